Source: an optimization exercise on an open RTL-to-GDS flow (aim: small area). Production flows keep margins and buffers that such runs may drop.
Where RTL was checked, it was by simulation tests only, not by an equivalence proof against the original.
The runs stand in the order in which they began. Some may have run side by side, so a run need not build on the results above it, and the first need not be the original design.
Some runs may be left out. An edit can pass the tests and still lose a function that they never use.
The RTL of run 15 was laid out without a check of its function.
The clock port is modelled as an ideal driver, which makes a skipped or thinned clock tree look cheaper than it is; a real chip needs a root buffer or a tree.

### flow/run.sh
#!/bin/bash
# synth_recipe.tcl (not shown) runs the flow's synth.tcl, then flattens the netlist and writes it again
# the make line also repeats each setting of config.mk as NAME=value (left out here)
make -C /OpenROAD-flow-scripts/flow DESIGN_CONFIG=/design/flow/config.mk WORK_HOME=/design/flow/orfs CLKGATE_MAP_FILE= SYNTH_SCRIPT=/design/flow/synth_recipe.tcl finish
### flow/config.mk
export PLATFORM = sky130hd
export DESIGN_NAME = Uart_Top
export DESIGN_NICKNAME = Uart_Top
export VERILOG_FILES = /design/flow/design.v
export SDC_FILE = /design/flow/constraint.sdc
export NUM_CORES = 4
export LEC_CHECK = 0
export CAP_MARGIN = 20
export CORE_MARGIN = 2
export CORE_UTILIZATION = 40
export SLEW_MARGIN = 20
### flow/constraint.sdc
create_clock -name core_clock -period 5.0 [get_ports {Sys_CLK}]
set_input_delay 1.0000 -clock core_clock [delete_from_list [all_inputs] [get_ports {Sys_CLK}]]
set_output_delay 1.0000 -clock core_clock [all_outputs]
set_load 0.01 [all_outputs]
### flow/design.v
module Uart_ClkDiv(Sys_CLK,Sys_RST,Uart_CE);
input Sys_CLK;
input Sys_RST;
output Uart_CE;
reg Uart_CLK;
reg [7:0]Uart_CLK_Cnt;
assign Uart_CE = (Uart_CLK_Cnt > 8'd161) && !Uart_CLK;
always@(posedge Sys_CLK or negedge Sys_RST)
begin
	if(!Sys_RST)
	begin
		Uart_CLK <= 1'b0;
		Uart_CLK_Cnt <= 8'd0;
	end
	else if(Uart_CLK_Cnt <= 8'd161)
		Uart_CLK_Cnt <= Uart_CLK_Cnt + 1'b1;
	else
	begin
		Uart_CLK <= ~Uart_CLK;
		Uart_CLK_Cnt <= 8'd0;
	end
end
endmodule
module Uart_Tx(Sys_CLK,Sys_RST,Uart_CE,Data_Tx,Wrsig,Idle,Signal_Tx);
input Sys_CLK;
input Sys_RST;
input Uart_CE;
input [7:0]Data_Tx;
input Wrsig;
output Idle;
output Signal_Tx;
reg Idle;
reg Signal_Tx;
reg Send;
reg WrsigBuf;
reg WrsigRise;
reg Presult;
reg	[7:0]Tx_Cnt;
parameter paritymode = 1'b0;
always@(posedge Sys_CLK or negedge Sys_RST)
begin
	if(!Sys_RST)
	begin
		WrsigBuf <= 1'b0;
		WrsigRise <= 1'b0;
	end
	else if(Uart_CE)
	begin
		WrsigBuf <= Wrsig;
		WrsigRise <= (~WrsigBuf) & Wrsig;
	end
end
always@(posedge Sys_CLK or negedge Sys_RST)
begin
	if(!Sys_RST)
		Send <= 1'b0;
	else if(Uart_CE)
	begin
		if(WrsigRise && (~Idle))   
			Send <= 1'b1;
		else if(Tx_Cnt == 8'd168)       
			Send <= 1'b0;
	end
end
always@(posedge Sys_CLK or negedge Sys_RST)
begin
	if(!Sys_RST)
	begin
		Signal_Tx <= 1'b1;
		Tx_Cnt <= 8'd0;
		Idle <= 1'b0;
		Presult <= 1'b0;
	end
	else if(Uart_CE)
	begin
	if(Send == 1'b1)
	begin
		case(Tx_Cnt)                  
			8'd0:
			begin
				Signal_Tx <= 1'b0;
				Idle <= 1'b1;
				Tx_Cnt <= Tx_Cnt + 8'd1;
			end
			8'd16:
			begin
				Signal_Tx <= Data_Tx[0];     
				Presult <= Data_Tx[0]^paritymode;
				Idle <= 1'b1;
				Tx_Cnt <= Tx_Cnt + 8'd1;
			end
			8'd32:
			begin
				Signal_Tx <= Data_Tx[1];     
				Presult <= Data_Tx[1]^Presult;
				Idle <= 1'b1;
				Tx_Cnt <= Tx_Cnt + 8'd1;
			end
			8'd48:
			begin
				Signal_Tx <= Data_Tx[2];     
				Presult <= Data_Tx[2]^Presult;
				Idle <= 1'b1;
				Tx_Cnt <= Tx_Cnt + 8'd1;
			end
			8'd64:
			begin
				Signal_Tx <= Data_Tx[3];     
				Presult <= Data_Tx[3]^Presult;
				Idle <= 1'b1;
				Tx_Cnt <= Tx_Cnt + 8'd1;
			end
			8'd80:
			begin
				Signal_Tx <= Data_Tx[4];     
				Presult <= Data_Tx[4]^Presult;
				Idle <= 1'b1;
				Tx_Cnt <= Tx_Cnt + 8'd1;
			end
			8'd96:
			begin
				Signal_Tx <= Data_Tx[5];     
				Presult <= Data_Tx[5]^Presult;
				Idle <= 1'b1;
				Tx_Cnt <= Tx_Cnt + 8'd1;
			end
			8'd112:
			begin
				Signal_Tx <= Data_Tx[6];     
				Presult <= Data_Tx[6]^Presult;
				Idle <= 1'b1;
				Tx_Cnt <= Tx_Cnt + 8'd1;
			end
			8'd128:
			begin
				Signal_Tx <= Data_Tx[7];     
				Presult <= Data_Tx[7]^Presult;
				Idle <= 1'b1;
				Tx_Cnt <= Tx_Cnt + 8'd1;
			end
			8'd144:
			begin
				Signal_Tx <= Presult;       
				Presult <= Data_Tx[0]^paritymode;
				Idle <= 1'b1;
				Tx_Cnt <= Tx_Cnt + 8'd1;
			end
			8'd160:
			begin
				Signal_Tx <= 1'b1;          
				Idle <= 1'b1;
				Tx_Cnt <= Tx_Cnt + 8'd1;
			end
			8'd168:
			begin
				Signal_Tx <= 1'b1;
				Idle <= 1'b0;        
				Tx_Cnt <= Tx_Cnt + 8'd1;
			end
			default:
				Tx_Cnt <= Tx_Cnt + 8'd1;
		endcase
	end
	else
	begin
		Signal_Tx <= 1'b1;
		Tx_Cnt <= 8'd0;
		Idle <= 1'b0;
	end
	end
end
endmodule
module Uart_Rx(Sys_CLK,RST,Uart_CE,Signal_Rx,Data_Rx,Rdsig,DataError_Flag,FrameError_Flag);
input Sys_CLK;              
input RST;                  
input Uart_CE;              
input Signal_Rx;            
output [7:0]Data_Rx;        
output Rdsig;
output DataError_Flag;      
output FrameError_Flag;     
reg [7:0]Data_Rx;
reg Rdsig;
reg DataError_Flag;
reg FrameError_Flag;
reg [7:0]cnt;
reg RxBuf;
reg RxFall;
reg Recieve;
reg Presult;
reg Idle;
parameter paritymode = 1'b0;
always@(posedge Sys_CLK or negedge RST)    
begin
	if(!RST)
	begin
		RxBuf <= 1'b1;
		RxFall <= 1'b0;
	end
	else if(Uart_CE)
	begin
		RxBuf <= Signal_Rx;
		RxFall <= RxBuf & (~Signal_Rx);
	end
end
always@(posedge Sys_CLK or negedge RST)
begin
	if(!RST)
		Recieve <= 1'b0;
	else if(Uart_CE)
	begin
		if (RxFall && (~Idle))	 
			Recieve <= 1'b1;
		else if(cnt == 8'd168)   
			Recieve <= 1'b0;
	end
end
always@(posedge Sys_CLK or negedge RST)
begin
	if (!RST)
	begin
		Idle<=1'b0;
		cnt<=8'd0;
		Rdsig <= 1'b0;
		FrameError_Flag <= 1'b0;
		DataError_Flag <= 1'b0;
		Presult<=1'b0;
		Data_Rx <= 8'd0;
	end
	else if(Uart_CE)
	begin
	if(Recieve == 1'b1)
	begin
		case(cnt)
			8'd0:begin
				Idle <= 1'b1;
				cnt <= cnt + 8'd1;
				Rdsig <= 1'b0;
			end
			8'd24:begin                  
				Idle <= 1'b1;
				Data_Rx[0] <= Signal_Rx;
				Presult <= paritymode^Signal_Rx;
				cnt <= cnt + 8'd1;
				Rdsig <= 1'b0;
			end
			8'd40:begin                  
				Idle <= 1'b1;
				Data_Rx[1] <= Signal_Rx;
				Presult <= Presult^Signal_Rx;
				cnt <= cnt + 8'd1;
				Rdsig <= 1'b0;
			end
			8'd56:begin                  
				Idle <= 1'b1;
				Data_Rx[2] <= Signal_Rx;
				Presult <= Presult^Signal_Rx;
				cnt <= cnt + 8'd1;
				Rdsig <= 1'b0;
			end
			8'd72:begin                  
				Idle <= 1'b1;
				Data_Rx[3] <= Signal_Rx;
				Presult <= Presult^Signal_Rx;
				cnt <= cnt + 8'd1;
				Rdsig <= 1'b0;
			end
			8'd88:begin                  
				Idle <= 1'b1;
				Data_Rx[4] <= Signal_Rx;
				Presult <= Presult^Signal_Rx;
				cnt <= cnt + 8'd1;
				Rdsig <= 1'b0;
			end
			8'd104:begin                  
				Idle <= 1'b1;
				Data_Rx[5] <= Signal_Rx;
				Presult <= Presult^Signal_Rx;
				cnt <= cnt + 8'd1;
				Rdsig <= 1'b0;
			end
			8'd120:begin                  
				Idle <= 1'b1;
				Data_Rx[6] <= Signal_Rx;
				Presult <= Presult^Signal_Rx;
				cnt <= cnt + 8'd1;
				Rdsig <= 1'b0;
			end
			8'd136:begin                  
				Idle <= 1'b1;
				Data_Rx[7] <= Signal_Rx;
				Presult <= Presult^Signal_Rx;
				cnt <= cnt + 8'd1;
				Rdsig <= 1'b1;
			end
			8'd152:begin             
				Idle <= 1'b1;
				if(Presult == Signal_Rx)
					DataError_Flag <= 1'b0;
				else
					DataError_Flag <= 1'b1;        
				cnt <= cnt + 8'd1;
				Rdsig <= 1'b1;
			end
			8'd168:begin
				Idle <= 1'b1;
				if(1'b1 == Signal_Rx)
					FrameError_Flag <= 1'b0;
				else
					FrameError_Flag <= 1'b1;       
				cnt <= cnt + 8'd1;
				Rdsig <= 1'b1;
			end
			default:
				cnt <= cnt + 8'd1;
		endcase
	end
	else
	begin
		cnt <= 8'd0;
		Idle <= 1'b0;
		Rdsig <= 1'b0;
	end
	end
end
endmodule
module Uart_Top(Sys_CLK,Sys_RST,Signal_Tx,Signal_Rx);
input Sys_CLK;
input Sys_RST;
input Signal_Rx;
output Signal_Tx;
wire Uart_CE;
Uart_ClkDiv Uart_ClkDiv(.Sys_CLK(Sys_CLK),.Sys_RST(Sys_RST),.Uart_CE(Uart_CE));
reg [7:0]Data_Tx;
wire [7:0]Data_Rx;
reg [7:0]Data_Reg;
reg Wrsig;
wire Rdsig;
wire Rx_DataError_Flag;
wire Rx_FrameError_Flag;
reg Error_Flag;
reg [2:0]State;
reg [7:0]cnt;
reg [3:0]Char_Cnt;
wire Idle;
parameter Wait_Rdsig = 3'b000;
parameter Check_Data = 3'b001;
parameter Save_Data = 3'b010;
parameter Trans_Data = 3'b011;
parameter State_Delay = 3'b100;
function [7:0]Char;
input [3:0]i;
begin
	case(i[2:0])
		3'd0: Char = 8'd82;	 
		3'd1: Char = 8'd101;	 
		3'd2: Char = 8'd116;	 
		3'd3: Char = 8'd117;	 
		3'd4: Char = 8'd114;	 
		3'd5: Char = 8'd110;	 
		3'd6: Char = 8'd58;	 
		default: Char = 8'd32;	 
	endcase
end
endfunction
function [7:0]Error_Char;
input [3:0]i;
begin
	case(i[2:0])
		3'd0: Error_Char = 8'd69;	 
		3'd1: Error_Char = 8'd114;	 
		3'd2: Error_Char = 8'd114;	 
		3'd3: Error_Char = 8'd111;	 
		3'd4: Error_Char = 8'd114;	 
		default: Error_Char = 8'd33;	 
	endcase
end
endfunction
always@(posedge Sys_CLK or negedge Sys_RST)
begin
	if(!Sys_RST)
	begin
		Wrsig <= 1'b0;
		cnt <= 8'd0;
		State <= 3'd0;
		Char_Cnt <= 4'b0;
		Data_Reg <= 8'b0;
		Data_Tx <= 8'b0;
		Error_Flag <= 1'b0;
	end
	else if(Uart_CE)
	begin
		case(State)
			Wait_Rdsig:begin
				if(!Rdsig)
					State <= Wait_Rdsig;
				else
					State <= Check_Data;
			end
			Check_Data:begin
				if(Rdsig)
					State <= Check_Data;
				else
				begin
					Error_Flag <= Rx_DataError_Flag || Rx_FrameError_Flag;
					State <= Save_Data;
				end
			end
			Save_Data:begin
				if(!Error_Flag)
					Data_Reg <= Data_Rx;
				State <= Trans_Data;
			end
			Trans_Data:begin
				if(!Error_Flag)
				begin
					if(Char_Cnt == 4'd8)
					begin
						Char_Cnt <= 4'd0;
						Data_Tx <= Data_Reg;
						State <= State_Delay;
					end
					else
					begin
						State <= Trans_Data;
						if(cnt == 254)
						begin
							Data_Tx <= Char(Char_Cnt);
							Wrsig <= 1'b1;
							cnt <= 8'd0;
							Char_Cnt <= Char_Cnt + 1'b1;
						end
						else
						begin
							Wrsig <= 1'b0;
							cnt <= cnt + 8'd1;
						end
					end
				end
				else
				begin
					if(Char_Cnt == 4'd6)
					begin
						Char_Cnt <= 4'd0;
						State <= State_Delay;
					end
					else
					begin
						State <= Trans_Data;
						if(cnt == 254)
						begin
							Data_Tx <= Error_Char(Char_Cnt);
							Wrsig <= 1'b1;
							cnt <= 8'd0;
							Char_Cnt <= Char_Cnt + 1'b1;
						end
						else
						begin
							Wrsig <= 1'b0;
							cnt <= cnt + 8'd1;
						end
					end
				end
			end
			State_Delay:begin
				if(cnt == 254)
				begin
					Data_Tx <= 8'd13;
					Wrsig <= 1'b1;
					cnt <= 8'd0;
					State <= Wait_Rdsig;
				end
				else
				begin
					Wrsig <= 1'b0;
					cnt <= cnt + 8'd1;
				end
			end
			default:begin
				Wrsig <= 1'b0;
				cnt <= 8'd0;
				State <= 3'd0;
				Char_Cnt <= 4'b0;
				Data_Reg <= 8'b0;
			end
		endcase
	end
end
Uart_Tx Uart_Tx(.Sys_CLK(Sys_CLK),.Sys_RST(Sys_RST),.Uart_CE(Uart_CE),.Data_Tx(Data_Tx),.Wrsig(Wrsig),.Idle(Idle),.Signal_Tx(Signal_Tx));
Uart_Rx Uart_Rx(.Sys_CLK(Sys_CLK),.RST(Sys_RST),.Uart_CE(Uart_CE),.Signal_Rx(Signal_Rx),.Data_Rx(Data_Rx),.Rdsig(Rdsig),
				.DataError_Flag(Rx_DataError_Flag),.FrameError_Flag(Rx_FrameError_Flag));
endmodule
==> results of run 1 <==
[worst paths after layout]
kind	startpoint	endpoint	slack (ps)	depth (start not counted)
min in group asynchronous	Sys_RST	Uart_ClkDiv.Uart_CLK_Cnt[6]	700	1
worst min-delay path	Uart_Rx.RxBuf	Uart_Rx.RxBuf	460	2
max in group asynchronous	Sys_RST	Uart_Rx.Presult	3810	1
worst min register to register	Uart_Rx.RxBuf	Uart_Rx.RxBuf	460	2
worst max register to register	Uart_ClkDiv.Uart_CLK_Cnt[0]	cnt[5]	2490	7
worst max-delay path	Uart_ClkDiv.Uart_CLK_Cnt[0]	cnt[5]	2490	7
[per-stage QoR]
step | cell area (µm²) | setup slack [ps] | utilization | instances | hold slack, ps
after global placement | 4700 | 2600 | 0.415 | 626 | 449
after detailed placement | 4700 | 2480 | 0.415 | 626 | 454
after CTS | 5010 | 2480 | 0.443 | 642 | 461
after floorplan | 4610 | 2980 | - | 509 | 437
after global routing | 5010 | 2290 | 0.443 | 642 | 500
final | 5010 | 2490 | 0.443 | 642 | 460
[routing by layer]
| layer | routed length (µm) | track usage | share of wire | vias up |
|---|---|---|---|---|
| met2 | 4600 | 0.263 | 0.48 | 50 |
| met1 | 4550 | 0.215 | 0.48 | 1751 |
| met5 | 0 | 0 | 0 | - |
| met3 | 297 | 0.0463 | 0.031 | 7 |
| li1 | - | - | - | 1809 |
| met4 | 121 | 0.0444 | 0.013 | 0 |
[synth_stat cells, drive strengths merged (7+ instances only)]
library cell / n / share of area
a21oi: 19 / 0.021
and3: 8 / 0.011
buf: 11 / 0.012
clkbuf: 19 / 0.016
dfrtp: 78 / 0.42
ha: 14 / 0.038
inv: 24 / 0.020
mux2: 11 / 0.027
nand2: 58 / 0.047
nand3: 31 / 0.036
nor2: 38 / 0.031
nor2b: 7 / 0.0095
nor3: 10 / 0.013
o21ai: 52 / 0.056
o31ai: 13 / 0.021
[worst register-to-register path, cell delays in order, from the launching register on]
cell                       delay [ps]
sky130_fd_sc_hd__dfrtp_1          440
sky130_fd_sc_hd__inv_1             70
sky130_fd_sc_hd__ha_1             230
sky130_fd_sc_hd__o21bai_2         200
sky130_fd_sc_hd__o211a_4          440
sky130_fd_sc_hd__nand2_1          340
sky130_fd_sc_hd__or2_1            400
sky130_fd_sc_hd__o41ai_2          290
[sequential cells by signal, summed over array words and instances, names as in the netlist, 3 cells and up]
register	cells
Char_Cnt	4
Uart_Rx.cnt	8
Uart_Tx.Tx_Cnt	8
Data_Reg	8
cnt	8
Uart_Rx.Data_Rx	8
Uart_ClkDiv.Uart_CLK_Cnt	8
Data_Tx	8
State	3
[cell families (layout without fill, tap and decap cells)]
logic type,count (synthesis),count (layout)
AOI/OAI and AO/OA,138,138
xor gates and xnor gates,9,9
buffers and inverters,54,44
and+or+nand+nor,197,197
DFF,80,80
adders and majority gates,14,14
muxes,17,17
[cell type report]
| cell class | instances | share of cell area |
|---|---|---|
| tap | 143 | 0.0357 |
| multi-input combinational | 375 | 0.476 |
| clock buffer | 11 | 0.0464 |
| inverter | 24 | 0.0180 |
| clock inverter | 5 | 0.0162 |
| sequential | 80 | 0.400 |
| timing repair buffer | 4 | 0.00774 |
==> notes.md, run 1 <==
- The flow ran to the end and the layout has no timing, DRC or antenna violations.
- At the pin with the least slew margin, the transition time is 993 ps.
- Summed over all nets, the half-perimeter wirelength after detailed placement is 6.31 mm.
- Across every metal layer, demand over resource in global routing totals 0.162.
- The core box area is roughly 11,000 µm².
- Of the total synthesized cell area, the portion taken by full adders, half adders and majority gates is 0.0380.
- Fill cells in the final layout number 1,106.
- For this run, the leading register cell type out of synthesis is sky130_fd_sc_hd__dfrtp_1.
- Measured against its own limit, the worst slew margin works out to 0.338.
- The H-tree was split into 3 levels.
- The time the final worst path needs with I/O delays and setup is ~2500 ps.
- The worst-skew pair later-pin latency is 340 ps.
- The achievable frequency is around 400 MHz.
- For this run, the detailed router's first-pass iteration total came to 4.
- The number of CTS-inserted buffers is 9.
- Dividing the final minimum period by the clock period gives 0.503.
- Measured against the total synthesized area, the mux share comes to 0.0399.
- In this run the core area contains 39 standard-cell rows.
- The multi-input combinational cells in the finished layout cover a total of 2390 µm².
- In the synthesized netlist the async set-or-reset flop fraction comes to 1.00.
- Data on the critical path is required at its endpoint by 5240 ps.
- The slowest stage of the critical path is the sky130_fd_sc_hd__dfrtp_1 cell.
- The final layout contains a little over 500 nets.
- The average instance in the mapped netlist occupies 9.06 µm².
- The detailed-route wire length per cell is 14.9 µm.
- Leaving out fill and tap cells, the most frequent cell in the layout is sky130_fd_sc_hd__dfrtp_1.
- The count of hold buffers inserted by post-cts repair is 0.
- 0 antenna diodes ended up in the layout.
- The die width is 111 µm.
- After technology mapping, the gate count stands at 509.
- The wire length of the first global-routing pass is ~17 mm.
- In this run the remaining antenna-violating nets after routing total 0.
- The number of antenna violations at the first check in global routing is 0.
- The total count of max-transition violations in the final report came to 0.
- In this design, the stage delay of the slowest critical-path cell is 440 ps.
- Buffers added to address setup during post-CTS repair amount to 0.
- Measured along the y axis, the die boundary spans approximately 110 µm.
- The count of different cell masters after synthesis is 68.
- CTS saw 80 sinks.
- The startpoint class of the critical path is a flop.
- In the final layout, flip-flops and latches occupy 2000 µm².
- The post-cts gate resize count is 0.
- The library cells used most frequently in the layout, excluding fill and tap cells, are sky130_fd_sc_hd__dfrtp_1, sky130_fd_sc_hd__nand2_1, sky130_fd_sc_hd__o21ai_0.
- Yosys printed 4 warnings.
- The die covers 12,400 µm².
- The area of the mapped netlist is 4610 µm².
- The overflow left after global routing is 0.
- The share of layout cells above drive strength 1 is 0.0842.
- Setup violations remaining at the end of the flow were counted as 0.
- The number of enable flip-flop cells after synthesis is 0.
- Across the run, the number of max-cap violations was 0.
- The via density per instance is 5.63.
- The area growth from synthesis to layout is 8.77%.
- The initial standard-cell utilization of the core is 0.407.
- The congestion estimate from routability-driven global placement came to 0.815.
- After clock tree synthesis, the clock-pin slew on the worst setup and hold paths is 60 ps.
- TritonCTS built the clock tree.
- After detailed routing, the number of remaining DRC violations is 0.
- Walking the worst path, the cells encountered are inv_1, ha_1, o21bai_2, o211a_4, nand2_1, or2_1, o41ai_2.
- Across all layers, the routed design uses 3,617 vias.
- The tightest min-delay check is of the flop to flop type.
- The maximum fanout count along the critical path is 33.
- The number of nets handed over by synthesis was 526.
- By area, the combinational part of the netlist is dominated by simple AND/OR/NAND/NOR gates.
- The synthesized design contains 80 register bits.
- The kind of cell adding the most delay to the critical path is compound AO/OA/AOI/OAI gates.
- The top-level I/O count is 4.
- The compound-gate portion of the synthesized area is 0.204.
- The count of buffers from port buffering is 3.
- For this run, the register share of the synthesized area comes to 0.435.
- The xor and xnor fraction of the mapped netlist area is 0.0171.
- Of the total synthesized cell area, the portion taken by AND, OR, NAND and NOR gates is 0.219.
- The endpoint type of the worst setup path is a flop.
- The clock skew is about 6.3 ps.
- The final layout contains routed wiring with a total length of between 9 and 10 mm.
- The classification of the worst setup path is flop to flop.
- Data on the critical path arrives at its endpoint at 2750 ps.
- The post-route setup TNS is 0 ps.
- The via count of the first global-routing pass was 3,441.
- Setup repair after global routing left no endpoint under its margin.
- The CTS root buffer is sky130_fd_sc_hd__clkbuf_16.
- In this run, the number of DRC markers left after iteration 0 of detailed routing was 238.
- The maximum number of pins on one net before global-route repair is 81.
- The final hold violation count was 0.
- The buffers plus inverters on the worst setup path is 1.
- The clock passes through at most 2 buffers.
Power of run 1 is not shown: the default activity estimate is doubtful for this run.
==> inputs of run 2 (changes only) <==
==> flow/design.v (replaced) <==
module Uart_ClkDiv(Sys_CLK,Sys_RST,Uart_CE);
input Sys_CLK;
input Sys_RST;
output Uart_CE;
reg [8:0]Div;
assign Uart_CE = (Div == 9'b110000010);
always@(posedge Sys_CLK or negedge Sys_RST)
begin
	if(!Sys_RST)
		Div <= 9'b001010110;
	else
		Div <= {Div[7:0], (Div[8] ^ Div[4]) & ~Uart_CE};
end
endmodule
module Uart_Tx(Sys_CLK,Sys_RST,Uart_CE,Fin,Err_Rx,Data_Rx,Signal_Tx);
input Sys_CLK;
input Sys_RST;
input Uart_CE;
input Fin;
input Err_Rx;
input [7:0]Data_Rx;
output Signal_Tx;
reg Signal_Tx;
reg Busy;
reg [3:0]Char_Cnt;        
reg [7:0]Tx_Cnt;
reg [7:0]Cnt;
reg Presult;
reg Error_Flag;
reg [7:0]Data_Reg;
wire Trig = Fin && !Busy && (Tx_Cnt != 8'hEE);
wire Last = Error_Flag ? (Char_Cnt == 4'd6) : (Char_Cnt == 4'd8);
wire Long = Last || (Char_Cnt == 4'd0);
wire Load = Busy && (Cnt[7:1] == 7'h7F) && (Cnt[0] || !Long);
wire Stop = Tx_Cnt[7] && !Tx_Cnt[6] && Tx_Cnt[4];
reg Bit;
always@(*)
begin
	case({Error_Flag, Char_Cnt})
		5'h01: Bit = 8'h52 >> Tx_Cnt[6:4];
		5'h02: Bit = 8'h65 >> Tx_Cnt[6:4];
		5'h03: Bit = 8'h74 >> Tx_Cnt[6:4];
		5'h04: Bit = 8'h75 >> Tx_Cnt[6:4];
		5'h05: Bit = 8'h72 >> Tx_Cnt[6:4];
		5'h06: Bit = 8'h6E >> Tx_Cnt[6:4];
		5'h07: Bit = 8'h3A >> Tx_Cnt[6:4];
		5'h08: Bit = Data_Reg >> Tx_Cnt[6:4];
		5'h11: Bit = 8'h45 >> Tx_Cnt[6:4];
		5'h12: Bit = 8'h72 >> Tx_Cnt[6:4];
		5'h13: Bit = 8'h72 >> Tx_Cnt[6:4];
		5'h14: Bit = 8'h6F >> Tx_Cnt[6:4];
		5'h15: Bit = 8'h72 >> Tx_Cnt[6:4];
		5'h16: Bit = 8'h21 >> Tx_Cnt[6:4];
		default: Bit = 8'h0D >> Tx_Cnt[6:4];
	endcase
end
always@(posedge Sys_CLK or negedge Sys_RST)
begin
	if(!Sys_RST)
	begin
		Busy <= 1'b0;
		Char_Cnt <= 4'd0;
		Tx_Cnt <= 8'h90;
		Signal_Tx <= 1'b1;
	end
	else if(Uart_CE)
	begin
		if(Trig)
			Busy <= 1'b1;
		else if(Load && Last)
			Busy <= 1'b0;
		if(Load)
		begin
			Char_Cnt <= Last ? 4'd0 : Char_Cnt + 4'd1;
			Tx_Cnt <= 8'hEE;
		end
		else if(!Stop)
			Tx_Cnt <= Tx_Cnt + 8'd1;
		if(Tx_Cnt[3:0] == 4'd0)
		begin
			if(!Tx_Cnt[7])
				Signal_Tx <= Bit;
			else if(Tx_Cnt[6])
				Signal_Tx <= 1'b0;             
			else if(!Tx_Cnt[4])
				Signal_Tx <= Presult;          
			else
				Signal_Tx <= 1'b1;             
		end
	end
end
always@(posedge Sys_CLK)
begin
	if(Uart_CE)
	begin
		if(Trig)
		begin
			Cnt <= 8'd0;
			Error_Flag <= Err_Rx;
			Data_Reg <= Data_Rx;
		end
		else
			Cnt <= Load ? 8'd0 : Cnt + 8'd1;
		if(Tx_Cnt[3:0] == 4'd0)
			Presult <= Tx_Cnt[7] ? 1'b0 : Presult ^ Bit;
	end
end
endmodule
module Uart_Rx(Sys_CLK,RST,Uart_CE,Signal_Rx,Data_Rx,Err,Fin);
input Sys_CLK;
input RST;
input Uart_CE;
input Signal_Rx;
output [7:0]Data_Rx;
output Err;
output Fin;               
reg [7:0]Data_Rx;
reg Err;
reg RxBuf;
reg RxFall;
reg [7:0]Cnt;
wire Idle = (Cnt == 8'd0) || (Cnt == 8'd171);
wire Samp = Uart_CE && (Cnt[3:0] == 4'd9) && (Cnt[7:4] != 4'd0);
assign Fin = (Cnt == 8'd171);
always@(posedge Sys_CLK or negedge RST)
begin
	if(!RST)
	begin
		RxBuf <= 1'b1;
		RxFall <= 1'b0;
		Cnt <= 8'd0;
	end
	else if(Uart_CE)
	begin
		RxBuf <= Signal_Rx;
		RxFall <= RxBuf & ~Signal_Rx;
		Cnt <= Idle ? {7'd0, RxFall} : Cnt + 8'd1;
	end
end
always@(posedge Sys_CLK)
begin
	if(Samp)
	begin
		if(Cnt[7:4] <= 4'd8)                  
			Data_Rx <= {Signal_Rx, Data_Rx[7:1]};
		if(Cnt[7:4] == 4'd1)
			Err <= Signal_Rx;
		else if(Cnt[7:4] == 4'd10)            
			Err <= Err | ~Signal_Rx;
		else                                  
			Err <= Err ^ Signal_Rx;
	end
end
endmodule
module Uart_Top(Sys_CLK,Sys_RST,Signal_Tx,Signal_Rx);
input Sys_CLK;
input Sys_RST;
input Signal_Rx;
output Signal_Tx;
wire Uart_CE;
wire [7:0]Data_Rx;
wire Err;
wire Fin;
Uart_ClkDiv Uart_ClkDiv(.Sys_CLK(Sys_CLK),.Sys_RST(Sys_RST),.Uart_CE(Uart_CE));
Uart_Rx Uart_Rx(.Sys_CLK(Sys_CLK),.RST(Sys_RST),.Uart_CE(Uart_CE),.Signal_Rx(Signal_Rx),
				.Data_Rx(Data_Rx),.Err(Err),.Fin(Fin));
Uart_Tx Uart_Tx(.Sys_CLK(Sys_CLK),.Sys_RST(Sys_RST),.Uart_CE(Uart_CE),.Fin(Fin),.Err_Rx(Err),
				.Data_Rx(Data_Rx),.Signal_Tx(Signal_Tx));
endmodule
==> run 2 against run 1 <==
Cell area shrank 32%. Global-route usage shrank 0.74 points. Register-to-register slack lost 160 ps. Sequential cell count shrank 20. Count of clock-buffer cells in the layout is the same. Sequential share of layout area grew 8.2 points. Routed wire length shrank 38%. Critical endpoint is now Uart_Tx.Presult. Largest cell class is now registers.
==> notes.md, run 2 <==
- The kind of path behind the tightest hold check was flop to flop (unchanged).
- The number of antenna repair diodes is 0 (unchanged).
- The flip-flop and latch area is 1650 µm² (was 2000 µm²).
- The via count of the first global-routing pass came to 2,259 (was 3,441).
- Result of the run: finished clean (unchanged).
- The achievable frequency came to 374 MHz (was 398 MHz).
- The average size of a mapped cell is 10.7 µm² (was 9.06 µm²).
- The commonest register cell after synthesis is sky130_fd_sc_hd__edfxtp_1 (was sky130_fd_sc_hd__dfrtp_1).
- The slew of the pin with the lowest slew margin was 742 ps (was 993 ps).
- The cell with the largest stage delay on the worst path is sky130_fd_sc_hd__dfrtp_1 (unchanged).
- The via density per instance is 5.40 (was 5.63).
- The most used standard cell by instance count after synthesis is sky130_fd_sc_hd__nor2_1 (was sky130_fd_sc_hd__dfrtp_1).
- The endpoint type of the worst setup path is a flop (unchanged).
- The flip-flop count of the largest register, all copies and words added is 9.
- The count of synthesis-stage warnings from yosys was 3 (was 4).
- The HPWL after detailed placement is 4.02 mm (was 6.31 mm).
- The startpoint class of the critical path is a flop (unchanged).
- The top-level I/O count is 4 (unchanged).
- The max-capacitance violation count is 0 (unchanged).
- The post-route antenna net violation count is 0 (unchanged).
- RSZ-0062 raised after global routing: false (unchanged).
- The fraction of the mapped netlist area in adder cells was 0.0478 (was 0.0380).
- The layout net count is 314 (was 511).
- The maximum root-to-sink buffer count was 2 (unchanged).
- The classification of the worst setup path is flop to flop (unchanged).
- The total non-filler cell area in the finished layout is 3420 µm² (was 5010 µm²).
- The post-synthesis share of cell area spent on and, or, nand and nor gates is 0.200 (was 0.219).
- The placed instance area came to 3250 µm² (was 4700 µm²).
- The synthesis-to-finish area growth is 8.84% (was 8.77%).
- The final hold violation count is 0 (unchanged).
- The final wirelength came to 5.92 mm (was 9.56 mm).
- The count of standard-cell rows is 32 (was 39).
- The register with the highest flop count is Uart_ClkDiv.Div.
- Synth top cells by count: sky130_fd_sc_hd__nor2_1, sky130_fd_sc_hd__edfxtp_1, sky130_fd_sc_hd__dfrtp_1 (was sky130_fd_sc_hd__dfrtp_1, sky130_fd_sc_hd__nand2_1, sky130_fd_sc_hd__o21ai_0).
- The met1 layer wirelength in the final routing is 2.98 mm (was 4.55 mm).
- The clock skew is 8.38 ps (was 6.30 ps).
- The met3 routed wirelength was 126 µm (was 297 µm).
- The detailed-route wire length per cell is 14.6 µm (was 14.9 µm).
- The number of fill cells is 731 (was 1,106).
- The area share of the leading cell type in the synthesized netlist is 0.258 (was 0.423).
- The maximum number of pins on one net before global-route repair is 34 (was 81).
- The number of CTS-inserted buffers is 9 (unchanged).
- The total clock sinks came to 60 (was 80).
- The area of the mapped netlist is 3140 µm² (was 4610 µm²).
- The vertical die dimension was 92.6 µm (was 111 µm).
- The total count of max-transition violations in the final report came to 0 (unchanged).
- The area taken by multi-input logic gates is 1370 µm² (was 2390 µm²).
- The number of endpoints failing setup at the final stage was 0 (unchanged).
- The highest cell delay on the worst timing path is 740 ps (was 440 ps).
- The topmost layer with routed signal wires is met4 (unchanged).
- The CTS root buffer is sky130_fd_sc_hd__clkbuf_8 (was sky130_fd_sc_hd__clkbuf_16).
- The die width came to 92.6 µm (was 111 µm).
- The synthesized instance count came to 294 (was 509).
- The initial detailed-routing violation count was 103 (was 238).
- The global-route usage over all layers came to 0.155 (was 0.162).
- The detailed-routing iteration count for the pre-antenna-repair pass is 4 (unchanged).
- The largest family of logic cells by synthesized area was simple AND/OR/NAND/NOR gates (unchanged).
- The count of hold buffers inserted by post-cts repair is 0 (unchanged).
- The time the final worst path needs with I/O delays and setup was 2670 ps (was 2510 ps).
- The count of buffers from port buffering is 3 (unchanged).
- The count of different cell masters after synthesis is 59 (was 68).
- The worst slew margin relative to its limit is 0.503 (was 0.338).
- The number of vias after detailed routing is 2,193 (was 3,617).
- The depth of the CTS H-tree was 3 (unchanged).
- The core box area is 7650 µm² (was 11,300 µm²).
- The post-CTS setup-driven buffer insertion count came to 0 (unchanged).
- The flip-flop and latch count after synthesis is 60 (was 80).
- The number of antenna violations at the first check in global routing was 0 (unchanged).
- The share of async-settable or async-resettable flops after synthesis came to 0.550 (was 1.00).
- The part of the cycle the worst path needs is 0.535 (was 0.503).
- The residual DRC count is 0 (unchanged).
- The data required time at the worst endpoint was 5080 ps (was 5240 ps).
- Ranking of synthesized cells by area: sky130_fd_sc_hd__edfxtp_1, sky130_fd_sc_hd__dfrtp_1, sky130_fd_sc_hd__dfstp_2 (was sky130_fd_sc_hd__dfrtp_1, sky130_fd_sc_hd__o21ai_0, sky130_fd_sc_hd__nand2_1).
- The xor and xnor fraction of the mapped netlist area came to 0.0363 (was 0.0171).
- The post-synthesis cell type with the largest combined area is sky130_fd_sc_hd__edfxtp_1 (was sky130_fd_sc_hd__dfrtp_1).
- The signal arrival time at the worst endpoint is 2750 ps (about the same).
- The number of enable flip-flop cells after synthesis is 27 (was 0).
- The maximum fanout count along the critical path came to 21 (was 33).
- The worst-skew pair later-pin latency is 330 ps (was 340 ps).
- The floorplan die area came to 8580 µm² (was 12,400 µm²).
- The post-route setup TNS is 0 ps (unchanged).
- The total nets after synthesis came to 309 (was 526).
- The post-cts gate resize count is 0 (unchanged).
- The compound-gate portion of the synthesized area was 0.131 (was 0.204).
- The final estimated routing congestion in global placement is 0.820 (was 0.815).
- The initial standard-cell utilization of the core is 0.411 (was 0.407).
- The overflow left after global routing is 0 (unchanged).
- The sequential-to-total area share from yosys stat is 0.524 (was 0.435).
- The clock transition at the register clock pins on the worst setup and hold paths after CTS is 60 ps (about the same).
- The routed length on met2 is 2.73 mm (was 4.60 mm).
- The share of layout cells above drive strength 1 came to 0.122 (was 0.0842).
- The most common library cell in the layout ignoring fill and taps is sky130_fd_sc_hd__nor2_1 (was sky130_fd_sc_hd__dfrtp_1).
- Series of cell instances along the critical path: mux2i_1, a211oi_1, a2111oi_0, o32ai_1, a211oi_2, mux2_1 (was inv_1, ha_1, o21bai_2, o211a_4, nand2_1, or2_1, o41ai_2).
- Leading cell types in the layout, fill and taps excluded: sky130_fd_sc_hd__nor2_1, sky130_fd_sc_hd__edfxtp_1, sky130_fd_sc_hd__dfrtp_1 (was sky130_fd_sc_hd__dfrtp_1, sky130_fd_sc_hd__nand2_1, sky130_fd_sc_hd__o21ai_0).
- The CTS tree is yes (unchanged).
- The mux share of post-synthesis cell area is 0.0199 (was 0.0399).
- The wire length of the first global-routing pass is 10.7 mm (was 16.7 mm).
==> run 2: kinds of logic (layout without fill, tap and decap cells) <==
| group | after synthesis | in the layout |
|---|---|---|
| simple gates | 118 | 118 |
| flops | 60 | 60 |
| xor+xnor | 13 | 13 |
| buf+inv | 28 | 38 |
| fa+ha+maj | 12 | 12 |
| compound gates | 57 | 57 |
| mux | 6 | 6 |
==> run 2: final cells by class <==
| cell class | instances | share of cell area |
|---|---|---|
| multi-input cells | 206 | 0.399 |
| flip-flops and latches | 60 | 0.482 |
| well taps | 102 | 0.0373 |
| repair buffers | 5 | 0.0132 |
| inverters | 17 | 0.0187 |
| clock buffers | 11 | 0.0414 |
| clock inverters | 5 | 0.00842 |
==> run 2: critical path, delay by kind of cell (launching register included) <==
| family | cells | cell delay [ps] |
|---|---|---|
| AO/OA/AOI/OAI | 4 | 960 |
| flip-flops | 1 | 740 |
| multiplexers | 2 | 720 |
==> run 2: through the flow <==
stage                      util  instances  hold slack [ps]  worst slack [ps]
after CTS                 0.447        406              368              2350
after global routing      0.447        406              368              2000
after detailed placement  0.425        390              360              2350
final                     0.447        406              367              2330
after global placement    0.425        390              359              2400
after floorplan               -        294              351              2570
==> run 2: metal layers <==
metal | vias to the layer above | global-route usage
li1 | 1091 | -
met3 | 13 | 0.0358
met2 | 20 | 0.249
met4 | 0 | 0.0535
met5 | - | 0
met1 | 1069 | 0.207
==> run 2: path summary, 6_finish.rpt <==
kind,slack [ps],to,depth (start not counted),start
max,2330,Uart_Tx.Presult,6,Uart_Tx.Char_Cnt[2]
max reg2reg,2330,Uart_Tx.Presult,6,Uart_Tx.Char_Cnt[2]
min reg2reg,370,Uart_ClkDiv.Div[2],0,Uart_ClkDiv.Div[1]
min in group asynchronous,1060,Uart_Rx.Cnt[3],2,Sys_RST
min,370,Uart_ClkDiv.Div[2],0,Uart_ClkDiv.Div[1]
max in group asynchronous,3600,Uart_Tx.Tx_Cnt[7],2,Sys_RST
Power of run 2 is not shown: the default activity estimate is doubtful for this run.
==> inputs of run 3 (changes only) <==
--- a/flow/design.v
+++ b/flow/design.v
@@ -12,48 +12,51 @@
 		Div <= {Div[7:0], (Div[8] ^ Div[4]) & ~Uart_CE};
 end
 endmodule
-module Uart_Tx(Sys_CLK,Sys_RST,Uart_CE,Fin,Err_Rx,Data_Rx,Signal_Tx);
+module Uart_Tx(Sys_CLK,Sys_RST,Uart_CE,Fin,Err_Rx,Data_Rx,Hold,Signal_Tx);
 input Sys_CLK;
 input Sys_RST;
 input Uart_CE;
 input Fin;
 input Err_Rx;
 input [7:0]Data_Rx;
+output Hold;
 output Signal_Tx;
 reg Signal_Tx;
 reg Busy;
-reg [3:0]Char_Cnt;        
+reg [3:0]Char_Cnt;
 reg [7:0]Tx_Cnt;
 reg [7:0]Cnt;
 reg Presult;
-reg Error_Flag;
-reg [7:0]Data_Reg;
+reg [1:0]Data_Hi;
 wire Trig = Fin && !Busy && (Tx_Cnt != 8'hEE);
-wire Last = Error_Flag ? (Char_Cnt == 4'd6) : (Char_Cnt == 4'd8);
+wire Last = (Char_Cnt[2:0] == 3'd7);
 wire Long = Last || (Char_Cnt == 4'd0);
 wire Load = Busy && (Cnt[7:1] == 7'h7F) && (Cnt[0] || !Long);
 wire Stop = Tx_Cnt[7] && !Tx_Cnt[6] && Tx_Cnt[4];
-reg Bit;
+wire Late = Tx_Cnt[7] ? !Tx_Cnt[6] : (Tx_Cnt[6] && (Tx_Cnt[5] || Tx_Cnt[4]));
+assign Hold = Busy && !(Last && Late);
+reg [7:0]Char;
 always@(*)
 begin
-	case({Error_Flag, Char_Cnt})
-		5'h01: Bit = 8'h52 >> Tx_Cnt[6:4];
-		5'h02: Bit = 8'h65 >> Tx_Cnt[6:4];
-		5'h03: Bit = 8'h74 >> Tx_Cnt[6:4];
-		5'h04: Bit = 8'h75 >> Tx_Cnt[6:4];
-		5'h05: Bit = 8'h72 >> Tx_Cnt[6:4];
-		5'h06: Bit = 8'h6E >> Tx_Cnt[6:4];
-		5'h07: Bit = 8'h3A >> Tx_Cnt[6:4];
-		5'h08: Bit = Data_Reg >> Tx_Cnt[6:4];
-		5'h11: Bit = 8'h45 >> Tx_Cnt[6:4];
-		5'h12: Bit = 8'h72 >> Tx_Cnt[6:4];
-		5'h13: Bit = 8'h72 >> Tx_Cnt[6:4];
-		5'h14: Bit = 8'h6F >> Tx_Cnt[6:4];
-		5'h15: Bit = 8'h72 >> Tx_Cnt[6:4];
-		5'h16: Bit = 8'h21 >> Tx_Cnt[6:4];
-		default: Bit = 8'h0D >> Tx_Cnt[6:4];
+	case(Char_Cnt)
+		4'd8: Char = 8'h52;    
+		4'd9: Char = 8'h65;    
+		4'd10: Char = 8'h74;   
+		4'd11: Char = 8'h75;   
+		4'd12: Char = 8'h72;   
+		4'd13: Char = 8'h6E;   
+		4'd14: Char = 8'h3A;   
+		4'd15: Char = {Data_Hi, Data_Rx[5:0]};
+		4'd2: Char = 8'h45;    
+		4'd3: Char = 8'h72;    
+		4'd4: Char = 8'h72;    
+		4'd5: Char = 8'h6F;    
+		4'd6: Char = 8'h72;    
+		4'd7: Char = 8'h21;    
+		default: Char = 8'h0D;
 	endcase
 end
+wire Bit = Char[Tx_Cnt[6:4]];
 always@(posedge Sys_CLK or negedge Sys_RST)
 begin
 	if(!Sys_RST)
@@ -71,7 +74,12 @@
 			Busy <= 1'b0;
 		if(Load)
 		begin
-			Char_Cnt <= Last ? 4'd0 : Char_Cnt + 4'd1;
+			if(Char_Cnt == 4'd0)
+				Char_Cnt <= Err_Rx ? 4'd2 : 4'd8;
+			else if(Char_Cnt == 4'd7)
+				Char_Cnt <= 4'd0;
+			else
+				Char_Cnt <= Char_Cnt + 4'd1;
 			Tx_Cnt <= 8'hEE;
 		end
 		else if(!Stop)
@@ -96,8 +104,7 @@
 		if(Trig)
 		begin
 			Cnt <= 8'd0;
-			Error_Flag <= Err_Rx;
-			Data_Reg <= Data_Rx;
+			Data_Hi <= Data_Rx[7:6];
 		end
 		else
 			Cnt <= Load ? 8'd0 : Cnt + 8'd1;
@@ -106,11 +113,12 @@
 	end
 end
 endmodule
-module Uart_Rx(Sys_CLK,RST,Uart_CE,Signal_Rx,Data_Rx,Err,Fin);
+module Uart_Rx(Sys_CLK,RST,Uart_CE,Signal_Rx,Hold,Data_Rx,Err,Fin);
 input Sys_CLK;
 input RST;
 input Uart_CE;
 input Signal_Rx;
+input Hold;
 output [7:0]Data_Rx;
 output Err;
 output Fin;               
@@ -120,7 +128,7 @@
 reg RxFall;
 reg [7:0]Cnt;
 wire Idle = (Cnt == 8'd0) || (Cnt == 8'd171);
-wire Samp = Uart_CE && (Cnt[3:0] == 4'd9) && (Cnt[7:4] != 4'd0);
+wire Samp = Uart_CE && !Hold && (Cnt[3:0] == 4'd9) && (Cnt[7:4] != 4'd0);
 assign Fin = (Cnt == 8'd171);
 always@(posedge Sys_CLK or negedge RST)
 begin
@@ -161,9 +169,10 @@
 wire [7:0]Data_Rx;
 wire Err;
 wire Fin;
+wire Hold;
 Uart_ClkDiv Uart_ClkDiv(.Sys_CLK(Sys_CLK),.Sys_RST(Sys_RST),.Uart_CE(Uart_CE));
-Uart_Rx Uart_Rx(.Sys_CLK(Sys_CLK),.RST(Sys_RST),.Uart_CE(Uart_CE),.Signal_Rx(Signal_Rx),
+Uart_Rx Uart_Rx(.Sys_CLK(Sys_CLK),.RST(Sys_RST),.Uart_CE(Uart_CE),.Signal_Rx(Signal_Rx),.Hold(Hold),
 				.Data_Rx(Data_Rx),.Err(Err),.Fin(Fin));
 Uart_Tx Uart_Tx(.Sys_CLK(Sys_CLK),.Sys_RST(Sys_RST),.Uart_CE(Uart_CE),.Fin(Fin),.Err_Rx(Err),
-				.Data_Rx(Data_Rx),.Signal_Tx(Signal_Tx));
+				.Data_Rx(Data_Rx),.Hold(Hold),.Signal_Tx(Signal_Tx));
 endmodule
==> run 3 against run 2 <==
Area after synthesis decreased by 6.5%. Hold slack improved by 3.4 ps. Cell count decreased by 5.7%. Count of clock-buffer cells in the layout decreased by 4. Critical endpoint is now Uart_Rx.Data_Rx[1]. Still clean. Largest cell class unchanged. First-iteration DRC count increased by 26%. Cell area decreased by 8.5%. Maximum frequency increased by 6.0%. Die area decreased by 6.2%. Highest routed layer unchanged.
==> notes.md, run 3 <==
- The via density per instance is 5.31 (was 5.40).
- The post-route setup TNS came to 0 ps (unchanged).
- Synth top cells by count: sky130_fd_sc_hd__nor2_1, sky130_fd_sc_hd__dfrtp_1, sky130_fd_sc_hd__nand2_1, sky130_fd_sc_hd__o21ai_0, sky130_fd_sc_hd__edfxtp_1 (was sky130_fd_sc_hd__nor2_1, sky130_fd_sc_hd__edfxtp_1, sky130_fd_sc_hd__dfrtp_1).
- The post-cts gate resize count is 0 (unchanged).
- The total nets after synthesis is 302 (was 309).
- The core utilization of the finished layout is 0.436 (was 0.447).
- The met1 layer usage reported by global route is 0.210 (was 0.207).
- The final wirelength is 5.47 mm (was 5.92 mm).
- The depth of the CTS H-tree is 2 (was 3).
- The count of different cell masters after synthesis is 58 (was 59).
- The most common library cell in the layout ignoring fill and taps is sky130_fd_sc_hd__nor2_1 (unchanged).
- The synthesis-to-finish area growth is 6.48% (was 8.84%).
- The area of the mapped netlist is 2940 µm² (was 3140 µm²).
- The max-capacitance violation count came to 0 (unchanged).
- The maximum number of pins on one net before global-route repair is 34 (unchanged).
- The core box area was 7180 µm² (was 7650 µm²).
- The CTS root buffer is sky130_fd_sc_hd__clkbuf_8 (unchanged).
- The most used standard cell by instance count after synthesis is sky130_fd_sc_hd__nor2_1 (unchanged).
- The final hold violation count is 0 (unchanged).
- The post-route antenna net violation count came to 0 (unchanged).
- The share of async-settable or async-resettable flops after synthesis is 0.623 (was 0.550).
- The detailed-route wire length per cell is 14.3 µm (was 14.6 µm).
- The number of vias after detailed routing came to 2,033 (was 2,193).
- The reg-to-reg endpoint is Uart_Rx.Data_Rx[1] (was Uart_Tx.Presult).
- The area taken by multi-input logic gates is 1380 µm² (was 1370 µm²).
- The average size of a mapped cell is 10.3 µm² (was 10.7 µm²).
- The number of instances on the worst hold path is 0 (unchanged).
- The HPWL after detailed placement was 3.77 mm (was 4.02 mm).
- The wire length of the first global-routing pass is 9.35 mm (was 10.7 mm).
- The count of hold buffers inserted by post-cts repair came to 0 (unchanged).
- The worst-skew pair later-pin latency was 310 ps (was 330 ps).
- The register with the highest flop count is Uart_ClkDiv.Div (unchanged).
- The post-synthesis cell type with the largest combined area is sky130_fd_sc_hd__dfrtp_1 (was sky130_fd_sc_hd__edfxtp_1).
- The total count of max-transition violations in the final report came to 0 (unchanged).
- The endpoint of the worst hold path is Uart_ClkDiv.Div[2] (unchanged).
- RSZ-0062 raised after global routing: false (unchanged).
- The clock skew was 8.89 ps (was 8.38 ps).
- The synthesized instance count is 286 (was 294).
- The number of antenna violations at the first check in global routing came to 0 (unchanged).
- The residual DRC count came to 0 (unchanged).
- Leading cell types in the layout, fill and taps excluded: sky130_fd_sc_hd__nor2_1, sky130_fd_sc_hd__dfrtp_1, sky130_fd_sc_hd__o21ai_0, sky130_fd_sc_hd__nand2_1, sky130_fd_sc_hd__edfxtp_1 (was sky130_fd_sc_hd__nor2_1, sky130_fd_sc_hd__edfxtp_1, sky130_fd_sc_hd__dfrtp_1).
- The vertical die dimension is 89.7 µm (was 92.6 µm).
- The signal arrival time at the worst endpoint is 2510 ps (was 2750 ps).
- The source of the worst hold timing path is Uart_ClkDiv.Div[1] (unchanged).
- The number of cell instances on the worst register-to-register path was 5 (was 6).
- The clock transition at the register clock pins on the worst setup and hold paths after CTS is 100 ps (was 60 ps).
- The area share of the leading cell type in the synthesized netlist is 0.213 (was 0.258).
- The endpoint type of the worst setup path is a flop (unchanged).
- The via count of the first global-routing pass is 1,936 (was 2,259).
- The worst-case hold slack is 371 ps (was 367 ps).
- The flip-flop count of the largest register, all copies and words added is 9 (unchanged).
- The flip-flop and latch area was 1440 µm² (was 1650 µm²).
- The final estimated routing congestion in global placement came to 0.819 (was 0.820).
- The kind of path behind the tightest hold check was flop to flop (unchanged).
- The total clock sinks came to 53 (was 60).
- Ranking of synthesized cells by area: sky130_fd_sc_hd__dfrtp_1, sky130_fd_sc_hd__edfxtp_1, sky130_fd_sc_hd__dfstp_2 (was sky130_fd_sc_hd__edfxtp_1, sky130_fd_sc_hd__dfrtp_1, sky130_fd_sc_hd__dfstp_2).
- The CTS tree is yes (unchanged).
- The count of buffers from port buffering came to 3 (unchanged).
- The number of enable flip-flop cells after synthesis came to 20 (was 27).
- The sequential-to-total area share from yosys stat is 0.489 (was 0.524).
- The minimum setup slack among reg-to-reg paths came to 2480 ps (was 2330 ps).
- The number of antenna repair diodes was 0 (unchanged).
- The data required time at the worst endpoint is 4990 ps (was 5080 ps).
- The number of CTS-inserted buffers is 5 (was 9).
- The highest cell delay on the worst timing path is 500 ps (was 740 ps).
- The global routing met3 resource utilization is 0.0366 (was 0.0358).
- The slew of the pin with the lowest slew margin is 726 ps (was 742 ps).
- The maximum fanout count along the critical path was 16 (was 21).
- The flip-flop and latch count after synthesis is 53 (was 60).
- The most crowded layer after global routing is met2 (unchanged).
- The time the final worst path needs with I/O delays and setup was 2520 ps (was 2670 ps).
- The detailed-routing iteration count for the pre-antenna-repair pass is 4 (unchanged).
- The layout net count is 299 (was 314).
- The achievable frequency came to 396 MHz (was 374 MHz).
- The worst slew margin relative to its limit came to 0.513 (was 0.503).
- The cell with the most instances on the worst path is sky130_fd_sc_hd__ha_1.
- The count of synthesis-stage warnings from yosys came to 3 (unchanged).
- The number of endpoints failing setup at the final stage is 0 (unchanged).
- The count of standard-cell rows is 31 (was 32).
- Series of cell instances along the critical path: ha_1, ha_1, o21ai_0, a2111oi_2, and2_1 (was mux2i_1, a211oi_1, a2111oi_0, o32ai_1, a211oi_2, mux2_1).
- The startpoint of the worst-slack reg-to-reg timing path is Uart_Tx.Char_Cnt[1] (was Uart_Tx.Char_Cnt[2]).
- The overflow left after global routing is 0 (unchanged).
- The number of fill cells came to 686 (was 731).
- The post-CTS setup-driven buffer insertion count is 0 (unchanged).
- The initial standard-cell utilization of the core is 0.409 (was 0.411).
- The origin of the worst setup path is Uart_Tx.Char_Cnt[1] (was Uart_Tx.Char_Cnt[2]).
- The commonest register cell after synthesis was sky130_fd_sc_hd__dfrtp_1 (was sky130_fd_sc_hd__edfxtp_1).
- The part of the cycle the worst path needs is 0.504 (was 0.535).
- The met2 global-route usage came to 0.236 (was 0.249).
- The maximum root-to-sink buffer count is 2 (unchanged).
- The floorplan die area is 8040 µm² (was 8580 µm²).
- The share of layout cells above drive strength 1 came to 0.106 (was 0.122).
- The startpoint class of the critical path was a flop (unchanged).
- The die width was 89.7 µm (was 92.6 µm).
- The classification of the worst setup path was flop to flop (unchanged).
- The global-route usage over all layers is 0.150 (was 0.155).
- The initial detailed-routing violation count is 130 (was 103).
- Result of the run: finished clean (unchanged).
- The top-level I/O count was 4 (unchanged).
- The cell with the largest stage delay on the worst path is sky130_fd_sc_hd__ha_1 (was sky130_fd_sc_hd__dfrtp_1).
==> run 3: changes by cell type in the layout (fill, tap and decap cells not counted), moves of 4 or more <==
cell / previous run / this run
sky130_fd_sc_hd__o21ai_0: 13 / 24
sky130_fd_sc_hd__nor4_1: 7 / 1
sky130_fd_sc_hd__edfxtp_1: 27 / 20
sky130_fd_sc_hd__clkbuf_8: 10 / 5
sky130_fd_sc_hd__a21oi_1: 4 / 16
sky130_fd_sc_hd__inv_1: 16 / 11
sky130_fd_sc_hd__nor3_1: 6 / 2
sky130_fd_sc_hd__a21o_1: 5 / 1
==> run 3: cell type report <==
| type | instances | share of cell area |
|---|---|---|
| clock inverters | 1 | 0.00280 |
| multi-input cells | 207 | 0.441 |
| repair buffers | 4 | 0.0120 |
| clock buffers | 7 | 0.0312 |
| well taps | 99 | 0.0396 |
| inverters | 12 | 0.0144 |
| flip-flops and latches | 53 | 0.459 |
==> run 3: worst max-delay path by stage <==
stage / to / slack, ps / cells after the start
final: Uart_Rx.Data_Rx[1] / 2480 / 5
after global placement: Uart_Rx.Data_Rx[2] / 2620 / 5
after CTS: Uart_Rx.Data_Rx[2] / 2470 / 5
after floorplan: Uart_Rx.Data_Rx[0] / 2900 / 6
after global routing: Uart_Rx.Data_Rx[2] / 2270 / 5
after detailed placement: Uart_Rx.Data_Rx[3] / 2460 / 5
==> run 3: per-stage QoR <==
stage,area [µm²],setup slack (ps),instances
CTS,3130,2470,383
floorplan,2940,2900,286
finish,3130,2480,383
global placement,3020,2620,375
detailed placement,3020,2460,375
global route,3130,2270,383
==> run 3: logic make-up (layout without fill, tap and decap cells) <==
family | count (synthesis) | count (layout) | share of synthesized area
AND/OR/NAND/NOR | 106 | 106 | 0.202
buffers and inverters | 26 | 24 | 0.0418
AO/OA/AOI/OAI | 69 | 69 | 0.150
XOR/XNOR | 10 | 10 | 0.0298
multiplexers | 9 | 9 | 0.0315
adder cells (fa/ha/maj) | 13 | 13 | 0.0554
flip-flops | 53 | 53 | 0.489
==> run 3: worst max-delay path: cells and delay by family, from the launching register on <==
family / cells / cell delay, ps
flip-flops: 1 / 420
AO/OA/AOI/OAI: 2 / 600
adder cells (fa/ha/maj): 2 / 780
AND/OR/NAND/NOR: 1 / 410
==> run 3: per-layer routing <==
layer / part of all wire / up-vias / wire, µm
met4: 0.0073 / 0 / 40
met3: 0.030 / 5 / 162
met2: 0.46 / 25 / 2520
li1: - / 1038 / -
met5: 0 / - / 0
met1: 0.50 / 965 / 2750
Power of run 3 is not shown: the default activity estimate is doubtful for this run.
==> inputs of run 4 (changes only) <==
--- a/flow/config.mk
+++ b/flow/config.mk
@@ -8,4 +8,7 @@
 export CAP_MARGIN = 20
 export CORE_MARGIN = 2
 export CORE_UTILIZATION = 40
+export CTS_BUF_LIST = sky130_fd_sc_hd__clkbuf_16
+export CTS_CLUSTER_DIAMETER = 500
+export CTS_CLUSTER_SIZE = 100
 export SLEW_MARGIN = 20
==> run 4 against run 3 <==
Critical endpoint is now Uart_Rx.Data_Rx[0]. Sequential cell count stayed put. Hold slack worse by 3.9 ps. Count of clock-buffer cells in the layout is 1 lower. Die area stayed put. Highest routed layer unchanged.
==> notes.md, run 4 <==
- The share of async-settable or async-resettable flops after synthesis is 0.623 (unchanged).
- The time the final worst path needs with I/O delays and setup came to 2530 ps (was 2520 ps).
- The register with the highest flop count was Uart_ClkDiv.Div (unchanged).
- The detailed-route wire length per cell is 14.3 µm (about the same).
- The synthesized instance count is 286 (unchanged).
- Ranking of synthesized cells by area: sky130_fd_sc_hd__dfrtp_1, sky130_fd_sc_hd__edfxtp_1, sky130_fd_sc_hd__dfstp_2 (unchanged).
- The final wirelength came to 5.46 mm (was 5.47 mm).
- The signal arrival time at the worst endpoint was 2490 ps (was 2510 ps).
- The total nets after synthesis came to 302 (unchanged).
- The final hold violation count is 0 (unchanged).
- The data required time at the worst endpoint was 4960 ps (was 4990 ps).
- The post-route setup TNS came to 0 ps (unchanged).
- The part of the cycle the worst path needs is 0.507 (was 0.504).
- The worst slew margin relative to its limit is 0.515 (was 0.513).
- The maximum fanout count along the critical path is 16 (unchanged).
- The number of CTS-inserted buffers is 5 (unchanged).
- The startpoint class of the critical path was a flop (unchanged).
- The origin of the worst setup path is Uart_Tx.Char_Cnt[1] (unchanged).
- The wire length of the first global-routing pass came to 9.40 mm (was 9.35 mm).
- The global-route usage over all layers was 0.149 (was 0.150).
- The flip-flop and latch count after synthesis is 53 (unchanged).
- The overflow left after global routing was 0 (unchanged).
- The number of vias after detailed routing is 2,025 (was 2,033).
- The maximum number of pins on one net before global-route repair is 34 (unchanged).
- The flip-flop count of the largest register, all copies and words added was 9 (unchanged).
- The clock skew is 9.87 ps (was 8.89 ps).
- The most common library cell in the layout ignoring fill and taps was sky130_fd_sc_hd__nor2_1 (unchanged).
- The number of antenna repair diodes was 0 (unchanged).
- The startpoint of the worst-slack reg-to-reg timing path is Uart_Tx.Char_Cnt[1] (unchanged).
- The slew of the pin with the lowest slew margin is 723 ps (was 726 ps).
- The total clock sinks is 53 (unchanged).
- The met2 global-route usage is 0.240 (was 0.236).
- Result of the run: finished clean (unchanged).
- The number of antenna violations at the first check in global routing is 0 (unchanged).
- The count of synthesis-stage warnings from yosys came to 3 (unchanged).
- The HPWL after detailed placement came to 3.77 mm (unchanged).
- The count of buffers from port buffering is 3 (unchanged).
- The synthesis-to-finish area growth is 8.39% (was 6.48%).
- The number of endpoints failing setup at the final stage came to 0 (unchanged).
- The share of layout cells above drive strength 1 is 0.106 (unchanged).
- The endpoint type of the worst setup path is a flop (unchanged).
- The most used standard cell by instance count after synthesis was sky130_fd_sc_hd__nor2_1 (unchanged).
- The residual DRC count came to 0 (unchanged).
- The area share of the leading cell type in the synthesized netlist is 0.213 (unchanged).
- The maximum root-to-sink buffer count is 2 (unchanged).
- Leading cell types in the layout, fill and taps excluded: sky130_fd_sc_hd__nor2_1, sky130_fd_sc_hd__dfrtp_1, sky130_fd_sc_hd__o21ai_0, sky130_fd_sc_hd__nand2_1, sky130_fd_sc_hd__edfxtp_1 (unchanged).
- The post-CTS setup-driven buffer insertion count is 0 (unchanged).
- The clock transition at the register clock pins on the worst setup and hold paths after CTS is 70 ps (was 100 ps).
- The commonest register cell after synthesis is sky130_fd_sc_hd__dfrtp_1 (unchanged).
- The average size of a mapped cell was 10.3 µm² (unchanged).
- The source of the worst hold timing path is Uart_ClkDiv.Div[1] (unchanged).
- The via count of the first global-routing pass is 1,955 (was 1,936).
- The post-cts gate resize count was 0 (unchanged).
- The achievable frequency is 395 MHz (was 396 MHz).
- The CTS tree is yes (unchanged).
- The vertical die dimension came to 89.7 µm (unchanged).
- The layout net count came to 299 (unchanged).
- The classification of the worst setup path is flop to flop (unchanged).
- The sequential-to-total area share from yosys stat is 0.489 (unchanged).
- The count of standard-cell rows was 31 (unchanged).
- The post-synthesis cell type with the largest combined area is sky130_fd_sc_hd__dfrtp_1 (unchanged).
- The worst-skew pair later-pin latency is 290 ps (was 310 ps).
- Synth top cells by count: sky130_fd_sc_hd__nor2_1, sky130_fd_sc_hd__dfrtp_1, sky130_fd_sc_hd__nand2_1, sky130_fd_sc_hd__o21ai_0, sky130_fd_sc_hd__edfxtp_1 (unchanged).
- The post-route antenna net violation count is 0 (unchanged).
- The kind of path behind the tightest hold check is flop to flop (unchanged).
- The global routing met3 resource utilization came to 0.0247 (was 0.0366).
- The count of different cell masters after synthesis was 58 (unchanged).
- The number of enable flip-flop cells after synthesis is 20 (unchanged).
- The core box area was 7180 µm² (unchanged).
- RSZ-0062 raised after global routing: false (unchanged).
- The initial standard-cell utilization of the core is 0.409 (unchanged).
- The max-capacitance violation count is 0 (unchanged).
- The top-level I/O count was 4 (unchanged).
- The initial detailed-routing violation count is 160 (was 130).
- The floorplan die area came to 8040 µm² (unchanged).
- The met1 layer usage reported by global route is 0.211 (was 0.210).
- The count of hold buffers inserted by post-cts repair is 0 (unchanged).
- The CTS root buffer was sky130_fd_sc_hd__clkbuf_16 (was sky130_fd_sc_hd__clkbuf_8).
- The depth of the CTS H-tree came to 2 (unchanged).
- The total count of max-transition violations in the final report came to 0 (unchanged).
- The detailed-routing iteration count for the pre-antenna-repair pass was 4 (unchanged).
- The area of the mapped netlist is 2940 µm² (unchanged).
- The final estimated routing congestion in global placement was 0.819 (unchanged).
- The via density per instance was 5.29 (was 5.31).
- The most crowded layer after global routing is met2 (unchanged).
- The die width is 89.7 µm (unchanged).
## run 4: cell count changes in the layout (fill, tap and decap cells not counted), sizes merged
cell    previous run  this run
clkbuf             7         6
inv               12        13
## run 4: path summary, 6_finish.rpt
path | end | slack (ps) | depth (start not counted)
setup / recovery | Uart_Rx.Data_Rx[0] | 2470 | 5
hold / removal | Uart_ClkDiv.Div[2] | 370 | 0
setup reg to reg | Uart_Rx.Data_Rx[0] | 2470 | 5
hold reg to reg | Uart_ClkDiv.Div[2] | 370 | 0
max in group asynchronous | Uart_Rx.RxBuf | 3550 | 2
min in group asynchronous | Uart_Tx.Busy | 1120 | 2
## run 4: metal layers
| layer | routed length (µm) | up-vias |
|---|---|---|
| met4 | 29 | 0 |
| met1 | 2780 | 963 |
| li1 | - | 1039 |
| met2 | 2550 | 21 |
| met3 | 107 | 2 |
| met5 | 0 | - |
## run 4: cell families (layout without fill, tap and decap cells)
family	count (synthesis)	count (layout)	synth area share
and+or+nand+nor	106	106	0.202
AOI/OAI and AO/OA	69	69	0.150
DFF	53	53	0.489
buffers and inverters	26	24	0.0418
adders and majority gates	13	13	0.0554
xor gates and xnor gates	10	10	0.0298
muxes	9	9	0.0315
## run 4: worst max-delay path: stages, from the launching register on
cell and delay [ps]:
sky130_fd_sc_hd__dfrtp_1 410, sky130_fd_sc_hd__ha_1 490, sky130_fd_sc_hd__ha_1 290, sky130_fd_sc_hd__o21ai_0 140, sky130_fd_sc_hd__a2111oi_2 460, sky130_fd_sc_hd__and2_1 410
## run 4: metrics by stage
step / instances / hold WS, ps / utilization / setup WS (ps) / area (µm²)
after floorplan: 286 / 351 / - / 2900 / 2940
after global placement: 375 / 352 / 0.421 / 2620 / 3020
after detailed placement: 375 / 355 / 0.421 / 2460 / 3020
after CTS: 383 / 367 / 0.444 / 2460 / 3180
after global routing: 383 / 376 / 0.444 / 2250 / 3180
final: 383 / 367 / 0.444 / 2470 / 3180
## run 4: area by class of cell
cell class	instances	area (µm²)
Clock buffer	6	150
Clock inverter	2	12.5
Fill cell	677	3990
Inverter	12	45.0
Multi-Input combinational cell	207	1380
Sequential cell	53	1440
Tap cell	99	124
Timing Repair Buffer	4	37.5
Power of run 4 is not shown: the default activity estimate is doubtful for this run.
==> inputs of run 5 (changes only) <==
==> flow/design.v (replaced) <==
module Uart_ClkDiv(Sys_CLK,Sys_RST,Uart_CE);
input Sys_CLK;
input Sys_RST;
output Uart_CE;
reg [8:0]Div;
assign Uart_CE = (Div == 9'b110000010);
always@(posedge Sys_CLK or negedge Sys_RST)
begin
	if(!Sys_RST)
		Div <= 9'b001010110;
	else
		Div <= {Div[7:0], (Div[8] ^ Div[4]) & ~Uart_CE};
end
endmodule
module Uart_Tx(Sys_CLK,Sys_RST,Uart_CE,Fin,Err_Rx,Data_Rx,Hold,Shift,Signal_Tx);
input Sys_CLK;
input Sys_RST;
input Uart_CE;
input Fin;
input Err_Rx;
input [7:0]Data_Rx;
output Hold;
output Shift;
output Signal_Tx;
reg Signal_Tx;
reg [3:0]Char_Cnt;
reg [7:0]Tx_Cnt;
reg [7:0]Cnt;
reg Presult;
reg [1:0]Data_Hi;
wire Busy = (Char_Cnt != 4'd0);
wire Trig = Fin && !Busy && (Tx_Cnt != 8'hEE);
wire Last = (Char_Cnt[2:0] == 3'd7);
wire Long = Last || (Char_Cnt == 4'd1);
wire Load = Busy && (Cnt[7:1] == 7'h7F) && (Cnt[0] || !Long);
wire Stop = Tx_Cnt[7] && !Tx_Cnt[6] && Tx_Cnt[4];
wire Late = Tx_Cnt[7] ? !Tx_Cnt[6] : (Tx_Cnt[6] && (Tx_Cnt[5] || Tx_Cnt[4]));
wire Upd = Uart_CE && (Tx_Cnt[3:0] == 4'd0);
assign Hold = Busy && !(Last && Late);
assign Shift = Upd && (Char_Cnt == 4'd15) && !Tx_Cnt[7] && !(Tx_Cnt[6] && Tx_Cnt[5]);
reg Bit;
always@(*)
begin
	case(Char_Cnt)
		4'd8: Bit = 8'h52 >> Tx_Cnt[6:4];    
		4'd9: Bit = 8'h65 >> Tx_Cnt[6:4];    
		4'd10: Bit = 8'h74 >> Tx_Cnt[6:4];   
		4'd11: Bit = 8'h75 >> Tx_Cnt[6:4];   
		4'd12: Bit = 8'h72 >> Tx_Cnt[6:4];   
		4'd13: Bit = 8'h6E >> Tx_Cnt[6:4];   
		4'd14: Bit = 8'h3A >> Tx_Cnt[6:4];   
		4'd15: Bit = (Tx_Cnt[6] && Tx_Cnt[5]) ? Data_Hi[Tx_Cnt[4]] : Data_Rx[0];
		4'd2: Bit = 8'h45 >> Tx_Cnt[6:4];    
		4'd3: Bit = 8'h72 >> Tx_Cnt[6:4];    
		4'd4: Bit = 8'h72 >> Tx_Cnt[6:4];    
		4'd5: Bit = 8'h6F >> Tx_Cnt[6:4];    
		4'd6: Bit = 8'h72 >> Tx_Cnt[6:4];    
		4'd7: Bit = 8'h21 >> Tx_Cnt[6:4];    
		default: Bit = 8'h0D >> Tx_Cnt[6:4];
	endcase
end
always@(posedge Sys_CLK or negedge Sys_RST)
begin
	if(!Sys_RST)
	begin
		Char_Cnt <= 4'd0;
		Tx_Cnt <= 8'h90;
		Signal_Tx <= 1'b1;
	end
	else if(Uart_CE)
	begin
		if(Trig)
			Char_Cnt <= 4'd1;
		else if(Load)
		begin
			if(Char_Cnt == 4'd1)
				Char_Cnt <= Err_Rx ? 4'd2 : 4'd8;
			else if(Last)
				Char_Cnt <= 4'd0;
			else
				Char_Cnt <= Char_Cnt + 4'd1;
		end
		if(Load)
			Tx_Cnt <= 8'hEE;
		else if(!Stop)
			Tx_Cnt <= Tx_Cnt + 8'd1;
		if(Tx_Cnt[3:0] == 4'd0)
		begin
			if(!Tx_Cnt[7])
				Signal_Tx <= Bit;
			else if(Tx_Cnt[6])
				Signal_Tx <= 1'b0;             
			else if(!Tx_Cnt[4])
				Signal_Tx <= Presult;          
			else
				Signal_Tx <= 1'b1;             
		end
	end
end
always@(posedge Sys_CLK)
begin
	if(Uart_CE)
	begin
		if(Trig)
		begin
			Cnt <= 8'd0;
			Data_Hi <= Data_Rx[7:6];
		end
		else
			Cnt <= Load ? 8'd0 : Cnt + 8'd1;
	end
	if(Upd)
		Presult <= Tx_Cnt[7] ? 1'b0 : Presult ^ Bit;
end
endmodule
module Uart_Rx(Sys_CLK,RST,Uart_CE,Signal_Rx,Hold,Shift,Data_Rx,Err,Fin);
input Sys_CLK;
input RST;
input Uart_CE;
input Signal_Rx;
input Hold;
input Shift;
output [7:0]Data_Rx;
output Err;
output Fin;               
reg [7:0]Data_Rx;
reg Err;
reg RxBuf;
reg RxFall;
reg [7:0]Cnt;
wire Idle = (Cnt == 8'd0) || (Cnt == 8'd171);
wire Samp = Uart_CE && !Hold && (Cnt[3:0] == 4'd9) && (Cnt[7:4] != 4'd0);
assign Fin = (Cnt == 8'd171);
always@(posedge Sys_CLK or negedge RST)
begin
	if(!RST)
	begin
		RxBuf <= 1'b1;
		RxFall <= 1'b0;
		Cnt <= 8'd0;
	end
	else if(Uart_CE)
	begin
		RxBuf <= Signal_Rx;
		RxFall <= RxBuf & ~Signal_Rx;
		Cnt <= Idle ? {7'd0, RxFall} : Cnt + 8'd1;
	end
end
always@(posedge Sys_CLK)
begin
	if((Samp && Cnt[7:4] <= 4'd8) || Shift)    
		Data_Rx <= {Signal_Rx, Data_Rx[7:1]};
	if(Samp)
	begin
		if(Cnt[7:4] == 4'd1)
			Err <= Signal_Rx;
		else if(Cnt[7:4] == 4'd10)            
			Err <= Err | ~Signal_Rx;
		else                                  
			Err <= Err ^ Signal_Rx;
	end
end
endmodule
module Uart_Top(Sys_CLK,Sys_RST,Signal_Tx,Signal_Rx);
input Sys_CLK;
input Sys_RST;
input Signal_Rx;
output Signal_Tx;
wire Uart_CE;
wire [7:0]Data_Rx;
wire Err;
wire Fin;
wire Hold;
wire Shift;
Uart_ClkDiv Uart_ClkDiv(.Sys_CLK(Sys_CLK),.Sys_RST(Sys_RST),.Uart_CE(Uart_CE));
Uart_Rx Uart_Rx(.Sys_CLK(Sys_CLK),.RST(Sys_RST),.Uart_CE(Uart_CE),.Signal_Rx(Signal_Rx),.Hold(Hold),.Shift(Shift),
				.Data_Rx(Data_Rx),.Err(Err),.Fin(Fin));
Uart_Tx Uart_Tx(.Sys_CLK(Sys_CLK),.Sys_RST(Sys_RST),.Uart_CE(Uart_CE),.Fin(Fin),.Err_Rx(Err),
				.Data_Rx(Data_Rx),.Hold(Hold),.Shift(Shift),.Signal_Tx(Signal_Tx));
endmodule
--- a/flow/config.mk
+++ b/flow/config.mk
@@ -8,7 +8,4 @@
 export CAP_MARGIN = 20
 export CORE_MARGIN = 2
 export CORE_UTILIZATION = 40
-export CTS_BUF_LIST = sky130_fd_sc_hd__clkbuf_16
-export CTS_CLUSTER_DIAMETER = 500
-export CTS_CLUSTER_SIZE = 100
 export SLEW_MARGIN = 20
==> run 5 against run 4 <==
Global-route usage up 0.10 points. Still clean on timing, DRC and antenna. Routed wire length up 1.6%. Highest routed layer unchanged. Largest cell class unchanged. Count of clock-buffer cells in the layout up 1.
==> notes.md, run 5 <==
- The met2 global-route usage was 0.241 (was 0.240).
- The sequential-to-total area share from yosys stat came to 0.491 (was 0.489).
- The layout net count is 298 (was 299).
- The minimum setup slack among reg-to-reg paths came to 1930 ps (was 2470 ps).
- The slew of the pin with the lowest slew margin is 757 ps (was 723 ps).
- The maximum fanout count along the critical path is 25 (was 16).
- The clock skew is 13.3 ps (was 9.87 ps).
- The post-synthesis cell type with the largest combined area is sky130_fd_sc_hd__dfrtp_1 (unchanged).
- The flip-flop and latch count after synthesis is 52 (was 53).
- The number of endpoints failing setup at the final stage is 0 (unchanged).
- The count of standard-cell rows is 30 (was 31).
- The number of instances on the worst hold path is 0 (unchanged).
- The number of fill cells is 643 (was 677).
- The count of buffers from port buffering is 3 (unchanged).
- The flip-flop count of the largest register, all copies and words added is 9 (unchanged).
- The initial standard-cell utilization of the core was 0.419 (was 0.409).
- The final hold violation count came to 0 (unchanged).
- The share of layout cells above drive strength 1 is 0.102 (was 0.106).
- The most crowded layer after global routing was met2 (unchanged).
- The CTS tree is yes (unchanged).
- The signal arrival time at the worst endpoint was 3050 ps (was 2490 ps).
- The commonest register cell after synthesis is sky130_fd_sc_hd__dfrtp_1 (unchanged).
- The via density per instance is 5.45 (was 5.29).
- The kind of path behind the tightest hold check is flop to flop (unchanged).
- The achievable frequency is 325 MHz (was 395 MHz).
- The synthesis-to-finish area growth is 5.48% (was 8.39%).
- Synth top cells by count: sky130_fd_sc_hd__nor2_1, sky130_fd_sc_hd__dfrtp_1, sky130_fd_sc_hd__nand2_1 (was sky130_fd_sc_hd__nor2_1, sky130_fd_sc_hd__dfrtp_1, sky130_fd_sc_hd__nand2_1, sky130_fd_sc_hd__o21ai_0, sky130_fd_sc_hd__edfxtp_1).
- The vertical die dimension is 88.8 µm (was 89.7 µm).
- The final wirelength is 5.55 mm (was 5.46 mm).
- The total count of max-transition violations in the final report came to 0 (unchanged).
- The via count of the first global-routing pass was 1,878 (was 1,955).
- The total clock sinks is 52 (was 53).
- The area taken by multi-input logic gates was 1330 µm² (was 1380 µm²).
- The most used standard cell by instance count after synthesis is sky130_fd_sc_hd__nor2_1 (unchanged).
- The register with the highest flop count is Uart_ClkDiv.Div (unchanged).
- The source of the worst hold timing path is Uart_ClkDiv.Div[1] (unchanged).
- The maximum root-to-sink buffer count is 2 (unchanged).
- The top-level I/O count is 4 (unchanged).
- The detailed-routing iteration count for the pre-antenna-repair pass is 4 (unchanged).
- The detailed-route wire length per cell was 14.6 µm (was 14.3 µm).
- The wire length of the first global-routing pass came to 9.22 mm (was 9.40 mm).
- Result of the run: finished clean (unchanged).
- The classification of the worst setup path was flop to flop (unchanged).
- The number of CTS-inserted buffers is 5 (unchanged).
- The synthesized instance count is 285 (was 286).
- The area of the mapped netlist came to 2880 µm² (was 2940 µm²).
- The flip-flop and latch area is 1410 µm² (was 1440 µm²).
- Ranking of synthesized cells by area: sky130_fd_sc_hd__dfrtp_1, sky130_fd_sc_hd__edfxtp_1, sky130_fd_sc_hd__dfstp_2 (unchanged).
- The post-cts gate resize count was 0 (unchanged).
- The initial detailed-routing violation count is 171 (was 160).
- The average size of a mapped cell is 10.1 µm² (was 10.3 µm²).
- The data required time at the worst endpoint is 4980 ps (was 4960 ps).
- The number of antenna repair diodes is 0 (unchanged).
- The number of cell instances on the worst register-to-register path is 6 (was 5).
- The share of async-settable or async-resettable flops after synthesis is 0.615 (was 0.623).
- The number of enable flip-flop cells after synthesis is 20 (unchanged).
- The met1 layer usage reported by global route is 0.212 (was 0.211).
- The endpoint type of the worst setup path is a flop (unchanged).
- The max-capacitance violation count is 0 (unchanged).
- The overflow left after global routing was 0 (unchanged).
- Leading cell types in the layout, fill and taps excluded: sky130_fd_sc_hd__nor2_1, sky130_fd_sc_hd__dfrtp_1, sky130_fd_sc_hd__nand2_1 (was sky130_fd_sc_hd__nor2_1, sky130_fd_sc_hd__dfrtp_1, sky130_fd_sc_hd__o21ai_0, sky130_fd_sc_hd__nand2_1, sky130_fd_sc_hd__edfxtp_1).
- The post-route setup TNS is 0 ps (unchanged).
- The startpoint of the worst-slack reg-to-reg timing path is Uart_ClkDiv.Div[1] (was Uart_Tx.Char_Cnt[1]).
- The post-route antenna net violation count was 0 (unchanged).
- The startpoint class of the critical path is a flop (unchanged).
- The area share of the leading cell type in the synthesized netlist was 0.209 (was 0.213).
- The global-route usage over all layers is 0.150 (was 0.149).
- The worst-skew pair later-pin latency is 300 ps (was 290 ps).
- The reg-to-reg endpoint was Uart_Rx.Data_Rx[4] (was Uart_Rx.Data_Rx[0]).
- The clock transition at the register clock pins on the worst setup and hold paths after CTS came to 90 ps (was 70 ps).
- The count of synthesis-stage warnings from yosys was 3 (unchanged).
- RSZ-0062 raised after global routing: false (unchanged).
- The number of antenna violations at the first check in global routing was 0 (unchanged).
- The most common library cell in the layout ignoring fill and taps was sky130_fd_sc_hd__nor2_1 (unchanged).
- The HPWL after detailed placement is 3.76 mm (was 3.77 mm).
- The final estimated routing congestion in global placement is 0.845 (was 0.819).
- The global routing met3 resource utilization was 0.0271 (was 0.0247).
- The residual DRC count was 0 (unchanged).
- The count of hold buffers inserted by post-cts repair came to 0 (unchanged).
- The count of different cell masters after synthesis is 57 (was 58).
- The floorplan die area came to 7880 µm² (was 8040 µm²).
- The core box area is 6870 µm² (was 7180 µm²).
- The part of the cycle the worst path needs is 0.615 (was 0.507).
- The post-CTS setup-driven buffer insertion count is 0 (unchanged).
- The time the final worst path needs with I/O delays and setup is 3070 ps (was 2530 ps).
- The die width is 88.8 µm (was 89.7 µm).
- The depth of the CTS H-tree is 2 (unchanged).
- The maximum number of pins on one net before global-route repair is 33 (was 34).
- The number of vias after detailed routing was 2,064 (was 2,025).
- The CTS root buffer is sky130_fd_sc_hd__clkbuf_8 (was sky130_fd_sc_hd__clkbuf_16).
- The total nets after synthesis is 301 (was 302).
- The endpoint of the worst hold path is Uart_ClkDiv.Div[2] (unchanged).
- The worst slew margin relative to its limit is 0.492 (was 0.515).
==> run 5: cells by family (layout without fill, tap and decap cells) <==
| family | count (synthesis) | after routing | synth area share |
|---|---|---|---|
| buffers and inverters | 28 | 26 | 0.0466 |
| multiplexers | 8 | 8 | 0.0296 |
| XOR/XNOR | 12 | 12 | 0.0366 |
| AO/OA/AOI/OAI | 63 | 63 | 0.143 |
| AND/OR/NAND/NOR | 109 | 109 | 0.197 |
| flip-flops | 52 | 52 | 0.491 |
| adder cells (fa/ha/maj) | 13 | 13 | 0.0566 |
==> run 5: through the flow <==
stage	cell area (µm²)	hold slack, ps	instances	worst slack [ps]	utilization
CTS	3030	371	379	1910	0.442
finish	3030	369	379	1930	0.442
global route	3030	373	379	1730	0.442
detailed placement	2950	359	371	1930	0.430
floorplan	2880	351	285	2820	-
global placement	2950	354	371	2110	0.430
==> run 5: area by class of cell <==
cell class | instances | share of cell area
Clock buffer | 7 | 0.0252
Timing Repair Buffer | 4 | 0.0124
Tap cell | 96 | 0.0396
Clock inverter | 1 | 0.00165
Sequential cell | 52 | 0.465
Inverter | 14 | 0.0173
Multi-Input combinational cell | 205 | 0.439
==> run 5: layer usage <==
layer	part of all wire	wire, µm
met1	0.50	2790
met2	0.46	2560
met3	0.031	171
met4	0.0052	29
met5	0	0
==> run 5: worst max-delay path by stage <==
stage	endpoint	slack, ps	cells past startpoint	from
2_1_floorplan	Uart_Rx.Data_Rx[0]	2820	5	Uart_ClkDiv.Div[1]
3_5_place_dp	Uart_Rx.Data_Rx[2]	1930	6	Uart_ClkDiv.Div[1]
6_report	Uart_Rx.Data_Rx[4]	1930	6	Uart_ClkDiv.Div[1]
4_1_cts	Uart_Rx.Data_Rx[7]	1910	6	Uart_ClkDiv.Div[1]
5_1_grt	Uart_Rx.Data_Rx[7]	1730	6	Uart_ClkDiv.Div[1]
3_3_place_gp	Uart_Rx.Data_Rx[5]	2110	6	Uart_ClkDiv.Div[1]
==> run 5: critical path, stage by stage, from the launching register on <==
cell	delay (ps)
sky130_fd_sc_hd__dfstp_2	530
sky130_fd_sc_hd__nor3b_1	270
sky130_fd_sc_hd__nand4_2	380
sky130_fd_sc_hd__clkinv_1	570
sky130_fd_sc_hd__nand3_1	290
sky130_fd_sc_hd__nor4b_1	400
sky130_fd_sc_hd__a21o_1	310
Power of run 5 is not shown: the default activity estimate is doubtful for this run.
==> inputs of run 6 (changes only) <==
--- a/flow/config.mk
+++ b/flow/config.mk
@@ -8,4 +8,5 @@
 export CAP_MARGIN = 20
 export CORE_MARGIN = 2
 export CORE_UTILIZATION = 40
+export CTS_BUF_LIST = sky130_fd_sc_hd__clkbuf_8
 export SLEW_MARGIN = 20
==> run 6 against run 5 <==
Hold slack did not move. Synthesized cell count did not move. Worst setup slack improved by 6.9 ps. Routed wire length fell by 0.45%. Sequential share of layout area did not move.
==> notes.md, run 6 <==
- The register with the highest flop count is Uart_ClkDiv.Div (unchanged).
- The clock transition at the register clock pins on the worst setup and hold paths after CTS was 90 ps (about the same).
- The total nets after synthesis is 301 (unchanged).
- The final wirelength was 5.52 mm (was 5.55 mm).
- The post-CTS setup-driven buffer insertion count is 0 (unchanged).
- The count of synthesis-stage warnings from yosys is 3 (unchanged).
- The vertical die dimension is 88.8 µm (unchanged).
- The origin of the worst setup path is Uart_ClkDiv.Div[1] (unchanged).
- The worst slew margin relative to its limit was 0.495 (was 0.492).
- The met1 layer wirelength in the final routing is 2.78 mm (was 2.79 mm).
- The maximum root-to-sink buffer count is 2 (unchanged).
- The final hold violation count is 0 (unchanged).
- The startpoint of the worst-slack reg-to-reg timing path is Uart_ClkDiv.Div[1] (unchanged).
- The worst-skew pair later-pin latency is 300 ps (about the same).
- Result of the run: finished clean (unchanged).
- The slew of the pin with the lowest slew margin was 753 ps (was 757 ps).
- The startpoint class of the critical path is a flop (unchanged).
- The classification of the worst setup path is flop to flop (unchanged).
- The most used standard cell by instance count after synthesis is sky130_fd_sc_hd__nor2_1 (unchanged).
- The overflow left after global routing was 0 (unchanged).
- The total clock sinks is 52 (unchanged).
- The clock skew was 13.6 ps (was 13.3 ps).
- The flip-flop and latch count after synthesis is 52 (unchanged).
- The final estimated routing congestion in global placement is 0.845 (unchanged).
- The flip-flop count of the largest register, all copies and words added came to 9 (unchanged).
- The signal arrival time at the worst endpoint is 3040 ps (was 3050 ps).
- The share of layout cells above drive strength 1 was 0.102 (unchanged).
- The met3 routed wirelength is 184 µm (was 171 µm).
- The count of standard-cell rows is 30 (unchanged).
- The post-route setup TNS is 0 ps (unchanged).
- The die width is 88.8 µm (unchanged).
- The maximum fanout count along the critical path is 25 (unchanged).
- The detailed-route wire length per cell is 14.6 µm (about the same).
- The top-level I/O count is 4 (unchanged).
- The number of CTS-inserted buffers was 5 (unchanged).
- The count of hold buffers inserted by post-cts repair is 0 (unchanged).
- The sequential-to-total area share from yosys stat is 0.491 (unchanged).
- The total count of max-transition violations in the final report is 0 (unchanged).
- The average size of a mapped cell was 10.1 µm² (unchanged).
- The synthesized instance count is 285 (unchanged).
- The worst-case hold slack is 369 ps (unchanged).
- The HPWL after detailed placement was 3.76 mm (unchanged).
- The layout net count is 298 (unchanged).
- The number of vias after detailed routing was 2,048 (was 2,064).
- The CTS tree is yes (unchanged).
- The max-capacitance violation count is 0 (unchanged).
- The number of enable flip-flop cells after synthesis is 20 (unchanged).
- The number of antenna repair diodes came to 0 (unchanged).
- The number of endpoints failing setup at the final stage came to 0 (unchanged).
- The CTS root buffer is sky130_fd_sc_hd__clkbuf_8 (unchanged).
- The synthesis-to-finish area growth was 5.48% (unchanged).
- The initial standard-cell utilization of the core was 0.419 (unchanged).
- The count of different cell masters after synthesis came to 57 (unchanged).
- The endpoint type of the worst setup path is a flop (unchanged).
- The wire length of the first global-routing pass came to 9.22 mm (unchanged).
- The commonest register cell after synthesis is sky130_fd_sc_hd__dfrtp_1 (unchanged).
- The post-synthesis cell type with the largest combined area is sky130_fd_sc_hd__dfrtp_1 (unchanged).
- The source of the worst hold timing path is Uart_ClkDiv.Div[1] (unchanged).
- The residual DRC count is 0 (unchanged).
- Ranking of synthesized cells by area: sky130_fd_sc_hd__dfrtp_1, sky130_fd_sc_hd__edfxtp_1, sky130_fd_sc_hd__dfstp_2 (unchanged).
- The data required time at the worst endpoint is 4980 ps (about the same).
- The depth of the CTS H-tree is 2 (unchanged).
- The global-route usage over all layers came to 0.150 (unchanged).
- The core box area is 6870 µm² (unchanged).
- Synth top cells by count: sky130_fd_sc_hd__nor2_1, sky130_fd_sc_hd__dfrtp_1, sky130_fd_sc_hd__nand2_1 (unchanged).
- The post-route antenna net violation count came to 0 (unchanged).
- The via density per instance was 5.40 (was 5.45).
- The area share of the leading cell type in the synthesized netlist was 0.209 (unchanged).
- The achievable frequency came to 326 MHz (was 325 MHz).
- The count of buffers from port buffering came to 3 (unchanged).
- The via count of the first global-routing pass is 1,878 (unchanged).
- The time the final worst path needs with I/O delays and setup is 3070 ps (about the same).
- The part of the cycle the worst path needs was 0.613 (was 0.615).
- The post-cts gate resize count is 0 (unchanged).
- The initial detailed-routing violation count was 171 (unchanged).
- Leading cell types in the layout, fill and taps excluded: sky130_fd_sc_hd__nor2_1, sky130_fd_sc_hd__dfrtp_1, sky130_fd_sc_hd__nand2_1 (unchanged).
- The detailed-routing iteration count for the pre-antenna-repair pass is 4 (unchanged).
- The most common library cell in the layout ignoring fill and taps is sky130_fd_sc_hd__nor2_1 (unchanged).
- RSZ-0062 raised after global routing: false (unchanged).
- The kind of path behind the tightest hold check is flop to flop (unchanged).
- The routed length on met2 is 2.53 mm (was 2.56 mm).
- The floorplan die area was 7880 µm² (unchanged).
- The maximum number of pins on one net before global-route repair is 33 (unchanged).
- The number of antenna violations at the first check in global routing is 0 (unchanged).
- The topmost layer with routed signal wires is met4 (unchanged).
- The share of async-settable or async-resettable flops after synthesis is 0.615 (unchanged).
- The area of the mapped netlist is 2880 µm² (unchanged).
## run 6: cell counts after synthesis
No cell type changed its count.
## run 6: final cells by class
| type | count | area, µm² |
|---|---|---|
| clock buffer | 5 | 68.8 |
| clock inverter | 3 | 12.5 |
| fill | 643 | 3840 |
| inverter | 14 | 52.6 |
| multi-input combinational | 205 | 1330 |
| sequential | 52 | 1410 |
| tap | 96 | 120 |
| timing repair buffer | 4 | 37.5 |
## run 6: per-layer routing
metal  GRT usage  vias up
li1            -     1019
met1       0.212      993
met2       0.241       34
met3      0.0271        2
met4      0.0358        0
met5           0        -
## run 6: path summary, 6_finish.rpt
check / endpoint / slack, ps / depth (start not counted)
worst max-delay path: Uart_Rx.Data_Rx[4] / 1930 / 6
worst min-delay path: Uart_ClkDiv.Div[2] / 370 / 0
worst max register to register: Uart_Rx.Data_Rx[4] / 1930 / 6
worst min register to register: Uart_ClkDiv.Div[2] / 370 / 0
max in group asynchronous: Uart_Rx.RxBuf / 3560 / 2
min in group asynchronous: Uart_Tx.Tx_Cnt[3] / 1100 / 2
## run 6: through the flow
stage                     setup slack, ps  instance area [µm²]  utilization  std cells
after floorplan                      2820                 2880            -        285
after global placement               2110                 2950        0.430        371
after detailed placement             1930                 2950        0.430        371
after CTS                            1910                 3030        0.442        379
after global routing                 1730                 3030        0.442        379
final                                1930                 3030        0.442        379
## run 6: critical path, stage by stage, from the launching register on
cell and delay (ps):
sky130_fd_sc_hd__dfstp_2 530, sky130_fd_sc_hd__nor3b_1 270, sky130_fd_sc_hd__nand4_2 380, sky130_fd_sc_hd__clkinv_1 570
sky130_fd_sc_hd__nand3_1 290, sky130_fd_sc_hd__nor4b_1 400, sky130_fd_sc_hd__a21o_1 310
## run 6: cells by family (layout without fill, tap and decap cells)
| logic type | after synthesis | after routing | share of synthesized area |
|---|---|---|---|
| simple gates | 109 | 109 | 0.197 |
| fa+ha+maj | 13 | 13 | 0.0566 |
| compound gates | 63 | 63 | 0.143 |
| mux | 8 | 8 | 0.0296 |
| xor+xnor | 12 | 12 | 0.0366 |
| buf+inv | 28 | 26 | 0.0466 |
| flops | 52 | 52 | 0.491 |
Power of run 6 is not shown: the default activity estimate is doubtful for this run.
==> inputs of run 7 (changes only) <==
==> flow/flow/run.sh (new file) <==
#!/bin/bash
# Layout flow: the standard flow, except that synthesis maps the logic with an
# area-oriented ABC script (flow/abc_area.script). Synthesis is ORFS's own
# script run from a copy of ORFS's scripts folder in which abc_area.script is
# replaced, with ABC_AREA=1; registers and names are as in the standard
# synthesis. Every step after synthesis is the standard flow.
set -euo pipefail
cp -r "$FLOW_HOME/scripts" synth_scripts
cp flow/abc_area.script synth_scripts/abc_area.script
bash standard.sh SCRIPTS_DIR="$PWD/synth_scripts" ABC_AREA=1 synth > synth.log 2>&1
bash standard.sh > layout.log 2>&1
==> flow/flow/abc_area.script (new file) <==
strash
&get -n
&st
&deepsyn -T 20
&put
dch -f
amap
topo
==> flow/standard.sh (new file) <==
#!/bin/bash
# synth_recipe.tcl (not shown) runs the flow's synth.tcl, then flattens the netlist and writes it again
# the make line also repeats each setting of config.mk as NAME=value (left out here)
make -C /OpenROAD-flow-scripts/flow DESIGN_CONFIG=/design/flow/config.mk WORK_HOME=/design/flow/orfs CLKGATE_MAP_FILE= SYNTH_SCRIPT=/design/flow/synth_recipe.tcl "${@:-finish}"
--- a/flow/config.mk
+++ b/flow/config.mk
@@ -8,5 +8,4 @@
 export CAP_MARGIN = 20
 export CORE_MARGIN = 2
 export CORE_UTILIZATION = 40
-export CTS_BUF_LIST = sky130_fd_sc_hd__clkbuf_8
 export SLEW_MARGIN = 20
removed: flow/run.sh
==> run 7 against run 6 <==
Still clean. Routed wire length is 13% lower. Cell count is 7.1% lower. Area after synthesis is 10% lower. Non-clock buffer count stayed put. Count of clock-buffer cells in the layout stayed put.
==> notes.md, run 7 <==
- The maximum root-to-sink buffer count is 2 (unchanged).
- The final estimated routing congestion in global placement is 0.791 (was 0.845).
- Result of the run: finished clean (unchanged).
- The number of CTS-inserted buffers is 5 (unchanged).
- The CTS tree is yes (unchanged).
- The post-cts gate resize count is 0 (unchanged).
- The worst slew margin relative to its limit came to 0.447 (was 0.495).
- The register with the highest flop count was Uart_ClkDiv.Div (unchanged).
- The kind of path behind the tightest hold check is flop to flop (unchanged).
- The area share of the leading cell type in the synthesized netlist is 0.233 (was 0.209).
- The post-route setup TNS is 0 ps (unchanged).
- The clock skew came to 8.18 ps (was 13.6 ps).
- The time the final worst path needs with I/O delays and setup was 3070 ps (about the same).
- The die width is 84.2 µm (was 88.8 µm).
- The via count of the first global-routing pass is 1,793 (was 1,878).
- The endpoint type of the worst setup path is a flop (unchanged).
- The detailed-routing iteration count for the pre-antenna-repair pass is 4 (unchanged).
- The part of the cycle the worst path needs is 0.615 (was 0.613).
- The classification of the worst setup path was flop to flop (unchanged).
- The count of different cell masters after synthesis is 35 (was 57).
- The origin of the worst setup path was Uart_ClkDiv.Div[1] (unchanged).
- The global-route usage over all layers is 0.151 (was 0.150).
- The depth of the CTS H-tree came to 2 (unchanged).
- The startpoint of the worst-slack reg-to-reg timing path is Uart_ClkDiv.Div[1] (unchanged).
- The post-synthesis cell type with the largest combined area is sky130_fd_sc_hd__dfrtp_1 (unchanged).
- The share of layout cells above drive strength 1 was 0.0655 (was 0.102).
- The most common library cell in the layout ignoring fill and taps is sky130_fd_sc_hd__clkinv_1 (was sky130_fd_sc_hd__nor2_1).
- The number of antenna violations at the first check in global routing is 0 (unchanged).
- The overflow left after global routing is 0 (unchanged).
- The max-capacitance violation count is 0 (unchanged).
- The top-level I/O count is 4 (unchanged).
- The residual DRC count is 0 (unchanged).
- The wire length of the first global-routing pass is 8.57 mm (was 9.22 mm).
- The floorplan die area is 7090 µm² (was 7880 µm²).
- The number of enable flip-flop cells after synthesis is 20 (unchanged).
- The met1 layer usage reported by global route is 0.224 (was 0.212).
- The number of cell instances on the worst register-to-register path is 7 (was 6).
- The number of endpoints failing setup at the final stage is 0 (unchanged).
- The count of buffers from port buffering was 3 (unchanged).
- The share of async-settable or async-resettable flops after synthesis is 0.615 (unchanged).
- The count of synthesis-stage warnings from yosys was 3 (unchanged).
- The final hold violation count is 0 (unchanged).
- The clock transition at the register clock pins on the worst setup and hold paths after CTS is 90 ps (about the same).
- The number of antenna repair diodes was 0 (unchanged).
- The post-placement setup slack is 1480 ps (was 1930 ps).
- The HPWL after detailed placement was 3.51 mm (was 3.76 mm).
- Leading cell types in the layout, fill and taps excluded: sky130_fd_sc_hd__clkinv_1, sky130_fd_sc_hd__nor2_1, sky130_fd_sc_hd__dfrtp_1 (was sky130_fd_sc_hd__nor2_1, sky130_fd_sc_hd__dfrtp_1, sky130_fd_sc_hd__nand2_1).
- The initial standard-cell utilization of the core is 0.410 (was 0.419).
- The flip-flop and latch count after synthesis is 52 (unchanged).
- The most crowded layer after global routing is met2 (unchanged).
- The most used standard cell by instance count after synthesis is sky130_fd_sc_hd__clkinv_1 (was sky130_fd_sc_hd__nor2_1).
- The synthesis-to-finish area growth is 9.04% (was 5.48%).
- Ranking of synthesized cells by area: sky130_fd_sc_hd__dfrtp_1, sky130_fd_sc_hd__edfxtp_1, sky130_fd_sc_hd__dfstp_2 (unchanged).
- The achievable frequency is 325 MHz (was 326 MHz).
- The global routing met3 resource utilization came to 0.0354 (was 0.0271).
- The detailed-route wire length per cell is 13.7 µm (was 14.6 µm).
- The layout net count was 290 (was 298).
- RSZ-0062 raised after global routing: false (unchanged).
- The data required time at the worst endpoint is 4950 ps (was 4980 ps).
- The total count of max-transition violations in the final report was 0 (unchanged).
- The number of fill cells is 620 (was 643).
- The slew of the pin with the lowest slew margin was 827 ps (was 753 ps).
- The synthesized instance count came to 263 (was 285).
- The minimum setup slack among reg-to-reg paths is 1930 ps (about the same).
- The CTS root buffer was sky130_fd_sc_hd__clkbuf_8 (unchanged).
- The via density per instance is 5.36 (was 5.40).
- The maximum number of pins on one net before global-route repair is 33 (unchanged).
- The total nets after synthesis came to 279 (was 301).
- The post-route antenna net violation count came to 0 (unchanged).
- The core box area was 6280 µm² (was 6870 µm²).
- The vertical die dimension is 84.2 µm (was 88.8 µm).
- The reg-to-reg endpoint is Uart_Rx.Data_Rx[3] (was Uart_Rx.Data_Rx[4]).
- The capturing instance or port of the critical path is Uart_Rx.Data_Rx[3] (was Uart_Rx.Data_Rx[4]).
- The signal arrival time at the worst endpoint is 3030 ps (was 3040 ps).
- The commonest register cell after synthesis is sky130_fd_sc_hd__dfrtp_1 (unchanged).
- Synth top cells by count: sky130_fd_sc_hd__clkinv_1, sky130_fd_sc_hd__nor2_1, sky130_fd_sc_hd__dfrtp_1 (was sky130_fd_sc_hd__nor2_1, sky130_fd_sc_hd__dfrtp_1, sky130_fd_sc_hd__nand2_1).
- The worst-skew pair later-pin latency came to 310 ps (was 300 ps).
- The sequential-to-total area share from yosys stat is 0.548 (was 0.491).
- The maximum fanout count along the critical path was 13 (was 25).
- The flip-flop count of the largest register, all copies and words added is 9 (unchanged).
- The number of vias after detailed routing is 1,886 (was 2,048).
- The final wirelength is 4.82 mm (was 5.52 mm).
- The startpoint class of the critical path is a flop (unchanged).
- The post-CTS setup-driven buffer insertion count is 0 (unchanged).
- The count of hold buffers inserted by post-cts repair was 0 (unchanged).
- The initial detailed-routing violation count is 109 (was 171).
- The total clock sinks is 52 (unchanged).
- The worst-case hold slack was 370 ps (was 369 ps).
- The met2 global-route usage is 0.224 (was 0.241).
- The average size of a mapped cell was 9.79 µm² (was 10.1 µm²).
- The count of standard-cell rows is 29 (was 30).
- The area of the mapped netlist is 2570 µm² (was 2880 µm²).
- The post-layout worst setup margin is 1930 ps (about the same).
[run 7: cell types whose count changed after synthesis, moves of 4 or more]
cell | previous run | this run
sky130_fd_sc_hd__a211oi_1 | 2 | 7
sky130_fd_sc_hd__xnor2_1 | 6 | 0
sky130_fd_sc_hd__or2_0 | 0 | 5
sky130_fd_sc_hd__nor2_1 | 30 | 39
sky130_fd_sc_hd__and3_1 | 4 | 0
sky130_fd_sc_hd__o21ai_0 | 20 | 15
sky130_fd_sc_hd__xor2_1 | 6 | 0
sky130_fd_sc_hd__mux2_2 | 4 | 0
sky130_fd_sc_hd__inv_1 | 13 | 0
sky130_fd_sc_hd__buf_2 | 8 | 0
sky130_fd_sc_hd__nand4_1 | 7 | 2
sky130_fd_sc_hd__o31ai_1 | 4 | 0
sky130_fd_sc_hd__clkinv_1 | 1 | 42
sky130_fd_sc_hd__mux2i_1 | 4 | 0
[run 7: area by class of cell]
class | instances | area, µm² | share of cell area
clock inverters | 3 | 22.5 | 0.00802
well taps | 77 | 96.3 | 0.0343
clock buffers | 5 | 68.8 | 0.0245
repair buffers | 4 | 37.5 | 0.0134
multi-input cells | 169 | 1010 | 0.361
inverters | 42 | 158 | 0.0562
flip-flops and latches | 52 | 1410 | 0.503
[run 7: cell families (layout without fill, tap and decap cells)]
family / Yosys count / in the layout / synth area share
AND/OR/NAND/NOR: 97 / 97 / 0.174
AO/OA/AOI/OAI: 59 / 59 / 0.154
adder cells (fa/ha/maj): 13 / 13 / 0.0632
flip-flops: 52 / 52 / 0.548
buffers and inverters: 42 / 54 / 0.0613
[run 7: worst max-delay path: stages (launching register included)]
cell and delay, ps:
sky130_fd_sc_hd__dfstp_2 540, sky130_fd_sc_hd__nand4bb_1 90, sky130_fd_sc_hd__nor4_1 270, sky130_fd_sc_hd__nand3_1 360, sky130_fd_sc_hd__clkinv_1 370, sky130_fd_sc_hd__nand4_1 220
sky130_fd_sc_hd__or2_0 290, sky130_fd_sc_hd__o32ai_2 570
[run 7: worst min-delay path by stage]
stage / start / endpoint / cells after the start
final: Uart_ClkDiv.Div[1] / Uart_ClkDiv.Div[2] / 0
after global routing: Uart_ClkDiv.Div[1] / Uart_ClkDiv.Div[2] / 0
after CTS: Uart_ClkDiv.Div[1] / Uart_ClkDiv.Div[2] / 0
after detailed placement: Uart_ClkDiv.Div[1] / Uart_ClkDiv.Div[2] / 0
after global placement: Uart_ClkDiv.Div[1] / Uart_ClkDiv.Div[2] / 0
after floorplan: Uart_ClkDiv.Div[1] / Uart_ClkDiv.Div[2] / 0
[run 7: per-layer routing]
metal | share of wire | routed length (µm)
met3 | 0.033 | 159
met4 | 0.012 | 57
met5 | 0 | 0
met1 | 0.51 | 2470
met2 | 0.44 | 2130
[run 7: metrics by stage]
step / utilization / instance area (µm²) / std cells
floorplan: - / 2570 / 263
global placement: 0.431 / 2710 / 344
detailed placement: 0.431 / 2710 / 344
CTS: 0.446 / 2800 / 352
global route: 0.447 / 2810 / 352
finish: 0.447 / 2810 / 352
Power of run 7 is not shown: the default activity estimate is doubtful for this run.
==> inputs of run 8 (changes only) <==
==> flow/flow/run.sh (replaced) <==
#!/bin/bash
# Layout flow: the standard flow, except that synthesis maps the logic with an
# area-oriented ABC script (flow/abc_area.script). Synthesis is ORFS's own
# script run from a copy of ORFS's scripts folder in which abc_area.script is
# replaced, with ABC_AREA=1 and without mapping adders to adder cells first, so
# that ABC maps the counters too; registers and names are as in the standard
# synthesis. Every step after synthesis is the standard flow.
set -euo pipefail
cp -r "$FLOW_HOME/scripts" synth_scripts
cp flow/abc_area.script synth_scripts/abc_area.script
bash standard.sh SCRIPTS_DIR="$PWD/synth_scripts" ABC_AREA=1 ADDER_MAP_FILE= synth > synth.log 2>&1
bash standard.sh > layout.log 2>&1
==> flow/flow/abc_area.script (replaced) <==
strash
&get -n
&st
&deepsyn -T 60
&put
dch -f
amap
topo
==> run 8 against run 7 <==
Die area is 11% lower. Sequential share of layout area rose by 5.6 points. Area after synthesis down 11%. Hold slack better by 0.55 ps. Synthesized cell count down 11%. Maximum frequency increased by 6.2%. First-iteration DRC count decreased by 9.2%. Worst setup slack improved by 180 ps. Cell area is 10% lower. Critical path depth grew 6. Non-clock buffer count unchanged. Via count decreased by 12%.
==> notes.md, run 8 <==
- Result of the run: finished clean (unchanged).
- The achievable frequency is 346 MHz (was 325 MHz).
- The total count of max-transition violations in the final report is 0 (unchanged).
- The detailed-routing iteration count for the pre-antenna-repair pass came to 4 (unchanged).
- The residual DRC count is 0 (unchanged).
- The mux share of post-synthesis cell area is 0 (unchanged).
- The number of enable flip-flop cells after synthesis is 20 (unchanged).
- The core utilization of the finished layout is 0.459 (was 0.447).
- The highest cell delay on the worst timing path is 540 ps (was 570 ps).
- The most common library cell in the layout ignoring fill and taps is sky130_fd_sc_hd__nor2_1 (was sky130_fd_sc_hd__clkinv_1).
- The post-placement setup slack is 2050 ps (was 1480 ps).
- The clock skew was 6.35 ps (was 8.18 ps).
- Synth top cells by count: sky130_fd_sc_hd__nor2_1, sky130_fd_sc_hd__clkinv_1, sky130_fd_sc_hd__dfrtp_1 (was sky130_fd_sc_hd__clkinv_1, sky130_fd_sc_hd__nor2_1, sky130_fd_sc_hd__dfrtp_1).
- The detailed-route wire length per cell came to 13.5 µm (was 13.7 µm).
- The share of layout cells above drive strength 1 is 0.0650 (was 0.0655).
- The buffers plus inverters on the worst setup path came to 1 (unchanged).
- The maximum number of pins on one net before global-route repair is 33 (unchanged).
- The synthesis-to-finish area growth is 10.3% (was 9.04%).
- The share of async-settable or async-resettable flops after synthesis is 0.615 (unchanged).
- The post-synthesis share of cell area spent on and, or, nand and nor gates is 0.199 (was 0.174).
- The final hold violation count is 0 (unchanged).
- The kind of cell adding the most delay to the critical path is simple AND/OR/NAND/NOR gates (unchanged).
- The largest family of logic cells by synthesized area is simple AND/OR/NAND/NOR gates (unchanged).
- The die width was 79.7 µm (was 84.2 µm).
- The via density per instance is 5.19 (was 5.36).
- The count of buffers from port buffering was 3 (unchanged).
- RSZ-0062 raised after global routing: false (unchanged).
- The count of different cell masters after synthesis is 35 (unchanged).
- The final wirelength came to 4.29 mm (was 4.82 mm).
- The CTS tree was yes (unchanged).
- The minimum setup slack among reg-to-reg paths is 2110 ps (was 1930 ps).
- The clock transition at the register clock pins on the worst setup and hold paths after CTS was 90 ps (about the same).
- The count of synthesis-stage warnings from yosys came to 3 (unchanged).
- Ranking of synthesized cells by area: sky130_fd_sc_hd__dfrtp_1, sky130_fd_sc_hd__edfxtp_1, sky130_fd_sc_hd__dfstp_2 (unchanged).
- The post-layout worst setup margin is 2110 ps (was 1930 ps).
- The top-level I/O count is 4 (unchanged).
- The overflow left after global routing is 0 (unchanged).
- The count of hold buffers inserted by post-cts repair is 0 (unchanged).
- The part of the cycle the worst path needs is 0.579 (was 0.615).
- Leading cell types in the layout, fill and taps excluded: sky130_fd_sc_hd__nor2_1, sky130_fd_sc_hd__clkinv_1, sky130_fd_sc_hd__dfrtp_1 (was sky130_fd_sc_hd__clkinv_1, sky130_fd_sc_hd__nor2_1, sky130_fd_sc_hd__dfrtp_1).
- The area of the mapped netlist is 2290 µm² (was 2570 µm²).
- The via count of the first global-routing pass is 1,614 (was 1,793).
- By instance count, the cell type seen most on the critical path is sky130_fd_sc_hd__nor2_1.
- The fraction of the mapped netlist area in adder cells came to 0 (was 0.0632).
- The number of antenna violations at the first check in global routing is 0 (unchanged).
- The post-cts gate resize count is 0 (unchanged).
- The worst slew margin relative to its limit was 0.522 (was 0.447).
- The maximum fanout count along the critical path is 8 (was 13).
- The total clock sinks is 52 (unchanged).
- The classification of the worst setup path is flop to flop (unchanged).
- The post-synthesis cell type with the largest combined area is sky130_fd_sc_hd__dfrtp_1 (unchanged).
- The time the final worst path needs with I/O delays and setup came to 2890 ps (was 3070 ps).
- The compound-gate portion of the synthesized area is 0.136 (was 0.154).
- The worst-case hold slack is 371 ps (was 370 ps).
- The flip-flop and latch count after synthesis is 52 (unchanged).
- The HPWL after detailed placement is 3.14 mm (was 3.51 mm).
- The post-CTS setup-driven buffer insertion count came to 0 (unchanged).
- The data required time at the worst endpoint was 5200 ps (was 4950 ps).
- The xor and xnor fraction of the mapped netlist area is 0 (unchanged).
- The initial detailed-routing violation count came to 99 (was 109).
- The global-route usage over all layers is 0.161 (was 0.151).
- The initial standard-cell utilization of the core is 0.416 (was 0.410).
- The slew of the pin with the lowest slew margin is 712 ps (was 827 ps).
- The most used standard cell by instance count after synthesis is sky130_fd_sc_hd__nor2_1 (was sky130_fd_sc_hd__clkinv_1).
- The CTS root buffer was sky130_fd_sc_hd__clkbuf_8 (unchanged).
- The area share of the leading cell type in the synthesized netlist is 0.262 (was 0.233).
- The signal arrival time at the worst endpoint is 3100 ps (was 3030 ps).
- The average size of a mapped cell is 9.79 µm² (about the same).
- The floorplan die area is 6350 µm² (was 7090 µm²).
- The register with the highest flop count is Uart_ClkDiv.Div (unchanged).
- The depth of the CTS H-tree was 2 (unchanged).
- The layout net count came to 248 (was 290).
- The final estimated routing congestion in global placement was 0.775 (was 0.791).
- The endpoint type of the worst setup path is a flop (unchanged).
- The worst-skew pair later-pin latency is 310 ps (about the same).
- The core box area is 5510 µm² (was 6280 µm²).
- The number of vias after detailed routing is 1,651 (was 1,886).
- The commonest register cell after synthesis is sky130_fd_sc_hd__dfrtp_1 (unchanged).
- The post-route antenna net violation count is 0 (unchanged).
- The startpoint class of the critical path is a flop (unchanged).
- The flip-flop count of the largest register, all copies and words added came to 9 (unchanged).
- The number of CTS-inserted buffers came to 5 (unchanged).
- The vertical die dimension is 79.7 µm (was 84.2 µm).
- The maximum root-to-sink buffer count is 2 (unchanged).
- The wire length of the first global-routing pass is 7.77 mm (was 8.57 mm).
- The total nets after synthesis came to 237 (was 279).
- The number of antenna repair diodes is 0 (unchanged).
- Series of cell instances along the critical path: nand4bb_1, nor4_1, nand3_1, nor2_1, clkinv_1, nor2_1, nand2_1, nor3_1, nand2_1, nor2_1, nor2_1, a21oi_1, nor2_1 (was nand4bb_1, nor4_1, nand3_1, clkinv_1, nand4_1, or2_0, o32ai_2).
- The cell with the largest stage delay on the worst path is sky130_fd_sc_hd__dfstp_2 (was sky130_fd_sc_hd__o32ai_2).
- The max-capacitance violation count was 0 (unchanged).
- The number of endpoints failing setup at the final stage is 0 (unchanged).
- The kind of path behind the tightest hold check was flop to flop (unchanged).
- The post-route setup TNS came to 0 ps (unchanged).
- The synthesized instance count is 234 (was 263).
- The sequential-to-total area share from yosys stat is 0.616 (was 0.548).
- The count of standard-cell rows came to 27 (was 29).
==> run 8: cell types whose count changed in the layout (fill, tap and decap cells not counted), moves of 4 or more <==
cell / previous run / this run
sky130_fd_sc_hd__a21oi_1: 10 / 14
sky130_fd_sc_hd__nand3_1: 8 / 3
sky130_fd_sc_hd__nor2b_1: 4 / 0
sky130_fd_sc_hd__or2_0: 5 / 1
sky130_fd_sc_hd__o22ai_1: 6 / 2
sky130_fd_sc_hd__nor2_1: 39 / 52
sky130_fd_sc_hd__clkinv_1: 42 / 30
sky130_fd_sc_hd__ha_1: 13 / 0
==> run 8: cell type report <==
| cell class | instances | area [µm²] |
|---|---|---|
| fill | 519 | 2980 |
| sequential | 52 | 1410 |
| multi-input combinational | 152 | 766 |
| inverter | 30 | 113 |
| tap | 72 | 90.1 |
| clock buffer | 6 | 72.6 |
| timing repair buffer | 4 | 37.5 |
| clock inverter | 2 | 35.0 |
==> run 8: path summary, 6_finish.rpt <==
check | start | end | cells after the start
setup reg to reg | Uart_ClkDiv.Div[1] | Uart_Rx.Cnt[7] | 13
min in group asynchronous | Sys_RST | Uart_Tx.Tx_Cnt[5] | 2
hold / removal | Uart_ClkDiv.Div[1] | Uart_ClkDiv.Div[2] | 0
max in group asynchronous | Sys_RST | Uart_ClkDiv.Div[2] | 2
setup / recovery | Uart_ClkDiv.Div[1] | Uart_Rx.Cnt[7] | 13
hold reg to reg | Uart_ClkDiv.Div[1] | Uart_ClkDiv.Div[2] | 0
==> run 8: layer usage <==
metal	track usage	wire length (µm)
met5	0	0
met4	0.0517	61
met3	0.0407	127
met2	0.247	1960
met1	0.223	2140
==> run 8: worst register-to-register path, stage by stage, from the launching register on <==
cell and delay (ps):
sky130_fd_sc_hd__dfstp_2 540, sky130_fd_sc_hd__nand4bb_1 100, sky130_fd_sc_hd__nor4_1 280, sky130_fd_sc_hd__nand3_1 330
sky130_fd_sc_hd__nor2_1 260, sky130_fd_sc_hd__clkinv_1 120, sky130_fd_sc_hd__nor2_1 190, sky130_fd_sc_hd__nand2_1 140
sky130_fd_sc_hd__nor3_1 310, sky130_fd_sc_hd__nand2_1 130, sky130_fd_sc_hd__nor2_1 170, sky130_fd_sc_hd__nor2_1 60
sky130_fd_sc_hd__a21oi_1 120, sky130_fd_sc_hd__nor2_1 50
==> run 8: kinds of logic (layout without fill, tap and decap cells) <==
family	Yosys count	count (layout)
flip-flops	52	52
buffers and inverters	30	42
AND/OR/NAND/NOR	103	103
AO/OA/AOI/OAI	49	49
==> run 8: per-stage QoR <==
step | instances | area (µm²)
2_1_floorplan | 234 | 2290
3_3_place_gp | 310 | 2420
3_5_place_dp | 310 | 2420
4_1_cts | 318 | 2520
5_1_grt | 318 | 2520
6_report | 318 | 2520
Power of run 8 is not shown: the default activity estimate is doubtful for this run.
==> inputs of run 9 (changes only) <==
--- a/flow/design.v
+++ b/flow/design.v
@@ -3,7 +3,7 @@
 input Sys_RST;
 output Uart_CE;
 reg [8:0]Div;
-assign Uart_CE = (Div == 9'b110000010);
+assign Uart_CE = Div[8] && (Div[6:1] == 6'b000001);    
 always@(posedge Sys_CLK or negedge Sys_RST)
 begin
 	if(!Sys_RST)
@@ -29,7 +29,7 @@
 reg Presult;
 reg [1:0]Data_Hi;
 wire Busy = (Char_Cnt != 4'd0);
-wire Trig = Fin && !Busy && (Tx_Cnt != 8'hEE);
+wire Trig = Fin && !Busy && !(Tx_Cnt[7:4] == 4'hE && !Tx_Cnt[0]);
 wire Last = (Char_Cnt[2:0] == 3'd7);
 wire Long = Last || (Char_Cnt == 4'd1);
 wire Load = Busy && (Cnt[7:1] == 7'h7F) && (Cnt[0] || !Long);
@@ -99,16 +99,9 @@
 end
 always@(posedge Sys_CLK)
 begin
-	if(Uart_CE)
-	begin
-		if(Trig)
-		begin
-			Cnt <= 8'd0;
-			Data_Hi <= Data_Rx[7:6];
-		end
-		else
-			Cnt <= Load ? 8'd0 : Cnt + 8'd1;
-	end
+	Cnt <= (Uart_CE && (Trig || Load)) ? 8'd0 : Cnt + {7'd0, Uart_CE};
+	if(Uart_CE && Trig)
+		Data_Hi <= Data_Rx[7:6];
 	if(Upd)
 		Presult <= Tx_Cnt[7] ? 1'b0 : Presult ^ Bit;
 end
@@ -126,24 +119,27 @@
 reg [7:0]Data_Rx;
 reg Err;
 reg RxBuf;
-reg RxFall;
 reg [7:0]Cnt;
-wire Idle = (Cnt == 8'd0) || (Cnt == 8'd171);
+wire Idle = Cnt[7] && Cnt[6];
+wire End = Cnt[7] && !Cnt[6] && Cnt[5] && Cnt[3] && Cnt[1];    
 wire Samp = Uart_CE && !Hold && (Cnt[3:0] == 4'd9) && (Cnt[7:4] != 4'd0);
-assign Fin = (Cnt == 8'd171);
+assign Fin = Idle && Cnt[1];
 always@(posedge Sys_CLK or negedge RST)
 begin
 	if(!RST)
 	begin
 		RxBuf <= 1'b1;
-		RxFall <= 1'b0;
-		Cnt <= 8'd0;
+		Cnt <= 8'hC0;
 	end
 	else if(Uart_CE)
 	begin
 		RxBuf <= Signal_Rx;
-		RxFall <= RxBuf & ~Signal_Rx;
-		Cnt <= Idle ? {7'd0, RxFall} : Cnt + 8'd1;
+		if(Idle && Cnt[0] && !RxBuf)
+			Cnt <= 8'd1;
+		else if(Idle || End)
+			Cnt <= {6'b110000, End, RxBuf};
+		else
+			Cnt <= Cnt + 8'd1;
 	end
 end
 always@(posedge Sys_CLK)
--- a/flow/flow/run.sh
+++ b/flow/flow/run.sh
@@ -9,4 +9,5 @@
 cp -r "$FLOW_HOME/scripts" synth_scripts
 cp flow/abc_area.script synth_scripts/abc_area.script
 bash standard.sh SCRIPTS_DIR="$PWD/synth_scripts" ABC_AREA=1 ADDER_MAP_FILE= synth > synth.log 2>&1
-bash standard.sh > layout.log 2>&1
+bash standard.sh "CTS_ARGS=-sink_clustering_enable -repair_clock_nets -dont_use_dummy_load -buf_list sky130_fd_sc_hd__clkbuf_8 -sink_clustering_size 30 -sink_clustering_max_diameter 200" \
+  "BUFFER_PORTS_ARGS=-buffer_cell sky130_fd_sc_hd__buf_1" > layout.log 2>&1
==> run 9 against run 8 <==
Non-clock buffer count stayed put. Sequential cell count is 1 lower. Global-route usage is 1.1 points lower. Still clean on timing, DRC and antenna. Synthesized cell count is 3.0% lower. Critical endpoint is now Uart_Rx.Cnt[6]. Cell area is 6.0% lower. Critical path depth is 1 lower. Cell count is 3.8% lower. Highest routed layer unchanged.
==> notes.md, run 9 <==
- Series of cell instances along the critical path: nor4b_1, nand3_1, clkinv_1, nand2_1, nor2_1, nand2_1, nor3_1, nand2_1, clkinv_1, nor2_1, a222oi_1, clkinv_1 (was nand4bb_1, nor4_1, nand3_1, nor2_1, clkinv_1, nor2_1, nand2_1, nor3_1, nand2_1, nor2_1, nor2_1, a21oi_1, nor2_1).
- The count of synthesis-stage warnings from yosys was 3 (unchanged).
- The floorplan die area was 6080 µm² (was 6350 µm²).
- The top-level I/O count is 4 (unchanged).
- The kind of cell adding the most delay to the critical path is simple AND/OR/NAND/NOR gates (unchanged).
- The total clock sinks is 51 (was 52).
- The vertical die dimension is 78.0 µm (was 79.7 µm).
- The core box area came to 5200 µm² (was 5510 µm²).
- The number of cell instances on the worst register-to-register path is 12 (was 13).
- The initial standard-cell utilization of the core is 0.421 (was 0.416).
- The wire length of the first global-routing pass was 7.18 mm (was 7.77 mm).
- The synthesized instance count was 227 (was 234).
- The data required time at the worst endpoint was 5220 ps (was 5200 ps).
- The most used standard cell by instance count after synthesis is sky130_fd_sc_hd__nor2_1 (unchanged).
- The number of vias after detailed routing is 1,590 (was 1,651).
- The part of the cycle the worst path needs was 0.551 (was 0.579).
- The clock transition at the register clock pins on the worst setup and hold paths after CTS is 90 ps (about the same).
- The source of the worst hold timing path is Uart_ClkDiv.Div[7] (was Uart_ClkDiv.Div[1]).
- The via density per instance is 5.20 (was 5.19).
- Result of the run: finished clean (unchanged).
- The overflow left after global routing is 0 (unchanged).
- The sequential-to-total area share from yosys stat is 0.597 (was 0.616).
- The count of buffers from port buffering was 3 (unchanged).
- The slew of the pin with the lowest slew margin is 699 ps (was 712 ps).
- The count of standard-cell rows came to 26 (was 27).
- The maximum root-to-sink buffer count is 2 (unchanged).
- The maximum number of pins on one net before global-route repair is 32 (was 33).
- The startpoint class of the critical path was a flop (unchanged).
- The final wirelength is 4.07 mm (was 4.29 mm).
- The area share of the leading cell type in the synthesized netlist is 0.240 (was 0.262).
- The time the final worst path needs with I/O delays and setup came to 2750 ps (was 2890 ps).
- The worst slew margin relative to its limit is 0.529 (was 0.522).
- Leading cell types in the layout, fill and taps excluded: sky130_fd_sc_hd__nor2_1, sky130_fd_sc_hd__clkinv_1, sky130_fd_sc_hd__dfrtp_1 (unchanged).
- The post-CTS setup-driven buffer insertion count is 0 (unchanged).
- The via count of the first global-routing pass is 1,549 (was 1,614).
- Ranking of synthesized cells by area: sky130_fd_sc_hd__dfrtp_1, sky130_fd_sc_hd__edfxtp_1, sky130_fd_sc_hd__dfstp_2 (unchanged).
- The classification of the worst setup path was flop to flop (unchanged).
- The cell with the largest stage delay on the worst path is sky130_fd_sc_hd__dfstp_2 (unchanged).
- The depth of the CTS H-tree is 2 (unchanged).
- The residual DRC count is 0 (unchanged).
- The number of CTS-inserted buffers came to 5 (unchanged).
- The post-cts gate resize count is 0 (unchanged).
- The clock skew is 22.1 ps (was 6.35 ps).
- The initial detailed-routing violation count is 57 (was 99).
- The worst-skew pair later-pin latency came to 290 ps (was 310 ps).
- The number of antenna repair diodes came to 0 (unchanged).
- The number of enable flip-flop cells after synthesis came to 12 (was 20).
- The die width is 78.0 µm (was 79.7 µm).
- The signal arrival time at the worst endpoint is 2970 ps (was 3100 ps).
- The CTS root buffer is sky130_fd_sc_hd__clkbuf_8 (unchanged).
- The minimum setup slack among reg-to-reg paths is 2250 ps (was 2110 ps).
- The buffers plus inverters on the worst setup path is 3 (was 1).
- The startpoint of the worst-slack reg-to-reg timing path is Uart_ClkDiv.Div[1] (unchanged).
- The average size of a mapped cell was 9.65 µm² (was 9.79 µm²).
- The share of layout cells above drive strength 1 was 0.0720 (was 0.0650).
- The count of hold buffers inserted by post-cts repair is 0 (unchanged).
- The reg-to-reg endpoint was Uart_Rx.Cnt[6] (was Uart_Rx.Cnt[7]).
- The post-route setup TNS is 0 ps (unchanged).
- The total count of max-transition violations in the final report came to 0 (unchanged).
- The commonest register cell after synthesis is sky130_fd_sc_hd__dfrtp_1 (unchanged).
- The detailed-route wire length per cell was 13.3 µm (was 13.5 µm).
- The post-synthesis cell type with the largest combined area is sky130_fd_sc_hd__dfrtp_1 (unchanged).
- The number of instances on the worst hold path is 0 (unchanged).
- The final hold violation count is 0 (unchanged).
- The number of antenna violations at the first check in global routing is 0 (unchanged).
- The area of the mapped netlist came to 2190 µm² (was 2290 µm²).
- The flip-flop and latch count after synthesis was 51 (was 52).
- The kind of path behind the tightest hold check is flop to flop (unchanged).
- The number of endpoints failing setup at the final stage is 0 (unchanged).
- The HPWL after detailed placement was 3.04 mm (was 3.14 mm).
- The detailed-routing iteration count for the pre-antenna-repair pass is 4 (unchanged).
- RSZ-0062 raised after global routing: false (unchanged).
- The total nets after synthesis is 230 (was 237).
- The register with the highest flop count is Uart_ClkDiv.Div (unchanged).
- The post-route antenna net violation count is 0 (unchanged).
- Synth top cells by count: sky130_fd_sc_hd__nor2_1, sky130_fd_sc_hd__clkinv_1, sky130_fd_sc_hd__dfrtp_1 (unchanged).
- The most common library cell in the layout ignoring fill and taps is sky130_fd_sc_hd__nor2_1 (unchanged).
- The flip-flop count of the largest register, all copies and words added was 9 (unchanged).
- The CTS tree is yes (unchanged).
- The synthesis-to-finish area growth came to 8.34% (was 10.3%).
- The max-capacitance violation count is 0 (unchanged).
- The global-route usage over all layers is 0.150 (was 0.161).
- The maximum fanout count along the critical path is 8 (unchanged).
- The share of async-settable or async-resettable flops after synthesis was 0.608 (was 0.615).
- The achievable frequency is 363 MHz (was 346 MHz).
- The highest cell delay on the worst timing path was 540 ps (about the same).
- The count of different cell masters after synthesis came to 34 (was 35).
- The layout net count was 241 (was 248).
- The final estimated routing congestion in global placement came to 0.825 (was 0.775).
- The endpoint of the worst hold path is Uart_ClkDiv.Div[8] (was Uart_ClkDiv.Div[2]).
- The endpoint type of the worst setup path is a flop (unchanged).
- The worst-case hold slack is 358 ps (was 371 ps).
==> run 9: worst max path at each step <==
| stage | slack [ps] | endpoint | from | cells after the start |
|---|---|---|---|---|
| global placement | 2100 | Uart_Rx.Data_Rx[0] | Uart_ClkDiv.Div[1] | 5 |
| floorplan | 2470 | Uart_Rx.Data_Rx[0] | Uart_ClkDiv.Div[1] | 5 |
| CTS | 1970 | Uart_Rx.Data_Rx[0] | Uart_ClkDiv.Div[1] | 5 |
| finish | 2250 | Uart_Rx.Cnt[6] | Uart_ClkDiv.Div[1] | 12 |
| detailed placement | 2010 | Uart_Rx.Data_Rx[0] | Uart_ClkDiv.Div[1] | 5 |
| global route | 1760 | Uart_Rx.Cnt[6] | Uart_ClkDiv.Div[1] | 12 |
==> run 9: per-layer routing <==
metal  up-vias  global-route usage  wire length (µm)
met5         -                   0                 0
met4         0              0.0526                21
met3         2              0.0326                87
met2        18               0.242              1970
met1       748               0.199              1990
li1        822                   -                 -
==> run 9: cell type report <==
type                    instances  area, µm²
fillers                       537       2830
flip-flops and latches         51       1310
multi-input cells             146        777
inverters                      30        113
well taps                      70       87.6
clock buffers                   5       68.8
repair buffers                  4       18.8
==> run 9: logic make-up after synthesis <==
kind of cell,synth area share
flip-flops,0.597
AND/OR/NAND/NOR,0.194
buffers and inverters,0.0514
AO/OA/AOI/OAI,0.157
==> run 9: metrics by stage <==
step / utilization / instances / cell area [µm²] / setup slack (ps)
2_1_floorplan: - / 227 / 2190 / 2470
3_3_place_gp: 0.441 / 301 / 2300 / 2100
3_5_place_dp: 0.441 / 301 / 2300 / 2010
4_1_cts: 0.455 / 306 / 2370 / 1970
5_1_grt: 0.456 / 306 / 2370 / 1760
6_report: 0.456 / 306 / 2370 / 2250
==> run 9: worst register-to-register path, cell delays in order, from the launching register on <==
cell and delay, ps:
sky130_fd_sc_hd__dfstp_2 540, sky130_fd_sc_hd__nor4b_1 220, sky130_fd_sc_hd__nand3_1 300, sky130_fd_sc_hd__clkinv_1 210
sky130_fd_sc_hd__nand2_1 110, sky130_fd_sc_hd__nor2_1 170, sky130_fd_sc_hd__nand2_1 130, sky130_fd_sc_hd__nor3_1 330
sky130_fd_sc_hd__nand2_1 130, sky130_fd_sc_hd__clkinv_1 70, sky130_fd_sc_hd__nor2_1 50, sky130_fd_sc_hd__a222oi_1 330
sky130_fd_sc_hd__clkinv_1 100
Power of run 9 is not shown: the default activity estimate is doubtful for this run.
==> inputs of run 10 (changes only) <==
--- a/flow/flow/run.sh
+++ b/flow/flow/run.sh
@@ -9,5 +9,5 @@
 cp -r "$FLOW_HOME/scripts" synth_scripts
 cp flow/abc_area.script synth_scripts/abc_area.script
 bash standard.sh SCRIPTS_DIR="$PWD/synth_scripts" ABC_AREA=1 ADDER_MAP_FILE= synth > synth.log 2>&1
-bash standard.sh "CTS_ARGS=-sink_clustering_enable -repair_clock_nets -dont_use_dummy_load -buf_list sky130_fd_sc_hd__clkbuf_8 -sink_clustering_size 30 -sink_clustering_max_diameter 200" \
+bash standard.sh "CTS_ARGS=-sink_clustering_enable -repair_clock_nets -dont_use_dummy_load" \
   "BUFFER_PORTS_ARGS=-buffer_cell sky130_fd_sc_hd__buf_1" > layout.log 2>&1
==> run 10 against run 9 <==
Synthesized cell count did not move. Utilization did not move. Worst setup slack did not move. Via count is the same. Clock skew unchanged. Area after synthesis unchanged. Count of clock-buffer cells in the layout unchanged. Routed wire length unchanged. Die area is the same. Sequential cell count unchanged. Maximum frequency unchanged. Cell count unchanged. Largest cell class unchanged. Highest routed layer unchanged.
==> notes.md, run 10 <==
- The count of different cell masters after synthesis is 34 (unchanged).
- The count of buffers from port buffering is 3 (unchanged).
- The total nets after synthesis came to 230 (unchanged).
- The count of synthesis-stage warnings from yosys is 3 (unchanged).
- The maximum root-to-sink buffer count is 2 (unchanged).
- The part of the cycle the worst path needs came to 0.551 (unchanged).
- The commonest register cell after synthesis is sky130_fd_sc_hd__dfrtp_1 (unchanged).
- The HPWL after detailed placement is 3.04 mm (unchanged).
- The share of layout cells above drive strength 1 is 0.0720 (unchanged).
- The post-route antenna net violation count is 0 (unchanged).
- Series of cell instances along the critical path: nor4b_1, nand3_1, clkinv_1, nand2_1, nor2_1, nand2_1, nor3_1, nand2_1, clkinv_1, nor2_1, a222oi_1, clkinv_1 (unchanged).
- The total non-filler cell area in the finished layout is 2370 µm² (unchanged).
- The post-placement setup slack was 2010 ps (unchanged).
- The final wirelength is 4.07 mm (unchanged).
- Synth top cells by count: sky130_fd_sc_hd__nor2_1, sky130_fd_sc_hd__clkinv_1, sky130_fd_sc_hd__dfrtp_1 (unchanged).
- The register with the highest flop count is Uart_ClkDiv.Div (unchanged).
- The total clock sinks was 51 (unchanged).
- The vertical die dimension was 78.0 µm (unchanged).
- The worst slew margin relative to its limit was 0.529 (unchanged).
- The wire length of the first global-routing pass came to 7.18 mm (unchanged).
- The data required time at the worst endpoint came to 5220 ps (about the same).
- The total count of max-transition violations in the final report is 0 (unchanged).
- The sequential-to-total area share from yosys stat is 0.597 (unchanged).
- The floorplan die area is 6080 µm² (unchanged).
- The detailed-routing iteration count for the pre-antenna-repair pass is 4 (unchanged).
- The post-synthesis share of cell area spent on and, or, nand and nor gates is 0.194 (unchanged).
- The post-synthesis cell type with the largest combined area is sky130_fd_sc_hd__dfrtp_1 (unchanged).
- The post-layout worst setup margin was 2250 ps (unchanged).
- Ranking of synthesized cells by area: sky130_fd_sc_hd__dfrtp_1, sky130_fd_sc_hd__edfxtp_1, sky130_fd_sc_hd__dfstp_2 (unchanged).
- The classification of the worst setup path was flop to flop (unchanged).
- The overflow left after global routing came to 0 (unchanged).
- The clock transition at the register clock pins on the worst setup and hold paths after CTS was 90 ps (about the same).
- The max-capacitance violation count is 0 (unchanged).
- The global-route usage over all layers is 0.150 (unchanged).
- The endpoint type of the worst setup path is a flop (unchanged).
- The number of antenna violations at the first check in global routing is 0 (unchanged).
- The startpoint class of the critical path was a flop (unchanged).
- The worst-skew pair later-pin latency is 290 ps (about the same).
- The maximum fanout count along the critical path is 8 (unchanged).
- The post-route setup TNS is 0 ps (unchanged).
- The count of hold buffers inserted by post-cts repair is 0 (unchanged).
- The most used standard cell by instance count after synthesis is sky130_fd_sc_hd__nor2_1 (unchanged).
- RSZ-0062 raised after global routing: false (unchanged).
- The flip-flop and latch count after synthesis is 51 (unchanged).
- The mux share of post-synthesis cell area is 0 (unchanged).
- The number of vias after detailed routing is 1,590 (unchanged).
- Result of the run: finished clean (unchanged).
- The cell with the largest stage delay on the worst path is sky130_fd_sc_hd__dfstp_2 (unchanged).
- The number of endpoints failing setup at the final stage is 0 (unchanged).
- The kind of path behind the tightest hold check is flop to flop (unchanged).
- The highest cell delay on the worst timing path came to 540 ps (about the same).
- The depth of the CTS H-tree is 2 (unchanged).
- The initial standard-cell utilization of the core is 0.421 (unchanged).
- The slew of the pin with the lowest slew margin is 699 ps (unchanged).
- The post-CTS setup-driven buffer insertion count was 0 (unchanged).
- The post-cts gate resize count is 0 (unchanged).
- The layout net count is 241 (unchanged).
- The maximum number of pins on one net before global-route repair is 32 (unchanged).
- The number of antenna repair diodes is 0 (unchanged).
- The CTS tree is yes (unchanged).
- Leading cell types in the layout, fill and taps excluded: sky130_fd_sc_hd__nor2_1, sky130_fd_sc_hd__clkinv_1, sky130_fd_sc_hd__dfrtp_1 (unchanged).
- The fraction of the mapped netlist area in adder cells is 0 (unchanged).
- The most common library cell in the layout ignoring fill and taps is sky130_fd_sc_hd__nor2_1 (unchanged).
- The compound-gate portion of the synthesized area is 0.157 (unchanged).
- The via count of the first global-routing pass came to 1,549 (unchanged).
- The number of enable flip-flop cells after synthesis is 12 (unchanged).
- The clock skew is 22.1 ps (unchanged).
- The core box area came to 5200 µm² (unchanged).
- The area share of the leading cell type in the synthesized netlist is 0.240 (unchanged).
- The placed instance area is 2300 µm² (unchanged).
- The die width is 78.0 µm (unchanged).
- The xor and xnor fraction of the mapped netlist area was 0 (unchanged).
- The initial detailed-routing violation count is 57 (unchanged).
- The detailed-route wire length per cell is 13.3 µm (unchanged).
- The top-level I/O count came to 4 (unchanged).
- The residual DRC count was 0 (unchanged).
- The area of the mapped netlist is 2190 µm² (unchanged).
- The number of CTS-inserted buffers is 5 (unchanged).
- The signal arrival time at the worst endpoint is 2970 ps (about the same).
- The count of standard-cell rows was 26 (unchanged).
- The largest family of logic cells by synthesized area was simple AND/OR/NAND/NOR gates (unchanged).
- The share of async-settable or async-resettable flops after synthesis was 0.608 (unchanged).
- The synthesis-to-finish area growth is 8.34% (unchanged).
- The final hold violation count is 0 (unchanged).
- The CTS root buffer is sky130_fd_sc_hd__clkbuf_8 (unchanged).
- The final estimated routing congestion in global placement is 0.825 (unchanged).
- The via density per instance is 5.20 (unchanged).
- The achievable frequency was 363 MHz (unchanged).
- The average size of a mapped cell is 9.65 µm² (unchanged).
- The synthesized instance count came to 227 (unchanged).
- The time the final worst path needs with I/O delays and setup came to 2750 ps (unchanged).
- The flip-flop count of the largest register, all copies and words added is 9 (unchanged).
[run 10: path summary, 6_finish.rpt]
check,start,to,slack [ps],cells after the start
worst max-delay path,Uart_ClkDiv.Div[1],Uart_Rx.Cnt[6],2250,12
worst min-delay path,Uart_ClkDiv.Div[7],Uart_ClkDiv.Div[8],360,0
worst max register to register,Uart_ClkDiv.Div[1],Uart_Rx.Cnt[6],2250,12
worst min register to register,Uart_ClkDiv.Div[7],Uart_ClkDiv.Div[8],360,0
max in group asynchronous,Sys_RST,Uart_Tx.Tx_Cnt[4],3960,2
min in group asynchronous,Sys_RST,Uart_ClkDiv.Div[8],690,2
[run 10: kinds of logic (layout without fill, tap and decap cells)]
kind of cell	Yosys count	count (layout)
simple gates	96	96
flops	51	51
compound gates	50	50
buf+inv	30	39
[run 10: area by class of cell]
type                       instances  area [µm²]
timing repair buffer               4        18.8
clock buffer                       5        68.8
fill                             537        2830
multi-input combinational        146         777
tap                               70        87.6
sequential                        51        1310
inverter                          30         113
[run 10: through the flow]
step,hold slack (ps),instances,util
floorplan,331,227,-
detailed placement,339,301,0.441
global placement,336,301,0.441
global route,379,306,0.456
finish,358,306,0.456
CTS,362,306,0.455
[run 10: critical path, delay by kind of cell (launching register included)]
family | cells | cell delay (ps)
AND/OR/NAND/NOR | 8 | 1430
AO/OA/AOI/OAI | 1 | 330
buffers and inverters | 3 | 380
flip-flops | 1 | 540
[run 10: layer usage]
| layer | vias to the layer above | wire, µm | track usage |
|---|---|---|---|
| li1 | 822 | - | - |
| met1 | 748 | 1990 | 0.199 |
| met2 | 18 | 1970 | 0.242 |
| met3 | 2 | 87 | 0.0326 |
| met4 | 0 | 21 | 0.0526 |
| met5 | - | 0 | 0 |
Power of run 10 is not shown: the default activity estimate is doubtful for this run.
==> inputs of run 11 (changes only) <==
--- a/flow/design.v
+++ b/flow/design.v
@@ -24,7 +24,9 @@
 output Signal_Tx;
 reg Signal_Tx;
 reg [3:0]Char_Cnt;
-reg [7:0]Tx_Cnt;
+reg [3:0]Tx_Hi;
+reg [3:0]Tx_Lo;
+wire [7:0]Tx_Cnt = {Tx_Hi, Tx_Lo};
 reg [7:0]Cnt;
 reg Presult;
 reg [1:0]Data_Hi;
@@ -59,12 +61,19 @@
 		default: Bit = 8'h0D >> Tx_Cnt[6:4];
 	endcase
 end
+wire [7:0]Tx_Nxt = (Uart_CE && Load) ? 8'hEE : Tx_Cnt + {7'd0, Uart_CE && !Stop};
+always@(posedge Sys_CLK or negedge Sys_RST)
+begin
+	if(!Sys_RST)
+		Tx_Hi <= 4'h9;
+	else
+		Tx_Hi <= Tx_Nxt[7:4];
+end
 always@(posedge Sys_CLK or negedge Sys_RST)
 begin
 	if(!Sys_RST)
 	begin
 		Char_Cnt <= 4'd0;
-		Tx_Cnt <= 8'h90;
 		Signal_Tx <= 1'b1;
 	end
 	else if(Uart_CE)
@@ -80,10 +89,6 @@
 			else
 				Char_Cnt <= Char_Cnt + 4'd1;
 		end
-		if(Load)
-			Tx_Cnt <= 8'hEE;
-		else if(!Stop)
-			Tx_Cnt <= Tx_Cnt + 8'd1;
 		if(Tx_Cnt[3:0] == 4'd0)
 		begin
 			if(!Tx_Cnt[7])
@@ -100,6 +105,7 @@
 always@(posedge Sys_CLK)
 begin
 	Cnt <= (Uart_CE && (Trig || Load)) ? 8'd0 : Cnt + {7'd0, Uart_CE};
+	Tx_Lo <= Tx_Nxt[3:0];
 	if(Uart_CE && Trig)
 		Data_Hi <= Data_Rx[7:6];
 	if(Upd)
@@ -119,29 +125,32 @@
 reg [7:0]Data_Rx;
 reg Err;
 reg RxBuf;
-reg [7:0]Cnt;
+reg [2:0]Cnt_R;            
+reg [4:0]Cnt_U;            
+wire [7:0]Cnt = {Cnt_R[2:1], Cnt_U[4:1], Cnt_R[0], Cnt_U[0]};
 wire Idle = Cnt[7] && Cnt[6];
 wire End = Cnt[7] && !Cnt[6] && Cnt[5] && Cnt[3] && Cnt[1];    
 wire Samp = Uart_CE && !Hold && (Cnt[3:0] == 4'd9) && (Cnt[7:4] != 4'd0);
 assign Fin = Idle && Cnt[1];
+wire [7:0]Cnt_Nxt = (Uart_CE && Idle && Cnt[0] && !RxBuf) ? 8'd1 :
+                    (Uart_CE && (Idle || End)) ? {6'b110000, End, RxBuf} :
+                    Cnt + {7'd0, Uart_CE};
 always@(posedge Sys_CLK or negedge RST)
 begin
 	if(!RST)
 	begin
 		RxBuf <= 1'b1;
-		Cnt <= 8'hC0;
+		Cnt_R <= 3'b110;
 	end
-	else if(Uart_CE)
+	else
 	begin
-		RxBuf <= Signal_Rx;
-		if(Idle && Cnt[0] && !RxBuf)
-			Cnt <= 8'd1;
-		else if(Idle || End)
-			Cnt <= {6'b110000, End, RxBuf};
-		else
-			Cnt <= Cnt + 8'd1;
+		if(Uart_CE)
+			RxBuf <= Signal_Rx;
+		Cnt_R <= {Cnt_Nxt[7:6], Cnt_Nxt[1]};
 	end
 end
+always@(posedge Sys_CLK)
+	Cnt_U <= {Cnt_Nxt[5:2], Cnt_Nxt[0]};
 always@(posedge Sys_CLK)
 begin
 	if((Samp && Cnt[7:4] <= 4'd8) || Shift)    
--- a/flow/flow/run.sh
+++ b/flow/flow/run.sh
@@ -4,7 +4,8 @@
 # script run from a copy of ORFS's scripts folder in which abc_area.script is
 # replaced, with ABC_AREA=1 and without mapping adders to adder cells first, so
 # that ABC maps the counters too; registers and names are as in the standard
-# synthesis. Every step after synthesis is the standard flow.
+# synthesis. The steps after synthesis are the standard flow, except that
+# clock tree synthesis adds no dummy loads and the ports get buf_1 buffers.
 set -euo pipefail
 cp -r "$FLOW_HOME/scripts" synth_scripts
 cp flow/abc_area.script synth_scripts/abc_area.script
==> run 11 against run 10 <==
Hold slack better by 0.53 ps. Utilization is 0.25 points lower. Cell area is 1.2% lower. Maximum frequency is 16% lower. Sequential share of layout area is 1.3 points lower. Clock skew is 6.6 ps higher.
==> notes.md, run 11 <==
- Result of the run: finished clean (unchanged).
- The most common library cell in the layout ignoring fill and taps is sky130_fd_sc_hd__nor2_1 (unchanged).
- The slew of the pin with the lowest slew margin is 1050 ps (was 699 ps).
- The final estimated routing congestion in global placement is 0.845 (was 0.825).
- The maximum root-to-sink buffer count came to 2 (unchanged).
- The die width was 77.5 µm (was 78.0 µm).
- The post-cts gate resize count came to 0 (unchanged).
- The achievable frequency came to 306 MHz (was 363 MHz).
- The signal arrival time at the worst endpoint was 3170 ps (was 2970 ps).
- The via density per instance came to 5.20 (about the same).
- The clock skew is 28.8 ps (was 22.1 ps).
- The count of standard-cell rows is 26 (unchanged).
- The register with the highest flop count is Uart_ClkDiv.Div (unchanged).
- The layout net count is 246 (was 241).
- The total count of max-transition violations in the final report is 0 (unchanged).
- The number of fill cells is 503 (was 537).
- The post-route antenna net violation count is 0 (unchanged).
- The post-route setup TNS is 0 ps (unchanged).
- Ranking of synthesized cells by area: sky130_fd_sc_hd__edfxtp_1, sky130_fd_sc_hd__dfxtp_1, sky130_fd_sc_hd__dfrtp_1 (was sky130_fd_sc_hd__dfrtp_1, sky130_fd_sc_hd__edfxtp_1, sky130_fd_sc_hd__dfstp_2).
- The synthesis-to-finish area growth was 8.44% (was 8.34%).
- The total clock sinks is 51 (unchanged).
- The synthesized instance count is 231 (was 227).
- The number of antenna violations at the first check in global routing was 0 (unchanged).
- The flip-flop count of the largest register, all copies and words added is 9 (unchanged).
- The final hold violation count is 0 (unchanged).
- The maximum number of pins on one net before global-route repair came to 23 (was 32).
- The global-route usage over all layers was 0.151 (was 0.150).
- The area share of the leading cell type in the synthesized netlist is 0.167 (was 0.240).
- The final wirelength came to 4.14 mm (was 4.07 mm).
- The depth of the CTS H-tree is 2 (unchanged).
- The area of the mapped netlist is 2160 µm² (was 2190 µm²).
- The sequential-to-total area share from yosys stat is 0.584 (was 0.597).
- The share of async-settable or async-resettable flops after synthesis is 0.431 (was 0.608).
- The worst-skew pair later-pin latency is 300 ps (was 290 ps).
- The detailed-routing iteration count for the pre-antenna-repair pass is 4 (unchanged).
- The commonest register cell after synthesis is sky130_fd_sc_hd__dfxtp_1 (was sky130_fd_sc_hd__dfrtp_1).
- The endpoint type of the worst setup path is a flop (unchanged).
- The number of vias after detailed routing is 1,616 (was 1,590).
- The largest registers in the layout are Uart_ClkDiv.Div (9), Uart_Rx.Data_Rx (8), Uart_Tx.Cnt (8).
- RSZ-0062 raised after global routing: false (unchanged).
- The minimum setup slack among reg-to-reg paths came to 1740 ps (was 2250 ps).
- The share of layout cells above drive strength 1 came to 0.0705 (was 0.0720).
- The residual DRC count came to 0 (unchanged).
- The most used standard cell by instance count after synthesis is sky130_fd_sc_hd__nor2_1 (unchanged).
- The number of antenna repair diodes is 0 (unchanged).
- Synth top cells by count: sky130_fd_sc_hd__nor2_1, sky130_fd_sc_hd__clkinv_1, sky130_fd_sc_hd__nand2_1 (was sky130_fd_sc_hd__nor2_1, sky130_fd_sc_hd__clkinv_1, sky130_fd_sc_hd__dfrtp_1).
- The maximum fanout count along the critical path came to 8 (unchanged).
- The initial standard-cell utilization of the core came to 0.418 (was 0.421).
- The startpoint class of the critical path was a flop (unchanged).
- The number of instances on the worst hold path is 0 (unchanged).
- The initial detailed-routing violation count came to 99 (was 57).
- The CTS root buffer is sky130_fd_sc_hd__clkbuf_8 (unchanged).
- The kind of path behind the tightest hold check is flop to flop (unchanged).
- The CTS tree is yes (unchanged).
- The total nets after synthesis is 234 (was 230).
- The post-CTS setup-driven buffer insertion count is 0 (unchanged).
- The worst slew margin relative to its limit is 0.292 (was 0.529).
- The number of endpoints failing setup at the final stage is 0 (unchanged).
- The reg-to-reg endpoint is Uart_Rx.Data_Rx[0] (was Uart_Rx.Cnt[6]).
- The count of different cell masters after synthesis is 32 (was 34).
- The HPWL after detailed placement came to 3.00 mm (was 3.04 mm).
- The time the final worst path needs with I/O delays and setup came to 3260 ps (was 2750 ps).
- The wire length of the first global-routing pass is 7.30 mm (was 7.18 mm).
- The top-level I/O count is 4 (unchanged).
- The max-capacitance violation count is 0 (unchanged).
- The count of synthesis-stage warnings from yosys is 3 (unchanged).
- Leading cell types in the layout, fill and taps excluded: sky130_fd_sc_hd__nor2_1, sky130_fd_sc_hd__clkinv_1, sky130_fd_sc_hd__nand2_1 (was sky130_fd_sc_hd__nor2_1, sky130_fd_sc_hd__clkinv_1, sky130_fd_sc_hd__dfrtp_1).
- The startpoint of the worst-slack reg-to-reg timing path is Uart_ClkDiv.Div[3] (was Uart_ClkDiv.Div[1]).
- The capturing instance or port of the critical path is Uart_Rx.Data_Rx[0] (was Uart_Rx.Cnt[6]).
- The classification of the worst setup path was flop to flop (unchanged).
- The clock transition at the register clock pins on the worst setup and hold paths after CTS is 100 ps (was 90 ps).
- The flip-flop and latch count after synthesis was 51 (unchanged).
- The data required time at the worst endpoint is 4910 ps (was 5220 ps).
- The overflow left after global routing is 0 (unchanged).
- The core box area is 5170 µm² (was 5200 µm²).
- The number of enable flip-flop cells after synthesis came to 12 (unchanged).
- The number of cell instances on the worst register-to-register path is 9 (was 12).
- The post-synthesis cell type with the largest combined area is sky130_fd_sc_hd__edfxtp_1 (was sky130_fd_sc_hd__dfrtp_1).
- The detailed-route wire length per cell is 13.3 µm (about the same).
- The number of CTS-inserted buffers came to 5 (unchanged).
- The count of buffers from port buffering was 3 (unchanged).
- The part of the cycle the worst path needs came to 0.653 (was 0.551).
- The count of hold buffers inserted by post-cts repair is 0 (unchanged).
- The origin of the worst setup path is Uart_ClkDiv.Div[3] (was Uart_ClkDiv.Div[1]).
- The average size of a mapped cell came to 9.37 µm² (was 9.65 µm²).
- The floorplan die area was 6010 µm² (was 6080 µm²).
- The via count of the first global-routing pass is 1,592 (was 1,549).
- The vertical die dimension is 77.5 µm (was 78.0 µm).
-- run 11: cell types whose count changed after synthesis, moves of 4 or more --
cell / before / now
sky130_fd_sc_hd__a211oi_1: 6 / 10
sky130_fd_sc_hd__dfrtp_1: 21 / 12
sky130_fd_sc_hd__dfxtp_1: 8 / 17
sky130_fd_sc_hd__nor2_1: 48 / 39
sky130_fd_sc_hd__nor3_1: 11 / 16
sky130_fd_sc_hd__o22ai_1: 2 / 6
-- run 11: kinds of logic after synthesis --
family / share of synthesized area
AO/OA/AOI/OAI: 0.169
flip-flops: 0.584
buffers and inverters: 0.0486
AND/OR/NAND/NOR: 0.198
-- run 11: metrics by stage --
step                      std cells  area [µm²]  hold WS, ps  utilization  setup WS (ps)
after floorplan                 231        2160          331            -           1910
after global placement          306        2280          338        0.440           1820
after detailed placement        306        2280          339        0.440           1680
after CTS                       311        2350          363        0.454           1660
after global routing            311        2350          367        0.454           1290
final                           311        2350          358        0.454           1740
-- run 11: area by class of cell --
class                           instances  area [µm²]  share of cell area
Clock buffer                            5        68.8              0.0293
Inverter                               28         105              0.0448
Multi-Input combinational cell        152         795               0.339
Sequential cell                        51        1260               0.539
Tap cell                               70        87.6              0.0373
Timing Repair Buffer                    5        26.3              0.0112
-- run 11: worst min path at each step --
stage	startpoint	end
final	Uart_ClkDiv.Div[0]	Uart_ClkDiv.Div[1]
after global routing	Uart_ClkDiv.Div[0]	Uart_ClkDiv.Div[1]
after CTS	Uart_ClkDiv.Div[7]	Uart_ClkDiv.Div[8]
after detailed placement	Uart_ClkDiv.Div[7]	Uart_ClkDiv.Div[8]
after global placement	Uart_ClkDiv.Div[7]	Uart_ClkDiv.Div[8]
after floorplan	Uart_ClkDiv.Div[7]	Uart_ClkDiv.Div[8]
-- run 11: worst max-delay path, stage by stage, from the launching register on --
cell,delay (ps)
sky130_fd_sc_hd__dfrtp_1,390
sky130_fd_sc_hd__nor3_1,190
sky130_fd_sc_hd__nor4bb_1,450
sky130_fd_sc_hd__buf_4,220
sky130_fd_sc_hd__clkinv_1,170
sky130_fd_sc_hd__nor2_1,180
sky130_fd_sc_hd__clkinv_1,130
sky130_fd_sc_hd__a2111oi_0,510
sky130_fd_sc_hd__o21ai_0,180
sky130_fd_sc_hd__o21ai_0,430
-- run 11: layer usage --
metal  global-route usage  share of wire  vias to the layer above
li1                     -              -                      848
met1                0.210           0.50                      734
met2                0.231           0.45                       29
met3               0.0349          0.037                        5
met4               0.0500          0.010                        0
met5                    0              0                        -
Power of run 11 is not shown: the default activity estimate is doubtful for this run.
==> inputs of run 12 (changes only) <==
--- a/flow/flow/run.sh
+++ b/flow/flow/run.sh
@@ -10,5 +10,5 @@
 cp -r "$FLOW_HOME/scripts" synth_scripts
 cp flow/abc_area.script synth_scripts/abc_area.script
 bash standard.sh SCRIPTS_DIR="$PWD/synth_scripts" ABC_AREA=1 ADDER_MAP_FILE= synth > synth.log 2>&1
-bash standard.sh "CTS_ARGS=-sink_clustering_enable -repair_clock_nets -dont_use_dummy_load" \
+bash standard.sh "CTS_ARGS=-sink_clustering_enable -repair_clock_nets -dont_use_dummy_load -root_buf sky130_fd_sc_hd__clkbuf_16 -buf_list sky130_fd_sc_hd__clkbuf_4" \
   "BUFFER_PORTS_ARGS=-buffer_cell sky130_fd_sc_hd__buf_1" > layout.log 2>&1
==> run 12 against run 11 <==
Via count up 0.74%. Worst setup slack improved by 14 ps. Area after synthesis did not move. Count of clock-buffer cells in the layout unchanged. Synthesized cell count unchanged. Die area is the same. Sequential cell count stayed put. Critical path depth stayed put.
==> notes.md, run 12 <==
- The post-layout worst setup margin is 1750 ps (was 1740 ps).
- The post-cts gate resize count is 0 (unchanged).
- The startpoint class of the critical path is a flop (unchanged).
- The share of async-settable or async-resettable flops after synthesis came to 0.431 (unchanged).
- Result of the run: finished clean (unchanged).
- The clock transition at the register clock pins on the worst setup and hold paths after CTS is 70 ps (was 100 ps).
- The HPWL after detailed placement was 3.00 mm (unchanged).
- The count of buffers from port buffering is 3 (unchanged).
- The initial standard-cell utilization of the core was 0.418 (unchanged).
- The initial detailed-routing violation count is 127 (was 99).
- The slew of the pin with the lowest slew margin came to 1060 ps (was 1050 ps).
- The number of antenna repair diodes was 0 (unchanged).
- The detailed-route wire length per cell came to 13.3 µm (about the same).
- The post-route setup TNS came to 0 ps (unchanged).
- The number of CTS-inserted buffers is 5 (unchanged).
- The count of synthesis-stage warnings from yosys is 3 (unchanged).
- The via density per instance is 5.23 (was 5.20).
- The area share of the leading cell type in the synthesized netlist is 0.167 (unchanged).
- Largest registers: Uart_ClkDiv.Div (9), Uart_Rx.Data_Rx (8), Uart_Tx.Cnt (8) (unchanged).
- The vertical die dimension came to 77.5 µm (unchanged).
- The depth of the CTS H-tree is 2 (unchanged).
- The maximum number of pins on one net before global-route repair is 23 (unchanged).
- The overflow left after global routing is 0 (unchanged).
- The number of antenna violations at the first check in global routing was 0 (unchanged).
- Synth top cells by count: sky130_fd_sc_hd__nor2_1, sky130_fd_sc_hd__clkinv_1, sky130_fd_sc_hd__nand2_1 (unchanged).
- The global-route usage over all layers is 0.152 (was 0.151).
- The die width is 77.5 µm (unchanged).
- The number of enable flip-flop cells after synthesis is 12 (unchanged).
- The classification of the worst setup path is flop to flop (unchanged).
- The endpoint type of the worst setup path is a flop (unchanged).
- The most used standard cell by instance count after synthesis is sky130_fd_sc_hd__nor2_1 (unchanged).
- The count of different cell masters after synthesis is 32 (unchanged).
- The post-placement setup slack came to 1680 ps (unchanged).
- The via count of the first global-routing pass came to 1,587 (was 1,592).
- The final hold violation count came to 0 (unchanged).
- The sequential-to-total area share from yosys stat was 0.584 (unchanged).
- The layout net count came to 246 (unchanged).
- The commonest register cell after synthesis is sky130_fd_sc_hd__dfxtp_1 (unchanged).
- The clock skew came to 17.7 ps (was 28.8 ps).
- The worst slew margin relative to its limit is 0.283 (was 0.292).
- The top-level I/O count is 4 (unchanged).
- The average size of a mapped cell is 9.37 µm² (unchanged).
- The total nets after synthesis came to 234 (unchanged).
- The share of layout cells above drive strength 1 was 0.0705 (unchanged).
- The worst-skew pair later-pin latency was 290 ps (was 300 ps).
- The post-synthesis cell type with the largest combined area is sky130_fd_sc_hd__edfxtp_1 (unchanged).
- The detailed-routing iteration count for the pre-antenna-repair pass came to 4 (unchanged).
- The wire length of the first global-routing pass is 7.33 mm (was 7.30 mm).
- The kind of path behind the tightest hold check is flop to flop (unchanged).
- The achievable frequency is 308 MHz (was 306 MHz).
- The core box area was 5170 µm² (unchanged).
- Leading cell types in the layout, fill and taps excluded: sky130_fd_sc_hd__nor2_1, sky130_fd_sc_hd__clkinv_1, sky130_fd_sc_hd__nand2_1 (unchanged).
- The count of standard-cell rows is 26 (unchanged).
- The post-route antenna net violation count is 0 (unchanged).
- The CTS root buffer is sky130_fd_sc_hd__clkbuf_16 (was sky130_fd_sc_hd__clkbuf_8).
- The most common library cell in the layout ignoring fill and taps was sky130_fd_sc_hd__nor2_1 (unchanged).
- RSZ-0062 raised after global routing: false (unchanged).
- Ranking of synthesized cells by area: sky130_fd_sc_hd__edfxtp_1, sky130_fd_sc_hd__dfxtp_1, sky130_fd_sc_hd__dfrtp_1 (unchanged).
- The max-capacitance violation count is 0 (unchanged).
- The residual DRC count was 0 (unchanged).
- The final wirelength was 4.15 mm (was 4.14 mm).
- The maximum root-to-sink buffer count is 2 (unchanged).
- The time the final worst path needs with I/O delays and setup was 3250 ps (was 3260 ps).
- The register with the highest flop count is Uart_ClkDiv.Div (unchanged).
- The signal arrival time at the worst endpoint is 3140 ps (was 3170 ps).
- The synthesized instance count is 231 (unchanged).
- The count of hold buffers inserted by post-cts repair is 0 (unchanged).
- The number of vias after detailed routing is 1,628 (was 1,616).
- The flip-flop count of the largest register, all copies and words added is 9 (unchanged).
- The CTS tree is yes (unchanged).
- The total count of max-transition violations in the final report is 0 (unchanged).
- The data required time at the worst endpoint is 4890 ps (was 4910 ps).
- The final estimated routing congestion in global placement is 0.845 (unchanged).
- The number of fill cells came to 496 (was 503).
- The maximum fanout count along the critical path is 8 (unchanged).
- The area of the mapped netlist is 2160 µm² (unchanged).
- The flip-flop and latch count after synthesis is 51 (unchanged).
- The synthesis-to-finish area growth was 11.0% (was 8.44%).
- The part of the cycle the worst path needs was 0.650 (was 0.653).
- The total clock sinks is 51 (unchanged).
- The post-CTS setup-driven buffer insertion count was 0 (unchanged).
- The floorplan die area is 6010 µm² (unchanged).
- The number of endpoints failing setup at the final stage was 0 (unchanged).
-- run 12: cell counts after synthesis --
Identical to the previous run, type by type.
-- run 12: worst max-delay path, cell delays in order (launching register included) --
cell and delay (ps):
sky130_fd_sc_hd__dfrtp_1 380, sky130_fd_sc_hd__nor3_1 190, sky130_fd_sc_hd__nor4bb_1 450, sky130_fd_sc_hd__buf_4 220
sky130_fd_sc_hd__clkinv_1 170, sky130_fd_sc_hd__nor2_1 180, sky130_fd_sc_hd__clkinv_1 120, sky130_fd_sc_hd__a2111oi_0 510
sky130_fd_sc_hd__o21ai_0 180, sky130_fd_sc_hd__o21ai_0 440
-- run 12: metal layers --
metal  vias up  part of all wire  track usage
met5         -                 0            0
met4         0             0.010       0.0446
met3         5             0.049       0.0384
met2        38              0.46        0.237
met1       738              0.48        0.209
li1        847                 -            -
-- run 12: cells by family (layout without fill, tap and decap cells) --
| group | count (synthesis) | count (layout) | synth area share |
|---|---|---|---|
| AND/OR/NAND/NOR | 95 | 95 | 0.198 |
| buffers and inverters | 28 | 38 | 0.0486 |
| AO/OA/AOI/OAI | 57 | 57 | 0.169 |
| flip-flops | 51 | 51 | 0.584 |
-- run 12: final cells by class --
| type | instances | area (µm²) | area share |
|---|---|---|---|
| flip-flops and latches | 51 | 1260 | 0.526 |
| multi-input cells | 152 | 795 | 0.331 |
| clock buffers | 5 | 125 | 0.0521 |
| inverters | 28 | 105 | 0.0438 |
| well taps | 70 | 87.6 | 0.0365 |
| repair buffers | 5 | 26.3 | 0.0109 |
-- run 12: worst paths after layout --
| path | startpoint | end | slack (ps) | cells past startpoint |
|---|---|---|---|---|
| worst max-delay path | Uart_ClkDiv.Div[3] | Uart_Rx.Data_Rx[0] | 1750 | 9 |
| worst min-delay path | Uart_ClkDiv.Div[0] | Uart_ClkDiv.Div[1] | 350 | 0 |
| worst max register to register | Uart_ClkDiv.Div[3] | Uart_Rx.Data_Rx[0] | 1750 | 9 |
| worst min register to register | Uart_ClkDiv.Div[0] | Uart_ClkDiv.Div[1] | 350 | 0 |
| max in group asynchronous | Sys_RST | Uart_Tx.Tx_Hi[3] | 4010 | 2 |
| min in group asynchronous | Sys_RST | Uart_Tx.Tx_Hi[2] | 680 | 2 |
-- run 12: through the flow --
stage	area [µm²]	instances	utilization	hold slack, ps
detailed placement	2280	306	0.440	339
global route	2400	311	0.464	360
global placement	2280	306	0.440	338
floorplan	2160	231	-	331
finish	2400	311	0.464	353
CTS	2400	311	0.464	355
Power of run 12 is not shown: the default activity estimate is doubtful for this run.
==> inputs of run 13 (changes only) <==
--- a/flow/flow/run.sh
+++ b/flow/flow/run.sh
@@ -10,5 +10,5 @@
 cp -r "$FLOW_HOME/scripts" synth_scripts
 cp flow/abc_area.script synth_scripts/abc_area.script
 bash standard.sh SCRIPTS_DIR="$PWD/synth_scripts" ABC_AREA=1 ADDER_MAP_FILE= synth > synth.log 2>&1
-bash standard.sh "CTS_ARGS=-sink_clustering_enable -repair_clock_nets -dont_use_dummy_load -root_buf sky130_fd_sc_hd__clkbuf_16 -buf_list sky130_fd_sc_hd__clkbuf_4" \
+bash standard.sh "CTS_ARGS=-sink_clustering_enable -repair_clock_nets -dont_use_dummy_load -sink_clustering_size 17 -sink_clustering_max_diameter 1000 -sink_clustering_levels 1" \
   "BUFFER_PORTS_ARGS=-buffer_cell sky130_fd_sc_hd__buf_1" > layout.log 2>&1
==> run 13 against run 12 <==
Count of clock-buffer cells in the layout is the same. Largest cell class unchanged. Clock skew grew 11 ps. Sequential cell count is the same. Still clean. Die area is the same.
==> notes.md, run 13 <==
- The overflow left after global routing is 0 (unchanged).
- Largest registers: Uart_ClkDiv.Div (9), Uart_Rx.Data_Rx (8), Uart_Tx.Cnt (8) (unchanged).
- The number of vias after detailed routing is 1,616 (was 1,628).
- The flip-flop count of the largest register, all copies and words added was 9 (unchanged).
- The worst slew margin relative to its limit is 0.292 (was 0.283).
- The post-cts gate resize count came to 0 (unchanged).
- The max-capacitance violation count is 0 (unchanged).
- Result of the run: finished clean (unchanged).
- RSZ-0062 raised after global routing: false (unchanged).
- The detailed-routing iteration count for the pre-antenna-repair pass is 4 (unchanged).
- The area share of the leading cell type in the synthesized netlist came to 0.167 (unchanged).
- The number of enable flip-flop cells after synthesis is 12 (unchanged).
- The count of synthesis-stage warnings from yosys is 3 (unchanged).
- The CTS tree is yes (unchanged).
- The residual DRC count is 0 (unchanged).
- The most used standard cell by instance count after synthesis is sky130_fd_sc_hd__nor2_1 (unchanged).
- The maximum number of pins on one net before global-route repair came to 23 (unchanged).
- The area of the mapped netlist is 2160 µm² (unchanged).
- The clock skew was 28.8 ps (was 17.7 ps).
- The post-CTS setup-driven buffer insertion count is 0 (unchanged).
- The endpoint type of the worst setup path is a flop (unchanged).
- The count of hold buffers inserted by post-cts repair is 0 (unchanged).
- The via count of the first global-routing pass is 1,592 (was 1,587).
- The number of antenna repair diodes was 0 (unchanged).
- The total count of max-transition violations in the final report is 0 (unchanged).
- The sequential-to-total area share from yosys stat is 0.584 (unchanged).
- The final wirelength is 4.14 mm (was 4.15 mm).
- The highest cell delay on the worst timing path is 510 ps (about the same).
- The maximum fanout count along the critical path is 8 (unchanged).
- The number of endpoints failing setup at the final stage is 0 (unchanged).
- The minimum setup slack among reg-to-reg paths is 1740 ps (was 1750 ps).
- The share of layout cells above drive strength 1 was 0.0705 (unchanged).
- The maximum root-to-sink buffer count is 2 (unchanged).
- Series of cell instances along the critical path: nor3_1, nor4bb_1, buf_4, clkinv_1, nor2_1, clkinv_1, a2111oi_0, o21ai_0, o21ai_0 (unchanged).
- The data required time at the worst endpoint is 4910 ps (was 4890 ps).
- The total nets after synthesis was 234 (unchanged).
- The layout net count is 246 (unchanged).
- The wire length of the first global-routing pass came to 7.30 mm (was 7.33 mm).
- The cell with the largest stage delay on the worst path is sky130_fd_sc_hd__a2111oi_0 (unchanged).
- The core box area is 5170 µm² (unchanged).
- The top-level I/O count is 4 (unchanged).
- Ranking of synthesized cells by area: sky130_fd_sc_hd__edfxtp_1, sky130_fd_sc_hd__dfxtp_1, sky130_fd_sc_hd__dfrtp_1 (unchanged).
- The share of async-settable or async-resettable flops after synthesis is 0.431 (unchanged).
- Synth top cells by count: sky130_fd_sc_hd__nor2_1, sky130_fd_sc_hd__clkinv_1, sky130_fd_sc_hd__nand2_1 (unchanged).
- The classification of the worst setup path is flop to flop (unchanged).
- The total clock sinks is 51 (unchanged).
- The flip-flop and latch count after synthesis is 51 (unchanged).
- The number of antenna violations at the first check in global routing is 0 (unchanged).
- The slew of the pin with the lowest slew margin is 1050 ps (was 1060 ps).
- The CTS root buffer is sky130_fd_sc_hd__clkbuf_8 (was sky130_fd_sc_hd__clkbuf_16).
- The initial detailed-routing violation count is 99 (was 127).
- The achievable frequency is 306 MHz (was 308 MHz).
- The count of different cell masters after synthesis was 32 (unchanged).
- The HPWL after detailed placement was 3.00 mm (unchanged).
- The part of the cycle the worst path needs is 0.653 (was 0.650).
- The most common library cell in the layout ignoring fill and taps is sky130_fd_sc_hd__nor2_1 (unchanged).
- Leading cell types in the layout, fill and taps excluded: sky130_fd_sc_hd__nor2_1, sky130_fd_sc_hd__clkinv_1, sky130_fd_sc_hd__nand2_1 (unchanged).
- The signal arrival time at the worst endpoint is 3170 ps (was 3140 ps).
- The time the final worst path needs with I/O delays and setup came to 3260 ps (was 3250 ps).
- The final estimated routing congestion in global placement is 0.845 (unchanged).
- The die width is 77.5 µm (unchanged).
- The detailed-route wire length per cell is 13.3 µm (about the same).
- The post-synthesis cell type with the largest combined area is sky130_fd_sc_hd__edfxtp_1 (unchanged).
- The via density per instance came to 5.20 (was 5.23).
- The commonest register cell after synthesis was sky130_fd_sc_hd__dfxtp_1 (unchanged).
- The vertical die dimension is 77.5 µm (unchanged).
- The synthesized instance count is 231 (unchanged).
- The count of standard-cell rows was 26 (unchanged).
- The register with the highest flop count is Uart_ClkDiv.Div (unchanged).
- The floorplan die area is 6010 µm² (unchanged).
- The kind of path behind the tightest hold check is flop to flop (unchanged).
- The final hold violation count is 0 (unchanged).
- The synthesis-to-finish area growth came to 8.44% (was 11.0%).
- The post-route antenna net violation count is 0 (unchanged).
- The worst-skew pair later-pin latency is 300 ps (was 290 ps).
- The global-route usage over all layers is 0.151 (was 0.152).
- The average size of a mapped cell is 9.37 µm² (unchanged).
- The depth of the CTS H-tree was 2 (unchanged).
- The post-route setup TNS is 0 ps (unchanged).
- The clock transition at the register clock pins on the worst setup and hold paths after CTS is 100 ps (was 70 ps).
- The initial standard-cell utilization of the core is 0.418 (unchanged).
- The number of CTS-inserted buffers is 5 (unchanged).
- The count of buffers from port buffering is 3 (unchanged).
- The startpoint class of the critical path was a flop (unchanged).
-- run 13: worst max-delay path, delay by kind of cell (launching register included) --
family	cells	cell delay, ps
simple gates	3	820
compound gates	3	1120
flops	1	390
buf+inv	3	520
-- run 13: area by class of cell --
type | instances | area [µm²]
Timing Repair Buffer | 5 | 26.3
Clock buffer | 5 | 68.8
Inverter | 28 | 105
Fill cell | 503 | 2830
Multi-Input combinational cell | 152 | 795
Sequential cell | 51 | 1260
Tap cell | 70 | 87.6
-- run 13: metrics by stage --
stage,cell area [µm²],instances,hold slack (ps),worst slack (ps),util
final,2350,311,358,1740,0.454
after global routing,2350,311,367,1290,0.454
after CTS,2350,311,363,1660,0.454
after detailed placement,2280,306,339,1680,0.440
after global placement,2280,306,338,1820,0.440
after floorplan,2160,231,331,1910,-
-- run 13: final timing paths --
path | end | depth (start not counted) | start
max in group asynchronous | Uart_Tx.Tx_Hi[3] | 2 | Sys_RST
min | Uart_ClkDiv.Div[1] | 0 | Uart_ClkDiv.Div[0]
max | Uart_Rx.Data_Rx[0] | 9 | Uart_ClkDiv.Div[3]
max reg2reg | Uart_Rx.Data_Rx[0] | 9 | Uart_ClkDiv.Div[3]
min in group asynchronous | Uart_Tx.Tx_Hi[2] | 2 | Sys_RST
min reg2reg | Uart_ClkDiv.Div[1] | 0 | Uart_ClkDiv.Div[0]
-- run 13: layer usage --
layer  part of all wire  global-route usage  up-vias  routed length, µm
li1                   -                   -      848                  -
met1               0.50               0.210      734               2070
met2               0.45               0.231       29               1870
met3              0.037              0.0349        5                151
met4              0.010              0.0500        0                 42
met5                  0                   0        -                  0
-- run 13: logic make-up after synthesis --
family / after synthesis / synth area share
buf+inv: 28 / 0.0486
flops: 51 / 0.584
simple gates: 95 / 0.198
compound gates: 57 / 0.169
Power of run 13 is not shown: the default activity estimate is doubtful for this run.
==> inputs of run 14 (changes only) <==
==> flow/flow/run.sh (replaced) <==
#!/bin/bash
# Layout flow: the standard flow, except for the logic mapping in synthesis and
# two settings of the later steps.
#
# Synthesis is ORFS's own script (the standard flow's synth_recipe.tcl), run four times in
# parallel from copies of ORFS's scripts folder in which abc_area.script is
# replaced by one of flow/abc_area*.script, with ABC_AREA=1 and without
# mapping adders to adder cells first, so that ABC maps the counters too. The
# run with the smallest cell area is kept. Registers and names are as in the
# standard synthesis: only the mapping of the logic between them differs.
#
# The steps after synthesis are the standard flow, except that clock tree
# synthesis adds no dummy loads and the ports get buf_1 buffers.
set -euo pipefail
best=""
best_area=""
pids=()
for s in flow/abc_area*.script; do
  n=$(basename "$s" .script)
  cp -r "$FLOW_HOME/scripts" "scripts_$n"
  cp "$s" "scripts_$n/abc_area.script"
  bash standard.sh WORK_HOME="$PWD/orfs_$n" SCRIPTS_DIR="$PWD/scripts_$n" ABC_AREA=1 ADDER_MAP_FILE= \
    synth > "synth_$n.log" 2>&1 &
  pids+=($!)
done
for p in "${pids[@]}"; do wait "$p" || true; done
for s in flow/abc_area*.script; do
  n=$(basename "$s" .script)
  stat="orfs_$n/reports/sky130hd/Uart_Top/base/synth_stat.txt"
  [[ -f "orfs_$n/results/sky130hd/Uart_Top/base/1_synth.odb" && -f "$stat" ]] || continue
  a=$(awk '/Chip area for module/ {print $NF}' "$stat" | tail -1)
  echo "$n $a" >> synth_areas.log
  if [[ -z "$best" ]] || awk -v a="$a" -v b="$best_area" 'BEGIN {exit !(a < b)}'; then
    best="$n"; best_area="$a"
  fi
done
[[ -n "$best" ]]
echo "kept $best" >> synth_areas.log
rm -rf orfs
mv "orfs_$best" orfs
bash standard.sh "CTS_ARGS=-sink_clustering_enable -repair_clock_nets -dont_use_dummy_load" \
  "BUFFER_PORTS_ARGS=-buffer_cell sky130_fd_sc_hd__buf_1" > layout.log 2>&1
==> flow/flow/abc_area_2.script (new file) <==
strash
dc2
&get -n
&st
&deepsyn -T 60
&put
dch -f
amap
topo
==> flow/flow/abc_area_3.script (new file) <==
strash
&get -n
&st
&deepsyn -T 60
&put
dch -f
amap
strash
&get -n
&st
&deepsyn -T 40
&put
dch -f
amap
topo
==> flow/flow/abc_area_4.script (new file) <==
strash
&get -n
&st
&deepsyn -T 60 -S 7
&put
dch -f
amap
topo
==> run 14 against run 13 <==
Non-clock buffer count did not move. Synthesized cell count did not move. Highest routed layer unchanged. Critical endpoint unchanged. Maximum frequency did not move. Sequential cell count did not move. Count of clock-buffer cells in the layout did not move. Routed wire length did not move.
==> notes.md, run 14 <==
- The count of standard-cell rows came to 26 (unchanged).
- The number of endpoints failing setup at the final stage is 0 (unchanged).
- The count of synthesis-stage warnings from yosys is 3 (unchanged).
- The maximum root-to-sink buffer count was 2 (unchanged).
- The register with the highest flop count is Uart_ClkDiv.Div (unchanged).
- The number of fill cells is 503 (unchanged).
- The CTS tree is yes (unchanged).
- The global-route usage over all layers is 0.151 (unchanged).
- The flip-flop and latch count after synthesis is 51 (unchanged).
- The slew of the pin with the lowest slew margin is 1050 ps (unchanged).
- The sequential-to-total area share from yosys stat is 0.584 (unchanged).
- The depth of the CTS H-tree is 2 (unchanged).
- The final estimated routing congestion in global placement was 0.845 (unchanged).
- The kind of path behind the tightest hold check is flop to flop (unchanged).
- The number of antenna violations at the first check in global routing is 0 (unchanged).
- The startpoint of the worst-slack reg-to-reg timing path was Uart_ClkDiv.Div[3] (unchanged).
- The HPWL after detailed placement is 3.00 mm (unchanged).
- The post-cts gate resize count is 0 (unchanged).
- The layout net count is 246 (unchanged).
- Largest registers: Uart_ClkDiv.Div (9), Uart_Rx.Data_Rx (8), Uart_Tx.Cnt (8) (unchanged).
- The placed instance area was 2280 µm² (unchanged).
- The area of the mapped netlist was 2160 µm² (unchanged).
- The time the final worst path needs with I/O delays and setup is 3260 ps (unchanged).
- The number of enable flip-flop cells after synthesis is 12 (unchanged).
- The detailed-route wire length per cell came to 13.3 µm (unchanged).
- The overflow left after global routing is 0 (unchanged).
- The maximum number of pins on one net before global-route repair was 23 (unchanged).
- The data required time at the worst endpoint was 4910 ps (about the same).
- Result of the run: finished clean (unchanged).
- The worst slew margin relative to its limit is 0.292 (unchanged).
- The max-capacitance violation count is 0 (unchanged).
- The post-route setup TNS is 0 ps (unchanged).
- The average size of a mapped cell is 9.37 µm² (unchanged).
- The total count of max-transition violations in the final report is 0 (unchanged).
- The synthesized instance count is 231 (unchanged).
- The post-layout worst setup margin is 1740 ps (unchanged).
- The number of vias after detailed routing was 1,616 (unchanged).
- The area share of the leading cell type in the synthesized netlist came to 0.167 (unchanged).
- The top-level I/O count came to 4 (unchanged).
- The number of antenna repair diodes is 0 (unchanged).
- The part of the cycle the worst path needs is 0.653 (unchanged).
- Synth top cells by count: sky130_fd_sc_hd__nor2_1, sky130_fd_sc_hd__clkinv_1, sky130_fd_sc_hd__nand2_1 (unchanged).
- Leading cell types in the layout, fill and taps excluded: sky130_fd_sc_hd__nor2_1, sky130_fd_sc_hd__clkinv_1, sky130_fd_sc_hd__nand2_1 (unchanged).
- The fraction of the mapped netlist area in adder cells is 0 (unchanged).
- The clock skew is 28.8 ps (unchanged).
- The worst-skew pair later-pin latency is 300 ps (about the same).
- The origin of the worst setup path was Uart_ClkDiv.Div[3] (unchanged).
- The flip-flop count of the largest register, all copies and words added is 9 (unchanged).
- The residual DRC count is 0 (unchanged).
- The detailed-routing iteration count for the pre-antenna-repair pass came to 4 (unchanged).
- The most used standard cell by instance count after synthesis is sky130_fd_sc_hd__nor2_1 (unchanged).
- The synthesis-to-finish area growth is 8.44% (unchanged).
- The clock transition at the register clock pins on the worst setup and hold paths after CTS was 100 ps (about the same).
- The initial detailed-routing violation count was 99 (unchanged).
- The via density per instance came to 5.20 (unchanged).
- The endpoint type of the worst setup path is a flop (unchanged).
- The post-route antenna net violation count is 0 (unchanged).
- The compound-gate portion of the synthesized area was 0.169 (unchanged).
- The source of the worst hold timing path was Uart_ClkDiv.Div[0] (unchanged).
- The wire length of the first global-routing pass was 7.30 mm (unchanged).
- The total non-filler cell area in the finished layout is 2350 µm² (unchanged).
- The largest family of logic cells by synthesized area is simple AND/OR/NAND/NOR gates (unchanged).
- The share of layout cells above drive strength 1 was 0.0705 (unchanged).
- The post-CTS setup-driven buffer insertion count was 0 (unchanged).
- The achievable frequency was 306 MHz (unchanged).
- The count of hold buffers inserted by post-cts repair was 0 (unchanged).
- The signal arrival time at the worst endpoint is 3170 ps (about the same).
- The final hold violation count is 0 (unchanged).
- The number of CTS-inserted buffers is 5 (unchanged).
- The post-synthesis cell type with the largest combined area is sky130_fd_sc_hd__edfxtp_1 (unchanged).
- The core box area is 5170 µm² (unchanged).
- The maximum fanout count along the critical path is 8 (unchanged).
- Ranking of synthesized cells by area: sky130_fd_sc_hd__edfxtp_1, sky130_fd_sc_hd__dfxtp_1, sky130_fd_sc_hd__dfrtp_1 (unchanged).
- The via count of the first global-routing pass is 1,592 (unchanged).
- The share of async-settable or async-resettable flops after synthesis is 0.431 (unchanged).
- The CTS root buffer is sky130_fd_sc_hd__clkbuf_8 (unchanged).
- The count of different cell masters after synthesis was 32 (unchanged).
- The startpoint class of the critical path is a flop (unchanged).
- The commonest register cell after synthesis is sky130_fd_sc_hd__dfxtp_1 (unchanged).
- The total nets after synthesis came to 234 (unchanged).
- The xor and xnor fraction of the mapped netlist area is 0 (unchanged).
- The count of buffers from port buffering came to 3 (unchanged).
- The classification of the worst setup path is flop to flop (unchanged).
- The floorplan die area is 6010 µm² (unchanged).
- The total clock sinks is 51 (unchanged).
- The final wirelength is 4.14 mm (unchanged).
- The post-synthesis share of cell area spent on and, or, nand and nor gates is 0.198 (unchanged).
- RSZ-0062 raised after global routing: false (unchanged).
- The vertical die dimension is 77.5 µm (unchanged).
- The initial standard-cell utilization of the core is 0.418 (unchanged).
- The most common library cell in the layout ignoring fill and taps was sky130_fd_sc_hd__nor2_1 (unchanged).
- The mux share of post-synthesis cell area is 0 (unchanged).
- The post-placement setup slack came to 1680 ps (unchanged).
- The die width is 77.5 µm (unchanged).
==> run 14: cell counts in the layout (fill, tap and decap cells not counted) <==
No cell type changed its count.
==> run 14: routing by layer <==
layer  track usage  wire length (µm)
met1         0.210              2070
met2         0.231              1870
met3        0.0349               151
met4        0.0500                42
met5             0                 0
==> run 14: through the flow <==
| stage | util | hold WS [ps] | cells |
|---|---|---|---|
| finish | 0.454 | 358 | 311 |
| global route | 0.454 | 367 | 311 |
| CTS | 0.454 | 363 | 311 |
| detailed placement | 0.440 | 339 | 306 |
| global placement | 0.440 | 338 | 306 |
| floorplan | - | 331 | 231 |
==> run 14: final cells by class <==
| cell class | count | area, µm² | area share |
|---|---|---|---|
| well taps | 70 | 87.6 | 0.0373 |
| multi-input cells | 152 | 795 | 0.339 |
| repair buffers | 5 | 26.3 | 0.0112 |
| inverters | 28 | 105 | 0.0448 |
| flip-flops and latches | 51 | 1260 | 0.539 |
| clock buffers | 5 | 68.8 | 0.0293 |
==> run 14: critical path, cell delays in order, from the launching register on <==
cell	delay [ps]
sky130_fd_sc_hd__dfrtp_1	390
sky130_fd_sc_hd__nor3_1	190
sky130_fd_sc_hd__nor4bb_1	450
sky130_fd_sc_hd__buf_4	220
sky130_fd_sc_hd__clkinv_1	170
sky130_fd_sc_hd__nor2_1	180
sky130_fd_sc_hd__clkinv_1	130
sky130_fd_sc_hd__a2111oi_0	510
sky130_fd_sc_hd__o21ai_0	180
sky130_fd_sc_hd__o21ai_0	430
==> run 14: path summary, 6_finish.rpt <==
check / cells after the start / end / slack [ps]
worst max register to register: 9 / Uart_Rx.Data_Rx[0] / 1740
worst min-delay path: 0 / Uart_ClkDiv.Div[1] / 360
worst min register to register: 0 / Uart_ClkDiv.Div[1] / 360
min in group asynchronous: 2 / Uart_Tx.Tx_Hi[2] / 660
max in group asynchronous: 2 / Uart_Tx.Tx_Hi[3] / 4020
worst max-delay path: 9 / Uart_Rx.Data_Rx[0] / 1740
==> run 14: cell families after synthesis <==
logic type	after synthesis
and+or+nand+nor	95
AOI/OAI and AO/OA	57
DFF	51
buffers and inverters	28
Power of run 14 is not shown: the default activity estimate is doubtful for this run.
==> inputs of run 15 (changes only) <==
--- a/flow/design.v
+++ b/flow/design.v
@@ -32,33 +32,53 @@
 reg [1:0]Data_Hi;
 wire Busy = (Char_Cnt != 4'd0);
 wire Trig = Fin && !Busy && !(Tx_Cnt[7:4] == 4'hE && !Tx_Cnt[0]);
-wire Last = (Char_Cnt[2:0] == 3'd7);
-wire Long = Last || (Char_Cnt == 4'd1);
+wire Last = (Char_Cnt == 4'd10) || (Char_Cnt == 4'd2);
+wire Long = Last || (Char_Cnt == 4'd8);
 wire Load = Busy && (Cnt[7:1] == 7'h7F) && (Cnt[0] || !Long);
 wire Stop = Tx_Cnt[7] && !Tx_Cnt[6] && Tx_Cnt[4];
 wire Late = Tx_Cnt[7] ? !Tx_Cnt[6] : (Tx_Cnt[6] && (Tx_Cnt[5] || Tx_Cnt[4]));
 wire Upd = Uart_CE && (Tx_Cnt[3:0] == 4'd0);
 assign Hold = Busy && !(Last && Late);
-assign Shift = Upd && (Char_Cnt == 4'd15) && !Tx_Cnt[7] && !(Tx_Cnt[6] && Tx_Cnt[5]);
+assign Shift = Upd && (Char_Cnt == 4'd10) && !Tx_Cnt[7] && !(Tx_Cnt[6] && Tx_Cnt[5]);
 reg Bit;
 always@(*)
 begin
 	case(Char_Cnt)
-		4'd8: Bit = 8'h52 >> Tx_Cnt[6:4];    
-		4'd9: Bit = 8'h65 >> Tx_Cnt[6:4];    
-		4'd10: Bit = 8'h74 >> Tx_Cnt[6:4];   
-		4'd11: Bit = 8'h75 >> Tx_Cnt[6:4];   
-		4'd12: Bit = 8'h72 >> Tx_Cnt[6:4];   
-		4'd13: Bit = 8'h6E >> Tx_Cnt[6:4];   
-		4'd14: Bit = 8'h3A >> Tx_Cnt[6:4];   
-		4'd15: Bit = (Tx_Cnt[6] && Tx_Cnt[5]) ? Data_Hi[Tx_Cnt[4]] : Data_Rx[0];
-		4'd2: Bit = 8'h45 >> Tx_Cnt[6:4];    
-		4'd3: Bit = 8'h72 >> Tx_Cnt[6:4];    
-		4'd4: Bit = 8'h72 >> Tx_Cnt[6:4];    
+		4'd9: Bit = 8'h52 >> Tx_Cnt[6:4];    
+		4'd3: Bit = 8'h65 >> Tx_Cnt[6:4];    
+		4'd12: Bit = 8'h74 >> Tx_Cnt[6:4];   
+		4'd14: Bit = 8'h75 >> Tx_Cnt[6:4];   
+		4'd15: Bit = 8'h72 >> Tx_Cnt[6:4];   
+		4'd7: Bit = 8'h6E >> Tx_Cnt[6:4];   
+		4'd4: Bit = 8'h3A >> Tx_Cnt[6:4];   
+		4'd10: Bit = (Tx_Cnt[6] && Tx_Cnt[5]) ? Data_Hi[Tx_Cnt[4]] : Data_Rx[0];
+		4'd1: Bit = 8'h45 >> Tx_Cnt[6:4];    
+		4'd6: Bit = 8'h72 >> Tx_Cnt[6:4];    
+		4'd13: Bit = 8'h72 >> Tx_Cnt[6:4];    
 		4'd5: Bit = 8'h6F >> Tx_Cnt[6:4];    
-		4'd6: Bit = 8'h72 >> Tx_Cnt[6:4];    
-		4'd7: Bit = 8'h21 >> Tx_Cnt[6:4];    
+		4'd11: Bit = 8'h72 >> Tx_Cnt[6:4];    
+		4'd2: Bit = 8'h21 >> Tx_Cnt[6:4];    
 		default: Bit = 8'h0D >> Tx_Cnt[6:4];
+	endcase
+end
+reg [3:0]Char_Nxt;
+always@(*)
+begin
+	case(Char_Cnt)
+		4'd8: Char_Nxt = Err_Rx ? 4'd1 : 4'd9;
+		4'd9: Char_Nxt = 4'd3;
+		4'd3: Char_Nxt = 4'd12;
+		4'd12: Char_Nxt = 4'd14;
+		4'd14: Char_Nxt = 4'd15;
+		4'd15: Char_Nxt = 4'd7;
+		4'd7: Char_Nxt = 4'd4;
+		4'd4: Char_Nxt = 4'd10;
+		4'd1: Char_Nxt = 4'd6;
+		4'd6: Char_Nxt = 4'd13;
+		4'd13: Char_Nxt = 4'd5;
+		4'd5: Char_Nxt = 4'd11;
+		4'd11: Char_Nxt = 4'd2;
+		default: Char_Nxt = 4'd0;
 	endcase
 end
 wire [7:0]Tx_Nxt = (Uart_CE && Load) ? 8'hEE : Tx_Cnt + {7'd0, Uart_CE && !Stop};
@@ -79,16 +99,9 @@
 	else if(Uart_CE)
 	begin
 		if(Trig)
-			Char_Cnt <= 4'd1;
+			Char_Cnt <= 4'd8;
 		else if(Load)
-		begin
-			if(Char_Cnt == 4'd1)
-				Char_Cnt <= Err_Rx ? 4'd2 : 4'd8;
-			else if(Last)
-				Char_Cnt <= 4'd0;
-			else
-				Char_Cnt <= Char_Cnt + 4'd1;
-		end
+			Char_Cnt <= Char_Nxt;
 		if(Tx_Cnt[3:0] == 4'd0)
 		begin
 			if(!Tx_Cnt[7])
==> run 15 against run 14 <==
Worst setup slack improved by 530 ps. First-iteration DRC count increased by 49%. Cell area increased by 0.53%. Register-to-register slack improved by 530 ps. Hold slack improved by 3.9 ps. Via count decreased by 2.2%. Clock skew decreased by 16 ps. Routed wire length decreased by 6.3%. Sequential cell count unchanged. Cell count increased by 0.64%. Largest cell class unchanged.
==> notes.md, run 15 <==
- The clock transition at the register clock pins on the worst setup and hold paths after CTS came to 90 ps (was 100 ps).
- Ranking of synthesized cells by area: sky130_fd_sc_hd__edfxtp_1, sky130_fd_sc_hd__dfxtp_1, sky130_fd_sc_hd__dfrtp_1 (unchanged).
- The number of endpoints failing setup at the final stage is 0 (unchanged).
- The number of vias after detailed routing is 1,580 (was 1,616).
- The worst slew margin relative to its limit is 0.570 (was 0.292).
- The synthesized instance count was 233 (was 231).
- The count of standard-cell rows was 26 (unchanged).
- The most used standard cell by instance count after synthesis is sky130_fd_sc_hd__nor2_1 (unchanged).
- The maximum fanout count along the critical path is 6 (was 8).
- The post-placement setup slack was 1930 ps (was 1680 ps).
- The flip-flop and latch area was 1260 µm² (unchanged).
- The floorplan die area is 6030 µm² (was 6010 µm²).
- The vertical die dimension came to 77.6 µm (was 77.5 µm).
- The number of CTS-inserted buffers is 5 (unchanged).
- The via count of the first global-routing pass is 1,493 (was 1,592).
- The area of the mapped netlist is 2170 µm² (was 2160 µm²).
- The count of synthesis-stage warnings from yosys is 3 (unchanged).
- The detailed-routing iteration count for the pre-antenna-repair pass was 4 (unchanged).
- The maximum number of pins on one net before global-route repair came to 23 (unchanged).
- The HPWL after detailed placement is 2.88 mm (was 3.00 mm).
- RSZ-0062 raised after global routing: false (unchanged).
- The count of buffers from port buffering was 3 (unchanged).
- The initial standard-cell utilization of the core came to 0.419 (was 0.418).
- The post-route antenna net violation count was 0 (unchanged).
- The cell with the largest stage delay on the worst path is sky130_fd_sc_hd__dfstp_2 (was sky130_fd_sc_hd__a2111oi_0).
- Leading cell types in the layout, fill and taps excluded: sky130_fd_sc_hd__nor2_1, sky130_fd_sc_hd__clkinv_1, sky130_fd_sc_hd__nand2_1 (unchanged).
- The buffers plus inverters on the worst setup path is 3 (unchanged).
- The total non-filler cell area in the finished layout is 2360 µm² (was 2350 µm²).
- The layout net count came to 248 (was 246).
- The CTS tree is yes (unchanged).
- The highest cell delay on the worst timing path is 530 ps (was 510 ps).
- The depth of the CTS H-tree is 2 (unchanged).
- By instance count, the cell type seen most on the critical path is sky130_fd_sc_hd__clkinv_1.
- The CTS root buffer is sky130_fd_sc_hd__clkbuf_8 (unchanged).
- The post-cts gate resize count is 0 (unchanged).
- The count of different cell masters after synthesis is 34 (was 32).
- The initial detailed-routing violation count is 148 (was 99).
- The number of fill cells was 503 (unchanged).
- The wire length of the first global-routing pass is 6.83 mm (was 7.30 mm).
- Result of the run: finished clean (unchanged).
- The via density per instance is 5.05 (was 5.20).
- The number of antenna violations at the first check in global routing was 0 (unchanged).
- The data required time at the worst endpoint was 5220 ps (was 4910 ps).
- The final wirelength was 3.88 mm (was 4.14 mm).
- Series of cell instances along the critical path: nor4bb_1, clkinv_1, a21oi_1, and2_0, and3_1, nand2_1, nor2_1, clkinv_1, nor2_1, clkinv_1, o221ai_1 (was nor3_1, nor4bb_1, buf_4, clkinv_1, nor2_1, clkinv_1, a2111oi_0, o21ai_0, o21ai_0).
- The count of hold buffers inserted by post-cts repair was 0 (unchanged).
- The synthesis-to-finish area growth is 8.77% (was 8.44%).
- The share of async-settable or async-resettable flops after synthesis came to 0.431 (unchanged).
- The worst-skew pair later-pin latency is 290 ps (was 300 ps).
- The kind of path behind the tightest hold check is flop to flop (unchanged).
- The number of antenna repair diodes came to 0 (unchanged).
- The final estimated routing congestion in global placement is 0.810 (was 0.845).
- The post-route setup TNS is 0 ps (unchanged).
- The kind of cell adding the most delay to the critical path was simple AND/OR/NAND/NOR gates (was compound AO/OA/AOI/OAI gates).
- The most common library cell in the layout ignoring fill and taps was sky130_fd_sc_hd__nor2_1 (unchanged).
- The share of layout cells above drive strength 1 is 0.0741 (was 0.0705).
- The top-level I/O count is 4 (unchanged).
- The core box area came to 5170 µm² (unchanged).
- The time the final worst path needs with I/O delays and setup is 2730 ps (was 3260 ps).
- The max-capacitance violation count was 0 (unchanged).
- The classification of the worst setup path is flop to flop (unchanged).
- The area taken by multi-input logic gates is 785 µm² (was 795 µm²).
- The post-layout worst setup margin is 2270 ps (was 1740 ps).
- The signal arrival time at the worst endpoint is 2950 ps (was 3170 ps).
- The startpoint class of the critical path is a flop (unchanged).
- The sequential-to-total area share from yosys stat was 0.583 (was 0.584).
- The maximum root-to-sink buffer count came to 2 (unchanged).
- The flip-flop count of the largest register, all copies and words added is 9 (unchanged).
- The number of enable flip-flop cells after synthesis is 12 (unchanged).
- The area share of the leading cell type in the synthesized netlist came to 0.166 (was 0.167).
- The average size of a mapped cell is 9.31 µm² (was 9.37 µm²).
- The flip-flop and latch count after synthesis came to 51 (unchanged).
- The overflow left after global routing is 0 (unchanged).
- The final hold violation count is 0 (unchanged).
- The endpoint type of the worst setup path was a flop (unchanged).
- The clock skew came to 12.5 ps (was 28.8 ps).
- The global-route usage over all layers is 0.142 (was 0.151).
- The die width came to 77.6 µm (was 77.5 µm).
- The detailed-route wire length per cell is 12.4 µm (was 13.3 µm).
- The residual DRC count is 0 (unchanged).
- The register with the highest flop count was Uart_ClkDiv.Div (unchanged).
- The commonest register cell after synthesis is sky130_fd_sc_hd__dfxtp_1 (unchanged).
- The total clock sinks is 51 (unchanged).
- The total count of max-transition violations in the final report is 0 (unchanged).
- The part of the cycle the worst path needs came to 0.546 (was 0.653).
- Synth top cells by count: sky130_fd_sc_hd__nor2_1, sky130_fd_sc_hd__clkinv_1, sky130_fd_sc_hd__nand2_1 (unchanged).
- The slew of the pin with the lowest slew margin is 646 ps (was 1050 ps).
- The achievable frequency came to 366 MHz (was 306 MHz).
- The post-synthesis cell type with the largest combined area is sky130_fd_sc_hd__edfxtp_1 (unchanged).
- The post-CTS setup-driven buffer insertion count was 0 (unchanged).
- Largest registers: Uart_ClkDiv.Div (9), Uart_Rx.Data_Rx (8), Uart_Tx.Cnt (8) (unchanged).
- The placed instance area is 2280 µm² (about the same).
- The total nets after synthesis is 236 (was 234).
[run 15: changes by cell type after synthesis, sizes merged, moves of 2 or more]
cell / change
clkinv: +6
nor2: +5
and3: -4
o21ai: -4
a211oi: -3
nor3: -3
a221oi: +2
nor4: +2
o21a: +2
o221ai: +2
o32ai: -2
[run 15: path summary, 6_finish.rpt]
| path | from | end | slack [ps] | cells after the start |
|---|---|---|---|---|
| worst max-delay path | Uart_ClkDiv.Div[1] | Uart_Tx.Tx_Hi[3] | 2270 | 11 |
| worst min-delay path | Uart_ClkDiv.Div[1] | Uart_ClkDiv.Div[2] | 360 | 0 |
| worst max register to register | Uart_ClkDiv.Div[1] | Uart_Tx.Tx_Hi[3] | 2270 | 11 |
| worst min register to register | Uart_ClkDiv.Div[1] | Uart_ClkDiv.Div[2] | 360 | 0 |
| max in group asynchronous | Sys_RST | Uart_Tx.Tx_Hi[0] | 4040 | 2 |
| min in group asynchronous | Sys_RST | Uart_Tx.Tx_Hi[1] | 670 | 2 |
[run 15: worst register-to-register path: stages, from the launching register on]
cell,delay [ps]
sky130_fd_sc_hd__dfstp_2,530
sky130_fd_sc_hd__nor4bb_1,370
sky130_fd_sc_hd__clkinv_1,270
sky130_fd_sc_hd__a21oi_1,230
sky130_fd_sc_hd__and2_0,240
sky130_fd_sc_hd__and3_1,220
sky130_fd_sc_hd__nand2_1,90
sky130_fd_sc_hd__nor2_1,180
sky130_fd_sc_hd__clkinv_1,110
sky130_fd_sc_hd__nor2_1,180
sky130_fd_sc_hd__clkinv_1,80
sky130_fd_sc_hd__o221ai_1,150
[run 15: kinds of logic (layout without fill, tap and decap cells)]
kind of cell	count (synthesis)	in the layout	synth area share
simple gates	94	94	0.192
buf+inv	34	44	0.0589
compound gates	54	54	0.166
flops	51	51	0.583
[run 15: stage by stage]
| step | cells | utilization | hold slack, ps |
|---|---|---|---|
| after floorplan | 233 | - | 331 |
| after global placement | 308 | 0.441 | 337 |
| after detailed placement | 308 | 0.441 | 342 |
| after CTS | 313 | 0.455 | 366 |
| after global routing | 313 | 0.456 | 374 |
| final | 313 | 0.456 | 362 |
[run 15: area by class of cell]
class,count,share of cell area
Sequential cell,51,0.536
Multi-Input combinational cell,148,0.333
Inverter,34,0.0541
Tap cell,70,0.0371
Clock buffer,5,0.0292
Timing Repair Buffer,5,0.0111
[run 15: layer usage]
layer,routed length [µm],share of wire,vias to the layer above,global-route usage
met5,0,0,-,0
met4,25,0.0064,0,0.0571
met3,107,0.028,2,0.0395
met2,1710,0.44,16,0.210
met1,2040,0.53,716,0.197
li1,-,-,846,-
Power of run 15 is not shown: the default activity estimate is doubtful for this run.
==> inputs of run 16 (changes only) <==
==> flow/design.v: back to that of run 11 <==
==> flow/flow/run.sh (replaced) <==
#!/bin/bash
# Layout flow: the standard flow, except that synthesis maps the logic with an
# area-oriented ABC script (flow/abc_area.script). Synthesis is ORFS's own
# script run from a copy of ORFS's scripts folder in which abc_area.script is
# replaced, with ABC_AREA=1 and without mapping adders to adder cells first, so
# that ABC maps the counters too; registers and names are as in the standard
# synthesis. The steps after synthesis are the standard flow, except that
# clock tree synthesis adds no dummy loads and the ports get buf_1 buffers.
set -euo pipefail
cp -r "$FLOW_HOME/scripts" synth_scripts
cp flow/abc_area.script synth_scripts/abc_area.script
bash standard.sh SCRIPTS_DIR="$PWD/synth_scripts" ABC_AREA=1 ADDER_MAP_FILE= synth > synth.log 2>&1
bash standard.sh "CTS_ARGS=-sink_clustering_enable -repair_clock_nets -dont_use_dummy_load" \
  "BUFFER_PORTS_ARGS=-buffer_cell sky130_fd_sc_hd__buf_1" POST_CTS_TCL="$PWD/flow/post_cts.tcl" > layout.log 2>&1
==> flow/flow/post_cts.tcl (new file) <==
# Runs after clock tree synthesis (POST_CTS_TCL). The tree is a root buffer
# driving leaf buffers that drive the registers. The leaf with the fewest
# registers is removed and each of its registers moved to the nearest other
# leaf, and the root, which only drives the leaves, is made a clkbuf_2.
set block [ord::get_db_block]
set clk_net [$block findNet Sys_CLK]
set root ""
foreach it [$clk_net getITerms] {
  if {[$it isInputSignal] && [string match "sky130_fd_sc_hd__clkbuf_*" [[[$it getInst] getMaster] getName]]} {
    set root [$it getInst]
  }
}
if {$root eq ""} { error "post_cts: no root clock buffer" }
set root_out [[$root findITerm X] getNet]
set leaves {}
foreach it [$root_out getITerms] {
  set inst [$it getInst]
  if {$inst ne $root && [string match "sky130_fd_sc_hd__clkbuf_*" [[$inst getMaster] getName]]} {
    lappend leaves $inst
  }
}
puts "post_cts: root [$root getName], [llength $leaves] leaves"
if {[llength $leaves] >= 3} {
  set small ""
  set small_n 1000000
  foreach l $leaves {
    set n [llength [[[$l findITerm X] getNet] getITerms]]
    if {$n < $small_n} { set small $l; set small_n $n }
  }
  set small_net [[$small findITerm X] getNet]
  foreach it [$small_net getITerms] {
    if {[$it getInst] eq $small} { continue }
    set loc [[$it getInst] getLocation]
    set best ""
    set best_d 1e18
    foreach l $leaves {
      if {$l eq $small} { continue }
      set ll [$l getLocation]
      set d [expr {abs([lindex $loc 0] - [lindex $ll 0]) + abs([lindex $loc 1] - [lindex $ll 1])}]
      if {$d < $best_d} { set best $l; set best_d $d }
    }
    $it disconnect
    $it connect [[$best findITerm X] getNet]
  }
  puts "post_cts: removed [$small getName] and moved its [expr {$small_n - 1}] registers"
  [$small findITerm A] disconnect
  [$small findITerm X] disconnect
  odb::dbInst_destroy $small
  odb::dbNet_destroy $small_net
}
$root swapMaster [[ord::get_db] findMaster sky130_fd_sc_hd__clkbuf_2]
detailed_placement
check_placement -verbose
estimate_parasitics -placement
report_clock_min_period
removed: flow/flow/abc_area_2.script
removed: flow/flow/abc_area_3.script
removed: flow/flow/abc_area_4.script
==> run 16 against run 15 <==
Worst setup slack worse by 500 ps. Critical endpoint is now Uart_Rx.Data_Rx[0]. Sequential share of layout area is 0.81 points higher. Cell area is 1.5% lower. Hold slack worse by 2.5 ps. Cell count is 0.96% lower. Via count is 1.5% higher. Sequential cell count stayed put. Synthesized cell count is 0.86% lower. Global-route usage is 0.57 points higher. Clock skew is 2.5 ps higher. Utilization is 0.68 points lower.
==> notes.md, run 16 <==
- The worst-skew pair later-pin latency was 340 ps (was 290 ps).
- The residual DRC count is 0 (unchanged).
- The slew of the pin with the lowest slew margin was 1050 ps (was 646 ps).
- The post-synthesis cell type with the largest combined area is sky130_fd_sc_hd__edfxtp_1 (unchanged).
- The number of antenna violations at the first check in global routing is 0 (unchanged).
- The most used standard cell by instance count after synthesis is sky130_fd_sc_hd__nor2_1 (unchanged).
- The count of synthesis-stage warnings from yosys is 3 (unchanged).
- The time the final worst path needs with I/O delays and setup is 3230 ps (was 2730 ps).
- The kind of path behind the tightest hold check is flop to flop (unchanged).
- The final estimated routing congestion in global placement came to 0.845 (was 0.810).
- The number of fill cells is 507 (was 503).
- The via density per instance is 5.17 (was 5.05).
- The flip-flop count of the largest register, all copies and words added is 9 (unchanged).
- The classification of the worst setup path is flop to flop (unchanged).
- The number of vias after detailed routing came to 1,604 (was 1,580).
- The area of the mapped netlist is 2160 µm² (was 2170 µm²).
- The endpoint type of the worst setup path is a flop (unchanged).
- The achievable frequency is 309 MHz (was 366 MHz).
- The final wirelength is 4.10 mm (was 3.88 mm).
- The number of antenna repair diodes came to 0 (unchanged).
- Leading cell types in the layout, fill and taps excluded: sky130_fd_sc_hd__nor2_1, sky130_fd_sc_hd__clkinv_1, sky130_fd_sc_hd__nand2_1 (unchanged).
- The clock skew is 15.0 ps (was 12.5 ps).
- The commonest register cell after synthesis is sky130_fd_sc_hd__dfxtp_1 (unchanged).
- The number of endpoints failing setup at the final stage is 0 (unchanged).
- The share of async-settable or async-resettable flops after synthesis is 0.431 (unchanged).
- The global-route usage over all layers is 0.148 (was 0.142).
- The sequential-to-total area share from yosys stat is 0.584 (was 0.583).
- The data required time at the worst endpoint is 4970 ps (was 5220 ps).
- The worst slew margin relative to its limit is 0.290 (was 0.570).
- The maximum fanout count along the critical path is 8 (was 6).
- The initial standard-cell utilization of the core came to 0.418 (was 0.419).
- The core box area is 5170 µm² (unchanged).
- The via count of the first global-routing pass is 1,579 (was 1,493).
- The post-route antenna net violation count was 0 (unchanged).
- The max-capacitance violation count was 0 (unchanged).
- The area share of the leading cell type in the synthesized netlist is 0.167 (was 0.166).
- RSZ-0062 raised after global routing: false (unchanged).
- The final hold violation count came to 0 (unchanged).
- The part of the cycle the worst path needs came to 0.647 (was 0.546).
- The register with the highest flop count is Uart_ClkDiv.Div (unchanged).
- The cell with the largest stage delay on the worst path is sky130_fd_sc_hd__a2111oi_0 (was sky130_fd_sc_hd__dfstp_2).
- The buffers plus inverters on the worst setup path is 3 (unchanged).
- The overflow left after global routing is 0 (unchanged).
- The number of enable flip-flop cells after synthesis was 12 (unchanged).
- The count of buffers from port buffering came to 3 (unchanged).
- The flip-flop and latch count after synthesis is 51 (unchanged).
- The count of different cell masters after synthesis is 32 (was 34).
- The initial detailed-routing violation count is 90 (was 148).
- The detailed-routing iteration count for the pre-antenna-repair pass is 4 (unchanged).
- The synthesized instance count is 231 (was 233).
- The count of standard-cell rows is 26 (unchanged).
- The maximum number of pins on one net before global-route repair is 23 (unchanged).
- The floorplan die area is 6010 µm² (was 6030 µm²).
- The synthesis-to-finish area growth is 7.40% (was 8.77%).
- The signal arrival time at the worst endpoint came to 3210 ps (was 2950 ps).
- Result of the run: finished clean (unchanged).
- The clock transition at the register clock pins on the worst setup and hold paths after CTS came to 110 ps (was 90 ps).
- The most common library cell in the layout ignoring fill and taps is sky130_fd_sc_hd__nor2_1 (unchanged).
- The total count of max-transition violations in the final report is 0 (unchanged).
- The highest cell delay on the worst timing path is 510 ps (was 530 ps).
- The kind of cell adding the most delay to the critical path is compound AO/OA/AOI/OAI gates (was simple AND/OR/NAND/NOR gates).
- Largest registers: Uart_ClkDiv.Div (9), Uart_Rx.Data_Rx (8), Uart_Tx.Cnt (8) (unchanged).
- The worst-case hold slack is 360 ps (was 362 ps).
- Synth top cells by count: sky130_fd_sc_hd__nor2_1, sky130_fd_sc_hd__clkinv_1, sky130_fd_sc_hd__nand2_1 (unchanged).
- The wire length of the first global-routing pass was 7.19 mm (was 6.83 mm).
- The detailed-route wire length per cell is 13.2 µm (was 12.4 µm).
- The post-route setup TNS was 0 ps (unchanged).
- The top-level I/O count came to 4 (unchanged).
- The total nets after synthesis is 234 (was 236).
- The total clock sinks is 51 (unchanged).
- The startpoint class of the critical path is a flop (unchanged).
- The HPWL after detailed placement is 3.00 mm (was 2.88 mm).
- The vertical die dimension is 77.5 µm (was 77.6 µm).
- The share of layout cells above drive strength 1 is 0.0667 (was 0.0741).
- The die width is 77.5 µm (was 77.6 µm).
- Ranking of synthesized cells by area: sky130_fd_sc_hd__edfxtp_1, sky130_fd_sc_hd__dfxtp_1, sky130_fd_sc_hd__dfrtp_1 (unchanged).
- Series of cell instances along the critical path: nor3_1, nor4bb_1, buf_4, clkinv_1, nor2_1, clkinv_1, a2111oi_0, o21ai_0, o21ai_0 (was nor4bb_1, clkinv_1, a21oi_1, and2_0, and3_1, nand2_1, nor2_1, clkinv_1, nor2_1, clkinv_1, o221ai_1).
- The average size of a mapped cell came to 9.37 µm² (was 9.31 µm²).
- The layout net count was 245 (was 248).
==> run 16: final cells by class <==
type	instances	area, µm²	area share
Sequential cell	51	1260	0.544
Tap cell	70	87.6	0.0377
Multi-Input combinational cell	152	795	0.342
Clock buffer	4	46.3	0.0199
Timing Repair Buffer	5	26.3	0.0113
Inverter	28	105	0.0452
==> run 16: kinds of logic (layout without fill, tap and decap cells) <==
kind of cell / Yosys count / in the layout / synth area share
buf+inv: 28 / 37 / 0.0486
flops: 51 / 51 / 0.584
compound gates: 57 / 57 / 0.169
simple gates: 95 / 95 / 0.198
==> run 16: stage by stage <==
step / area [µm²] / instances / setup slack (ps) / util
after floorplan: 2160 / 231 / 1910 / -
after global placement: 2280 / 306 / 1820 / 0.440
after detailed placement: 2280 / 306 / 1680 / 0.440
after global routing: 2320 / 310 / 1320 / 0.449
final: 2320 / 310 / 1770 / 0.449
==> run 16: path summary, 6_finish.rpt <==
path,slack [ps],cells after the start,startpoint,end
worst min-delay path,360,0,Uart_ClkDiv.Div[0],Uart_ClkDiv.Div[1]
max in group asynchronous,4080,2,Sys_RST,Uart_Rx.RxBuf
min in group asynchronous,620,2,Sys_RST,Uart_Tx.Char_Cnt[3]
worst max-delay path,1770,9,Uart_ClkDiv.Div[3],Uart_Rx.Data_Rx[0]
worst max register to register,1770,9,Uart_ClkDiv.Div[3],Uart_Rx.Data_Rx[0]
worst min register to register,360,0,Uart_ClkDiv.Div[0],Uart_ClkDiv.Div[1]
==> run 16: layer usage <==
metal / up-vias / share of wire / global-route usage
li1: 849 / - / -
met1: 740 / 0.51 / 0.203
met2: 13 / 0.46 / 0.236
met3: 2 / 0.021 / 0.0326
met4: 0 / 0.0066 / 0.0429
met5: - / 0 / 0
Power of run 16 is not shown: the default activity estimate is doubtful for this run.
==> inputs of run 17 (changes only) <==
--- a/flow/flow/post_cts.tcl
+++ b/flow/flow/post_cts.tcl
@@ -1,7 +1,7 @@
 # Runs after clock tree synthesis (POST_CTS_TCL). The tree is a root buffer
 # driving leaf buffers that drive the registers. The leaf with the fewest
 # registers is removed and each of its registers moved to the nearest other
-# leaf, and the root, which only drives the leaves, is made a clkbuf_2.
+# leaf, and the root is removed.
 set block [ord::get_db_block]
 set clk_net [$block findNet Sys_CLK]
 set root ""
@@ -48,7 +48,15 @@
   odb::dbInst_destroy $small
   odb::dbNet_destroy $small_net
 }
-$root swapMaster [[ord::get_db] findMaster sky130_fd_sc_hd__clkbuf_2]
+foreach it [$root_out getITerms] {
+  if {[$it getInst] eq $root} { continue }
+  $it disconnect
+  $it connect $clk_net
+}
+[$root findITerm A] disconnect
+[$root findITerm X] disconnect
+odb::dbInst_destroy $root
+odb::dbNet_destroy $root_out
 detailed_placement
 check_placement -verbose
 estimate_parasitics -placement
==> run 17 against run 16 <==
Still clean on timing, DRC and antenna. Utilization fell by 0.097 points. Global-route usage down 0.22 points. Register-to-register slack is essentially flat. Area after synthesis unchanged. Critical path type unchanged. Largest cell class unchanged.
==> notes.md, run 17 <==
- The cell with the largest stage delay on the worst path is sky130_fd_sc_hd__a2111oi_0 (unchanged).
- The maximum number of pins on one net before global-route repair is 23 (unchanged).
- Largest registers: Uart_ClkDiv.Div (9), Uart_Rx.Data_Rx (8), Uart_Tx.Cnt (8) (unchanged).
- The total nets after synthesis came to 234 (unchanged).
- The detailed-route wire length per cell came to 13.2 µm (about the same).
- The buffers plus inverters on the worst setup path is 3 (unchanged).
- The detailed-routing iteration count for the pre-antenna-repair pass was 4 (unchanged).
- The number of cell instances on the worst register-to-register path is 9 (unchanged).
- The number of enable flip-flop cells after synthesis is 12 (unchanged).
- The source of the worst hold timing path is Uart_ClkDiv.Div[7] (was Uart_ClkDiv.Div[0]).
- The initial detailed-routing violation count was 105 (was 90).
- Result of the run: finished clean (unchanged).
- The post-synthesis cell type with the largest combined area was sky130_fd_sc_hd__edfxtp_1 (unchanged).
- The flip-flop and latch area is 1260 µm² (unchanged).
- The area share of the leading cell type in the synthesized netlist is 0.167 (unchanged).
- The total count of max-transition violations in the final report is 0 (unchanged).
- The final hold violation count is 0 (unchanged).
- The kind of cell adding the most delay to the critical path is compound AO/OA/AOI/OAI gates (unchanged).
- The kind of path behind the tightest hold check is flop to flop (unchanged).
- The signal arrival time at the worst endpoint is 3030 ps (was 3210 ps).
- The final estimated routing congestion in global placement is 0.845 (unchanged).
- The total clock sinks is 51 (unchanged).
- The reg-to-reg endpoint is Uart_Rx.Data_Rx[0] (unchanged).
- The wire length of the first global-routing pass was 7.16 mm (was 7.19 mm).
- The data required time at the worst endpoint came to 4800 ps (was 4970 ps).
- The startpoint of the worst-slack reg-to-reg timing path is Uart_ClkDiv.Div[3] (unchanged).
- The total non-filler cell area in the finished layout is 2320 µm² (about the same).
- The worst-case hold slack is 360 ps (about the same).
- The overflow left after global routing came to 0 (unchanged).
- The number of antenna repair diodes was 0 (unchanged).
- Series of cell instances along the critical path: nor3_1, nor4bb_1, buf_4, clkinv_1, nor2_1, clkinv_1, a2111oi_0, o21ai_0, o21ai_0 (unchanged).
- The count of synthesis-stage warnings from yosys was 3 (unchanged).
- Synth top cells by count: sky130_fd_sc_hd__nor2_1, sky130_fd_sc_hd__clkinv_1, sky130_fd_sc_hd__nand2_1 (unchanged).
- The startpoint class of the critical path is a flop (unchanged).
- The fraction of the mapped netlist area in adder cells was 0 (unchanged).
- The max-capacitance violation count is 0 (unchanged).
- The part of the cycle the worst path needs is 0.647 (about the same).
- The average size of a mapped cell is 9.37 µm² (unchanged).
- The die width came to 77.5 µm (unchanged).
- The flip-flop and latch count after synthesis is 51 (unchanged).
- The placed instance area is 2280 µm² (unchanged).
- The sequential-to-total area share from yosys stat is 0.584 (unchanged).
- The mux share of post-synthesis cell area is 0 (unchanged).
- The floorplan die area is 6010 µm² (unchanged).
- The share of async-settable or async-resettable flops after synthesis is 0.431 (unchanged).
- The initial standard-cell utilization of the core was 0.418 (unchanged).
- The final wirelength came to 4.07 mm (was 4.10 mm).
- The HPWL after detailed placement is 3.00 mm (unchanged).
- The highest cell delay on the worst timing path came to 510 ps (about the same).
- The xor and xnor fraction of the mapped netlist area is 0 (unchanged).
- The vertical die dimension is 77.5 µm (unchanged).
- Ranking of synthesized cells by area: sky130_fd_sc_hd__edfxtp_1, sky130_fd_sc_hd__dfxtp_1, sky130_fd_sc_hd__dfrtp_1 (unchanged).
- The commonest register cell after synthesis was sky130_fd_sc_hd__dfxtp_1 (unchanged).
- The post-route antenna net violation count is 0 (unchanged).
- The maximum fanout count along the critical path was 8 (unchanged).
- The count of different cell masters after synthesis came to 32 (unchanged).
- The endpoint type of the worst setup path was a flop (unchanged).
- The count of buffers from port buffering is 3 (unchanged).
- The clock transition at the register clock pins on the worst setup and hold paths after CTS is 110 ps (about the same).
- The worst slew margin relative to its limit is 0.290 (unchanged).
- The layout net count is 244 (was 245).
- The synthesis-to-finish area growth was 7.17% (was 7.40%).
- The compound-gate portion of the synthesized area is 0.169 (unchanged).
- The post-route setup TNS is 0 ps (unchanged).
- Leading cell types in the layout, fill and taps excluded: sky130_fd_sc_hd__nor2_1, sky130_fd_sc_hd__clkinv_1, sky130_fd_sc_hd__nand2_1 (unchanged).
- RSZ-0062 raised after global routing: false (unchanged).
- The area of the mapped netlist is 2160 µm² (unchanged).
- The flip-flop count of the largest register, all copies and words added came to 9 (unchanged).
- The most used standard cell by instance count after synthesis is sky130_fd_sc_hd__nor2_1 (unchanged).
- The share of layout cells above drive strength 1 is 0.0628 (was 0.0667).
- The core box area is 5170 µm² (unchanged).
- The slew of the pin with the lowest slew margin came to 1050 ps (about the same).
- The clock skew is 14.2 ps (was 15.0 ps).
- The via density per instance is 5.17 (about the same).
- The global-route usage over all layers was 0.146 (was 0.148).
- The post-synthesis share of cell area spent on and, or, nand and nor gates is 0.198 (unchanged).
- The minimum setup slack among reg-to-reg paths is 1760 ps (was 1770 ps).
- The top-level I/O count came to 4 (unchanged).
- The number of vias after detailed routing is 1,597 (was 1,604).
- The number of antenna violations at the first check in global routing is 0 (unchanged).
- The number of endpoints failing setup at the final stage is 0 (unchanged).
- The residual DRC count is 0 (unchanged).
- The achievable frequency is 309 MHz (about the same).
- The most common library cell in the layout ignoring fill and taps is sky130_fd_sc_hd__nor2_1 (unchanged).
- The count of standard-cell rows was 26 (unchanged).
- The number of instances on the worst hold path is 0 (unchanged).
- The synthesized instance count is 231 (unchanged).
- The worst-skew pair later-pin latency is 160 ps (was 340 ps).
- The largest family of logic cells by synthesized area is simple AND/OR/NAND/NOR gates (unchanged).
- The register with the highest flop count was Uart_ClkDiv.Div (unchanged).
- The area taken by multi-input logic gates is 795 µm² (unchanged).
- The number of fill cells came to 505 (was 507).
- The endpoint of the worst hold path was Uart_ClkDiv.Div[8] (was Uart_ClkDiv.Div[1]).
- The classification of the worst setup path is flop to flop (unchanged).
- The via count of the first global-routing pass is 1,567 (was 1,579).
- The time the final worst path needs with I/O delays and setup is 3240 ps (was 3230 ps).
[run 17: cell counts after synthesis]
Identical to the previous run, type by type.
[run 17: layout make-up]
class                           count  share of cell area
Clock buffer                        3              0.0178
Inverter                           28              0.0453
Tap cell                           70              0.0378
Multi-Input combinational cell    152               0.343
Timing Repair Buffer                5              0.0113
Sequential cell                    51               0.545
[run 17: layer usage]
layer,routed length (µm),part of all wire,GRT usage
met4,32,0.0079,0.0375
met1,2070,0.51,0.203
met5,0,0,0
met3,94,0.023,0.0256
met2,1870,0.46,0.236
[run 17: stage by stage]
stage | utilization | worst slack (ps) | instances
after global placement | 0.440 | 1820 | 306
after floorplan | - | 1910 | 231
final | 0.448 | 1760 | 309
after global routing | 0.448 | 1320 | 309
after detailed placement | 0.440 | 1680 | 306
[run 17: worst reg2reg max path, delay by kind of cell (launching register included)]
| kind | cells | cell delay [ps] |
|---|---|---|
| flops | 1 | 390 |
| buf+inv | 3 | 520 |
| simple gates | 3 | 820 |
| compound gates | 3 | 1140 |
[run 17: cell families (layout without fill, tap and decap cells)]
logic type | after synthesis | in the layout
buf+inv | 28 | 36
flops | 51 | 51
simple gates | 95 | 95
compound gates | 57 | 57
[run 17: how the worst max path moves through the flow]
stage	start	endpoint	slack (ps)	cells past startpoint
after floorplan	Uart_ClkDiv.Div[1]	Uart_Rx.Data_Rx[0]	1910	7
after global placement	Uart_ClkDiv.Div[1]	Uart_Rx.Data_Rx[0]	1820	8
after detailed placement	Uart_ClkDiv.Div[3]	Uart_Rx.Data_Rx[3]	1680	7
after global routing	Uart_ClkDiv.Div[3]	Uart_Tx.Char_Cnt[3]	1320	11
final	Uart_ClkDiv.Div[3]	Uart_Rx.Data_Rx[0]	1760	9
Power of run 17 is not shown: the default activity estimate is doubtful for this run.
==> inputs of run 18 (changes only) <==
--- a/flow/config.mk
+++ b/flow/config.mk
@@ -5,7 +5,7 @@
 export SDC_FILE = /design/flow/constraint.sdc
 export NUM_CORES = 4
 export LEC_CHECK = 0
-export CAP_MARGIN = 20
+export CAP_MARGIN = 0
 export CORE_MARGIN = 2
 export CORE_UTILIZATION = 40
-export SLEW_MARGIN = 20
+export SLEW_MARGIN = 0
==> run 18 against run 17 <==
Sequential share of layout area did not move. Critical path depth did not move. Critical endpoint unchanged. Global-route usage did not move. Hold slack did not move. Routed wire length did not move. Critical path type unchanged. Cell count did not move. Via count did not move. Die area did not move. Synthesized cell count did not move. Register-to-register slack barely moved.
==> notes.md, run 18 <==
- The time the final worst path needs with I/O delays and setup was 3240 ps (unchanged).
- The endpoint type of the worst setup path is a flop (unchanged).
- The top-level I/O count is 4 (unchanged).
- The area of the mapped netlist was 2160 µm² (unchanged).
- The die width is 77.5 µm (unchanged).
- The count of buffers from port buffering came to 3 (unchanged).
- The wire length of the first global-routing pass came to 7.16 mm (unchanged).
- The cell with the largest stage delay on the worst path is sky130_fd_sc_hd__a2111oi_0 (unchanged).
- Series of cell instances along the critical path: nor3_1, nor4bb_1, buf_4, clkinv_1, nor2_1, clkinv_1, a2111oi_0, o21ai_0, o21ai_0 (unchanged).
- The count of synthesis-stage warnings from yosys is 3 (unchanged).
- The commonest register cell after synthesis is sky130_fd_sc_hd__dfxtp_1 (unchanged).
- The startpoint class of the critical path is a flop (unchanged).
- The vertical die dimension was 77.5 µm (unchanged).
- The total nets after synthesis is 234 (unchanged).
- The final hold violation count is 0 (unchanged).
- The detailed-routing iteration count for the pre-antenna-repair pass is 4 (unchanged).
- The flip-flop count of the largest register, all copies and words added was 9 (unchanged).
- The data required time at the worst endpoint is 4800 ps (about the same).
- The maximum number of pins on one net before global-route repair is 23 (unchanged).
- The synthesized instance count came to 231 (unchanged).
- Largest registers: Uart_ClkDiv.Div (9), Uart_Rx.Data_Rx (8), Uart_Tx.Cnt (8) (unchanged).
- The number of fill cells was 505 (unchanged).
- The global-route usage over all layers is 0.146 (unchanged).
- The share of layout cells above drive strength 1 came to 0.0628 (unchanged).
- RSZ-0062 raised after global routing: false (unchanged).
- Result of the run: finished clean (unchanged).
- The flip-flop and latch count after synthesis is 51 (unchanged).
- The classification of the worst setup path is flop to flop (unchanged).
- The highest cell delay on the worst timing path was 510 ps (about the same).
- The endpoint of the worst hold path is Uart_ClkDiv.Div[8] (unchanged).
- The part of the cycle the worst path needs came to 0.647 (unchanged).
- The core box area is 5170 µm² (unchanged).
- The minimum setup slack among reg-to-reg paths is 1760 ps (about the same).
- The layout net count is 244 (unchanged).
- The detailed-route wire length per cell is 13.2 µm (unchanged).
- The initial detailed-routing violation count is 105 (unchanged).
- The post-route antenna net violation count is 0 (unchanged).
- The area taken by multi-input logic gates was 795 µm² (unchanged).
- The sequential-to-total area share from yosys stat is 0.584 (unchanged).
- The count of standard-cell rows is 26 (unchanged).
- The number of instances on the worst hold path was 0 (unchanged).
- The overflow left after global routing was 0 (unchanged).
- The total instance count after detailed placement is 306 (unchanged).
- The initial standard-cell utilization of the core is 0.418 (unchanged).
- The count of non-filler cells in the finished layout is 309 (unchanged).
- The register with the highest flop count is Uart_ClkDiv.Div (unchanged).
- The most common library cell in the layout ignoring fill and taps is sky130_fd_sc_hd__nor2_1 (unchanged).
- The via density per instance is 5.17 (unchanged).
- The post-synthesis cell type with the largest combined area is sky130_fd_sc_hd__edfxtp_1 (unchanged).
- The core utilization of the finished layout is 0.448 (unchanged).
- The source of the worst hold timing path is Uart_ClkDiv.Div[7] (unchanged).
- The clock skew is 14.2 ps (unchanged).
- The flip-flop and latch area is 1260 µm² (unchanged).
- The startpoint of the worst-slack reg-to-reg timing path is Uart_ClkDiv.Div[3] (unchanged).
- The reg-to-reg endpoint is Uart_Rx.Data_Rx[0] (unchanged).
- The number of vias after detailed routing was 1,597 (unchanged).
- The clock transition at the register clock pins on the worst setup and hold paths after CTS came to 110 ps (about the same).
- The total clock sinks was 51 (unchanged).
- The signal arrival time at the worst endpoint is 3030 ps (about the same).
- The maximum fanout count along the critical path is 8 (unchanged).
- The number of endpoints failing setup at the final stage is 0 (unchanged).
- The worst-case hold slack is 360 ps (unchanged).
- The kind of path behind the tightest hold check is flop to flop (unchanged).
- The final wirelength was 4.07 mm (unchanged).
- The number of antenna violations at the first check in global routing is 0 (unchanged).
- The floorplan die area came to 6010 µm² (unchanged).
- The worst slew margin relative to its limit is 0.290 (unchanged).
- The achievable frequency is 309 MHz (unchanged).
- The via count of the first global-routing pass is 1,567 (unchanged).
- The slew of the pin with the lowest slew margin is 1050 ps (unchanged).
- The number of antenna repair diodes is 0 (unchanged).
- The number of cell instances on the worst register-to-register path came to 9 (unchanged).
- The post-route setup TNS came to 0 ps (unchanged).
- The max-capacitance violation count is 0 (unchanged).
- The most used standard cell by instance count after synthesis is sky130_fd_sc_hd__nor2_1 (unchanged).
- The worst-skew pair later-pin latency came to 160 ps (about the same).
- Ranking of synthesized cells by area: sky130_fd_sc_hd__edfxtp_1, sky130_fd_sc_hd__dfxtp_1, sky130_fd_sc_hd__dfrtp_1 (unchanged).
- The synthesis-to-finish area growth is 7.17% (unchanged).
- The total count of max-transition violations in the final report is 0 (unchanged).
- The number of enable flip-flop cells after synthesis is 12 (unchanged).
- The count of different cell masters after synthesis is 32 (unchanged).
- The area share of the leading cell type in the synthesized netlist is 0.167 (unchanged).
- The residual DRC count was 0 (unchanged).
- The average size of a mapped cell is 9.37 µm² (unchanged).
- The share of async-settable or async-resettable flops after synthesis is 0.431 (unchanged).
- Leading cell types in the layout, fill and taps excluded: sky130_fd_sc_hd__nor2_1, sky130_fd_sc_hd__clkinv_1, sky130_fd_sc_hd__nand2_1 (unchanged).
- Synth top cells by count: sky130_fd_sc_hd__nor2_1, sky130_fd_sc_hd__clkinv_1, sky130_fd_sc_hd__nand2_1 (unchanged).
- The final estimated routing congestion in global placement is 0.845 (unchanged).
- The HPWL after detailed placement is 3.00 mm (unchanged).
run 18: kinds of logic after synthesis:
logic type | Yosys count | synth area share
flops | 51 | 0.584
simple gates | 95 | 0.198
buf+inv | 28 | 0.0486
compound gates | 57 | 0.169
run 18: worst max path at each step:
stage,startpoint,to,slack (ps),cells past startpoint
global placement,Uart_ClkDiv.Div[1],Uart_Rx.Data_Rx[0],1820,8
global route,Uart_ClkDiv.Div[3],Uart_Tx.Char_Cnt[3],1320,11
finish,Uart_ClkDiv.Div[3],Uart_Rx.Data_Rx[0],1760,9
detailed placement,Uart_ClkDiv.Div[3],Uart_Rx.Data_Rx[3],1680,7
floorplan,Uart_ClkDiv.Div[1],Uart_Rx.Data_Rx[0],1910,7
run 18: per-stage QoR:
step,instance area [µm²],setup slack (ps)
global placement,2280,1820
finish,2320,1760
global route,2320,1320
floorplan,2160,1910
detailed placement,2280,1680
run 18: routing by layer:
metal / up-vias / track usage / part of all wire
met5: - / 0 / 0
met2: 13 / 0.236 / 0.46
met1: 738 / 0.203 / 0.51
li1: 842 / - / -
met3: 4 / 0.0256 / 0.023
met4: 0 / 0.0375 / 0.0079
run 18: worst max-delay path, delay by kind of cell (launching register included):
family	cells	cell delay (ps)
simple gates	3	820
flops	1	390
compound gates	3	1140
buf+inv	3	520
run 18: cell type report:
type	count	area share
Clock buffer	3	0.0178
Inverter	28	0.0453
Sequential cell	51	0.545
Timing Repair Buffer	5	0.0113
Multi-Input combinational cell	152	0.343
Tap cell	70	0.0378
Power of run 18 is not shown: the default activity estimate is doubtful for this run.
==> inputs of run 19 (changes only) <==
--- a/flow/flow/post_cts.tcl
+++ b/flow/flow/post_cts.tcl
@@ -1,7 +1,7 @@
 # Runs after clock tree synthesis (POST_CTS_TCL). The tree is a root buffer
 # driving leaf buffers that drive the registers. The leaf with the fewest
 # registers is removed and each of its registers moved to the nearest other
-# leaf, and the root is removed.
+# leaf, the leaves are made clkbuf_8 and the root is removed.
 set block [ord::get_db_block]
 set clk_net [$block findNet Sys_CLK]
 set root ""
@@ -47,7 +47,11 @@
   [$small findITerm X] disconnect
   odb::dbInst_destroy $small
   odb::dbNet_destroy $small_net
+  set leaves [lsearch -all -inline -not -exact $leaves $small]
 }
+# Each remaining leaf drives about 17 registers: a clkbuf_8 keeps their clock
+# slew well under the limit.
+foreach l $leaves { $l swapMaster [[ord::get_db] findMaster sky130_fd_sc_hd__clkbuf_8] }
 foreach it [$root_out getITerms] {
   if {[$it getInst] eq $root} { continue }
   $it disconnect
==> flow/config.mk (replaced) <==
export PLATFORM = sky130hd
export DESIGN_NAME = Uart_Top
export DESIGN_NICKNAME = Uart_Top
export VERILOG_FILES = /design/flow/design.v
export SDC_FILE = /design/flow/constraint.sdc
export NUM_CORES = 4
export LEC_CHECK = 0
export CAP_MARGIN = 20
export CORE_MARGIN = 2
export CORE_UTILIZATION = 60
export GPL_TIMING_DRIVEN = 0
export SLEW_MARGIN = 20
==> run 19 against run 18 <==
Global-route usage is 6.8 points higher. Via count is 3.9% higher. Cell area is 1.6% lower. Sequential cell count stayed put. Sequential share of layout area is 0.90 points higher. First-iteration DRC count is 62% higher. Maximum frequency is 12% lower. Cell count is 8.4% lower. Clock skew is 26 ps higher. Area after synthesis stayed put. Still clean. Utilization is 22 points higher. Synthesized cell count stayed put.
==> notes.md, run 19 <==
- Largest registers: Uart_ClkDiv.Div (9), Uart_Rx.Data_Rx (8), Uart_Tx.Cnt (8) (unchanged).
- The floorplan die area is 4100 µm² (was 6010 µm²).
- The total count of max-transition violations in the final report is 0 (unchanged).
- The endpoint of the worst hold path is Uart_ClkDiv.Div[1] (was Uart_ClkDiv.Div[8]).
- The origin of the worst setup path is Uart_ClkDiv.Div[4] (was Uart_ClkDiv.Div[3]).
- The initial standard-cell utilization of the core was 0.638 (was 0.418).
- The number of endpoints failing setup at the final stage is 0 (unchanged).
- The number of antenna repair diodes came to 0 (unchanged).
- The register with the highest flop count was Uart_ClkDiv.Div (unchanged).
- The signal arrival time at the worst endpoint is 3460 ps (was 3030 ps).
- The classification of the worst setup path is flop to flop (unchanged).
- Synth top cells by count: sky130_fd_sc_hd__nor2_1, sky130_fd_sc_hd__clkinv_1, sky130_fd_sc_hd__nand2_1 (unchanged).
- The global-route usage over all layers came to 0.214 (was 0.146).
- The kind of path behind the tightest hold check is flop to flop (unchanged).
- The number of vias after detailed routing came to 1,660 (was 1,597).
- The largest family of logic cells by synthesized area is simple AND/OR/NAND/NOR gates (unchanged).
- The total clock sinks is 51 (unchanged).
- The data required time at the worst endpoint came to 4770 ps (was 4800 ps).
- The compound-gate portion of the synthesized area is 0.169 (unchanged).
- The achievable frequency is 271 MHz (was 309 MHz).
- The post-placement setup slack was 957 ps (was 1680 ps).
- The minimum setup slack among reg-to-reg paths was 1320 ps (was 1760 ps).
- The flip-flop and latch count after synthesis was 51 (unchanged).
- The residual DRC count is 0 (unchanged).
- The clock transition at the register clock pins on the worst setup and hold paths after CTS is 100 ps (was 110 ps).
- RSZ-0062 raised after global routing: false (unchanged).
- The average size of a mapped cell is 9.37 µm² (unchanged).
- The count of buffers from port buffering is 3 (unchanged).
- The fraction of the mapped netlist area in adder cells is 0 (unchanged).
- The number of instances on the worst hold path is 0 (unchanged).
- The synthesis-to-finish area growth came to 5.44% (was 7.17%).
- The count of synthesis-stage warnings from yosys is 3 (unchanged).
- The area of the mapped netlist came to 2160 µm² (unchanged).
- The slew of the pin with the lowest slew margin is 755 ps (was 1050 ps).
- The startpoint class of the critical path is a flop (unchanged).
- Result of the run: finished clean (unchanged).
- The count of standard-cell rows is 21 (was 26).
- The worst slew margin relative to its limit came to 0.490 (was 0.290).
- The post-route antenna net violation count is 0 (unchanged).
- The initial detailed-routing violation count is 170 (was 105).
- The detailed-route wire length per cell is 14.2 µm (was 13.2 µm).
- The HPWL after detailed placement is 3.04 mm (was 3.00 mm).
- The kind of cell adding the most delay to the critical path is compound AO/OA/AOI/OAI gates (unchanged).
- The startpoint of the worst-slack reg-to-reg timing path is Uart_ClkDiv.Div[4] (was Uart_ClkDiv.Div[3]).
- The cell with the largest stage delay on the worst path is sky130_fd_sc_hd__nor4bb_2 (was sky130_fd_sc_hd__a2111oi_0).
- The number of cell instances on the worst register-to-register path was 9 (unchanged).
- The maximum fanout count along the critical path came to 8 (unchanged).
- The synthesized instance count came to 231 (unchanged).
- The number of enable flip-flop cells after synthesis is 12 (unchanged).
- The number of antenna violations at the first check in global routing is 0 (unchanged).
- The area share of the leading cell type in the synthesized netlist is 0.167 (unchanged).
- The source of the worst hold timing path is Uart_ClkDiv.Div[0] (was Uart_ClkDiv.Div[7]).
- The post-synthesis cell type with the largest combined area is sky130_fd_sc_hd__edfxtp_1 (unchanged).
- The highest cell delay on the worst timing path is 710 ps (was 510 ps).
- The post-synthesis share of cell area spent on and, or, nand and nor gates is 0.198 (unchanged).
- The placed instance area is 2230 µm² (was 2280 µm²).
- The clock skew is 40.6 ps (was 14.2 ps).
- The via count of the first global-routing pass was 1,568 (was 1,567).
- The via density per instance was 5.87 (was 5.17).
- The flip-flop count of the largest register, all copies and words added is 9 (unchanged).
- The share of async-settable or async-resettable flops after synthesis is 0.431 (unchanged).
- The share of layout cells above drive strength 1 is 0.0633 (was 0.0628).
- The post-route setup TNS is 0 ps (unchanged).
- The buffers plus inverters on the worst setup path is 3 (unchanged).
- The maximum number of pins on one net before global-route repair is 23 (unchanged).
- The most used standard cell by instance count after synthesis is sky130_fd_sc_hd__nor2_1 (unchanged).
- The post-layout worst setup margin is 1320 ps (was 1760 ps).
- The endpoint type of the worst setup path is a flop (unchanged).
- Ranking of synthesized cells by area: sky130_fd_sc_hd__edfxtp_1, sky130_fd_sc_hd__dfxtp_1, sky130_fd_sc_hd__dfrtp_1 (unchanged).
- Leading cell types in the layout, fill and taps excluded: sky130_fd_sc_hd__nor2_1, sky130_fd_sc_hd__clkinv_1, sky130_fd_sc_hd__nand2_1 (unchanged).
- The detailed-routing iteration count for the pre-antenna-repair pass is 5 (was 4).
- The max-capacitance violation count is 0 (unchanged).
- The total nets after synthesis is 234 (unchanged).
- The sequential-to-total area share from yosys stat is 0.584 (unchanged).
- The part of the cycle the worst path needs came to 0.737 (was 0.647).
- The overflow left after global routing is 0 (unchanged).
- The final hold violation count is 0 (unchanged).
- The reg-to-reg endpoint was Uart_Rx.Data_Rx[5] (was Uart_Rx.Data_Rx[0]).
- The commonest register cell after synthesis is sky130_fd_sc_hd__dfxtp_1 (unchanged).
- The mux share of post-synthesis cell area is 0 (unchanged).
- The die width is 64.0 µm (was 77.5 µm).
- The number of fill cells was 270 (was 505).
- The time the final worst path needs with I/O delays and setup was 3680 ps (was 3240 ps).
- The xor and xnor fraction of the mapped netlist area was 0 (unchanged).
- The final estimated routing congestion in global placement is 0.870 (was 0.845).
- The vertical die dimension is 64.0 µm (was 77.5 µm).
- The top-level I/O count came to 4 (unchanged).
- Series of cell instances along the critical path: clkinv_1, nand2_1, nor4bb_2, clkinv_1, nor2_1, clkinv_1, a2111oi_0, o21ai_0, o21ai_1 (was nor3_1, nor4bb_1, buf_4, clkinv_1, nor2_1, clkinv_1, a2111oi_0, o21ai_0, o21ai_0).
- The most common library cell in the layout ignoring fill and taps is sky130_fd_sc_hd__nor2_1 (unchanged).
- The wire length of the first global-routing pass is 6.99 mm (was 7.16 mm).
- The core box area is 3390 µm² (was 5170 µm²).
- Counting stages on the worst path, the most repeated cell is sky130_fd_sc_hd__clkinv_1.
- The count of different cell masters after synthesis is 32 (unchanged).
- The final wirelength came to 4.01 mm (was 4.07 mm).
- The total non-filler cell area in the finished layout is 2280 µm² (was 2320 µm²).
- The worst-skew pair later-pin latency is 170 ps (was 160 ps).
- The layout net count was 242 (was 244).
## run 19: cell counts after synthesis
No cell type changed its count.
## run 19: how the worst max path moves through the flow
stage                          to  depth (start not counted)  slack [ps]
2_1_floorplan  Uart_Rx.Data_Rx[0]                          7        1910
3_3_place_gp   Uart_Rx.Data_Rx[5]                          7        1040
3_5_place_dp   Uart_Rx.Data_Rx[3]                          7         960
5_1_grt        Uart_Rx.Data_Rx[5]                          8         920
6_report       Uart_Rx.Data_Rx[5]                          9        1320
## run 19: layer usage
metal	vias to the layer above	routed length, µm	GRT usage
met5	-	0	0
met4	0	19	0.0462
met3	4	142	0.0317
met2	37	1940	0.355
met1	783	1910	0.299
li1	836	-	-
## run 19: through the flow
step / cells / hold slack (ps) / utilization
final: 283 / 364 / 0.673
after detailed placement: 280 / 339 / 0.659
after global placement: 280 / 337 / 0.659
after global routing: 283 / 378 / 0.673
after floorplan: 231 / 331 / -
## run 19: cell type report
type | instances | area [µm²] | area share
Clock buffer | 3 | 41.3 | 0.0181
Tap cell | 46 | 57.6 | 0.0252
Sequential cell | 51 | 1260 | 0.554
Inverter | 28 | 105 | 0.0461
Multi-Input combinational cell | 152 | 801 | 0.351
Timing Repair Buffer | 3 | 12.5 | 0.00549
## run 19: logic make-up after synthesis
group | after synthesis
simple gates | 95
compound gates | 57
buf+inv | 28
flops | 51
Power of run 19 is not shown: the default activity estimate is doubtful for this run.
==> inputs of run 20 (changes only) <==
==> flow/flow/run.sh (replaced) <==
#!/bin/bash
# Layout flow: the standard flow, except for the logic mapping in synthesis and
# a few settings of the later steps.
#
# Synthesis is ORFS's own script (the standard flow's synth_recipe.tcl), run from a copy of
# ORFS's scripts folder in which abc_area.script is replaced by
# flow/abc_area.script, with ABC_AREA=1 and without mapping adders to adder
# cells first, so that ABC maps the counters too. Registers and names are as in
# the standard synthesis: only the mapping of the logic between them differs.
#
# The steps after synthesis are the standard flow, except that clock tree
# synthesis adds no dummy loads, the ports get buf_1 buffers, and
# flow/post_cts.tcl trims the clock tree after CTS.
set -euo pipefail
cp -r "$FLOW_HOME/scripts" synth_scripts
cp flow/abc_area.script synth_scripts/abc_area.script
bash standard.sh SCRIPTS_DIR="$PWD/synth_scripts" ABC_AREA=1 ADDER_MAP_FILE= synth > synth.log 2>&1
bash standard.sh "CTS_ARGS=-sink_clustering_enable -repair_clock_nets -dont_use_dummy_load" \
  "BUFFER_PORTS_ARGS=-buffer_cell sky130_fd_sc_hd__buf_1" POST_CTS_TCL="$PWD/flow/post_cts.tcl" \
  > layout.log 2>&1
==> flow/flow/post_cts.tcl (replaced) <==
set block [ord::get_db_block]
set clk_net [$block findNet Sys_CLK]
proc is_clkbuf {inst} {
  return [string match "sky130_fd_sc_hd__clkbuf_*" [[$inst getMaster] getName]]
}
set roots {}
foreach it [$clk_net getITerms] {
  if {[$it isInputSignal] && [is_clkbuf [$it getInst]]} { lappend roots [$it getInst] }
}
set leaves {}
set ok 0
if {[llength $roots] == 1} {
  set root [lindex $roots 0]
  set root_out [[$root findITerm X] getNet]
  set ok 1
  foreach it [$root_out getITerms] {
    set inst [$it getInst]
    if {$inst eq $root} { continue }
    if {![is_clkbuf $inst]} { set ok 0; continue }
    lappend leaves $inst
    foreach sit [[[$inst findITerm X] getNet] getITerms] {
      if {[$sit getInst] ne $inst && [is_clkbuf [$sit getInst]]} { set ok 0 }
    }
  }
}
if {!$ok || [llength $leaves] < 2 || [llength $leaves] > 4} {
  puts "post_cts: clock tree left as built ([llength $roots] roots, [llength $leaves] leaves)"
} else {
  puts "post_cts: root [$root getName], [llength $leaves] leaves"
  if {[llength $leaves] == 4} {
    set small ""
    set small_n 1000000
    foreach l $leaves {
      set n [llength [[[$l findITerm X] getNet] getITerms]]
      if {$n < $small_n} { set small $l; set small_n $n }
    }
    set small_net [[$small findITerm X] getNet]
    foreach it [$small_net getITerms] {
      if {[$it getInst] eq $small} { continue }
      set loc [[$it getInst] getLocation]
      set best ""
      set best_d 1e18
      foreach l $leaves {
        if {$l eq $small} { continue }
        set ll [$l getLocation]
        set d [expr {abs([lindex $loc 0] - [lindex $ll 0]) + abs([lindex $loc 1] - [lindex $ll 1])}]
        if {$d < $best_d} { set best $l; set best_d $d }
      }
      $it disconnect
      $it connect [[$best findITerm X] getNet]
    }
    puts "post_cts: removed [$small getName] and moved its [expr {$small_n - 1}] registers"
    [$small findITerm A] disconnect
    [$small findITerm X] disconnect
    odb::dbInst_destroy $small
    odb::dbNet_destroy $small_net
    set leaves [lsearch -all -inline -not -exact $leaves $small]
  }
  foreach l $leaves {
    $l swapMaster [[ord::get_db] findMaster sky130_fd_sc_hd__clkbuf_8]
    [$l findITerm A] disconnect
    [$l findITerm A] connect $clk_net
  }
  [$root findITerm A] disconnect
  [$root findITerm X] disconnect
  odb::dbInst_destroy $root
  odb::dbNet_destroy $root_out
  puts "post_cts: removed the root; the clock port feeds [llength $leaves] leaves"
  detailed_placement
  check_placement -verbose
  estimate_parasitics -placement
}
--- a/flow/config.mk
+++ b/flow/config.mk
@@ -7,6 +7,5 @@
 export LEC_CHECK = 0
 export CAP_MARGIN = 20
 export CORE_MARGIN = 2
-export CORE_UTILIZATION = 60
-export GPL_TIMING_DRIVEN = 0
+export CORE_UTILIZATION = 40
 export SLEW_MARGIN = 20
==> run 20 against run 19 <==
Still clean. Routed wire length up 1.3%. Synthesized cell count is the same. First-iteration DRC count decreased by 38%. Critical path depth unchanged. Hold slack worse by 4.3 ps. Sequential cell count unchanged. Maximum frequency increased by 14%. Cell area increased by 1.6%. Count of clock-buffer cells in the layout stayed put. Register-to-register slack improved by 450 ps.
==> notes.md, run 20 <==
- The final hold violation count came to 0 (unchanged).
- The startpoint class of the critical path is a flop (unchanged).
- The achievable frequency is 309 MHz (was 271 MHz).
- The time the final worst path needs with I/O delays and setup is 3240 ps (was 3680 ps).
- The data required time at the worst endpoint is 4800 ps (was 4770 ps).
- The count of different cell masters after synthesis is 32 (unchanged).
- Result of the run: finished clean (unchanged).
- The via density per instance is 5.17 (was 5.87).
- The total nets after synthesis is 234 (unchanged).
- The most used standard cell by instance count after synthesis is sky130_fd_sc_hd__nor2_1 (unchanged).
- The clock skew is 14.2 ps (was 40.6 ps).
- The share of layout cells above drive strength 1 came to 0.0628 (was 0.0633).
- Leading cell types in the layout, fill and taps excluded: sky130_fd_sc_hd__nor2_1, sky130_fd_sc_hd__clkinv_1, sky130_fd_sc_hd__nand2_1 (unchanged).
- The core utilization of the finished layout was 0.448 (was 0.673).
- The wire length of the first global-routing pass is 7.16 mm (was 6.99 mm).
- The area of the mapped netlist is 2160 µm² (unchanged).
- The classification of the worst setup path is flop to flop (unchanged).
- The most common library cell in the layout ignoring fill and taps is sky130_fd_sc_hd__nor2_1 (unchanged).
- The global-route usage over all layers was 0.146 (was 0.214).
- The share of async-settable or async-resettable flops after synthesis is 0.431 (unchanged).
- The post-route antenna net violation count came to 0 (unchanged).
- The number of enable flip-flop cells after synthesis is 12 (unchanged).
- The synthesis-to-finish area growth was 7.17% (was 5.44%).
- The number of antenna violations at the first check in global routing is 0 (unchanged).
- The overflow left after global routing is 0 (unchanged).
- The core box area was 5170 µm² (was 3390 µm²).
- The average size of a mapped cell is 9.37 µm² (unchanged).
- The initial detailed-routing violation count is 105 (was 170).
- The met2 global-route usage came to 0.236 (was 0.355).
- The count of synthesis-stage warnings from yosys is 3 (unchanged).
- The HPWL after detailed placement is 3.00 mm (was 3.04 mm).
- Largest registers: Uart_ClkDiv.Div (9), Uart_Rx.Data_Rx (8), Uart_Tx.Cnt (8) (unchanged).
- The post-placement setup slack is 1680 ps (was 957 ps).
- The synthesized instance count was 231 (unchanged).
- The signal arrival time at the worst endpoint is 3030 ps (was 3460 ps).
- The part of the cycle the worst path needs is 0.647 (was 0.737).
- The max-capacitance violation count is 0 (unchanged).
- The sequential-to-total area share from yosys stat is 0.584 (unchanged).
- The slew of the pin with the lowest slew margin is 1050 ps (was 755 ps).
- The detailed-routing iteration count for the pre-antenna-repair pass is 4 (was 5).
- The total count of max-transition violations in the final report is 0 (unchanged).
- The flip-flop count of the largest register, all copies and words added is 9 (unchanged).
- The worst slew margin relative to its limit is 0.290 (was 0.490).
- The die width is 77.5 µm (was 64.0 µm).
- The top-level I/O count is 4 (unchanged).
- The number of cell instances on the worst register-to-register path is 9 (unchanged).
- The worst-skew pair later-pin latency is 160 ps (was 170 ps).
- The met1 layer usage reported by global route is 0.203 (was 0.299).
- The floorplan die area is 6010 µm² (was 4100 µm²).
- The number of antenna repair diodes is 0 (unchanged).
- RSZ-0062 raised after global routing: false (unchanged).
- The layout net count is 244 (was 242).
- The number of endpoints failing setup at the final stage is 0 (unchanged).
- Ranking of synthesized cells by area: sky130_fd_sc_hd__edfxtp_1, sky130_fd_sc_hd__dfxtp_1, sky130_fd_sc_hd__dfrtp_1 (unchanged).
- The initial standard-cell utilization of the core is 0.418 (was 0.638).
- The endpoint type of the worst setup path is a flop (unchanged).
- The register with the highest flop count is Uart_ClkDiv.Div (unchanged).
- The post-route setup TNS is 0 ps (unchanged).
- The number of instances on the worst hold path came to 0 (unchanged).
- The vertical die dimension is 77.5 µm (was 64.0 µm).
- Synth top cells by count: sky130_fd_sc_hd__nor2_1, sky130_fd_sc_hd__clkinv_1, sky130_fd_sc_hd__nand2_1 (unchanged).
- The post-synthesis cell type with the largest combined area is sky130_fd_sc_hd__edfxtp_1 (unchanged).
- The global routing met3 resource utilization is 0.0256 (was 0.0317).
- The flip-flop and latch count after synthesis is 51 (unchanged).
- The number of vias after detailed routing came to 1,597 (was 1,660).
- The worst-case hold slack is 360 ps (was 364 ps).
- The maximum number of pins on one net before global-route repair came to 23 (unchanged).
- The count of standard-cell rows is 26 (was 21).
- The post-layout worst setup margin is 1760 ps (was 1320 ps).
- The area share of the leading cell type in the synthesized netlist is 0.167 (unchanged).
- The total clock sinks is 51 (unchanged).
- The final estimated routing congestion in global placement is 0.845 (was 0.870).
- The most crowded layer after global routing is met2 (unchanged).
- The kind of path behind the tightest hold check is flop to flop (unchanged).
- The clock transition at the register clock pins on the worst setup and hold paths after CTS came to 110 ps (was 100 ps).
- The commonest register cell after synthesis is sky130_fd_sc_hd__dfxtp_1 (unchanged).
- The residual DRC count is 0 (unchanged).
- The detailed-route wire length per cell is 13.2 µm (was 14.2 µm).
- The maximum fanout count along the critical path is 8 (unchanged).
- The count of buffers from port buffering came to 3 (unchanged).
- The final wirelength is 4.07 mm (was 4.01 mm).
- The via count of the first global-routing pass was 1,567 (was 1,568).
==> run 20: changes by cell type in the layout (fill, tap and decap cells not counted), sizes merged <==
cell / before / now
buf: 2 / 5
clkbuf: 4 / 3
==> run 20: area by class of cell <==
cell class / instances / area, µm²
multi-input cells: 152 / 795
repair buffers: 5 / 26.3
clock buffers: 3 / 41.3
flip-flops and latches: 51 / 1260
fillers: 505 / 2850
inverters: 28 / 105
well taps: 70 / 87.6
==> run 20: worst paths after layout <==
check | start | endpoint | slack, ps
min in group asynchronous | Sys_RST | Uart_Tx.Char_Cnt[3] | 790
max in group asynchronous | Sys_RST | Uart_Rx.RxBuf | 3900
worst min-delay path | Uart_ClkDiv.Div[7] | Uart_ClkDiv.Div[8] | 360
worst max-delay path | Uart_ClkDiv.Div[3] | Uart_Rx.Data_Rx[0] | 1760
worst min register to register | Uart_ClkDiv.Div[7] | Uart_ClkDiv.Div[8] | 360
worst max register to register | Uart_ClkDiv.Div[3] | Uart_Rx.Data_Rx[0] | 1760
==> run 20: per-layer routing <==
metal / part of all wire / wire length (µm)
met2: 0.46 / 1870
met4: 0.0079 / 32
met1: 0.51 / 2070
met3: 0.023 / 94
met5: 0 / 0
==> run 20: metrics by stage <==
| step | std cells | instance area, µm² |
|---|---|---|
| after floorplan | 231 | 2160 |
| after global placement | 306 | 2280 |
| after detailed placement | 306 | 2280 |
| after global routing | 309 | 2320 |
| final | 309 | 2320 |
==> run 20: critical path: stages (launching register included) <==
cell                        delay (ps)
sky130_fd_sc_hd__dfrtp_1           390
sky130_fd_sc_hd__nor3_1            190
sky130_fd_sc_hd__nor4bb_1          450
sky130_fd_sc_hd__buf_4             220
sky130_fd_sc_hd__clkinv_1          170
sky130_fd_sc_hd__nor2_1            180
sky130_fd_sc_hd__clkinv_1          130
sky130_fd_sc_hd__a2111oi_0         510
sky130_fd_sc_hd__o21ai_0           190
sky130_fd_sc_hd__o21ai_0           440
==> run 20: cell families after synthesis <==
group,count (synthesis),synth area share
buf+inv,28,0.0486
flops,51,0.584
compound gates,57,0.169
simple gates,95,0.198
Power of run 20 is not shown: the default activity estimate is doubtful for this run.
==> inputs of run 21 (changes only) <==
--- a/flow/flow/post_cts.tcl
+++ b/flow/flow/post_cts.tcl
@@ -70,3 +70,29 @@
   check_placement -verbose
   estimate_parasitics -placement
 }
+# Buffers that timing-driven placement added on nets with spare timing are
+# removed again: their loads go back on the buffer's input net.
+set removed 0
+foreach inst [$block getInsts] {
+  if {![string match "place*" [$inst getName]]} { continue }
+  if {![string match "sky130_fd_sc_hd__buf_*" [[$inst getMaster] getName]]} { continue }
+  set in_net [[$inst findITerm A] getNet]
+  set out_net [[$inst findITerm X] getNet]
+  if {$in_net eq "NULL" || $out_net eq "NULL"} { continue }
+  if {[llength [$out_net getBTerms]] > 0} { continue }
+  foreach it [$out_net getITerms] {
+    if {[$it getInst] eq $inst} { continue }
+    $it disconnect
+    $it connect $in_net
+  }
+  [$inst findITerm A] disconnect
+  [$inst findITerm X] disconnect
+  odb::dbInst_destroy $inst
+  odb::dbNet_destroy $out_net
+  incr removed
+}
+puts "post_cts: removed $removed placement buffers"
+if {$removed > 0} {
+  detailed_placement
+  estimate_parasitics -placement
+}
==> run 21 against run 20 <==
Sequential share of layout area increased by 0.33 points. Cell count down 0.65%. Synthesized cell count is the same. Non-clock buffer count shrank 2. Area after synthesis unchanged. Count of clock-buffer cells in the layout did not move. Global-route usage unchanged. Utilization decreased by 0.27 points. Critical path type unchanged. Critical endpoint unchanged.
==> notes.md, run 21 <==
- The detailed-routing iteration count for the pre-antenna-repair pass came to 4 (unchanged).
- The part of the cycle the worst path needs is 0.734 (was 0.647).
- The highest cell delay on the worst timing path was 760 ps (was 510 ps).
- The max-capacitance violation count is 0 (unchanged).
- The achievable frequency came to 272 MHz (was 309 MHz).
- The capturing instance or port of the critical path is Uart_Rx.Data_Rx[0] (unchanged).
- Result of the run: finished clean (unchanged).
- The source of the worst hold timing path is Uart_ClkDiv.Div[7] (unchanged).
- The endpoint type of the worst setup path is a flop (unchanged).
- The number of cell instances on the worst register-to-register path is 8 (was 9).
- The classification of the worst setup path is flop to flop (unchanged).
- The area share of the leading cell type in the synthesized netlist is 0.167 (unchanged).
- The number of antenna violations at the first check in global routing is 0 (unchanged).
- The register with the highest flop count was Uart_ClkDiv.Div (unchanged).
- The via density per instance is 5.18 (was 5.17).
- The residual DRC count came to 0 (unchanged).
- The startpoint of the worst-slack reg-to-reg timing path is Uart_ClkDiv.Div[3] (unchanged).
- The maximum fanout count along the critical path is 8 (unchanged).
- The count of synthesis-stage warnings from yosys was 3 (unchanged).
- The maximum number of pins on one net before global-route repair is 23 (unchanged).
- The initial standard-cell utilization of the core is 0.418 (unchanged).
- The overflow left after global routing is 0 (unchanged).
- The data required time at the worst endpoint is 4800 ps (about the same).
- The signal arrival time at the worst endpoint is 3470 ps (was 3030 ps).
- The number of enable flip-flop cells after synthesis is 12 (unchanged).
- The kind of cell adding the most delay to the critical path is simple AND/OR/NAND/NOR gates (was compound AO/OA/AOI/OAI gates).
- The die width is 77.5 µm (unchanged).
- The detailed-route wire length per cell is 13.3 µm (was 13.2 µm).
- The synthesized instance count is 231 (unchanged).
- The initial detailed-routing violation count is 92 (was 105).
- The synthesis-to-finish area growth is 6.54% (was 7.17%).
- The average size of a mapped cell is 9.37 µm² (unchanged).
- The vertical die dimension is 77.5 µm (unchanged).
- The flip-flop count of the largest register, all copies and words added came to 9 (unchanged).
- Largest registers: Uart_ClkDiv.Div (9), Uart_Rx.Data_Rx (8), Uart_Tx.Cnt (8) (unchanged).
- The top-level I/O count is 4 (unchanged).
- The flip-flop and latch area is 1260 µm² (unchanged).
- The time the final worst path needs with I/O delays and setup came to 3670 ps (was 3240 ps).
- The area of the mapped netlist is 2160 µm² (unchanged).
- The number of endpoints failing setup at the final stage is 0 (unchanged).
- The number of vias after detailed routing is 1,590 (was 1,597).
- The core box area is 5170 µm² (unchanged).
- The final estimated routing congestion in global placement came to 0.845 (unchanged).
- The via count of the first global-routing pass came to 1,560 (was 1,567).
- The post-route setup TNS was 0 ps (unchanged).
- The share of async-settable or async-resettable flops after synthesis was 0.431 (unchanged).
- The origin of the worst setup path is Uart_ClkDiv.Div[3] (unchanged).
- The buffers plus inverters on the worst setup path is 2 (was 3).
- The kind of path behind the tightest hold check is flop to flop (unchanged).
- The area taken by multi-input logic gates is 795 µm² (unchanged).
- The sequential-to-total area share from yosys stat came to 0.584 (unchanged).
- The reg-to-reg endpoint is Uart_Rx.Data_Rx[0] (unchanged).
- The final wirelength was 4.09 mm (was 4.07 mm).
- The count of different cell masters after synthesis was 32 (unchanged).
- The global-route usage over all layers was 0.146 (unchanged).
- Series of cell instances along the critical path: nor3_1, nor4bb_1, clkinv_1, nor2_1, clkinv_1, a2111oi_0, o21ai_0, o21ai_0 (was nor3_1, nor4bb_1, buf_4, clkinv_1, nor2_1, clkinv_1, a2111oi_0, o21ai_0, o21ai_0).
- The clock skew was 14.5 ps (was 14.2 ps).
- The count of buffers from port buffering is 3 (unchanged).
- The most used standard cell by instance count after synthesis was sky130_fd_sc_hd__nor2_1 (unchanged).
- The number of fill cells is 506 (was 505).
- RSZ-0062 raised after global routing: false (unchanged).
- The commonest register cell after synthesis is sky130_fd_sc_hd__dfxtp_1 (unchanged).
- The total nets after synthesis is 234 (unchanged).
- The clock transition at the register clock pins on the worst setup and hold paths after CTS is 110 ps (about the same).
- The worst-skew pair later-pin latency is 160 ps (about the same).
- The cell with the largest stage delay on the worst path is sky130_fd_sc_hd__nor4bb_1 (was sky130_fd_sc_hd__a2111oi_0).
- Ranking of synthesized cells by area: sky130_fd_sc_hd__edfxtp_1, sky130_fd_sc_hd__dfxtp_1, sky130_fd_sc_hd__dfrtp_1 (unchanged).
- The post-route antenna net violation count came to 0 (unchanged).
- The number of antenna repair diodes is 0 (unchanged).
- The HPWL after detailed placement is 3.00 mm (unchanged).
- The layout net count is 242 (was 244).
- The total count of max-transition violations in the final report was 0 (unchanged).
- The wire length of the first global-routing pass is 7.16 mm (about the same).
- The minimum setup slack among reg-to-reg paths is 1330 ps (was 1760 ps).
- The total stage count of the critical path came to 8 (was 9).
- The final hold violation count is 0 (unchanged).
- The most common library cell in the layout ignoring fill and taps is sky130_fd_sc_hd__nor2_1 (unchanged).
- The worst slew margin relative to its limit is 0.290 (unchanged).
- The count of standard-cell rows is 26 (unchanged).
- The slew of the pin with the lowest slew margin is 1050 ps (about the same).
- The floorplan die area was 6010 µm² (unchanged).
- The startpoint class of the critical path is a flop (unchanged).
- The flip-flop and latch count after synthesis is 51 (unchanged).
- The post-synthesis cell type with the largest combined area is sky130_fd_sc_hd__edfxtp_1 (unchanged).
- The total clock sinks is 51 (unchanged).
- The share of layout cells above drive strength 1 came to 0.0591 (was 0.0628).
- Leading cell types in the layout, fill and taps excluded: sky130_fd_sc_hd__nor2_1, sky130_fd_sc_hd__clkinv_1, sky130_fd_sc_hd__nand2_1 (unchanged).
- Synth top cells by count: sky130_fd_sc_hd__nor2_1, sky130_fd_sc_hd__clkinv_1, sky130_fd_sc_hd__nand2_1 (unchanged).
==> run 21: cell counts after synthesis <==
No cell type changed its count.
==> run 21: cell type report <==
cell class	instances	share of cell area
multi-input cells	152	0.345
clock buffers	3	0.0179
well taps	70	0.0380
repair buffers	3	0.00543
flip-flops and latches	51	0.548
inverters	28	0.0456
==> run 21: logic make-up after synthesis <==
| group | count (synthesis) | share of synthesized area |
|---|---|---|
| AO/OA/AOI/OAI | 57 | 0.169 |
| buffers and inverters | 28 | 0.0486 |
| flip-flops | 51 | 0.584 |
| AND/OR/NAND/NOR | 95 | 0.198 |
==> run 21: how the worst min path moves through the flow <==
stage / to / depth (start not counted) / slack [ps]
floorplan: Uart_ClkDiv.Div[8] / 0 / 330
global placement: Uart_ClkDiv.Div[8] / 0 / 340
detailed placement: Uart_ClkDiv.Div[8] / 0 / 340
global route: Uart_ClkDiv.Div[1] / 0 / 370
finish: Uart_ClkDiv.Div[8] / 0 / 360
==> run 21: stage by stage <==
stage,hold slack [ps],util,cell area (µm²),worst slack (ps),std cells
after global routing,368,0.446,2300,926,307
after detailed placement,339,0.440,2280,1680,306
after global placement,338,0.440,2280,1820,306
after floorplan,331,-,2160,1910,231
final,360,0.446,2300,1330,307
==> run 21: per-layer routing <==
metal	GRT usage	vias to the layer above	wire, µm
li1	-	840	-
met1	0.203	737	2090
met2	0.235	9	1880
met3	0.0256	4	81
met4	0.0375	0	32
met5	0	-	0
Power of run 21 is not shown: the default activity estimate is doubtful for this run.
==> inputs of run 22 (changes only) <==
--- a/flow/flow/run.sh
+++ b/flow/flow/run.sh
@@ -10,7 +10,8 @@
 #
 # The steps after synthesis are the standard flow, except that clock tree
 # synthesis adds no dummy loads, the ports get buf_1 buffers, and
-# flow/post_cts.tcl trims the clock tree after CTS.
+# flow/post_cts.tcl trims the clock tree after CTS and removes the buffers
+# that timing-driven placement added.
 set -euo pipefail
 cp -r "$FLOW_HOME/scripts" synth_scripts
 cp flow/abc_area.script synth_scripts/abc_area.script
==> run 22 against run 21 <==
Still clean. Clock skew stayed put. Utilization stayed put. Register-to-register slack hardly changed. Critical path depth stayed put.
==> notes.md, run 22 <==
- The via density per instance is 5.18 (unchanged).
- The post-route antenna net violation count is 0 (unchanged).
- The time the final worst path needs with I/O delays and setup is 3670 ps (unchanged).
- The xor and xnor fraction of the mapped netlist area is 0 (unchanged).
- Leading cell types in the layout, fill and taps excluded: sky130_fd_sc_hd__nor2_1, sky130_fd_sc_hd__clkinv_1, sky130_fd_sc_hd__nand2_1 (unchanged).
- The max-capacitance violation count is 0 (unchanged).
- The total clock sinks is 51 (unchanged).
- The area of the mapped netlist was 2160 µm² (unchanged).
- The highest cell delay on the worst timing path was 760 ps (about the same).
- The die width is 77.5 µm (unchanged).
- The data required time at the worst endpoint is 4800 ps (about the same).
- The vertical die dimension was 77.5 µm (unchanged).
- The cell with the largest stage delay on the worst path is sky130_fd_sc_hd__nor4bb_1 (unchanged).
- The initial standard-cell utilization of the core is 0.418 (unchanged).
- The count of synthesis-stage warnings from yosys is 3 (unchanged).
- The number of vias after detailed routing is 1,590 (unchanged).
- The classification of the worst setup path is flop to flop (unchanged).
- The source of the worst hold timing path is Uart_ClkDiv.Div[7] (unchanged).
- The global-route usage over all layers is 0.146 (unchanged).
- The number of enable flip-flop cells after synthesis is 12 (unchanged).
- The compound-gate portion of the synthesized area is 0.169 (unchanged).
- The total non-filler cell area in the finished layout is 2300 µm² (unchanged).
- The part of the cycle the worst path needs is 0.734 (unchanged).
- The total count of max-transition violations in the final report was 0 (unchanged).
- The number of antenna repair diodes is 0 (unchanged).
- Ranking of synthesized cells by area: sky130_fd_sc_hd__edfxtp_1, sky130_fd_sc_hd__dfxtp_1, sky130_fd_sc_hd__dfrtp_1 (unchanged).
- The placed instance area is 2280 µm² (unchanged).
- The achievable frequency is 272 MHz (unchanged).
- The mux share of post-synthesis cell area is 0 (unchanged).
- The commonest register cell after synthesis is sky130_fd_sc_hd__dfxtp_1 (unchanged).
- The startpoint of the worst-slack reg-to-reg timing path is Uart_ClkDiv.Div[3] (unchanged).
- Series of cell instances along the critical path: nor3_1, nor4bb_1, clkinv_1, nor2_1, clkinv_1, a2111oi_0, o21ai_0, o21ai_0 (unchanged).
- The overflow left after global routing is 0 (unchanged).
- The maximum number of pins on one net before global-route repair is 23 (unchanged).
- The clock transition at the register clock pins on the worst setup and hold paths after CTS is 110 ps (about the same).
- The core utilization of the finished layout is 0.446 (unchanged).
- The average size of a mapped cell came to 9.37 µm² (unchanged).
- The synthesized instance count is 231 (unchanged).
- The worst slew margin relative to its limit was 0.290 (unchanged).
- The flip-flop and latch count after synthesis is 51 (unchanged).
- The layout net count is 242 (unchanged).
- The final hold violation count is 0 (unchanged).
- Synth top cells by count: sky130_fd_sc_hd__nor2_1, sky130_fd_sc_hd__clkinv_1, sky130_fd_sc_hd__nand2_1 (unchanged).
- The origin of the worst setup path is Uart_ClkDiv.Div[3] (unchanged).
- The kind of path behind the tightest hold check is flop to flop (unchanged).
- The area share of the leading cell type in the synthesized netlist was 0.167 (unchanged).
- The largest family of logic cells by synthesized area was simple AND/OR/NAND/NOR gates (unchanged).
- The maximum fanout count along the critical path is 8 (unchanged).
- The signal arrival time at the worst endpoint came to 3470 ps (about the same).
- The share of layout cells above drive strength 1 is 0.0591 (unchanged).
- The share of async-settable or async-resettable flops after synthesis is 0.431 (unchanged).
- The most used standard cell by instance count after synthesis is sky130_fd_sc_hd__nor2_1 (unchanged).
- The count of different cell masters after synthesis is 32 (unchanged).
- The detailed-route wire length per cell is 13.3 µm (unchanged).
- The final estimated routing congestion in global placement came to 0.845 (unchanged).
- The clock skew is 14.5 ps (unchanged).
- The count of buffers from port buffering was 3 (unchanged).
- The total nets after synthesis is 234 (unchanged).
- The slew of the pin with the lowest slew margin is 1050 ps (unchanged).
- The startpoint class of the critical path is a flop (unchanged).
- The fraction of the mapped netlist area in adder cells is 0 (unchanged).
- Largest registers: Uart_ClkDiv.Div (9), Uart_Rx.Data_Rx (8), Uart_Tx.Cnt (8) (unchanged).
- The number of endpoints failing setup at the final stage is 0 (unchanged).
- The HPWL after detailed placement is 3.00 mm (unchanged).
- The number of fill cells is 506 (unchanged).
- The via count of the first global-routing pass is 1,560 (unchanged).
- The count of standard-cell rows is 26 (unchanged).
- The synthesis-to-finish area growth is 6.54% (unchanged).
- The final wirelength came to 4.09 mm (unchanged).
- The endpoint type of the worst setup path was a flop (unchanged).
- The detailed-routing iteration count for the pre-antenna-repair pass came to 4 (unchanged).
- RSZ-0062 raised after global routing: false (unchanged).
- The post-synthesis cell type with the largest combined area was sky130_fd_sc_hd__edfxtp_1 (unchanged).
- The initial detailed-routing violation count is 92 (unchanged).
- The most common library cell in the layout ignoring fill and taps is sky130_fd_sc_hd__nor2_1 (unchanged).
- The sequential-to-total area share from yosys stat is 0.584 (unchanged).
- The number of antenna violations at the first check in global routing came to 0 (unchanged).
- The core box area is 5170 µm² (unchanged).
- The top-level I/O count is 4 (unchanged).
- The residual DRC count is 0 (unchanged).
- The register with the highest flop count is Uart_ClkDiv.Div (unchanged).
- The post-route setup TNS is 0 ps (unchanged).
- Result of the run: finished clean (unchanged).
- The floorplan die area is 6010 µm² (unchanged).
- The worst-skew pair later-pin latency is 160 ps (about the same).
- The flip-flop count of the largest register, all copies and words added is 9 (unchanged).
- The wire length of the first global-routing pass is 7.16 mm (unchanged).
- The post-synthesis share of cell area spent on and, or, nand and nor gates is 0.198 (unchanged).
[run 22: routing by layer]
metal  wire (µm)  part of all wire  global-route usage
met5           0                 0                   0
met4          32            0.0078              0.0375
met3          81             0.020              0.0256
met2        1880              0.46               0.235
met1        2090              0.51               0.203
[run 22: path summary, 6_finish.rpt]
check                                       to  slack [ps]  cells after the start
hold / removal              Uart_ClkDiv.Div[8]         360                      0
max in group asynchronous   Uart_ClkDiv.Div[0]        3780                      1
setup reg to reg            Uart_Rx.Data_Rx[0]        1330                      8
hold reg to reg             Uart_ClkDiv.Div[8]         360                      0
setup / recovery            Uart_Rx.Data_Rx[0]        1330                      8
min in group asynchronous  Uart_Tx.Char_Cnt[3]         820                      1
[run 22: logic make-up (layout without fill, tap and decap cells)]
group	count (synthesis)	after routing
AND/OR/NAND/NOR	95	95
AO/OA/AOI/OAI	57	57
flip-flops	51	51
buffers and inverters	28	34
[run 22: layout make-up]
class / instances / area (µm²) / share of cell area
inverter: 28 / 105 / 0.0456
tap: 70 / 87.6 / 0.0380
sequential: 51 / 1260 / 0.548
multi-input combinational: 152 / 795 / 0.345
clock buffer: 3 / 41.3 / 0.0179
timing repair buffer: 3 / 12.5 / 0.00543
[run 22: critical path: cells and delay by family (launching register included)]
kind	cells	cell delay (ps)
AOI/OAI and AO/OA	3	1150
DFF	1	390
buffers and inverters	2	580
and+or+nand+nor	3	1190
[run 22: through the flow]
stage          worst slack, ps  hold WS [ps]  instances
6_report                  1330           360        307
3_5_place_dp              1680           339        306
2_1_floorplan             1910           331        231
5_1_grt                    926           368        307
3_3_place_gp              1820           338        306
Power of run 22 is not shown: the default activity estimate is doubtful for this run.
==> inputs of run 23 (changes only) <==
==> flow/flow/abc_area.script (replaced) <==
strash
dc2
&get -n
&st
&deepsyn -T 60
&put
dch -f
amap
topo
==> run 23 against run 22 <==
Hold slack gained 6.2 ps. Routed wire length increased by 1.2%. Clock skew grew 13 ps. Sequential cell count unchanged. Maximum frequency grew 2.1%. Synthesized cell count up 1.3%. Global-route usage is 0.50 points higher.
==> notes.md, run 23 <==
- The count of buffers from port buffering came to 3 (unchanged).
- The slew of the pin with the lowest slew margin is 863 ps (was 1050 ps).
- Result of the run: finished clean (unchanged).
- Synth top cells by count: sky130_fd_sc_hd__nor2_1, sky130_fd_sc_hd__clkinv_1, sky130_fd_sc_hd__dfxtp_1 (was sky130_fd_sc_hd__nor2_1, sky130_fd_sc_hd__clkinv_1, sky130_fd_sc_hd__nand2_1).
- The flip-flop and latch area is 1260 µm² (unchanged).
- The wire length of the first global-routing pass is 7.40 mm (was 7.16 mm).
- The vertical die dimension is 77.6 µm (was 77.5 µm).
- The initial standard-cell utilization of the core is 0.419 (was 0.418).
- The worst-skew pair later-pin latency is 170 ps (was 160 ps).
- The initial detailed-routing violation count is 140 (was 92).
- The max-capacitance violation count is 0 (unchanged).
- The mux share of post-synthesis cell area is 0 (unchanged).
- The data required time at the worst endpoint came to 4820 ps (was 4800 ps).
- The core utilization of the finished layout is 0.447 (was 0.446).
- The compound-gate portion of the synthesized area came to 0.142 (was 0.169).
- The startpoint class of the critical path was a flop (unchanged).
- The overflow left after global routing is 0 (unchanged).
- The total clock sinks came to 51 (unchanged).
- The time the final worst path needs with I/O delays and setup was 3590 ps (was 3670 ps).
- The part of the cycle the worst path needs is 0.719 (was 0.734).
- The kind of path behind the tightest hold check is flop to flop (unchanged).
- The core box area is 5170 µm² (unchanged).
- The number of fill cells is 508 (was 506).
- The post-synthesis share of cell area spent on and, or, nand and nor gates is 0.220 (was 0.198).
- The via density per instance was 5.25 (was 5.18).
- The classification of the worst setup path is flop to flop (unchanged).
- The largest family of logic cells by synthesized area is simple AND/OR/NAND/NOR gates (unchanged).
- Leading cell types in the layout, fill and taps excluded: sky130_fd_sc_hd__nor2_1, sky130_fd_sc_hd__clkinv_1, sky130_fd_sc_hd__dfxtp_1 (was sky130_fd_sc_hd__nor2_1, sky130_fd_sc_hd__clkinv_1, sky130_fd_sc_hd__nand2_1).
- The area of the mapped netlist is 2170 µm² (was 2160 µm²).
- The post-synthesis cell type with the largest combined area is sky130_fd_sc_hd__edfxtp_1 (unchanged).
- The share of layout cells above drive strength 1 was 0.0583 (was 0.0591).
- The synthesized instance count came to 234 (was 231).
- The signal arrival time at the worst endpoint is 3420 ps (was 3470 ps).
- The number of cell instances on the worst register-to-register path is 7 (was 8).
- The die width is 77.6 µm (was 77.5 µm).
- The number of instances on the worst hold path is 0 (unchanged).
- The flip-flop and latch count after synthesis is 51 (unchanged).
- The area taken by multi-input logic gates is 786 µm² (was 795 µm²).
- The achievable frequency is 278 MHz (was 272 MHz).
- The residual DRC count was 0 (unchanged).
- The post-route antenna net violation count is 0 (unchanged).
- The floorplan die area is 6030 µm² (was 6010 µm²).
- The minimum setup slack among reg-to-reg paths was 1410 ps (was 1330 ps).
- The flip-flop count of the largest register, all copies and words added was 9 (unchanged).
- The detailed-route wire length per cell was 13.4 µm (was 13.3 µm).
- The HPWL after detailed placement is 3.07 mm (was 3.00 mm).
- The via count of the first global-routing pass is 1,579 (was 1,560).
- The register with the highest flop count is Uart_ClkDiv.Div (unchanged).
- The post-route setup TNS was 0 ps (unchanged).
- The total nets after synthesis is 237 (was 234).
- The number of antenna violations at the first check in global routing is 0 (unchanged).
- The most common library cell in the layout ignoring fill and taps was sky130_fd_sc_hd__nor2_1 (unchanged).
- The count of synthesis-stage warnings from yosys was 3 (unchanged).
- The number of vias after detailed routing is 1,628 (was 1,590).
- The number of antenna repair diodes is 0 (unchanged).
- The count of standard-cell rows came to 26 (unchanged).
- The clock skew was 27.8 ps (was 14.5 ps).
- The clock transition at the register clock pins on the worst setup and hold paths after CTS came to 120 ps (was 110 ps).
- The maximum number of pins on one net before global-route repair came to 23 (unchanged).
- The final hold violation count is 0 (unchanged).
- The commonest register cell after synthesis was sky130_fd_sc_hd__dfxtp_1 (unchanged).
- The synthesis-to-finish area growth is 6.52% (was 6.54%).
- The worst slew margin relative to its limit is 0.417 (was 0.290).
- The global-route usage over all layers came to 0.151 (was 0.146).
- The xor and xnor fraction of the mapped netlist area was 0 (unchanged).
- The average size of a mapped cell was 9.27 µm² (was 9.37 µm²).
- The area share of the leading cell type in the synthesized netlist is 0.166 (was 0.167).
- The most used standard cell by instance count after synthesis is sky130_fd_sc_hd__nor2_1 (unchanged).
- The top-level I/O count was 4 (unchanged).
- The total count of max-transition violations in the final report was 0 (unchanged).
- The worst-case hold slack came to 366 ps (was 360 ps).
- RSZ-0062 raised after global routing: false (unchanged).
- The final wirelength was 4.14 mm (was 4.09 mm).
- The maximum fanout count along the critical path is 9 (was 8).
- The origin of the worst setup path is Uart_ClkDiv.Div[1] (was Uart_ClkDiv.Div[3]).
- The number of endpoints failing setup at the final stage is 0 (unchanged).
- The number of enable flip-flop cells after synthesis is 12 (unchanged).
- Ranking of synthesized cells by area: sky130_fd_sc_hd__edfxtp_1, sky130_fd_sc_hd__dfxtp_1, sky130_fd_sc_hd__dfrtp_1 (unchanged).
- The detailed-routing iteration count for the pre-antenna-repair pass was 4 (unchanged).
- The share of async-settable or async-resettable flops after synthesis came to 0.431 (unchanged).
- The source of the worst hold timing path is Uart_ClkDiv.Div[7] (unchanged).
- The fraction of the mapped netlist area in adder cells was 0 (unchanged).
- The layout net count is 245 (was 242).
- The final estimated routing congestion in global placement came to 0.856 (was 0.845).
- The endpoint type of the worst setup path is a flop (unchanged).
- The startpoint of the worst-slack reg-to-reg timing path is Uart_ClkDiv.Div[1] (was Uart_ClkDiv.Div[3]).
- The sequential-to-total area share from yosys stat is 0.582 (was 0.584).
- Largest registers: Uart_ClkDiv.Div (9), Uart_Rx.Data_Rx (8), Uart_Tx.Cnt (8) (unchanged).
- The count of different cell masters after synthesis is 35 (was 32).
[run 23: changes by cell type after synthesis, moves of 3 or more]
cell / delta
sky130_fd_sc_hd__nor3_1: -3
sky130_fd_sc_hd__nor2_1: +9
sky130_fd_sc_hd__clkinv_1: +4
sky130_fd_sc_hd__nand2_1: -4
sky130_fd_sc_hd__a211oi_1: -6
sky130_fd_sc_hd__o22ai_1: -3
sky130_fd_sc_hd__nand4_1: +4
[run 23: routing by layer]
layer	track usage	up-vias	routed length, µm
met2	0.228	27	1830
li1	-	837	-
met3	0.0244	6	140
met5	0	-	0
met1	0.228	758	2130
met4	0.0304	0	42
[run 23: worst paths after layout]
path / to
max reg2reg: Uart_Rx.Data_Rx[0]
max: Uart_Rx.Data_Rx[0]
max in group asynchronous: Uart_Tx.Tx_Hi[3]
min reg2reg: Uart_ClkDiv.Div[8]
min in group asynchronous: Uart_ClkDiv.Div[3]
min: Uart_ClkDiv.Div[8]
[run 23: final cells by class]
type                    count  share of cell area
repair buffers              3             0.00541
multi-input cells         151               0.340
clock buffers               3              0.0179
inverters                  32              0.0520
well taps                  70              0.0379
flip-flops and latches     51               0.547
[run 23: logic make-up (layout without fill, tap and decap cells)]
group / count (synthesis) / count (layout)
buf+inv: 32 / 38
compound gates: 47 / 47
flops: 51 / 51
simple gates: 104 / 104
[run 23: critical path, cell delays in order (launching register included)]
cell and delay [ps]:
sky130_fd_sc_hd__dfstp_2 550, sky130_fd_sc_hd__nor4bb_1 750, sky130_fd_sc_hd__clkinv_1 510, sky130_fd_sc_hd__nor2_1 290, sky130_fd_sc_hd__clkinv_1 140, sky130_fd_sc_hd__nor4b_1 450, sky130_fd_sc_hd__o21a_1 220, sky130_fd_sc_hd__a31o_1 330
[run 23: stage by stage]
stage	setup WS, ps	instances	cell area (µm²)
finish	1410	310	2310
global route	984	310	2310
detailed placement	1440	308	2280
global placement	1670	308	2280
floorplan	2110	234	2170
Power of run 23 is not shown: the default activity estimate is doubtful for this run.

port drivers added, routing unchanged:
In the flow no input, the clock included, has a driving cell. The finished layouts below were timed again as built, in two steps. Step 1 (the two cells are an assumption about what drives the block):
set clk [get_ports {Sys_CLK}]
set_driving_cell -lib_cell sky130_fd_sc_hd__clkbuf_16 $clk
set_driving_cell -lib_cell sky130_fd_sc_hd__buf_2 [delete_from_list [all_inputs] $clk]
Step 2 times the ports against the registers' clock, not the clock port: input delays grow and output delays shrink by t, the midpoint of the rising clock arrivals with the driver on. a / b / c = no drivers / after step 1 / after step 2; a / b = the first two.
| run | shift t [ns] | setup slack, ns | clock arrival spread, ns | worst data-port slew with drivers (ns) |
|---|---|---|---|---|
| run 1 | 0.375 | 2.486 / 2.486 / 2.486 | 0.006 / 0.006 | 0.04 |
| run 2 | 0.358 | 2.326 / 2.326 / 2.326 | 0.009 / 0.008 | 0.03 |
| run 3 | 0.335 | 2.478 / 2.478 / 2.478 | 0.009 / 0.009 | 0.03 |
| run 4 | 0.317 | 2.467 / 2.467 / 2.467 | 0.009 / 0.010 | 0.03 |
| run 5 | 0.317 | 1.926 / 1.926 / 1.926 | 0.014 / 0.014 | 0.04 |
| run 6 | 0.318 | 1.933 / 1.933 / 1.933 | 0.015 / 0.015 | 0.04 |
| run 7 | 0.334 | 1.927 / 1.927 / 1.927 | 0.008 / 0.008 | 0.03 |
| run 8 | 0.328 | 2.107 / 2.107 / 2.107 | 0.006 / 0.007 | 0.03 |
| run 9 | 0.308 | 2.246 / 2.246 / 2.246 | 0.023 / 0.022 | 0.03 |
| run 10 | 0.308 | 2.246 / 2.246 / 2.246 | 0.023 / 0.022 | 0.03 |
| run 11 | 0.318 | 1.736 / 1.736 / 1.736 | 0.029 / 0.029 | 0.03 |
| run 12 | 0.308 | 1.750 / 1.750 / 1.750 | 0.018 / 0.018 | 0.03 |
| run 13 | 0.318 | 1.736 / 1.736 / 1.736 | 0.029 / 0.029 | 0.03 |
| run 14 | 0.318 | 1.736 / 1.736 / 1.736 | 0.029 / 0.029 | 0.03 |
| run 15 | 0.315 | 2.269 / 2.269 / 2.269 | 0.012 / 0.013 | 0.03 |
| run 16 | 0.355 | 1.766 / 1.766 / 1.766 | 0.015 / 0.015 | 0.03 |
| run 17 | 0.199 | 1.764 / 1.764 / 1.764 | 0.015 / 0.015 | 0.03 |
| run 18 | 0.199 | 1.764 / 1.764 / 1.764 | 0.015 / 0.015 | 0.03 |
| run 19 | 0.195 | 1.316 / 1.316 / 1.316 | 0.041 / 0.041 | 0.03 |
| run 20 | 0.199 | 1.764 / 1.764 / 1.764 | 0.015 / 0.015 | 0.03 |
| run 21 | 0.199 | 1.330 / 1.330 / 1.330 | 0.015 / 0.015 | 0.03 |
| run 22 | 0.199 | 1.330 / 1.330 / 1.330 | 0.015 / 0.015 | 0.03 |
| run 23 | 0.202 | 1.407 / 1.407 / 1.407 | 0.028 / 0.028 | 0.03 |
After both steps every run listed still meets setup and hold.
